Background: an optimization exercise with open tools, aiming at small area. Do not read the settings as production practice. The RTL was checked by simulation tests, not by an equivalence proof against the original design. Order is by start time. A run may have started before the one above it ended, and the first run may already hold edits. Not every run is shown, and edits may drop behaviour that the tests do not exercise.

`design/flow/design.v`:
```
`timescale 1ns/1ps
   typedef struct packed {
    logic [1:0] rx_trigger;         
    logic [1:0] reserved;           
    logic       dma_mode;           
    logic       tx_rst;             
    logic       rx_rst;             
    logic       ena;                
  } fcr_t; 
   typedef struct packed {
    logic       dlab;               
    logic       set_break;          
    logic       stick_parity;       
    logic       eps;                
    logic       pen;                
    logic       stb;                
    logic [1:0] wls;                
  } lcr_t;   
typedef struct packed {
    logic       rx_fifo_error;      
    logic       temt;               
    logic       thre;               
    logic       bi;                 
    logic       fe;                 
    logic       pe;                 
    logic       oe;                 
    logic       dr;                 
  } lsr_t; 
 typedef struct packed {
 fcr_t       fcr;                   
 lcr_t       lcr;                   
 lsr_t       lsr;                   
 logic [7:0] scr;                   
 } csr_t;
 typedef struct packed {
    logic [7:0] dmsb;                
    logic [7:0] dlsb;                
  } div_t;
module regs_uart(
    input logic clk,
    input logic rst,
    input logic wr_i,
    input logic rd_i,
    input logic rx_fifo_empty_i,
    input logic rx_oe,
    input logic rx_pe,
    input logic rx_fe,
    input logic rx_bi,
    input logic [7:0] rx_fifo_in,
    input logic [2:0] addr_i,
    input logic [7:0] din_i,
    output logic tx_push_o,
    output logic rx_pop_o,
    output logic baud_out,
    output logic tx_rst,
    output logic rx_rst,
    output logic [3:0] rx_fifo_threshold,
    output logic [7:0] dout_o,
    output csr_t csr_o
);
    csr_t csr;
    assign csr_o = csr;
    assign tx_push_o = wr_i & (addr_i == 3'b000) & (~csr.lcr.dlab);
    assign rx_pop_o = rd_i & (addr_i == 3'b000) & (~csr.lcr.dlab);
    logic [7:0] rx_data;
    always_ff @(posedge clk, posedge rst) begin
        if(rst)                 rx_data <= '0;
        else if(rx_pop_o) begin
            rx_data <= rx_fifo_in;
        end
    end
    div_t dl;
    logic wr_dlsb;
    assign wr_dlsb = wr_i & (addr_i == 3'b000) & (csr.lcr.dlab);
    always_ff @(posedge clk, posedge rst) begin
        if(rst)             dl.dlsb <= '0;
        else if(wr_dlsb)    dl.dlsb <= din_i;
    end
    logic wr_dmsb;
    assign wr_dmsb = wr_i & (addr_i == 3'b001) & (csr.lcr.dlab);
    always_ff @(posedge clk, posedge rst) begin
        if(rst)             dl.dmsb <= '0;
        else if(wr_dmsb)    dl.dmsb <= din_i;
    end
    logic dl_updated;
    always_ff @ (posedge clk, posedge rst) begin
        if(rst)     dl_updated <= 1'b0;
        else        dl_updated <= wr_dlsb | wr_dmsb;
    end
    logic [15:0] baud_counter;
    always_ff @(posedge clk, posedge rst) begin
        if(rst)                                     baud_counter <= '0;
        else if(dl_updated | (baud_counter == 0))   baud_counter <= {dl.dmsb, dl.dlsb};
        else                                        baud_counter <= baud_counter - 1;
    end
    always @(posedge clk, posedge rst) begin
        if(rst)     baud_out <= 1'b0;
        else        baud_out <= (| dl) & (baud_counter == 0); 
    end
    logic wr_fcr;
    assign wr_fcr = wr_i & (addr_i == 3'h2);
    always_ff @(posedge clk, posedge rst) begin
        if(rst)             csr.fcr <= '0;
        else if(wr_fcr) begin
            csr.fcr.rx_trigger <= din_i[7:6];
            csr.fcr.dma_mode   <= din_i[3];
            csr.fcr.tx_rst     <= din_i[2];
            csr.fcr.rx_rst     <= din_i[1];
            csr.fcr.ena        <= din_i[0];
        end
        else begin
            csr.fcr.tx_rst     <= 1'b0;
            csr.fcr.rx_rst     <= 1'b0;
        end
    end
    assign tx_rst = csr.fcr.tx_rst;
    assign rx_rst = csr.fcr.rx_rst;
    always_comb begin
        if(csr.fcr.ena == 1'b0) begin
            rx_fifo_threshold = 4'd0;
        end
        else
            case(csr.fcr.rx_trigger)
            2'b00: rx_fifo_threshold = 4'd1;
            2'b01: rx_fifo_threshold = 4'd4;
            2'b10: rx_fifo_threshold = 4'd8;
            2'b11: rx_fifo_threshold = 4'd14;
            endcase
    end
    logic wr_lcr;
    assign wr_lcr = wr_i & (addr_i == 3'h3);
    always_ff @(posedge clk, posedge rst) begin
        if(rst)             csr.lcr <= '0;
        else if (wr_lcr)    csr.lcr <= din_i;
    end
    logic [7:0] lcr_temp;
    logic read_lcr; 
    assign read_lcr = rd_i & (addr_i == 3'h3);
    always_ff @( posedge clk, posedge rst ) begin
        if(rst)             lcr_temp <= '0;
        else if(read_lcr)   lcr_temp <= csr.lcr;
    end
    always@(posedge clk, posedge rst) begin
        if(rst)     csr.lsr <= 8'h60;                            
        else begin
                    csr.lsr.dr <=  ~rx_fifo_empty_i;
                    csr.lsr.oe <=   rx_oe;
                    csr.lsr.pe <=   rx_pe;
                    csr.lsr.fe <=   rx_fe;
                    csr.lsr.bi <=   rx_bi;
        end
    end
    logic [7:0] lsr_temp; 
    logic read_lsr;
    assign read_lsr = rd_i & (addr_i == 3'h5); 
    always@(posedge clk, posedge rst) begin
        if(rst)             lsr_temp <= '0;
        else if(read_lsr)   lsr_temp <= csr.lsr; 
    end
    logic wr_scr;
    assign wr_scr = wr_i & (addr_i == 3'h7);
    always_ff @(posedge clk, posedge rst) begin
        if(rst)             csr.scr <= '0;
        else if (wr_scr)    csr.scr <= din_i;
    end
    logic [7:0] scr_temp; 
    logic read_scr;
    assign read_scr = rd_i & (addr_i == 3'h7); 
    always@(posedge clk, posedge rst) begin
        if(rst)             scr_temp <= '0;
        else if(read_scr)   scr_temp <= csr.scr; 
    end
    always_ff @(posedge clk, posedge rst) begin
        if(rst)             dout_o <= '0;
        else
        case(addr_i)
            0: dout_o <= csr.lcr.dlab ? dl.dlsb : rx_data;       
            1: dout_o <= csr.lcr.dlab ? dl.dmsb : 8'h00;         
            2: dout_o <= 8'h00;                                  
            3: dout_o <= lcr_temp;                               
            4: dout_o <= 8'h00;                                  
            5: dout_o <= lsr_temp;                               
            6: dout_o <= 8'h00;                                  
            7: dout_o <= scr_temp;                               
            default: ;
        endcase
    end
endmodule
`timescale 1ns/1ps
module fifo_top (
    input  logic clk,
    input  logic rst,
    input  logic en,
    input  logic push_in,
    input  logic pop_in,
    input  logic [7:0] din,
    output logic [7:0] dout,
    output logic empty,
    output logic full,
    output logic overrun,
    output logic underrun,
    input  logic [3:0] threshold,
    output logic thre_trigger
);
    logic [7:0] mem [16];
    logic [3:0] waddr;
    logic push, pop;
    logic empty_t;
    always_ff@(posedge clk, posedge rst) begin
        if(rst) empty_t <= 1'b1;
        else begin
            case({push, pop})
                2'b01: empty_t <= ((waddr <= 4'd1) | ~en );  
                2'b10: empty_t <= 1'b0;
                default: empty_t <= empty_t;
            endcase
        end
    end
    logic full_t;
    always_ff@(posedge clk, posedge rst) begin
        if(rst) full_t <= 1'b0;
        else begin
            case({push, pop})
                2'b10: full_t <= ((waddr == 4'he) | ~en );  
                2'b01: full_t <= 1'b0;
                default: full_t <= full_t;
            endcase
        end
    end
    assign push = push_in & ~full_t;
    assign pop = pop_in & ~empty_t;
    assign dout = mem [0];
    always_ff@(posedge clk, posedge rst) begin
        if(rst) waddr <= 4'b0;
        else begin
            case({push, pop})
                2'b10: if(waddr != 4'hf && full_t == 1'b0)  waddr <= waddr + 1;
                       else                                 waddr <= waddr;
                2'b01: if(waddr != 4'h0 && empty_t == 1'b0) waddr <= waddr - 1;
                       else                                 waddr <= waddr;
                       default:                             waddr <= waddr;
            endcase
        end
    end
    always_ff@(posedge clk, posedge rst) begin
        if(rst) begin
            for(int i = 0; i < 16; i++) begin
                mem[i] <= '0;
            end
        end
        else begin
            case({push, pop})
                2'b01: begin
                    for(int i = 0; i < 15; i++) begin
                        mem[i] <= mem[i + 1];
                    end
                    mem[15] <= 8'h00;
                end
                2'b10: mem[waddr] <= din;
                2'b11: begin
                    for(int i = 0; i < 15; i++) begin
                        mem[i] <= mem[i + 1];
                    end
                    mem[15] <= 8'h00;
                    mem[waddr - 1] <= din;
                end
                default: ;
            endcase
        end
    end
    logic underrun_t;
    always_ff@(posedge clk, posedge rst) begin
        if(rst)                     underrun_t <= 1'b0;
        else if(pop_in & empty_t)   underrun_t <= 1'b1;
        else                        underrun_t <= 1'b0;
    end
    logic overrun_t;
    always_ff@(posedge clk, posedge rst) begin
        if(rst)                     overrun_t <= 1'b0;
        else if(push_in & full_t)   overrun_t <= 1'b1;
        else                        overrun_t <= 1'b0;
    end
    logic thre_t;
    always_ff@(posedge clk, posedge rst) begin
        if(rst)             thre_t <= 1'b0;
        else if(push ^ pop) thre_t <= (waddr >= threshold) ? 1'b1 : 1'b0;
    end
    assign empty = empty_t;
    assign full = full_t;
    assign overrun = overrun_t;
    assign underrun = underrun_t;
    assign thre_trigger = thre_t;
endmodule
`timescale 1ns / 1ps
module uart_tx_top (
    input logic clk, 
    input logic rst,
    input logic baud_pulse,
    input logic thre,
    input logic set_break,
    input logic sticky_parity,
    input logic eps,
    input logic pen,
    input logic stb,
    input logic [1:0] wls,
    input logic [7:0] din,
    output logic pop,
    output logic sreg_empty,
    output logic tx 
);
    localparam STATE_IDLE = 2'b00;
    localparam STATE_STRT = 2'b01;
    localparam STATE_TRAN = 2'b10;
    localparam STATE_PARI = 2'b11;
    logic [1:0] state_reg;
    logic [1:0] state_next;
    logic [4:0] count;
    logic [2:0] bit_count;
    logic [7:0] shift_reg;
    logic tx_data;
    logic next_pop;
    logic next_sreg_empty;
    logic d_parity;
    logic parity_out;
    always_ff @( posedge clk ) begin
        if ( rst )
            state_reg <= STATE_IDLE;
        else
            state_reg <= state_next;
    end
    always_comb begin
        state_next = state_reg;
        if(baud_pulse) begin
            case(state_reg)
                STATE_IDLE: if((~thre) && (count == 0))                         state_next = STATE_STRT;
                STATE_STRT: if(count == 0)                                      state_next = STATE_TRAN;
                STATE_TRAN: if((bit_count == 0) && (count == 0) && pen)         state_next = STATE_PARI;
                            else if((bit_count == 0) && (count == 0) && ~pen)   state_next = STATE_IDLE;
                STATE_PARI: if(count == 0)                                      state_next = STATE_IDLE;
                default:                                                        state_next = STATE_IDLE;
            endcase
        end
    end
    always_ff@(posedge clk, posedge rst) begin
        if(rst)     count <= 0;
        else if(baud_pulse) begin
            case(state_reg)
                STATE_IDLE:     if(count != 0)                    count <= count - 1;
                                else                              count <= 5'd15;
                STATE_STRT:     if(count != 0)                    count <= count - 1;
                                else                              count <= 5'd15;
                STATE_TRAN:     if(count != 0)                    count <= count - 1;
                                else if(bit_count != 0)           count <= 5'd15;
                                else if(pen)                      count <= 5'd15;
                                else                              count <= (~stb)? 5'd15 : (wls == 2'b00) ? 5'd23 : 5'd31;
                STATE_PARI:     if(count != 0)                    count <= count - 1;
                                else                              count <= (~stb)? 5'd15 : (wls == 2'b00) ? 5'd23 : 5'd31;
                default:                                          count <= count;
            endcase
        end
    end
    always@(posedge clk, posedge rst) begin
        if(rst) bit_count <= '0;
        else if(baud_pulse) begin
            case(state_reg)
                STATE_IDLE:   if((~thre) && (count == 0))                   bit_count <= {1'b1, wls};
                STATE_TRAN:   if(bit_count != 0 && (count == 0))            bit_count <= bit_count - 1;
            endcase
        end
    end    
    always_ff@(posedge clk, posedge rst) begin
        if(rst) shift_reg <= '0;
        else if(baud_pulse) begin
            case(state_reg)
                STATE_IDLE:   if((~thre) && (count == 0))                   shift_reg <= din;
                STATE_STRT:   if(count == 0)                                shift_reg  <= (shift_reg >> 1);
                STATE_TRAN:   if(bit_count != 0 && (count == 0))            shift_reg  <= (shift_reg >> 1);
            endcase
        end
    end    
    always_ff@(posedge clk, posedge rst) begin
        if(rst) tx <= 1'b1;
        else    tx <= tx_data & ~set_break;
    end    
    always_ff@(posedge clk, posedge rst) begin
        if(rst) pop <= 1'b0;
        else    pop <= next_pop;
    end    
    always_ff@(posedge clk, posedge rst) begin
        if(rst) sreg_empty <= 1'b0;
        else    sreg_empty <= next_sreg_empty;
    end    
    task cs
    (
        input logic           cs_tx_data,
        input logic           cs_pop,
        input logic           cs_sreg_empty
    );
    begin
        tx_data = cs_tx_data;
        next_pop = cs_pop;
        next_sreg_empty = cs_sreg_empty;
    end
    endtask
    always_comb begin
        cs( tx, 1'b0, sreg_empty);
        if(baud_pulse) begin
            case(state_reg)
                STATE_IDLE: if((~thre) && (count == 0))                         cs( 1'b0,               1'b1,               1'b0     );
                STATE_STRT: if(count == 0)                                      cs( shift_reg[0],       1'b0,               1'b0     );
                STATE_TRAN: if((bit_count != 0) && (count == 0))                cs( shift_reg[0],       1'b0,               1'b0     );
                            else if((bit_count == 0) && (count == 0) && pen)    cs( parity_out,         1'b0,               1'b1     );
                            else if((bit_count == 0) && (count == 0) && ~pen)   cs( 1'b1,               1'b0,               1'b1     );
                STATE_PARI: if(count == 0)                                      cs( 1'b1,               1'b0,               1'b1     );
            endcase
        end
    end
    always_ff @(posedge clk, posedge rst) begin
        if(rst)     d_parity <= 0;
        else if(baud_pulse) begin
            case(state_reg)
                STATE_STRT: begin
                    case(wls)
                        2'b00: d_parity <= ^shift_reg[4:0];
                        2'b01: d_parity <= ^shift_reg[5:0];
                        2'b10: d_parity <= ^shift_reg[6:0];
                        2'b11: d_parity <= ^shift_reg[7:0];
                    endcase
                end
            endcase
        end
    end
   always_ff @(posedge clk, posedge rst) begin
        if(rst)    parity_out <= 0;
        else if(baud_pulse) begin
            case(state_reg)
                STATE_TRAN: begin
                    case({sticky_parity, eps})
                        2'b00: parity_out <= ~d_parity;
                        2'b01: parity_out <= d_parity;
                        2'b10: parity_out <= 1'b1;
                        2'b11: parity_out <= 1'b0;
                    endcase
                end
            endcase
        end
   end
endmodule
`timescale 1ns / 1ps
module uart_rx_top (
    input logic clk, 
    input logic rst,
    input logic baud_pulse,
    input logic sticky_parity,
    input logic eps,
    input logic pen,
    input logic [1:0] wls,
    input logic rx,
    output logic push,
    output logic pe,             
    output logic fe,             
    output logic bi,
    output logic [7:0] data_out
);
    logic rx_reg;
    logic fall_edge;
    always_ff @(posedge clk, posedge rst) begin
        if(rst) rx_reg <= 1;
        else    rx_reg <= rx;
    end
    assign fall_edge = ~ rx_reg;
    localparam STATE_IDLE = 3'b000;
    localparam STATE_STRT = 3'b001;
    localparam STATE_TRAN = 3'b010;
    localparam STATE_PARI = 3'b011;
    localparam STATE_STOP = 3'b100;
    logic [2:0] state_reg;
    logic [2:0] state_next;
    logic [4:0] count;
    logic [2:0] bit_count;
    logic pe_reg;                           
    always_ff @( posedge clk ) begin
        if ( rst )
            state_reg <= STATE_IDLE;
        else
            state_reg <= state_next;
    end
    always_comb begin
        state_next = state_reg;
        if(baud_pulse) begin
            case(state_reg)
                STATE_IDLE: if(fall_edge)                                       state_next = STATE_STRT;
                STATE_STRT: if(count == 7 && rx)                                state_next = STATE_IDLE;
                            else if(count == 0)                                 state_next = STATE_TRAN;
                STATE_TRAN: if((bit_count == 0) && (count == 0) && pen)         state_next = STATE_PARI;
                            else if((bit_count == 0) && (count == 0) && ~pen)   state_next = STATE_STOP;
                STATE_PARI: if(count == 0)                                      state_next = STATE_STOP;
                STATE_STOP: if(count == 0)                                      state_next = STATE_IDLE;
                default:                                                        state_next = STATE_IDLE;
            endcase
        end
    end
    always_ff@(posedge clk, posedge rst) begin
        if(rst)     count <= '0;
        else if(baud_pulse) begin
            case(state_reg)
                STATE_IDLE:     if(fall_edge)                     count <= 5'd15;
                STATE_STRT:     begin                             count <= count - 1;
                                if(count == 7 && rx)              count <= 5'd15;
                                else if(count == 0)               count <= 5'd15;
                                end
                STATE_TRAN:     begin                             count <= count - 1;
                                if(count == 0)                    count <= 5'd15;
                                end
                STATE_PARI:     begin                             count <= count - 1;
                                if(count == 0)                    count <= 5'd15;
                                end
                STATE_STOP:     begin                             count <= count - 1;
                                if(count == 0)                    count <= 5'd15;
                                end
                default:                                          count <= count;
            endcase
        end
    end
    always_ff@(posedge clk, posedge rst) begin
        if(rst) bit_count <= '0;
        else if(baud_pulse) begin
            case(state_reg)
                STATE_STRT:   if(count == 0)                                bit_count <= {1'b1, wls};
                STATE_TRAN:   if(bit_count != 0 && (count == 0))            bit_count <= bit_count - 1;
            endcase
        end
    end    
    always_ff@(posedge clk, posedge rst) begin
        if(rst) data_out <= '0;
        else if(baud_pulse) begin
            case(state_reg)
                STATE_TRAN:   begin
                    if(count == 7)  begin 
                        case(wls)
                        2'b00: data_out <= {3'b000, rx, data_out[4:1]}; 
                        2'b01: data_out <= {2'b00 , rx, data_out[5:1]}; 
                        2'b10: data_out <= {1'b0  , rx, data_out[6:1]}; 
                        2'b11: data_out <= {        rx, data_out[7:1]}; 
                        endcase
                    end
                end
            endcase
        end
    end
    always_ff@(posedge clk, posedge rst) begin
        if(rst) pe_reg <= '0;
        else if(baud_pulse) begin
            case(state_reg)
                STATE_TRAN:   begin
                    if(count == 0 && bit_count == 0)  begin 
                        case({sticky_parity, eps})
                            2'b00: pe_reg <= ~^{rx,data_out};        
                            2'b01: pe_reg <= ^{rx,data_out};         
                            2'b10: pe_reg <= ~rx;                    
                            2'b11: pe_reg <= rx;                     
                        endcase
                    end
                end
            endcase
        end
    end
    always_ff@(posedge clk, posedge rst) begin
        if(rst) pe <= '0;
        else if(baud_pulse) begin
            case(state_reg)
                STATE_PARI: if(count == 7)    pe <= pe_reg;
            endcase
        end
    end
    always_ff @(posedge clk, posedge rst) begin
        if(rst) fe <= 0;
        else if(baud_pulse) begin
            case(state_reg)
                STATE_STOP: if(count == 7)    fe <= ~rx;
            endcase
        end
    end
    always_ff @(posedge clk, posedge rst) begin
        if(rst) push <= 0;
        else begin
            push <= 1'b0;
            if(baud_pulse) begin
                case(state_reg)
                    STATE_STOP: if(count == 7)    push <= 1'b1;
                endcase
            end
        end
    end
    assign bi = 0;
endmodule
`timescale 1ns /1ps
module all_mod(
        input logic clk, rst, wr, rd,
        input logic rx,
        input logic [2:0] addr,
        input logic [7:0] din,
        output logic tx,
        output logic [7:0] dout
    );
    csr_t csr;
    logic baud_pulse, pen, thre, stb; 
    logic tx_fifo_pop;
    logic [7:0] tx_fifo_out;
    logic tx_fifo_push; 
    logic r_oe, r_pe, r_fe, r_bi;
    logic rx_fifo_push, rx_fifo_pop;
    logic tx_rst, rx_rst;
    logic [7:0] rx_fifo_out;
    logic [3:0] rx_fifo_threshold;
    logic [7:0] rx_out;
    logic tx_fifo_empty, rx_fifo_empty;
    regs_uart uart_regs_inst (
        .clk (clk),
        .rst (rst),
        .wr_i (wr),
        .rd_i (rd),
        .rx_fifo_empty_i (rx_fifo_empty),
        .rx_oe (r_oe),
        .rx_pe (r_pe),
        .rx_fe (r_fe),
        .rx_bi (r_bi),
        .rx_fifo_in(rx_fifo_out),
        .addr_i (addr),
        .din_i (din),
        .tx_push_o (tx_fifo_push),
        .rx_pop_o (rx_fifo_pop),
        .baud_out (baud_pulse),
        .tx_rst (tx_rst),
        .rx_rst (rx_rst),
        .rx_fifo_threshold (rx_fifo_threshold),
        .dout_o (dout),
        .csr_o (csr)
    );
    uart_tx_top uart_tx_inst (
        .clk (clk),
        .rst (rst),
        .baud_pulse (baud_pulse),
        .pen (csr.lcr.pen),
        .thre (tx_fifo_empty),
        .stb (csr.lcr.stb),
        .sticky_parity (csr.lcr.stick_parity),
        .eps (csr.lcr.eps),
        .set_break (csr.lcr.set_break),
        .din (tx_fifo_out),
        .wls (csr.lcr.wls),
        .pop (tx_fifo_pop),
        .sreg_empty (),                      
        .tx (tx)
    );
    fifo_top tx_fifo_inst (
        .rst (rst),
        .clk (clk),
        .en (csr.fcr.ena),
        .push_in (tx_fifo_push),
        .pop_in (tx_fifo_pop),
        .din (din),
        .dout (tx_fifo_out),
        .empty (tx_fifo_empty),              
        .full (),
        .overrun (),
        .underrun (),
        .threshold (4'h0),
        .thre_trigger ()
    );
    uart_rx_top uart_rx_inst (
        .clk (clk),
        .rst (rst),
        .baud_pulse (baud_pulse),
        .sticky_parity (csr.lcr.stick_parity),
        .eps (csr.lcr.eps),
        .pen (csr.lcr.pen),
        .wls (csr.lcr.wls),
        .rx (rx),
        .push (rx_fifo_push),
        .pe (r_pe),
        .fe (r_fe),
        .bi (r_bi),
        .data_out(rx_out)
    );
    fifo_top rx_fifo_inst (
        .rst (rst),
        .clk (clk),
        .en (csr.fcr.ena),
        .push_in (rx_fifo_push),
        .pop_in (rx_fifo_pop),
        .din (rx_out),
        .dout (rx_fifo_out),
        .empty (rx_fifo_empty),          
        .full (),
        .overrun (r_oe),
        .underrun (),
        .threshold (rx_fifo_threshold),
        .thre_trigger ()
    );
endmodule
```
`design/flow/config.mk`:
```
export PLATFORM = sky130hd
export DESIGN_NAME = all_mod
export DESIGN_NICKNAME = all_mod
export VERILOG_FILES = /design/flow/design.v
export SDC_FILE = /design/flow/constraint.sdc
export NUM_CORES = 4
export LEC_CHECK = 0
export CAP_MARGIN = 20
export CORE_MARGIN = 2
export CORE_UTILIZATION = 40
export SLEW_MARGIN = 20
```
`design/flow/constraint.sdc`:
```
create_clock -name core_clock -period 10.0 [get_ports {clk}]
set_input_delay 2.0000 -clock core_clock [delete_from_list [all_inputs] [get_ports {clk}]]
set_output_delay 2.0000 -clock core_clock [all_outputs]
set_load 0.01 [all_outputs]
```
`design/flow/run.sh`:
```
#!/bin/bash
# synth_recipe.tcl (not shown) runs the flow's synth.tcl, then flattens the netlist and writes it again
# the make line also repeats each setting of config.mk as NAME=value (left out here)
make -C /OpenROAD-flow-scripts/flow DESIGN_CONFIG=/design/flow/config.mk WORK_HOME=/design/flow/orfs CLKGATE_MAP_FILE= SYNTH_SCRIPT=/design/flow/synth_recipe.tcl finish
```
==> run notes, run 1 <==
* Status: finished clean
* Worst-path clk slew at around 0.06 ns
* Reg2reg start: rx_fifo_inst.full_t
* Post-synth ARST share at 0.988
* Overall routing resource usage at 0.226
* Top-count cell post-synth: dfrtp_1
* Hold buffer count at cts at 0
* Worst-Margin Slew at around 1.2 ns
* Count of different cell masters after synthesis at between 80 and 90
* CP Capture Type: flip-flop
* Clock latency at the later pin of the worst-skew pair at ~0.6 ns
* H-tree levels at 2
* DRC at 0
* Post-synthesis instance total at between 2000 and 2500
* Hold Path Stages at 0
* R2r setup slk at 5.13 ns
* Most instantiated cells after synthesis: 398 x dfrtp_1, 319 x nor2_1, 198 x a21oi_1
* Required time of the critical path at around 10 ns
* Worst Hold Path EP: uart_regs_inst.csr[9]
* Core area at ~53000 um2
* FF-to-FF End: rx_fifo_inst.mem[1][4]
* Pin count of the biggest net entering global routing at approximately 170
* CTS tree: yes
* Horiz. Die Dim at ~240 um
* Final period util at 0.597
* Vias/cell at around 6.1
* Share of the synthesized area in the top cell type at 0.464
* Synthesized flop and latch total at slightly above 400
* Number of flops mapped to enable cells by yosys at 0
* Post-CTS sizing at 0
* CP Class: input port to flip-flop
* Rows at between 80 and 90
* CTS sink cnt at around 400
* Ys flop type: dfrtp_1
* Synth area leader: dfrtp_1
* Vias post-DR at between 15000 and 20000
* Antenna Nets Post-Route at 0
* RSZ-0062 raised after global routing: no
* Sequential area share after synthesis at 0.474
* Largest cells by area after synthesis: dfrtp_1 46%, nor2_1 5.6%, a21oi_1 4.6%, a221oi_1 4.4%, o21ai_0 3.6%
* Max Slew Vio Count at 0
* Max Freq at between 0.15 and 0.2 GHz
* Die Y at approximately 240 um
* I/O Pins at 25
* IO Port Bufs at 24
* Clk_skew at about 0.030 ns
* Share of layout cells above drive strength 1 at 0.0938
* Setup crit start kind: input port
* CTS buffer count at 47
* Total grt overflow at 0
* Nets at 2284
* Gpl congestion at approximately 0.85
* MaxCap Viol Count at 0
* Post-CTS Setup Repair Bufs at 0
* ANT cells at 0
* Fin crit period at roughly 6.0 ns
* Crit path DAT at roughly 6.4 ns
* Global-route wire length before repair at around 100000 um
* Final WL at between 60000 and 70000 um
* Final Setup Violations at 0
* Mapped cell area at roughly 21000 um2
* Initial antenna violation count at 0
* Max_slew headroom at 0.196
* 1st-pass router iterations at 7
* Worst-case reg-to-reg path depth at 9
* Critical Path Fanout Max at 23
* Synthesized area per cell at around 9.3 um2
* Synth warn at 5
* Post-Synthesis Net Count at around 2300
* Worst hold start: rx_fifo_inst.overrun_t
* Final Hold Fails at 0
* CTS Buffer Depth at 3
* Root Buffer: clkbuf_16
* Post-route setup TNS at 0 ns
* Die area at between 50000 and 60000 um2
* Layout Area Growth over Synthesis at 10.8%
* Vias in the first global route at between 15000 and 20000
* Min-Delay Path Class: flip-flop to flip-flop
* Initial DRC Count at roughly 1700
* DR WL/cell at approximately 22 um
* # fillers at between 5000 and 6000
* Initial Utilization at 0.407
* Post-DP HPWL at between 40000 and 50000 um
* Top Registers: rx_fifo_inst.mem: 128 flops, tx_fifo_inst.mem: 128 flops, uart_regs_inst.csr: 21 flops
worst max-delay path, stage by stage:
cell and delay, ns:
clkdlybuf4s50_1 0.96, or3_1 0.30, nor2_1 0.11, nand3_1 0.20, inv_1 0.10, ha_1 0.35, inv_1 0.51, nand2_1 0.47
a21oi_1 0.95, buf_4 0.32, a221oi_1 0.10
through the flow:
step           utilization  instances  worst slack [ns]  area (um2)  hold slack [ns]
6_report             0.450       2959              4.03       23800            0.371
5_1_grt              0.450       2959              3.72       23800            0.387
4_1_cts              0.450       2959              4.03       23700            0.372
3_5_place_dp         0.420       2876              3.40       22200            0.348
3_3_place_gp         0.420       2876              3.58       22200            0.339
2_1_floorplan            -       2296              1.52       21500            0.331
placed cells by master, fill, tap and decap left out, types with 13 or more instances in the layout:
| cell type | synthesis | layout |
|---|---|---|
| and2_1 | 28 | 28 |
| buf_4 | 2 | 27 |
| mux2_2 | 66 | 66 |
| nand2b_1 | 13 | 13 |
| o21ai_0 | 153 | 153 |
| inv_1 | 56 | 54 |
| a221oi_1 | 109 | 109 |
| nor3_1 | 13 | 13 |
| a21oi_1 | 198 | 183 |
| clkbuf_16 | 0 | 47 |
| and3_1 | 18 | 18 |
| ha_1 | 31 | 31 |
| nor2b_1 | 70 | 70 |
| a31oi_1 | 50 | 50 |
| nand3_1 | 27 | 27 |
| mux2i_1 | 27 | 27 |
| a22oi_1 | 34 | 34 |
| nor2_1 | 319 | 317 |
| a22o_1 | 28 | 28 |
| nand2_1 | 194 | 194 |
| a221o_1 | 60 | 60 |
| clkbuf_1 | 133 | 13 |
| o21a_1 | 13 | 13 |
| or3_1 | 19 | 19 |
| clkdlybuf4s50_1 | 0 | 24 |
| dfrtp_1 | 398 | 398 |
| xnor2_1 | 27 | 27 |
cells by family (layout without fill, tap and decap cells):
| kind of cell | Yosys count | after routing | share of synthesized area |
|---|---|---|---|
| buffers and inverters | 217 | 192 | 0.0397 |
| muxes | 93 | 93 | 0.0472 |
| DFF | 407 | 407 | 0.474 |
| AOI/OAI and AO/OA | 740 | 740 | 0.237 |
| adders and majority gates | 31 | 31 | 0.0181 |
| and+or+nand+nor | 770 | 770 | 0.169 |
| xor gates and xnor gates | 38 | 38 | 0.0155 |
how the worst max path moves through the flow:
stage | slack [ns] | start | cells after the start | endpoint
3_3_place_gp | 3.58 | addr[0] | 9 | rx_fifo_inst.mem[0][2]
3_5_place_dp | 3.40 | addr[0] | 12 | tx_fifo_inst.mem[11][0]
4_1_cts | 4.03 | addr[0] | 12 | tx_fifo_inst.mem[11][0]
5_1_grt | 3.72 | addr[0] | 9 | rx_fifo_inst.mem[14][2]
2_1_floorplan | 1.52 | rst | 3 | uart_tx_inst.state_reg[1]
6_report | 4.03 | addr[0] | 11 | rx_fifo_inst.mem[1][4]
area by class of cell:
cell class,instances,area (um2),share of cell area
inverter,57,218,0.00916
clock buffer,66,1310,0.0550
clock inverter,17,231,0.00974
tap,688,861,0.0362
timing repair buffer,52,463,0.0195
sequential,407,10200,0.428
multi-input combinational,1672,10500,0.443
routing by layer:
metal	global-route usage	share of wire
met5	0	0
met4	0.0718	0.028
met3	0.0393	0.064
met2	0.358	0.46
met1	0.316	0.45
Power of run 1 is not shown: the default activity estimate is doubtful for this run.
==> run 2: changes to the inputs <==
==> design/flow/design.v (replaced) <==
`timescale 1ns/1ps
module regs_uart (
    input  logic       clk,
    input  logic       rst,
    input  logic       wr_i,
    input  logic       rd_i,
    input  logic       rx_fifo_empty_i,
    input  logic       rx_oe,
    input  logic       rx_pe,
    input  logic       rx_fe,
    input  logic [7:0] rx_fifo_in,
    input  logic [2:0] addr_i,
    input  logic [7:0] din_i,
    output logic       tx_push_o,
    output logic       rx_pop_o,
    output logic       baud_out,
    output logic       fifo_en,
    output logic [7:0] lcr,
    output logic [7:0] dout_o
);
    logic dlab;
    assign dlab = lcr[7];
    logic a0, a1, a2, a3, a5, a7;
    assign a0 = (addr_i == 3'd0);
    assign a1 = (addr_i == 3'd1);
    assign a2 = (addr_i == 3'd2);
    assign a3 = (addr_i == 3'd3);
    assign a5 = (addr_i == 3'd5);
    assign a7 = (addr_i == 3'd7);
    assign tx_push_o = wr_i & a0 & ~dlab;
    assign rx_pop_o  = rd_i & a0 & ~dlab;
    logic [7:0] rx_data;
    always_ff @(posedge clk, posedge rst) begin
        if (rst)           rx_data <= '0;
        else if (rx_pop_o) rx_data <= rx_fifo_in;
    end
    logic [7:0] dlsb, dmsb;
    logic wr_dlsb, wr_dmsb;
    assign wr_dlsb = wr_i & a0 & dlab;
    assign wr_dmsb = wr_i & a1 & dlab;
    always_ff @(posedge clk, posedge rst) begin
        if (rst)          dlsb <= '0;
        else if (wr_dlsb) dlsb <= din_i;
    end
    always_ff @(posedge clk, posedge rst) begin
        if (rst)          dmsb <= '0;
        else if (wr_dmsb) dmsb <= din_i;
    end
    logic dl_updated;
    always_ff @(posedge clk, posedge rst) begin
        if (rst) dl_updated <= 1'b0;
        else     dl_updated <= wr_dlsb | wr_dmsb;
    end
    logic [15:0] baud_counter;
    logic        bc_zero;
    assign bc_zero = (baud_counter == 16'd0);
    always_ff @(posedge clk, posedge rst) begin
        if (rst)                         baud_counter <= '0;
        else if (dl_updated | bc_zero)   baud_counter <= {dmsb, dlsb};
        else                             baud_counter <= baud_counter - 16'd1;
    end
    always_ff @(posedge clk, posedge rst) begin
        if (rst) baud_out <= 1'b0;
        else     baud_out <= (|{dmsb, dlsb}) & bc_zero;
    end
    always_ff @(posedge clk, posedge rst) begin
        if (rst)              fifo_en <= 1'b0;
        else if (wr_i & a2)   fifo_en <= din_i[0];
    end
    always_ff @(posedge clk, posedge rst) begin
        if (rst)             lcr <= '0;
        else if (wr_i & a3)  lcr <= din_i;
    end
    logic [7:0] lcr_temp;
    always_ff @(posedge clk, posedge rst) begin
        if (rst)             lcr_temp <= '0;
        else if (rd_i & a3)  lcr_temp <= lcr;
    end
    logic lsr_dr, lsr_oe, lsr_pe, lsr_fe;
    always_ff @(posedge clk, posedge rst) begin
        if (rst) begin
            lsr_dr <= 1'b0;
            lsr_oe <= 1'b0;
            lsr_pe <= 1'b0;
            lsr_fe <= 1'b0;
        end else begin
            lsr_dr <= ~rx_fifo_empty_i;
            lsr_oe <= rx_oe;
            lsr_pe <= rx_pe;
            lsr_fe <= rx_fe;
        end
    end
    logic [4:0] lsr_temp;    
    always_ff @(posedge clk, posedge rst) begin
        if (rst)             lsr_temp <= '0;
        else if (rd_i & a5)  lsr_temp <= {1'b1, lsr_fe, lsr_pe, lsr_oe, lsr_dr};
    end
    logic [7:0] scr, scr_temp;
    always_ff @(posedge clk, posedge rst) begin
        if (rst)             scr <= '0;
        else if (wr_i & a7)  scr <= din_i;
    end
    always_ff @(posedge clk, posedge rst) begin
        if (rst)             scr_temp <= '0;
        else if (rd_i & a7)  scr_temp <= scr;
    end
    always_ff @(posedge clk, posedge rst) begin
        if (rst) dout_o <= '0;
        else case (addr_i)
            3'd0:    dout_o <= dlab ? dlsb : rx_data;
            3'd1:    dout_o <= dlab ? dmsb : 8'h00;
            3'd3:    dout_o <= lcr_temp;
            3'd5:    dout_o <= {1'b0, lsr_temp[4], lsr_temp[4], 1'b0, lsr_temp[3:0]};
            3'd7:    dout_o <= scr_temp;
            default: dout_o <= 8'h00;
        endcase
    end
endmodule
`timescale 1ns/1ps
module fifo_top #(
    parameter bit ZERO_HEAD = 1'b0    
) (
    input  logic       clk,
    input  logic       rst,
    input  logic       en,
    input  logic       push_in,
    input  logic       pop_in,
    input  logic [7:0] din,
    output logic [7:0] dout,
    output logic       empty,
    output logic       overrun
);
    logic [7:0] s [15];
    logic [3:0] p;
    logic       empty_t, full_t;
    logic push, pop;
    assign push = push_in & ~full_t;
    assign pop  = pop_in & ~empty_t;
    always_ff @(posedge clk) begin
        if (push) begin
            s[0] <= din;
            for (int i = 1; i < 15; i++) s[i] <= s[i-1];
        end
    end
    always_ff @(posedge clk, posedge rst) begin
        if (rst) begin
            p       <= 4'hf;
            empty_t <= 1'b1;
            full_t  <= 1'b0;
        end else begin
            case ({push, pop})
                2'b10: begin
                    p       <= p + 4'd1;
                    empty_t <= 1'b0;
                    full_t  <= (p == 4'd13) | ~en;
                end
                2'b01: begin
                    p       <= p - 4'd1;
                    empty_t <= (p == 4'd0) | ~en;
                    full_t  <= 1'b0;
                end
                default: ;
            endcase
        end
    end
    always_comb begin
        dout = ZERO_HEAD ? 8'h00 : s[14];
        for (int i = 0; i < 15; i++)
            if (p == 4'(i)) dout = s[i];
    end
    always_ff @(posedge clk, posedge rst) begin
        if (rst) overrun <= 1'b0;
        else     overrun <= push_in & full_t;
    end
    assign empty = empty_t;
endmodule
`timescale 1ns / 1ps
module uart_tx_top (
    input  logic       clk,
    input  logic       rst,
    input  logic       baud_pulse,
    input  logic       thre,
    input  logic       set_break,
    input  logic       sticky_parity,
    input  logic       eps,
    input  logic       pen,
    input  logic       stb,
    input  logic [1:0] wls,
    input  logic [7:0] din,
    output logic       pop,
    output logic       tx
);
    localparam STATE_IDLE = 2'b00;
    localparam STATE_STRT = 2'b01;
    localparam STATE_TRAN = 2'b10;
    localparam STATE_PARI = 2'b11;
    logic [1:0] state_reg;
    logic [4:0] count;
    logic [2:0] bit_count;
    logic [7:0] shift_reg;
    logic       d_parity, parity_out;
    logic cz, bz, start;
    assign cz    = (count == 5'd0);
    assign bz    = (bit_count == 3'd0);
    assign start = ~thre & cz;
    logic [4:0] stop_len;
    assign stop_len = ~stb ? 5'd15 : (wls == 2'b00) ? 5'd23 : 5'd31;
    always_ff @(posedge clk) begin
        if (rst) state_reg <= STATE_IDLE;
        else if (baud_pulse) begin
            case (state_reg)
                STATE_IDLE: if (start)       state_reg <= STATE_STRT;
                STATE_STRT: if (cz)          state_reg <= STATE_TRAN;
                STATE_TRAN: if (bz & cz)     state_reg <= pen ? STATE_PARI : STATE_IDLE;
                STATE_PARI: if (cz)          state_reg <= STATE_IDLE;
            endcase
        end
    end
    always_ff @(posedge clk, posedge rst) begin
        if (rst) count <= '0;
        else if (baud_pulse) begin
            if (!cz)                                            count <= count - 5'd1;
            else if (state_reg == STATE_PARI ||
                     (state_reg == STATE_TRAN && bz && !pen))   count <= stop_len;
            else                                                count <= 5'd15;
        end
    end
    always_ff @(posedge clk) begin
        if (baud_pulse) begin
            case (state_reg)
                STATE_IDLE: if (start)     bit_count <= {1'b1, wls};
                STATE_TRAN: if (!bz & cz)  bit_count <= bit_count - 3'd1;
                default: ;
            endcase
        end
    end
    always_ff @(posedge clk) begin
        if (baud_pulse) begin
            case (state_reg)
                STATE_IDLE: if (start)     shift_reg <= din;
                STATE_STRT: if (cz)        shift_reg <= shift_reg >> 1;
                STATE_TRAN: if (!bz & cz)  shift_reg <= shift_reg >> 1;
                default: ;
            endcase
        end
    end
    always_ff @(posedge clk) begin
        if (baud_pulse && state_reg == STATE_STRT)
            case (wls)
                2'b00: d_parity <= ^shift_reg[4:0];
                2'b01: d_parity <= ^shift_reg[5:0];
                2'b10: d_parity <= ^shift_reg[6:0];
                2'b11: d_parity <= ^shift_reg[7:0];
            endcase
    end
    always_ff @(posedge clk) begin
        if (baud_pulse && state_reg == STATE_TRAN)
            parity_out <= sticky_parity ? ~eps : (d_parity ^ ~eps);
    end
    logic tx_data, next_pop;
    always_comb begin
        tx_data  = tx;
        next_pop = 1'b0;
        if (baud_pulse) begin
            case (state_reg)
                STATE_IDLE: if (start) begin tx_data = 1'b0; next_pop = 1'b1; end
                STATE_STRT: if (cz) tx_data = shift_reg[0];
                STATE_TRAN: if (cz) tx_data = !bz ? shift_reg[0] : pen ? parity_out : 1'b1;
                STATE_PARI: if (cz) tx_data = 1'b1;
            endcase
        end
    end
    always_ff @(posedge clk, posedge rst) begin
        if (rst) begin
            tx  <= 1'b1;
            pop <= 1'b0;
        end else begin
            tx  <= tx_data & ~set_break;
            pop <= next_pop;
        end
    end
endmodule
`timescale 1ns / 1ps
module uart_rx_top (
    input  logic       clk,
    input  logic       rst,
    input  logic       baud_pulse,
    input  logic       sticky_parity,
    input  logic       eps,
    input  logic       pen,
    input  logic [1:0] wls,
    input  logic       rx,
    output logic       push,
    output logic       pe,
    output logic       fe,
    output logic [7:0] data_out
);
    logic rx_reg;
    always_ff @(posedge clk, posedge rst) begin
        if (rst) rx_reg <= 1'b1;
        else     rx_reg <= rx;
    end
    localparam STATE_IDLE = 3'b000;
    localparam STATE_STRT = 3'b001;
    localparam STATE_TRAN = 3'b010;
    localparam STATE_PARI = 3'b011;
    localparam STATE_STOP = 3'b100;
    logic [2:0] state_reg;
    logic [3:0] count;
    logic [2:0] bit_count;
    logic       pe_reg;
    logic cz, c7, bz;
    assign cz = (count == 4'd0);
    assign c7 = (count == 4'd7);
    assign bz = (bit_count == 3'd0);
    always_ff @(posedge clk) begin
        if (rst) state_reg <= STATE_IDLE;
        else if (baud_pulse) begin
            case (state_reg)
                STATE_IDLE: if (~rx_reg)       state_reg <= STATE_STRT;
                STATE_STRT: if (c7 & rx)       state_reg <= STATE_IDLE;
                            else if (cz)       state_reg <= STATE_TRAN;
                STATE_TRAN: if (bz & cz)       state_reg <= pen ? STATE_PARI : STATE_STOP;
                STATE_PARI: if (cz)            state_reg <= STATE_STOP;
                STATE_STOP: if (cz)            state_reg <= STATE_IDLE;
                default:                       state_reg <= STATE_IDLE;
            endcase
        end
    end
    always_ff @(posedge clk) begin
        if (baud_pulse) begin
            if (state_reg == STATE_IDLE || cz || (state_reg == STATE_STRT && c7 && rx))
                count <= 4'd15;
            else
                count <= count - 4'd1;
        end
    end
    always_ff @(posedge clk) begin
        if (baud_pulse) begin
            case (state_reg)
                STATE_STRT: if (cz)        bit_count <= {1'b1, wls};
                STATE_TRAN: if (!bz & cz)  bit_count <= bit_count - 3'd1;
                default: ;
            endcase
        end
    end
    always_ff @(posedge clk, posedge rst) begin
        if (rst) data_out <= '0;
        else if (baud_pulse && state_reg == STATE_TRAN && c7) begin
            case (wls)
                2'b00: data_out <= {3'b000, rx, data_out[4:1]};
                2'b01: data_out <= {2'b00,  rx, data_out[5:1]};
                2'b10: data_out <= {1'b0,   rx, data_out[6:1]};
                2'b11: data_out <= {        rx, data_out[7:1]};
            endcase
        end
    end
    always_ff @(posedge clk) begin
        if (baud_pulse && state_reg == STATE_TRAN && cz && bz)
            pe_reg <= sticky_parity ? ~(rx ^ eps) : ~^{rx, data_out, eps};
    end
    always_ff @(posedge clk, posedge rst) begin
        if (rst) begin
            pe   <= 1'b0;
            fe   <= 1'b0;
            push <= 1'b0;
        end else begin
            push <= 1'b0;
            if (baud_pulse && c7) begin
                if (state_reg == STATE_PARI) pe <= pe_reg;
                if (state_reg == STATE_STOP) begin
                    fe   <= ~rx;
                    push <= 1'b1;
                end
            end
        end
    end
endmodule
`timescale 1ns /1ps
module all_mod (
    input  logic       clk, rst, wr, rd,
    input  logic       rx,
    input  logic [2:0] addr,
    input  logic [7:0] din,
    output logic       tx,
    output logic [7:0] dout
);
    logic       baud_pulse, fifo_en;
    logic [7:0] lcr;
    logic       tx_fifo_push, tx_fifo_pop, tx_fifo_empty;
    logic [7:0] tx_fifo_out;
    logic       rx_fifo_push, rx_fifo_pop, rx_fifo_empty, r_oe, r_pe, r_fe;
    logic [7:0] rx_fifo_out, rx_out;
    regs_uart uart_regs_inst (
        .clk (clk),
        .rst (rst),
        .wr_i (wr),
        .rd_i (rd),
        .rx_fifo_empty_i (rx_fifo_empty),
        .rx_oe (r_oe),
        .rx_pe (r_pe),
        .rx_fe (r_fe),
        .rx_fifo_in (rx_fifo_out),
        .addr_i (addr),
        .din_i (din),
        .tx_push_o (tx_fifo_push),
        .rx_pop_o (rx_fifo_pop),
        .baud_out (baud_pulse),
        .fifo_en (fifo_en),
        .lcr (lcr),
        .dout_o (dout)
    );
    uart_tx_top uart_tx_inst (
        .clk (clk),
        .rst (rst),
        .baud_pulse (baud_pulse),
        .thre (tx_fifo_empty),
        .set_break (lcr[6]),
        .sticky_parity (lcr[5]),
        .eps (lcr[4]),
        .pen (lcr[3]),
        .stb (lcr[2]),
        .wls (lcr[1:0]),
        .din (tx_fifo_out),
        .pop (tx_fifo_pop),
        .tx (tx)
    );
    fifo_top #(.ZERO_HEAD(1'b0)) tx_fifo_inst (
        .clk (clk),
        .rst (rst),
        .en (fifo_en),
        .push_in (tx_fifo_push),
        .pop_in (tx_fifo_pop),
        .din (din),
        .dout (tx_fifo_out),
        .empty (tx_fifo_empty),
        .overrun ()
    );
    uart_rx_top uart_rx_inst (
        .clk (clk),
        .rst (rst),
        .baud_pulse (baud_pulse),
        .sticky_parity (lcr[5]),
        .eps (lcr[4]),
        .pen (lcr[3]),
        .wls (lcr[1:0]),
        .rx (rx),
        .push (rx_fifo_push),
        .pe (r_pe),
        .fe (r_fe),
        .data_out (rx_out)
    );
    fifo_top #(.ZERO_HEAD(1'b1)) rx_fifo_inst (
        .clk (clk),
        .rst (rst),
        .en (fifo_en),
        .push_in (rx_fifo_push),
        .pop_in (rx_fifo_pop),
        .din (rx_out),
        .dout (rx_fifo_out),
        .empty (rx_fifo_empty),
        .overrun (r_oe)
    );
endmodule
==> run 2 against run 1 <==
  * Global-route usage shrank 4.0 points
  * Cell count shrank 35%
  * First-iteration DRC count down 42%
  * Maximum frequency grew 32%
  * Register-to-register slack better by 1.7 ns
  * Non-clock buffer count shrank 15
  * Worst setup slack better by 1.5 ns
  * Die area fell by 20%
  * Area after synthesis fell by 20%
  * Critical endpoint is now tx_fifo_inst.s[4][7]
==> run notes, run 2 <==
* Critical Path Fanout Max at 65 (was 23)
* CTS Buffer Depth at 3 (unchanged)
* Ys flop type: edfxtp_1 (was dfrtp_1)
* Final Hold Fails at 0 (unchanged)
* Reg2reg start: rx_fifo_inst.p[0] (was rx_fifo_inst.full_t)
* Total grt overflow at 0 (unchanged)
* CP Class: input port to flip-flop (unchanged)
* 1st-pass router iterations at 5 (was 7)
* Required time of the critical path at 10.19 ns (was 10.43 ns)
* CP max stage cell: buf_4 (was clkdlybuf4s50_1)
* Horiz. Die Dim at 211 um (was 236 um)
* Top-count cell post-synth: edfxtp_1 (was dfrtp_1)
* DRC at 0 (unchanged)
* Largest cells by area after synthesis: edfxtp_1 46%, dfrtp_1 16%, mux2_2 4.4%, a21oi_1 2.2%, o21ai_0 2.2% (was dfrtp_1 46%, nor2_1 5.6%, a21oi_1 4.6%, a221oi_1 4.4%, o21ai_0 3.6%)
* Synth Area in Simple Gates at 0.0957 (was 0.169)
* Final Util at 0.458 (was 0.450)
* Largest family of logic cells by synthesized area: compound AO/OA/AOI/OAI gates (unchanged)
* Crit-path cells: clkdlybuf4s50_1 > nor2_1 > nand2_1 > or4_1 > inv_4 > buf_4 (was clkdlybuf4s50_1 > or3_1 > nor2_1 > nand3_1 > inv_1 > ha_1 > inv_1 > nand2_1 > a21oi_1 > buf_4 > a221oi_1)
* Mapped cell area at 17200 um2 (was 21500 um2)
* Max Freq at 0.222 GHz (was 0.167 GHz)
* Worst Hold Path EP: uart_regs_inst.lsr_oe (was uart_regs_inst.csr[9])
* CP Capture Type: flip-flop (unchanged)
* Max Slew Vio Count at 0 (unchanged)
* Post-synthesis mux area share at 0.0497 (was 0.0472)
* I/O Pins at 25 (unchanged)
* Top Registers: rx_fifo_inst.s: 120 flops, tx_fifo_inst.s: 120 flops, uart_regs_inst.baud_counter: 16 flops (was rx_fifo_inst.mem: 128 flops, tx_fifo_inst.mem: 128 flops, uart_regs_inst.csr: 21 flops)
* Worst-case reg-to-reg path depth at 8 (was 9)
* H-tree levels at 2 (unchanged)
* Post-Synthesis Net Count at 1391 (was 2343)
* Max incr delay on CP at 0.71 ns (was 0.96 ns)
* GRT met2 Usage at 0.291 (was 0.358)
* Overall routing resource usage at 0.186 (was 0.226)
* Gpl congestion at 0.817 (was 0.853)
* Count of different cell masters after synthesis at 80 (was 84)
* Initial Utilization at 0.407 (about the same)
* Vias/cell at 5.80 (was 6.10)
* GR Util met3 at 0.0326 (was 0.0393)
* RSZ-0062 raised after global routing: no (unchanged)
* Final period util at 0.451 (was 0.597)
* R2r setup slk at 6.86 ns (was 5.13 ns)
* Synthesized flop and latch total at 390 (was 407)
* Number of flops mapped to enable cells by yosys at 261 (was 0)
* FF-to-FF End: uart_regs_inst.rx_data[4] (was rx_fifo_inst.mem[1][4])
* Status: finished clean (unchanged)
* MaxCap Viol Count at 0 (unchanged)
* Rows at 75 (was 84)
* Core area at 42200 um2 (was 52800 um2)
* Post-synth ARST share at 0.318 (was 0.988)
* Clock latency at the later pin of the worst-skew pair at 0.58 ns (was 0.60 ns)
* Nets at 1396 (was 2284)
* Met1 Use GR at 0.259 (was 0.316)
* Worst hold start: rx_fifo_inst.overrun (was rx_fifo_inst.overrun_t)
* CTS tree: yes (unchanged)
* Max_slew headroom at 0.253 (was 0.196)
* CP startpoint: addr[2] (was addr[0])
* CTS buffer count at 42 (was 47)
* Gr busiest metal: met2 (unchanged)
* Most frequent cells in the layout: 261 x edfxtp_1, 112 x dfrtp_1, 93 x nand2_1 (was 398 x dfrtp_1, 317 x nor2_1, 194 x nand2_1)
* CTS sink cnt at 390 (was 407)
* Share of layout cells above drive strength 1 at 0.137 (was 0.0938)
* Post-CTS Setup Repair Bufs at 0 (unchanged)
* Crit path DAT at 4.71 ns (was 6.40 ns)
* Hold Path Stages at 0 (unchanged)
* Synth warn at 7 (was 5)
* Post-Synth Adder-Cell Area at 0.0175 (was 0.0181)
* Final WL at 40900 um (was 63800 um)
* Min-Delay Path Class: flip-flop to flip-flop (unchanged)
* Synthesized area per cell at 12.7 um2 (was 9.34 um2)
* DR WL/cell at 21.2 um (was 21.5 um)
* Initial DRC Count at 999 (was 1714)
* Global-route wire length before repair at 64600 um (was 101000 um)
* Most instantiated cells after synthesis: 261 x edfxtp_1, 112 x dfrtp_1, 93 x nand2_1 (was 398 x dfrtp_1, 319 x nor2_1, 198 x a21oi_1)
* Setup crit start kind: input port (unchanged)
* Post-synthesis xor/xnor area fraction at 0.0219 (was 0.0155)
* Post-CTS sizing at 0 (unchanged)
* IO Port Bufs at 24 (unchanged)
* Hold buffer count at cts at 0 (unchanged)
* Synth Area in Compound Gates at 0.142 (was 0.237)
* Post-DP HPWL at 25700 um (was 41100 um)
* Antenna Nets Post-Route at 0 (unchanged)
* Layout Area Growth over Synthesis at 12.4% (was 10.8%)
* Sequential area share after synthesis at 0.643 (was 0.474)
* Post-synthesis instance total at 1351 (was 2296)
* Share of the synthesized area in the top cell type at 0.456 (was 0.464)
* Synth area leader: edfxtp_1 (was dfrtp_1)
* Fin crit period at 4.51 ns (was 5.97 ns)
* Worst-path clk slew at 0.06 ns (about the same)
* Die area at 44700 um2 (was 55500 um2)
* Clk_skew at 0.0204 ns (was 0.0300 ns)
* Die Y at 211 um (was 236 um)
* Commonest non-fill, non-tap cell in the layout: edfxtp_1 (was dfrtp_1)
* Initial antenna violation count at 0 (unchanged)
* Final Setup Violations at 0 (unchanged)
* Worst-Margin Slew at 1.12 ns (was 1.21 ns)
* Vias in the first global route at 11100 (was 17500)
* WP buf/inv at 3 (was 4)
* CP delay by family, top: buffers and inverters (unchanged)
* Pin count of the biggest net entering global routing at 85 (was 171)
* Root Buffer: clkbuf_16 (unchanged)
* Vias post-DR at 11200 (was 18100)
* Post-route setup TNS at 0 ns (unchanged)
[run 2: cell types whose count changed in the layout (fill, tap and decap cells not counted), sizes merged, moves of 35 or more]
cell	change
dfrtp	-286
a221o	-55
o21ai	-84
nand2	-100
nor2	-250
a31oi	-35
edfxtp	+261
nor2b	-51
a21oi	-123
a221oi	-73
[run 2: logic make-up after synthesis]
group / Yosys count
buffers and inverters: 134
multiplexers: 77
XOR/XNOR: 43
flip-flops: 390
AND/OR/NAND/NOR: 327
adder cells (fa/ha/maj): 24
AO/OA/AOI/OAI: 356
[run 2: how the worst max path moves through the flow]
stage | end | slack (ns) | cells after the start
floorplan | tx_fifo_inst.s[0][0] | 4.53 | 3
global placement | tx_fifo_inst.s[8][7] | 4.96 | 6
detailed placement | tx_fifo_inst.s[9][7] | 4.92 | 6
finish | tx_fifo_inst.s[4][7] | 5.49 | 6
CTS | tx_fifo_inst.s[7][5] | 5.53 | 6
global route | tx_fifo_inst.s[5][6] | 5.32 | 6
[run 2: layout make-up]
type,count,area [um2]
Fill cell,3808,22900
Clock buffer,62,1250
Antenna cell,1,2.50
Multi-Input combinational cell,827,5640
Clock inverter,16,150
Timing Repair Buffer,37,338
Sequential cell,390,11100
Inverter,58,225
Tap cell,539,674
[run 2: worst register-to-register path, delay by kind of cell (launching register included)]
kind / cells / cell delay (ns)
buffers and inverters: 2 / 0.42
AO/OA/AOI/OAI: 3 / 0.56
AND/OR/NAND/NOR: 2 / 0.95
flip-flops: 1 / 0.40
adder cells (fa/ha/maj): 1 / 0.71
[run 2: per-layer routing]
metal,vias to the layer above,wire (um)
met5,-,0
li1,5140,-
met1,5611,18500
met4,0,1240
met3,77,2400
met2,358,18700
[run 2: metrics by stage]
step	area, um2	hold WS (ns)	setup slack (ns)	cells
3_5_place_dp	17900	0.342	4.92	1851
6_report	19300	0.356	5.49	1930
5_1_grt	19300	0.370	5.32	1929
4_1_cts	19300	0.357	5.53	1929
2_1_floorplan	17200	0.331	4.53	1351
3_3_place_gp	17900	0.338	4.96	1851
Power of run 2 is not shown: the default activity estimate is doubtful for this run.
==> run 3: changes to the inputs <==
--- a/design/flow/config.mk
+++ b/design/flow/config.mk
@@ -10,2 +10,4 @@
 export CORE_UTILIZATION = 40
+export CTS_BUF_LIST = sky130_fd_sc_hd__clkbuf_4
+export CTS_CLUSTER_SIZE = 30
 export SLEW_MARGIN = 20
==> run 3 against run 2 <==
  * Wire length grew 1.5%
  * First-iteration DRC count grew 0.70%
  * Clock-buffer cell count grew 85
  * Register-to-register slack lost 0.09 ns
  * Critical endpoint is now tx_fifo_inst.s[3][5]
  * Worst setup slack gained 0.22 ns
  * Die area is the same
  * Highest routed layer unchanged
  * Clock skew grew 0.048 ns
  * Global-route usage grew 0.32 points
  * Non-clock buffer count is the same
  * Synthesized cell count is the same
  * Sequential share of layout area grew 0.37 points
  * Still clean on timing, DRC and antenna
  * Core utilization shrank 0.29 points
==> run notes, run 3 <==
* Non-Filler Instances at 2032 (was 1930)
* Horiz. Die Dim at 211 um (unchanged)
* Crit path DAT at 4.70 ns (was 4.71 ns)
* Setup crit start kind: input port (unchanged)
* Most frequent cells in the layout: 261 x edfxtp_1, 147 x clkbuf_4, 112 x dfrtp_1 (was 261 x edfxtp_1, 112 x dfrtp_1, 93 x nand2_1)
* Gpl congestion at 0.817 (unchanged)
* Clk_skew at 0.0686 ns (was 0.0204 ns)
* Clock latency at the later pin of the worst-skew pair at 0.83 ns (was 0.58 ns)
* Required time of the critical path at 10.40 ns (was 10.19 ns)
* CTS Buffer Depth at 3 (unchanged)
* Synthesized flop and latch total at 390 (unchanged)
* Root Buffer: clkbuf_4 (was clkbuf_16)
* MaxCap Viol Count at 0 (unchanged)
* Fin crit period at 4.30 ns (was 4.51 ns)
* Initial antenna violation count at 2 (was 0)
* Post-synth ARST share at 0.318 (unchanged)
* CTS buffer count at 101 (was 42)
* Die Y at 211 um (unchanged)
* CP Class: input port to flip-flop (unchanged)
* M1 WL at 18500 um (about the same)
* Post-CTS Setup Repair Bufs at 0 (unchanged)
* Max_slew headroom at 0.230 (was 0.253)
* Rows at 75 (unchanged)
* H-tree levels at 3 (was 2)
* Count of different cell masters after synthesis at 80 (unchanged)
* Max Slew Vio Count at 0 (unchanged)
* Top sig layer: met4 (unchanged)
* Final WL at 41500 um (was 40900 um)
* Synth area leader: edfxtp_1 (unchanged)
* Most instantiated cells after synthesis: 261 x edfxtp_1, 112 x dfrtp_1, 93 x nand2_1 (unchanged)
* Largest cells by area after synthesis: edfxtp_1 46%, dfrtp_1 16%, mux2_2 4.4%, a21oi_1 2.2%, o21ai_0 2.2% (unchanged)
* Layout Area Growth over Synthesis at 11.7% (was 12.4%)
* DR WL/cell at 20.4 um (was 21.2 um)
* Final Setup Violations at 0 (unchanged)
* Top-count cell post-synth: edfxtp_1 (unchanged)
* Post-route setup TNS at 0 ns (unchanged)
* Post-DP HPWL at 25700 um (unchanged)
* DRC at 0 (unchanged)
* Final Hold Fails at 0 (unchanged)
* Share of layout cells above drive strength 1 at 0.188 (was 0.137)
* Sequential area share after synthesis at 0.643 (unchanged)
* Share of the synthesized area in the top cell type at 0.456 (unchanged)
* Final worst setup slack at 5.70 ns (was 5.49 ns)
* CP Capture Type: flip-flop (unchanged)
* Pre-CTS setup slack at 4.92 ns (unchanged)
* Worst-Margin Slew at 1.15 ns (was 1.12 ns)
* Synth warn at 7 (unchanged)
* Total grt overflow at 0 (unchanged)
* Cells after DPL at 1851 (unchanged)
* # fillers at 3873 (was 3808)
* Initial DRC Count at 1006 (was 999)
* Seq. cell area at 11100 um2 (unchanged)
* Pin count of the biggest net entering global routing at 85 (unchanged)
* RSZ-0062 raised after global routing: no (unchanged)
* CTS tree: yes (unchanged)
* Final period util at 0.430 (was 0.451)
* Antenna Nets Post-Route at 0 (unchanged)
* Initial Utilization at 0.407 (unchanged)
* Status: finished clean (unchanged)
* Area of the multi-input gates at 5640 um2 (unchanged)
* Die area at 44700 um2 (unchanged)
* Commonest non-fill, non-tap cell in the layout: edfxtp_1 (unchanged)
* Vias in the first global route at 11600 (was 11100)
* Ys flop type: edfxtp_1 (unchanged)
* Vias/cell at 5.69 (was 5.80)
* Post-CTS sizing at 0 (unchanged)
* Worst-path clk slew at 0.07 ns (was 0.06 ns)
* Mapped cell area at 17200 um2 (unchanged)
* Hold buffer count at cts at 0 (unchanged)
* IO Port Bufs at 24 (unchanged)
* Post-synthesis instance total at 1351 (unchanged)
* Max Freq at 0.233 GHz (was 0.222 GHz)
* Global-route wire length before repair at 65500 um (was 64600 um)
* Synthesized area per cell at 12.7 um2 (unchanged)
* Number of flops mapped to enable cells by yosys at 261 (unchanged)
* CTS sink cnt at 390 (unchanged)
* Overall routing resource usage at 0.189 (was 0.186)
* Nets at 1455 (was 1396)
* Vias post-DR at 11600 (was 11200)
* Post-Synthesis Net Count at 1391 (unchanged)
* Met2 WL at 18600 um (was 18700 um)
* I/O Pins at 25 (unchanged)
* Routed wl met3 at 2700 um (was 2400 um)
* Critical Path Fanout Max at 65 (unchanged)
* Core area at 42200 um2 (unchanged)
* Top Registers: rx_fifo_inst.s: 120 flops, tx_fifo_inst.s: 120 flops, uart_regs_inst.baud_counter: 16 flops (unchanged)
* 1st-pass router iterations at 5 (unchanged)
* Min-Delay Path Class: flip-flop to flip-flop (unchanged)
run 3: through the flow:
stage | hold slack, ns | utilization | cell area [um2]
after global placement | 0.338 | 0.425 | 17900
after detailed placement | 0.342 | 0.425 | 17900
after global routing | 0.383 | 0.455 | 19200
after CTS | 0.362 | 0.455 | 19200
final | 0.360 | 0.455 | 19200
after floorplan | 0.331 | - | 17200
run 3: final cells by class:
type | instances | area share
inverter | 58 | 0.0117
timing repair buffer | 37 | 0.0176
clock inverter | 33 | 0.00905
antenna | 1 | 0.000130
multi-input combinational | 827 | 0.293
tap | 539 | 0.0351
clock buffer | 147 | 0.0574
sequential | 390 | 0.575
run 3: metal layers:
| metal | GRT usage | up-vias |
|---|---|---|
| li1 | - | 5339 |
| met1 | 0.256 | 5713 |
| met2 | 0.285 | 424 |
| met3 | 0.0441 | 93 |
| met4 | 0.0976 | 0 |
| met5 | 0 | - |
run 3: path summary, 6_finish.rpt:
path	slack (ns)	endpoint	start	cells after the start
worst max-delay path	5.70	tx_fifo_inst.s[3][5]	addr[2]	6
max in group asynchronous	6.74	uart_regs_inst.lcr_temp[4]	rst	3
worst max register to register	6.77	uart_tx_inst.shift_reg[4]	tx_fifo_inst.p[2]	5
min in group asynchronous	1.88	uart_tx_inst.count[0]	rst	2
worst min-delay path	0.36	uart_regs_inst.lsr_oe	rx_fifo_inst.overrun	0
worst min register to register	0.36	uart_regs_inst.lsr_oe	rx_fifo_inst.overrun	0
run 3: kinds of logic (layout without fill, tap and decap cells):
group | Yosys count | count (layout) | share of synthesized area
simple gates | 327 | 327 | 0.0957
other cells | 0 | 1 | 0
compound gates | 356 | 356 | 0.142
fa+ha+maj | 24 | 24 | 0.0175
xor+xnor | 43 | 43 | 0.0219
flops | 390 | 390 | 0.643
buf+inv | 134 | 275 | 0.0302
mux | 77 | 77 | 0.0497
run 3: worst max-delay path: stages:
cell             delay (ns)
clkdlybuf4s50_1        0.51
nor2_1                 0.23
nand2_1                0.06
or4_1                  0.48
inv_4                  0.60
buf_4                  0.70
Power of run 3 is not shown: the default activity estimate is doubtful for this run.
==> run 4: changes to the inputs <==
--- a/design/flow/config.mk
+++ b/design/flow/config.mk
@@ -9,5 +9,4 @@
 export CORE_MARGIN = 2
-export CORE_UTILIZATION = 40
-export CTS_BUF_LIST = sky130_fd_sc_hd__clkbuf_4
-export CTS_CLUSTER_SIZE = 30
+export CORE_UTILIZATION = 60
+export CTS_BUF_LIST = sky130_fd_sc_hd__clkbuf_2 sky130_fd_sc_hd__clkbuf_4 sky130_fd_sc_hd__clkbuf_8
 export SLEW_MARGIN = 20
==> run 4 against run 3 <==
  * Still clean on timing, DRC and antenna
  * Critical path depth is the same
  * Clock-buffer cell count shrank 42
  * First-iteration DRC count grew 41%
  * Sequential cell count is the same
  * Wire length shrank 3.8%
  * Non-clock buffer count grew 1
  * Core utilization grew 23 points
  * Sequential share of layout area grew 0.50 points
  * Register-to-register slack gained 0.13 ns
  * Synthesized cell count is the same
  * Via count shrank 1.2%
  * Global-route usage grew 8.2 points
==> run notes, run 4 <==
* Antenna Nets Post-Route at 0 (unchanged)
* Largest family of logic cells by synthesized area: compound AO/OA/AOI/OAI gates (unchanged)
* Initial Utilization at 0.614 (was 0.407)
* Horiz. Die Dim at 173 um (was 211 um)
* Initial antenna violation count at 0 (was 2)
* Worst hold start: rx_fifo_inst.overrun (unchanged)
* Share of layout cells above drive strength 1 at 0.166 (was 0.188)
* CP startpoint: addr[2] (unchanged)
* Required time of the critical path at 10.19 ns (was 10.40 ns)
* Top Registers: rx_fifo_inst.s: 120 flops, tx_fifo_inst.s: 120 flops, uart_regs_inst.baud_counter: 16 flops (unchanged)
* Die Y at 173 um (was 211 um)
* # fillers at 2098 (was 3873)
* CTS buffer count at 66 (was 101)
* Most frequent cells in the layout: 261 x edfxtp_1, 112 x dfrtp_1, 93 x nand2_1 (was 261 x edfxtp_1, 147 x clkbuf_4, 112 x dfrtp_1)
* Synth warn at 7 (unchanged)
* Clock latency at the later pin of the worst-skew pair at 0.58 ns (was 0.83 ns)
* Post-CTS sizing at 0 (unchanged)
* MaxCap Viol Count at 0 (unchanged)
* I/O Pins at 25 (unchanged)
* Most instantiated cells after synthesis: 261 x edfxtp_1, 112 x dfrtp_1, 93 x nand2_1 (unchanged)
* Post-synthesis mux area share at 0.0497 (unchanged)
* Synth area leader: edfxtp_1 (unchanged)
* CP Class: input port to flip-flop (unchanged)
* Largest cells by area after synthesis: edfxtp_1 46%, dfrtp_1 16%, mux2_2 4.4%, a21oi_1 2.2%, o21ai_0 2.2% (unchanged)
* Worst-Margin Slew at 1.10 ns (was 1.15 ns)
* RSZ-0062 raised after global routing: no (unchanged)
* Share of the synthesized area in the top cell type at 0.456 (unchanged)
* Final Setup Violations at 0 (unchanged)
* Gpl congestion at 0.863 (was 0.817)
* H-tree levels at 3 (unchanged)
* Seq. cell area at 11100 um2 (unchanged)
* Overall routing resource usage at 0.271 (was 0.189)
* Met2 WL at 17500 um (was 18600 um)
* Post-DP HPWL at 25200 um (was 25700 um)
* Routed wl met3 at 3320 um (was 2700 um)
* Critical Path Fanout Max at 65 (unchanged)
* ANT cells at 0 (was 1)
* Min-Delay Path Class: flip-flop to flip-flop (unchanged)
* Max Slew Vio Count at 0 (unchanged)
* CP Capture Type: flip-flop (unchanged)
* Max_slew headroom at 0.266 (was 0.230)
* Die area at 30000 um2 (was 44700 um2)
* Synth Area in Simple Gates at 0.0957 (unchanged)
* Top sig layer: met4 (unchanged)
* Post-CTS Setup Repair Bufs at 0 (unchanged)
* Fin crit period at 4.58 ns (was 4.30 ns)
* Worst-case reg-to-reg path depth at 3 (was 5)
* Post-Synthesis Net Count at 1391 (unchanged)
* Clk_skew at 0.0262 ns (was 0.0686 ns)
* Top-count cell post-synth: edfxtp_1 (unchanged)
* Hold buffer count at cts at 0 (unchanged)
* Post-route setup TNS at 0 ns (unchanged)
* DRC at 0 (unchanged)
* Layout Area Growth over Synthesis at 10.7% (was 11.7%)
* Mapped cell area at 17200 um2 (unchanged)
* Core area at 28000 um2 (was 42200 um2)
* Total grt overflow at 0 (unchanged)
* Reg2reg start: uart_regs_inst.lcr[7] (was tx_fifo_inst.p[2])
* Max Freq at 0.218 GHz (was 0.233 GHz)
* Worst-path clk slew at 0.06 ns (was 0.07 ns)
* Post-synthesis xor/xnor area fraction at 0.0219 (unchanged)
* Count of different cell masters after synthesis at 80 (unchanged)
* Final WL at 39900 um (was 41500 um)
* DR WL/cell at 22.1 um (was 20.4 um)
* Pin count of the biggest net entering global routing at 79 (was 85)
* Vias/cell at 6.32 (was 5.69)
* Root Buffer: clkbuf_8 (was clkbuf_4)
* M1 WL at 18100 um (was 18500 um)
* Post-Synth Adder-Cell Area at 0.0175 (unchanged)
* Final Hold Fails at 0 (unchanged)
* IO Port Bufs at 24 (unchanged)
* Synthesized area per cell at 12.7 um2 (unchanged)
* Crit path DAT at 4.77 ns (was 4.70 ns)
* Setup crit start kind: input port (unchanged)
* Area of the multi-input gates at 5640 um2 (unchanged)
* CTS sink cnt at 390 (unchanged)
* Sequential area share after synthesis at 0.643 (unchanged)
* Global-route wire length before repair at 63900 um (was 65500 um)
* Vias post-DR at 11400 (was 11600)
* Post-synth ARST share at 0.318 (unchanged)
* Hold Path Stages at 0 (unchanged)
* Final period util at 0.458 (was 0.430)
* Rows at 61 (was 75)
* 1st-pass router iterations at 8 (was 5)
* Number of flops mapped to enable cells by yosys at 261 (unchanged)
* Status: finished clean (unchanged)
* CTS Buffer Depth at 3 (unchanged)
* Post-synthesis instance total at 1351 (unchanged)
* Ys flop type: edfxtp_1 (unchanged)
* Commonest non-fill, non-tap cell in the layout: edfxtp_1 (unchanged)
* Synthesized flop and latch total at 390 (unchanged)
* Initial DRC Count at 1420 (was 1006)
* CTS tree: yes (unchanged)
* Vias in the first global route at 11300 (was 11600)
* Synth Area in Compound Gates at 0.142 (unchanged)
* Nets at 1421 (was 1455)
[run 4: cell counts after synthesis]
Identical to the previous run, type by type.
[run 4: final timing paths]
kind	end	slack, ns
worst min-delay path	uart_regs_inst.lsr_oe	0.35
worst min register to register	uart_regs_inst.lsr_oe	0.35
min in group asynchronous	uart_regs_inst.lcr[6]	2.11
max in group asynchronous	tx_fifo_inst.full_t	6.57
worst max-delay path	tx_fifo_inst.s[1][7]	5.42
worst max register to register	tx_fifo_inst.s[1][7]	6.90
[run 4: per-stage QoR]
| step | setup WS (ns) | util | hold slack [ns] | std cells | instance area (um2) |
|---|---|---|---|---|---|
| 6_report | 5.42 | 0.680 | 0.350 | 1809 | 19000 |
| 5_1_grt | 5.25 | 0.680 | 0.353 | 1809 | 19000 |
| 4_1_cts | 5.48 | 0.680 | 0.351 | 1809 | 19000 |
| 3_5_place_dp | 4.87 | 0.633 | 0.347 | 1691 | 17700 |
| 3_3_place_gp | 4.96 | 0.633 | 0.337 | 1691 | 17700 |
| 2_1_floorplan | 4.53 | - | 0.331 | 1351 | 17200 |
[run 4: cell families (layout without fill, tap and decap cells)]
group | count (synthesis) | count (layout)
simple gates | 327 | 327
compound gates | 356 | 356
xor+xnor | 43 | 43
flops | 390 | 390
mux | 77 | 77
fa+ha+maj | 24 | 24
buf+inv | 134 | 214
[run 4: critical path, cell delays in order]
cell and delay (ns):
clkdlybuf4s50_1 0.53, nor2_1 0.23, nand2_1 0.09, or4_1 0.51, inv_4 0.57, buf_4 0.76
[run 4: cell type report]
| class | instances | area share |
|---|---|---|
| flip-flops and latches | 390 | 0.580 |
| multi-input cells | 827 | 0.296 |
| clock buffers | 105 | 0.0647 |
| well taps | 378 | 0.0248 |
| repair buffers | 38 | 0.0181 |
| inverters | 58 | 0.0118 |
| clock inverters | 13 | 0.00407 |
[run 4: layer usage]
metal | up-vias | track usage
met5 | - | 0
met4 | 0 | 0.0960
met3 | 82 | 0.0539
met2 | 503 | 0.395
met1 | 5659 | 0.409
li1 | 5184 | -
Power of run 4 is not shown: the default activity estimate is doubtful for this run.
==> run 5: changes to the inputs <==
--- a/design/flow/config.mk
+++ b/design/flow/config.mk
@@ -9,4 +9,6 @@
 export CORE_MARGIN = 2
-export CORE_UTILIZATION = 60
-export CTS_BUF_LIST = sky130_fd_sc_hd__clkbuf_2 sky130_fd_sc_hd__clkbuf_4 sky130_fd_sc_hd__clkbuf_8
+export CORE_UTILIZATION = 40
+export CTS_BUF_LIST = sky130_fd_sc_hd__clkbuf_8
+export CTS_CLUSTER_DIAMETER = 60
+export CTS_CLUSTER_SIZE = 18
 export SLEW_MARGIN = 20
==> run 5 against run 4 <==
  * Non-clock buffer count fell by 1
  * Via count is 2.1% lower
  * Still clean on timing, DRC and antenna
  * Register-to-register slack lost 0.08 ns
  * First-iteration DRC count down 24%
  * Wire length is 1.9% higher
  * Critical path depth stayed put
  * Maximum frequency increased by 2.1%
==> run notes, run 5 <==
* CTS Buffer Depth at 3 (unchanged)
* Critical Path Fanout Max at 65 (unchanged)
* Horiz. Die Dim at 211 um (was 173 um)
* Hold Path Stages at 0 (unchanged)
* Top-count cell post-synth: edfxtp_1 (unchanged)
* Required time of the critical path at 10.21 ns (was 10.19 ns)
* Worst Hold Path EP: uart_regs_inst.lsr_oe (unchanged)
* Max incr delay on CP at 0.70 ns (was 0.76 ns)
* Count of different cell masters after synthesis at 80 (unchanged)
* CP max stage cell: buf_4 (unchanged)
* I/O Pins at 25 (unchanged)
* Synth area leader: edfxtp_1 (unchanged)
* Share of layout cells above drive strength 1 at 0.132 (was 0.166)
* Status: finished clean (unchanged)
* Vias post-DR at 11200 (was 11400)
* Max Freq at 0.223 GHz (was 0.218 GHz)
* Post-CTS Setup Repair Bufs at 0 (unchanged)
* Pin count of the biggest net entering global routing at 85 (was 79)
* Final WL at 40700 um (was 39900 um)
* Most instantiated cells after synthesis: 261 x edfxtp_1, 112 x dfrtp_1, 93 x nand2_1 (unchanged)
* Post-CTS sizing at 0 (unchanged)
* Overall routing resource usage at 0.185 (was 0.271)
* Top Registers: rx_fifo_inst.s: 120 flops, tx_fifo_inst.s: 120 flops, uart_regs_inst.baud_counter: 16 flops (unchanged)
* RSZ-0062 raised after global routing: no (unchanged)
* Die Y at 211 um (was 173 um)
* Post-synth ARST share at 0.318 (unchanged)
* Most frequent cells in the layout: 261 x edfxtp_1, 112 x dfrtp_1, 93 x nand2_1 (unchanged)
* CTS buffer count at 34 (was 66)
* Synthesized flop and latch total at 390 (unchanged)
* Post-synthesis instance total at 1351 (unchanged)
* Antenna Nets Post-Route at 0 (unchanged)
* Crit-path cells: clkdlybuf4s50_1 > nor2_1 > nand2_1 > or4_1 > inv_4 > buf_4 (unchanged)
* Hold buffer count at cts at 0 (unchanged)
* Routed wl met3 at 2380 um (was 3320 um)
* Vias/cell at 5.85 (was 6.32)
* Layout Area Growth over Synthesis at 9.18% (was 10.7%)
* IO Port Bufs at 24 (unchanged)
* H-tree levels at 2 (was 3)
* # fillers at 3859 (was 2098)
* Sequential area share after synthesis at 0.643 (unchanged)
* Area of the multi-input gates at 5640 um2 (unchanged)
* Max Slew Vio Count at 0 (unchanged)
* DR WL/cell at 21.3 um (was 22.1 um)
* Final period util at 0.449 (was 0.458)
* Max_slew headroom at 0.183 (was 0.266)
* DRC at 0 (unchanged)
* Worst-case reg-to-reg path depth at 8 (was 3)
* Setup crit start kind: input port (unchanged)
* WP buf/inv at 3 (unchanged)
* Final Hold Fails at 0 (unchanged)
* Worst-Margin Slew at 1.22 ns (was 1.10 ns)
* Post-Synthesis Net Count at 1391 (unchanged)
* CP Class: input port to flip-flop (unchanged)
* Crit path depth at 6 (unchanged)
* Crit path DAT at 4.69 ns (was 4.77 ns)
* MaxCap Viol Count at 0 (unchanged)
* Mapped cell area at 17200 um2 (unchanged)
* Final Setup Violations at 0 (unchanged)
* Synthesized area per cell at 12.7 um2 (unchanged)
* FF-to-FF End: uart_regs_inst.rx_data[2] (was tx_fifo_inst.s[1][7])
* CP delay by family, top: buffers and inverters (unchanged)
* Met2 WL at 18400 um (was 17500 um)
* CP Capture Type: flip-flop (unchanged)
* M1 WL at 18400 um (was 18100 um)
* CTS sink cnt at 390 (unchanged)
* 1st-pass router iterations at 5 (was 8)
* Fin crit period at 4.49 ns (was 4.58 ns)
* Nets at 1388 (was 1421)
* Share of the synthesized area in the top cell type at 0.456 (unchanged)
* Root Buffer: clkbuf_8 (unchanged)
* Worst-path clk slew at 0.10 ns (was 0.06 ns)
* ANT cells at 0 (unchanged)
* Number of flops mapped to enable cells by yosys at 261 (unchanged)
* Clock latency at the later pin of the worst-skew pair at 0.62 ns (was 0.58 ns)
* Initial DRC Count at 1078 (was 1420)
* Seq. cell area at 11100 um2 (unchanged)
* Rows at 75 (was 61)
* Synth warn at 7 (unchanged)
* Commonest non-fill, non-tap cell in the layout: edfxtp_1 (unchanged)
* Top sig layer: met4 (unchanged)
* Gpl congestion at 0.817 (was 0.863)
* Largest cells by area after synthesis: edfxtp_1 46%, dfrtp_1 16%, mux2_2 4.4%, a21oi_1 2.2%, o21ai_0 2.2% (unchanged)
* CTS tree: yes (unchanged)
* Total grt overflow at 0 (unchanged)
* Initial antenna violation count at 0 (unchanged)
* Reg2reg start: rx_fifo_inst.p[0] (was uart_regs_inst.lcr[7])
* Post-route setup TNS at 0 ns (unchanged)
* Vias in the first global route at 11000 (was 11300)
* Post-DP HPWL at 25700 um (was 25200 um)
* Min-Delay Path Class: flip-flop to flip-flop (unchanged)
* R2r setup slk at 6.82 ns (was 6.90 ns)
* Core area at 42200 um2 (was 28000 um2)
* Die area at 44700 um2 (was 30000 um2)
* Clk_skew at 0.0390 ns (was 0.0262 ns)
* Global-route wire length before repair at 64100 um (was 63900 um)
* Ys flop type: edfxtp_1 (unchanged)
* Worst hold start: rx_fifo_inst.overrun (unchanged)
* Initial Utilization at 0.407 (was 0.614)
==> run 5: cell counts after synthesis <==
No cell type changed its count.
==> run 5: kinds of logic (layout without fill, tap and decap cells) <==
kind of cell	after synthesis	after routing	share of synthesized area
compound gates	356	356	0.142
flops	390	390	0.643
buf+inv	134	157	0.0302
xor+xnor	43	43	0.0219
fa+ha+maj	24	24	0.0175
simple gates	327	327	0.0957
mux	77	77	0.0497
==> run 5: layout make-up <==
class                   count  share of cell area
clock buffers              35              0.0256
clock inverters            27              0.0196
inverters                  58              0.0120
multi-input cells         827               0.300
flip-flops and latches    390               0.589
well taps                 539              0.0359
repair buffers             37              0.0180
==> run 5: worst max-delay path by stage <==
stage / startpoint / endpoint
floorplan: addr[1] / tx_fifo_inst.s[0][0]
global placement: addr[2] / tx_fifo_inst.s[8][7]
detailed placement: addr[2] / tx_fifo_inst.s[9][7]
CTS: addr[2] / tx_fifo_inst.s[12][5]
global route: addr[2] / tx_fifo_inst.s[12][5]
finish: addr[2] / tx_fifo_inst.s[12][5]
==> run 5: worst reg2reg max path: cells and delay by family, from the launching register on <==
| family | cells | cell delay, ns |
|---|---|---|
| and+or+nand+nor | 2 | 0.94 |
| adders and majority gates | 1 | 0.73 |
| AOI/OAI and AO/OA | 3 | 0.58 |
| DFF | 1 | 0.41 |
| buffers and inverters | 2 | 0.42 |
==> run 5: per-stage QoR <==
stage | cells | util | area [um2] | hold slack [ns] | setup WS [ns]
finish | 1913 | 0.445 | 18800 | 0.362 | 5.51
floorplan | 1351 | - | 17200 | 0.331 | 4.53
global route | 1913 | 0.445 | 18800 | 0.391 | 5.34
global placement | 1851 | 0.425 | 17900 | 0.338 | 4.96
CTS | 1913 | 0.445 | 18800 | 0.369 | 5.57
detailed placement | 1851 | 0.425 | 17900 | 0.342 | 4.92
==> run 5: routing by layer <==
layer  up-vias  global-route usage
met4         0              0.0801
li1       5113                   -
met1      5615               0.260
met5         -                   0
met3        75              0.0266
met2       388               0.286
Power of run 5 is not shown: the default activity estimate is doubtful for this run.
==> run 6: changes to the inputs <==
--- a/design/flow/config.mk
+++ b/design/flow/config.mk
@@ -10,5 +10,5 @@
 export CORE_UTILIZATION = 40
-export CTS_BUF_LIST = sky130_fd_sc_hd__clkbuf_8
-export CTS_CLUSTER_DIAMETER = 60
-export CTS_CLUSTER_SIZE = 18
+export CTS_BUF_LIST = sky130_fd_sc_hd__clkbuf_16
+export CTS_CLUSTER_DIAMETER = 100
+export CTS_CLUSTER_SIZE = 30
 export SLEW_MARGIN = 20
==> run 6 against run 5 <==
  * Worst setup slack lost 0.050 ns
  * Cell count shrank 1.8%
  * Final area shrank 2.1%
  * Maximum frequency shrank 1.1%
  * Sequential share of layout area grew 1.3 points
  * Critical endpoint is now tx_fifo_inst.s[1][4]
  * Highest routed layer is now met5
==> run notes, run 6 <==
* Status: finished clean (unchanged)
* Required time of the critical path at 10.16 ns (was 10.21 ns)
* Final Hold Fails at 0 (unchanged)
* Vias post-DR at 10900 (was 11200)
* DR WL/cell at 21.2 um (was 21.3 um)
* # fillers at 3898 (was 3859)
* Top-count cell post-synth: edfxtp_1 (unchanged)
* Worst-Margin Slew at 1.14 ns (was 1.22 ns)
* CP Class: input port to flip-flop (unchanged)
* Max Freq at 0.220 GHz (was 0.223 GHz)
* Most frequent cells in the layout: 261 x edfxtp_1, 112 x dfrtp_1, 93 x nand2_1 (unchanged)
* Antenna Nets Post-Route at 0 (unchanged)
* Post-CTS sizing at 0 (unchanged)
* Worst-path clk slew at 0.11 ns (was 0.10 ns)
* Area of the multi-input gates at 5640 um2 (unchanged)
* Synth warn at 7 (unchanged)
* CTS Buffer Depth at 3 (unchanged)
* Final Setup Violations at 0 (unchanged)
* Root Buffer: clkbuf_16 (was clkbuf_8)
* Horiz. Die Dim at 211 um (unchanged)
* Synth Area in Simple Gates at 0.0957 (unchanged)
* Min-Delay Path Class: flip-flop to flip-flop (unchanged)
* Layout Area Growth over Synthesis at 6.90% (was 9.18%)
* Total grt overflow at 0 (unchanged)
* Post-route setup TNS at 0 ns (unchanged)
* CP Capture Type: flip-flop (unchanged)
* H-tree levels at 1 (was 2)
* Core area at 42200 um2 (unchanged)
* Crit path DAT at 4.70 ns (was 4.69 ns)
* CTS sink cnt at 390 (unchanged)
* Gpl congestion at 0.817 (unchanged)
* Count of different cell masters after synthesis at 80 (unchanged)
* Post-synthesis instance total at 1351 (unchanged)
* Synth Area in Compound Gates at 0.142 (unchanged)
* Synth area leader: edfxtp_1 (unchanged)
* Initial Utilization at 0.407 (unchanged)
* Die area at 44700 um2 (unchanged)
* Most instantiated cells after synthesis: 261 x edfxtp_1, 112 x dfrtp_1, 93 x nand2_1 (unchanged)
* I/O Pins at 25 (unchanged)
* Vias/cell at 5.80 (was 5.85)
* Global-route wire length before repair at 62800 um (was 64100 um)
* Sequential area share after synthesis at 0.643 (unchanged)
* CP max stage cell: buf_4 (unchanged)
* ANT cells at 0 (unchanged)
* Synthesized flop and latch total at 390 (unchanged)
* 1st-pass router iterations at 5 (unchanged)
* Post-CTS Setup Repair Bufs at 0 (unchanged)
* Fin crit period at 4.54 ns (was 4.49 ns)
* Post-synthesis xor/xnor area fraction at 0.0219 (unchanged)
* Clock latency at the later pin of the worst-skew pair at 0.55 ns (was 0.62 ns)
* Share of the synthesized area in the top cell type at 0.456 (unchanged)
* Largest cells by area after synthesis: edfxtp_1 46%, dfrtp_1 16%, mux2_2 4.4%, a21oi_1 2.2%, o21ai_0 2.2% (unchanged)
* Max_slew headroom at 0.241 (was 0.183)
* Final period util at 0.454 (was 0.449)
* Max Slew Vio Count at 0 (unchanged)
* Ys flop type: edfxtp_1 (unchanged)
* Fin area at 18400 um2 (was 18800 um2)
* Synthesized area per cell at 12.7 um2 (unchanged)
* IO Port Bufs at 24 (unchanged)
* Clk_skew at 0.0317 ns (was 0.0390 ns)
* Share of layout cells above drive strength 1 at 0.104 (was 0.132)
* Critical Path Fanout Max at 65 (unchanged)
* Crit-path cells: clkdlybuf4s50_1 > nor2_1 > nand2_1 > or4_1 > inv_4 > buf_4 (unchanged)
* Post-synth ARST share at 0.318 (unchanged)
* Max incr delay on CP at 0.71 ns (was 0.70 ns)
* Nets at 1370 (was 1388)
* Rows at 75 (unchanged)
* CTS tree: yes (unchanged)
* Initial antenna violation count at 0 (unchanged)
* Post-Synthesis Net Count at 1391 (unchanged)
* Number of flops mapped to enable cells by yosys at 261 (unchanged)
* Post-Synth Adder-Cell Area at 0.0175 (unchanged)
* Pin count of the biggest net entering global routing at 85 (unchanged)
* Vias in the first global route at 10800 (was 11000)
* Post-synthesis mux area share at 0.0497 (unchanged)
* Overall routing resource usage at 0.179 (was 0.185)
* R2r setup slk at 6.87 ns (was 6.82 ns)
* CTS buffer count at 16 (was 34)
* Die Y at 211 um (unchanged)
* Final WL at 39800 um (was 40700 um)
* MaxCap Viol Count at 0 (unchanged)
* Top Registers: rx_fifo_inst.s: 120 flops, tx_fifo_inst.s: 120 flops, uart_regs_inst.baud_counter: 16 flops (unchanged)
* Setup crit start kind: input port (unchanged)
* Post-DP HPWL at 25700 um (unchanged)
* Hold buffer count at cts at 0 (unchanged)
* Area post-placement at 17900 um2 (unchanged)
* Commonest non-fill, non-tap cell in the layout: edfxtp_1 (unchanged)
* Initial DRC Count at 1064 (was 1078)
* RSZ-0062 raised after global routing: no (unchanged)
* DRC at 0 (unchanged)
* Largest family of logic cells by synthesized area: compound AO/OA/AOI/OAI gates (unchanged)
* Seq. cell area at 11100 um2 (unchanged)
* Mapped cell area at 17200 um2 (unchanged)
run 6: metrics by stage:
stage                util  setup WS (ns)  cells  hold WS (ns)
finish              0.435           5.46   1879         0.366
global placement    0.425           4.96   1851         0.338
global route        0.435           5.30   1879         0.383
detailed placement  0.425           4.92   1851         0.342
floorplan               -           4.53   1351         0.331
CTS                 0.435           5.50   1879         0.368
run 6: kinds of logic (layout without fill, tap and decap cells):
| family | after synthesis | in the layout |
|---|---|---|
| and+or+nand+nor | 327 | 327 |
| xor gates and xnor gates | 43 | 43 |
| DFF | 390 | 390 |
| AOI/OAI and AO/OA | 356 | 356 |
| adders and majority gates | 24 | 24 |
| buffers and inverters | 134 | 123 |
| muxes | 77 | 77 |
run 6: worst max-delay path: cells and delay by family:
kind                   cells  cell delay [ns]
buffers and inverters      3             1.83
AND/OR/NAND/NOR            3             0.77
run 6: path summary, 6_finish.rpt:
path | cells past startpoint | to | from
setup / recovery | 6 | tx_fifo_inst.s[1][4] | addr[2]
hold / removal | 0 | uart_regs_inst.lsr_oe | rx_fifo_inst.overrun
setup reg to reg | 8 | uart_regs_inst.rx_data[2] | rx_fifo_inst.p[0]
hold reg to reg | 0 | uart_regs_inst.lsr_oe | rx_fifo_inst.overrun
max in group asynchronous | 3 | uart_regs_inst.scr_temp[2] | rst
min in group asynchronous | 2 | uart_tx_inst.count[0] | rst
run 6: cell type report:
type	instances	area share
clock buffers	16	0.0218
multi-input cells	827	0.307
inverters	58	0.0122
clock inverters	12	0.00313
well taps	539	0.0367
repair buffers	37	0.0184
flip-flops and latches	390	0.601
run 6: metal layers:
metal | wire length [um] | up-vias | part of all wire | GRT usage
met5 | 34 | - | 0.00085 | 0.00556
met1 | 18100 | 5470 | 0.45 | 0.256
met3 | 2110 | 55 | 0.053 | 0.0231
met4 | 1330 | 2 | 0.033 | 0.0639
met2 | 18200 | 318 | 0.46 | 0.279
li1 | - | 5062 | - | -
Power of run 6 is not shown: the default activity estimate is doubtful for this run.
==> run 7: changes to the inputs <==
--- a/design/flow/design.v
+++ b/design/flow/design.v
@@ -16,2 +16,3 @@
     output logic       baud_out,
+    output logic       baud_d,
     output logic       fifo_en,
@@ -66,2 +67,6 @@
     always_ff @(posedge clk, posedge rst) begin
+        if (rst) baud_d <= 1'b0;
+        else     baud_d <= baud_out;
+    end
+    always_ff @(posedge clk, posedge rst) begin
         if (rst)              fifo_en <= 1'b0;
@@ -78,3 +83,3 @@
     end
-    logic lsr_dr, lsr_oe, lsr_pe, lsr_fe;
+    logic lsr_dr, lsr_oe;
     always_ff @(posedge clk, posedge rst) begin
@@ -83,4 +88,2 @@
             lsr_oe <= 1'b0;
-            lsr_pe <= 1'b0;
-            lsr_fe <= 1'b0;
         end else begin
@@ -88,4 +91,2 @@
             lsr_oe <= rx_oe;
-            lsr_pe <= rx_pe;
-            lsr_fe <= rx_fe;
         end
@@ -95,3 +96,3 @@
         if (rst)             lsr_temp <= '0;
-        else if (rd_i & a5)  lsr_temp <= {1'b1, lsr_fe, lsr_pe, lsr_oe, lsr_dr};
+        else if (rd_i & a5)  lsr_temp <= {1'b1, rx_fe, rx_pe, lsr_oe, lsr_dr};
     end
@@ -133,7 +134,7 @@
     logic [7:0] s [15];
-    logic [3:0] p;
-    logic       empty_t, full_t;
+    logic [3:0] n;
+    logic       nonempty, full_t;
     logic push, pop;
     assign push = push_in & ~full_t;
-    assign pop  = pop_in & ~empty_t;
+    assign pop  = pop_in & nonempty;
     always_ff @(posedge clk) begin
@@ -146,5 +147,5 @@
         if (rst) begin
-            p       <= 4'hf;
-            empty_t <= 1'b1;
-            full_t  <= 1'b0;
+            n        <= 4'd0;
+            nonempty <= 1'b0;
+            full_t   <= 1'b0;
         end else begin
@@ -152,10 +153,10 @@
                 2'b10: begin
-                    p       <= p + 4'd1;
-                    empty_t <= 1'b0;
-                    full_t  <= (p == 4'd13) | ~en;
+                    n        <= n + 4'd1;
+                    nonempty <= 1'b1;
+                    full_t   <= (n == 4'd14) | ~en;
                 end
                 2'b01: begin
-                    p       <= p - 4'd1;
-                    empty_t <= (p == 4'd0) | ~en;
-                    full_t  <= 1'b0;
+                    n        <= n - 4'd1;
+                    nonempty <= (n != 4'd1) & en;
+                    full_t   <= 1'b0;
                 end
@@ -166,5 +167,9 @@
     always_comb begin
-        dout = ZERO_HEAD ? 8'h00 : s[14];
-        for (int i = 0; i < 15; i++)
-            if (p == 4'(i)) dout = s[i];
+        case (n)
+            4'd1: dout = s[0];   4'd2: dout = s[1];   4'd3: dout = s[2];   4'd4: dout = s[3];
+            4'd5: dout = s[4];   4'd6: dout = s[5];   4'd7: dout = s[6];   4'd8: dout = s[7];
+            4'd9: dout = s[8];   4'd10: dout = s[9];  4'd11: dout = s[10]; 4'd12: dout = s[11];
+            4'd13: dout = s[12]; 4'd14: dout = s[13]; 4'd15: dout = s[14];
+            default: dout = ZERO_HEAD ? 8'h00 : s[0];
+        endcase
     end
@@ -174,3 +179,3 @@
     end
-    assign empty = empty_t;
+    assign empty = ~nonempty;
 endmodule
@@ -181,2 +186,3 @@
     input  logic       baud_pulse,
+    input  logic       baud_d,        
     input  logic       thre,
@@ -259,9 +265,9 @@
     end
-    logic tx_data, next_pop;
+    assign pop = baud_d & (state_reg == STATE_STRT) & (count == 5'd15);
+    logic tx_data;
     always_comb begin
         tx_data  = tx;
-        next_pop = 1'b0;
         if (baud_pulse) begin
             case (state_reg)
-                STATE_IDLE: if (start) begin tx_data = 1'b0; next_pop = 1'b1; end
+                STATE_IDLE: if (start) tx_data = 1'b0;
                 STATE_STRT: if (cz) tx_data = shift_reg[0];
@@ -273,9 +279,4 @@
     always_ff @(posedge clk, posedge rst) begin
-        if (rst) begin
-            tx  <= 1'b1;
-            pop <= 1'b0;
-        end else begin
-            tx  <= tx_data & ~set_break;
-            pop <= next_pop;
-        end
+        if (rst) tx <= 1'b1;
+        else     tx <= tx_data & ~set_break;
     end
@@ -287,2 +288,3 @@
     input  logic       baud_pulse,
+    input  logic       baud_d,        
     input  logic       sticky_parity,
@@ -293,4 +295,4 @@
     output logic       push,
-    output logic       pe,
-    output logic       fe,
+    output logic       pe,            
+    output logic       fe,            
     output logic [7:0] data_out
@@ -311,5 +313,6 @@
     logic       pe_reg;
-    logic cz, c7, bz;
+    logic cz, c7, c6, bz;
     assign cz = (count == 4'd0);
     assign c7 = (count == 4'd7);
+    assign c6 = (count == 4'd6);
     assign bz = (bit_count == 3'd0);
@@ -361,16 +364,12 @@
     end
+    logic pe_strobe;
+    assign pe_strobe = baud_d & c6 & (state_reg == STATE_PARI);
+    assign push      = baud_d & c6 & (state_reg == STATE_STOP);
     always_ff @(posedge clk, posedge rst) begin
         if (rst) begin
-            pe   <= 1'b0;
-            fe   <= 1'b0;
-            push <= 1'b0;
+            pe <= 1'b0;
+            fe <= 1'b0;
         end else begin
-            push <= 1'b0;
-            if (baud_pulse && c7) begin
-                if (state_reg == STATE_PARI) pe <= pe_reg;
-                if (state_reg == STATE_STOP) begin
-                    fe   <= ~rx;
-                    push <= 1'b1;
-                end
-            end
+            if (pe_strobe) pe <= pe_reg;
+            if (push)      fe <= ~rx_reg;
         end
@@ -387,3 +386,3 @@
 );
-    logic       baud_pulse, fifo_en;
+    logic       baud_pulse, baud_d, fifo_en;
     logic [7:0] lcr;
@@ -408,2 +407,3 @@
         .baud_out (baud_pulse),
+        .baud_d (baud_d),
         .fifo_en (fifo_en),
@@ -416,2 +416,3 @@
         .baud_pulse (baud_pulse),
+        .baud_d (baud_d),
         .thre (tx_fifo_empty),
@@ -442,2 +443,3 @@
         .baud_pulse (baud_pulse),
+        .baud_d (baud_d),
         .sticky_parity (lcr[5]),
--- a/design/flow/config.mk
+++ b/design/flow/config.mk
@@ -11,3 +11,3 @@
 export CTS_BUF_LIST = sky130_fd_sc_hd__clkbuf_16
-export CTS_CLUSTER_DIAMETER = 100
+export CTS_CLUSTER_DIAMETER = 70
 export CTS_CLUSTER_SIZE = 30
==> run 7 against run 6 <==
  * Still clean on timing, DRC and antenna
  * Die area fell by 4.1%
  * Via count down 10%
  * Global-route usage fell by 1.3 points
  * Clock-buffer cell count increased by 15
  * Clock skew fell by 0.011 ns
  * Non-clock buffer count is 5 higher
  * Sequential share of layout area shrank 0.051 points
  * Final area fell by 0.71%
  * Register-to-register slack worse by 0.09 ns
  * Worst setup slack worse by 0.33 ns
  * Sequential cell count fell by 3
  * Critical path depth unchanged
==> run notes, run 7 <==
* Status: finished clean (unchanged)
* Synthesized flop and latch total at 387 (was 390)
* Initial Utilization at 0.405 (was 0.407)
* Max incr delay on CP at 0.89 ns (was 0.71 ns)
* Seq. cell area at 11000 um2 (was 11100 um2)
* Vias post-DR at 9768 (was 10900)
* Share of the synthesized area in the top cell type at 0.476 (was 0.456)
* Horiz. Die Dim at 207 um (was 211 um)
* Total grt overflow at 0 (unchanged)
* Commonest non-fill, non-tap cell in the layout: edfxtp_1 (unchanged)
* DRC at 0 (unchanged)
* Post-CTS Setup Repair Bufs at 0 (unchanged)
* Setup crit start kind: input port (unchanged)
* Die Y at 207 um (was 211 um)
* Gr busiest metal: met2 (unchanged)
* Final period util at 0.487 (was 0.454)
* CP Class: input port to flip-flop (unchanged)
* Layout Area Growth over Synthesis at 10.8% (was 6.90%)
* CTS buffer count at 28 (was 16)
* Final Hold Fails at 0 (unchanged)
* CTS sink cnt at 387 (was 390)
* CP Capture Type: flip-flop (unchanged)
* Core area at 40700 um2 (was 42200 um2)
* Most frequent cells in the layout: 261 x edfxtp_1, 119 x dfrtp_1, 73 x mux2_2 (was 261 x edfxtp_1, 112 x dfrtp_1, 93 x nand2_1)
* Crit-path cells: clkdlybuf4s50_1 > nor3_1 > nand2_1 > or3_1 > inv_4 > buf_4 (was clkdlybuf4s50_1 > nor2_1 > nand2_1 > or4_1 > inv_4 > buf_4)
* Synth area leader: edfxtp_1 (unchanged)
* Pin count of the biggest net entering global routing at 88 (was 85)
* Synth warn at 7 (unchanged)
* Root Buffer: clkbuf_16 (unchanged)
* Most instantiated cells after synthesis: 261 x edfxtp_1, 119 x dfrtp_1, 73 x mux2_2 (was 261 x edfxtp_1, 112 x dfrtp_1, 93 x nand2_1)
* Vias/cell at 5.60 (was 5.80)
* Clk_skew at 0.0211 ns (was 0.0317 ns)
* Gpl congestion at 0.818 (was 0.817)
* Die area at 42800 um2 (was 44700 um2)
* Worst-path clk slew at 0.09 ns (was 0.11 ns)
* Top Registers: rx_fifo_inst.s: 120 flops, tx_fifo_inst.s: 120 flops, uart_regs_inst.baud_counter: 16 flops (unchanged)
* Fin crit period at 4.87 ns (was 4.54 ns)
* I/O Pins at 25 (unchanged)
* Post-Synthesis Net Count at 1227 (was 1391)
* Initial DRC Count at 887 (was 1064)
* Area of the multi-input gates at 5120 um2 (was 5640 um2)
* Post-synth ARST share at 0.313 (was 0.318)
* Number of flops mapped to enable cells by yosys at 261 (unchanged)
* CP max stage cell: buf_4 (unchanged)
* Critical Path Fanout Max at 87 (was 65)
* Top-count cell post-synth: edfxtp_1 (unchanged)
* Mapped cell area at 16500 um2 (was 17200 um2)
* Synthesized area per cell at 13.9 um2 (was 12.7 um2)
* Max Slew Vio Count at 0 (unchanged)
* Required time of the critical path at 10.20 ns (was 10.16 ns)
* H-tree levels at 1 (unchanged)
* Met1 Use GR at 0.246 (was 0.256)
* Count of different cell masters after synthesis at 76 (was 80)
* Share of layout cells above drive strength 1 at 0.134 (was 0.104)
* # fillers at 3714 (was 3898)
* Post-route setup TNS at 0 ns (unchanged)
* Clock latency at the later pin of the worst-skew pair at 0.59 ns (was 0.55 ns)
* Largest cells by area after synthesis: edfxtp_1 48%, dfrtp_1 18%, mux2_2 5.0%, ha_1 2.1%, a21oi_1 1.8% (was edfxtp_1 46%, dfrtp_1 16%, mux2_2 4.4%, a21oi_1 2.2%, o21ai_0 2.2%)
* GRT met2 Usage at 0.258 (was 0.279)
* Antenna Nets Post-Route at 0 (unchanged)
* Post-synthesis instance total at 1183 (was 1351)
* Final Setup Violations at 0 (unchanged)
* Post-CTS sizing at 0 (unchanged)
* MaxCap Viol Count at 0 (unchanged)
* Final WL at 34900 um (was 39800 um)
* Crit path DAT at 5.07 ns (was 4.70 ns)
* Sequential area share after synthesis at 0.665 (was 0.643)
* Rows at 74 (was 75)
* DR WL/cell at 20.0 um (was 21.2 um)
* IO Port Bufs at 24 (unchanged)
* CTS tree: yes (unchanged)
* Overall routing resource usage at 0.165 (was 0.179)
* Vias in the first global route at 9499 (was 10800)
* CTS Buffer Depth at 3 (unchanged)
* Max Freq at 0.205 GHz (was 0.220 GHz)
* Min-Delay Path Class: flip-flop to flip-flop (unchanged)
* Ys flop type: edfxtp_1 (unchanged)
* Initial antenna violation count at 0 (unchanged)
* GR Util met3 at 0.0226 (was 0.0231)
* Global-route wire length before repair at 55400 um (was 62800 um)
* Max_slew headroom at 0.305 (was 0.241)
* Nets at 1234 (was 1370)
* RSZ-0062 raised after global routing: no (unchanged)
* 1st-pass router iterations at 7 (was 5)
* Hold buffer count at cts at 0 (unchanged)
* Worst-Margin Slew at 1.02 ns (was 1.14 ns)
* Post-DP HPWL at 22400 um (was 25700 um)
[run 7: final cells by class]
type,instances,area share
flip-flops and latches,387,0.601
multi-input cells,697,0.280
clock buffers,31,0.0425
well taps,532,0.0365
repair buffers,42,0.0206
clock inverters,21,0.0119
inverters,34,0.00740
diodes,1,0.000137
[run 7: through the flow]
step	area [um2]	setup WS, ns	instances	hold WS, ns	util
final	18300	5.13	1745	0.358	0.448
after global routing	18300	4.85	1744	0.350	0.448
after CTS	18300	5.17	1744	0.346	0.448
after detailed placement	17300	4.52	1692	0.345	0.424
after global placement	17300	4.63	1692	0.343	0.424
after floorplan	16500	4.40	1183	0.331	-
[run 7: cell families (layout without fill, tap and decap cells)]
logic type / after synthesis / in the layout / synth area share
other: 0 / 1 / 0
buffers and inverters: 99 / 128 / 0.0243
adders and majority gates: 28 / 28 / 0.0213
muxes: 107 / 107 / 0.0744
DFF: 387 / 387 / 0.665
AOI/OAI and AO/OA: 250 / 250 / 0.107
xor gates and xnor gates: 43 / 43 / 0.0228
and+or+nand+nor: 269 / 269 / 0.0843
[run 7: critical path: cells and delay by family]
family        cells  cell delay [ns]
simple gates      3             0.94
buf+inv           3             2.07
[run 7: layer usage]
metal,share of wire,vias up
met5,0,-
met4,0.017,0
met3,0.047,39
met2,0.46,224
met1,0.47,4979
li1,-,4526
[run 7: path summary, 6_finish.rpt]
path                                      startpoint                endpoint  slack, ns  cells after the start
min in group asynchronous                        rst   uart_tx_inst.count[4]       2.09                      2
min reg2reg                     rx_fifo_inst.overrun   uart_regs_inst.lsr_oe       0.36                      0
max in group asynchronous                        rst  uart_regs_inst.dmsb[7]       6.52                      3
max reg2reg                uart_rx_inst.state_reg[2]   rx_fifo_inst.s[11][0]       6.78                      4
max                                          addr[0]    tx_fifo_inst.s[9][6]       5.13                      6
min                             rx_fifo_inst.overrun   uart_regs_inst.lsr_oe       0.36                      0
Power of run 7 is not shown: the default activity estimate is doubtful for this run.
==> run 8: changes to the inputs <==
--- a/design/flow/config.mk
+++ b/design/flow/config.mk
@@ -11,4 +11,4 @@
 export CTS_BUF_LIST = sky130_fd_sc_hd__clkbuf_16
-export CTS_CLUSTER_DIAMETER = 70
-export CTS_CLUSTER_SIZE = 30
+export CTS_CLUSTER_DIAMETER = 100
+export CTS_CLUSTER_SIZE = 26
 export SLEW_MARGIN = 20
==> run 8 against run 7 <==
  * Hold slack got worse by 0.00093 ns
  * Maximum frequency fell by 1.7%
  * Global-route usage fell by 0.31 points
  * Final area fell by 2.6%
  * Synthesized cell count did not move
==> run notes, run 8 <==
* Status: finished clean (unchanged)
* IO Port Bufs at 24 (unchanged)
* Min-Delay Path Class: flip-flop to flip-flop (unchanged)
* Initial antenna violation count at 0 (unchanged)
* Post-DP HPWL at 22400 um (unchanged)
* Ys flop type: edfxtp_1 (unchanged)
* Layout Area Growth over Synthesis at 7.93% (was 10.8%)
* Sequential area share after synthesis at 0.665 (unchanged)
* Share of layout cells above drive strength 1 at 0.112 (was 0.134)
* Vias/cell at 5.63 (was 5.60)
* # fillers at 3736 (was 3714)
* CTS tree: yes (unchanged)
* CP Capture Type: flip-flop (unchanged)
* DRC at 0 (unchanged)
* CTS buffer count at 18 (was 28)
* Largest cells by area after synthesis: edfxtp_1 48%, dfrtp_1 18%, mux2_2 5.0%, ha_1 2.1%, a21oi_1 1.8% (unchanged)
* Horiz. Die Dim at 207 um (unchanged)
* Pin count of the biggest net entering global routing at 88 (unchanged)
* CTS sink cnt at 387 (unchanged)
* Clock latency at the later pin of the worst-skew pair at 0.53 ns (was 0.59 ns)
* Hold buffer count at cts at 0 (unchanged)
* Most frequent cells in the layout: 261 x edfxtp_1, 119 x dfrtp_1, 73 x mux2_2 (unchanged)
* Total grt overflow at 0 (unchanged)
* Final WL at 34500 um (was 34900 um)
* RSZ-0062 raised after global routing: no (unchanged)
* Nets at 1224 (was 1234)
* DR WL/cell at 20.0 um (about the same)
* Critical Path Fanout Max at 87 (unchanged)
* Die area at 42800 um2 (unchanged)
* GR Util met3 at 0.0151 (was 0.0226)
* Required time of the critical path at 10.15 ns (was 10.20 ns)
* 1st-pass router iterations at 7 (unchanged)
* Max Slew Vio Count at 0 (unchanged)
* Count of different cell masters after synthesis at 76 (unchanged)
* Worst-path clk slew at 0.10 ns (was 0.09 ns)
* CTS Buffer Depth at 3 (unchanged)
* Max Freq at 0.202 GHz (was 0.205 GHz)
* Post-CTS sizing at 0 (unchanged)
* Die Y at 207 um (unchanged)
* Root Buffer: clkbuf_16 (unchanged)
* Top-count cell post-synth: edfxtp_1 (unchanged)
* Post-synth ARST share at 0.313 (unchanged)
* Overall routing resource usage at 0.162 (was 0.165)
* Clk_skew at 0.0142 ns (was 0.0211 ns)
* Worst-Margin Slew at 1.07 ns (was 1.02 ns)
* GRT met2 Usage at 0.257 (was 0.258)
* Synth area leader: edfxtp_1 (unchanged)
* MaxCap Viol Count at 0 (unchanged)
* Core area at 40700 um2 (unchanged)
* Antenna Nets Post-Route at 0 (unchanged)
* Rows at 74 (unchanged)
* Synthesized area per cell at 13.9 um2 (unchanged)
* ANT cells at 0 (was 1)
* Mapped cell area at 16500 um2 (unchanged)
* Synthesized flop and latch total at 387 (unchanged)
* Final period util at 0.495 (was 0.487)
* Post-CTS Setup Repair Bufs at 0 (unchanged)
* CP Class: input port to flip-flop (unchanged)
* Top Registers: rx_fifo_inst.s: 120 flops, tx_fifo_inst.s: 120 flops, uart_regs_inst.baud_counter: 16 flops (unchanged)
* Share of the synthesized area in the top cell type at 0.476 (unchanged)
* WP buf/inv at 3 (unchanged)
* Fin crit period at 4.95 ns (was 4.87 ns)
* Global-route wire length before repair at 54600 um (was 55400 um)
* Number of flops mapped to enable cells by yosys at 261 (unchanged)
* Post-Synthesis Net Count at 1227 (unchanged)
* Crit path DAT at 5.10 ns (was 5.07 ns)
* CP max stage cell: buf_4 (unchanged)
* Vias in the first global route at 9388 (was 9499)
* Vias post-DR at 9703 (was 9768)
* Setup crit start kind: input port (unchanged)
* Commonest non-fill, non-tap cell in the layout: edfxtp_1 (unchanged)
* R2r setup slk at 6.77 ns (was 6.78 ns)
* Final Setup Violations at 0 (unchanged)
* Post-synthesis instance total at 1183 (unchanged)
* Final Hold Fails at 0 (unchanged)
* Initial DRC Count at 931 (was 887)
* CP delay by family, top: buffers and inverters (unchanged)
* Max_slew headroom at 0.290 (was 0.305)
* Gr busiest metal: met2 (unchanged)
* Initial Utilization at 0.405 (unchanged)
* I/O Pins at 25 (unchanged)
* Most instantiated cells after synthesis: 261 x edfxtp_1, 119 x dfrtp_1, 73 x mux2_2 (unchanged)
* Post-route setup TNS at 0 ns (unchanged)
* H-tree levels at 1 (unchanged)
* Max incr delay on CP at 0.91 ns (was 0.89 ns)
* Gpl congestion at 0.818 (unchanged)
* Synth warn at 7 (unchanged)
* Crit-path cells: clkdlybuf4s50_1 > nor3_1 > nand2_1 > or3_1 > inv_4 > buf_4 (unchanged)
* Met1 Use GR at 0.245 (was 0.246)
-- run 8: final timing paths --
path                                           startpoint                     end  depth (start not counted)
worst max register to register  uart_rx_inst.state_reg[2]    rx_fifo_inst.s[3][2]                          4
max in group asynchronous                             rst  uart_regs_inst.dmsb[5]                          3
worst max-delay path                              addr[0]   tx_fifo_inst.s[14][3]                          6
min in group asynchronous                             rst   uart_tx_inst.count[4]                          2
worst min-delay path                 rx_fifo_inst.overrun   uart_regs_inst.lsr_oe                          0
worst min register to register       rx_fifo_inst.overrun   uart_regs_inst.lsr_oe                          0
-- run 8: cells by family (layout without fill, tap and decap cells) --
group	count (synthesis)	count (layout)	synth area share
flip-flops	387	387	0.665
AND/OR/NAND/NOR	269	269	0.0843
AO/OA/AOI/OAI	250	250	0.107
multiplexers	107	107	0.0744
buffers and inverters	99	108	0.0243
XOR/XNOR	43	43	0.0228
adder cells (fa/ha/maj)	28	28	0.0213
-- run 8: stage by stage --
stage	instance area [um2]	hold WS (ns)	worst slack (ns)	cells	util
after floorplan	16500	0.331	4.40	1183	-
final	17800	0.357	5.05	1724	0.437
after global placement	17300	0.343	4.63	1692	0.424
after CTS	17800	0.360	5.11	1724	0.437
after global routing	17800	0.370	4.79	1724	0.437
after detailed placement	17300	0.345	4.52	1692	0.424
-- run 8: cell type report --
class                   count  area, um2  share of cell area
flip-flops and latches    387      11000               0.617
multi-input cells         697       5120               0.288
clock inverters            13       50.0             0.00281
inverters                  34        135             0.00760
repair buffers             42        375              0.0211
clock buffers              19        475              0.0267
well taps                 532        666              0.0374
-- run 8: worst reg2reg max path, cell delays in order (launching register included) --
cell	delay (ns)
dfxtp_1	0.55
or3b_2	0.51
or3_1	0.45
inv_4	0.43
buf_4	0.84
-- run 8: routing by layer --
metal	vias to the layer above	wire length [um]
met1	4971	16500
li1	4486	-
met5	-	0
met2	211	16100
met3	35	1390
met4	0	493
Power of run 8 is not shown: the default activity estimate is doubtful for this run.
==> run 9: changes to the inputs <==
--- a/design/flow/config.mk
+++ b/design/flow/config.mk
@@ -9,3 +9,3 @@
 export CORE_MARGIN = 2
-export CORE_UTILIZATION = 40
+export CORE_UTILIZATION = 60
 export CTS_BUF_LIST = sky130_fd_sc_hd__clkbuf_16
==> run 9 against run 8 <==
  * Highest routed layer unchanged
  * Clock-buffer cell count fell by 1
  * Non-clock buffer count down 1
  * Cell count decreased by 11%
  * Sequential share of layout area grew 0.90 points
  * Worst setup slack better by 0.0097 ns
  * First-iteration DRC count rose by 20%
  * Maximum frequency is 0.20% higher
  * Via count about the same
  * Critical path depth is the same
  * Hold slack improved by 0.0041 ns
==> run notes, run 9 <==
* Status: finished clean (unchanged)
* Required time of the critical path at 10.15 ns (about the same)
* Antenna Nets Post-Route at 0 (unchanged)
* Largest family of logic cells by synthesized area: compound AO/OA/AOI/OAI gates (unchanged)
* CP Class: input port to flip-flop (unchanged)
* CP Capture Type: flip-flop (unchanged)
* Post-CTS Setup Repair Bufs at 0 (unchanged)
* Initial antenna violation count at 0 (unchanged)
* Min-Delay Path Class: flip-flop to flip-flop (unchanged)
* CP max stage cell: clkdlybuf4s50_1 (was buf_4)
* Synth area leader: edfxtp_1 (unchanged)
* Gpl congestion at 0.813 (was 0.818)
* H-tree levels at 1 (unchanged)
* Final WL at 33600 um (was 34500 um)
* CTS buffer count at 18 (unchanged)
* Pre-CTS setup slack at 4.59 ns (was 4.52 ns)
* Most instantiated cells after synthesis: 261 x edfxtp_1, 119 x dfrtp_1, 73 x mux2_2 (unchanged)
* Synth Area in Simple Gates at 0.0843 (unchanged)
* Vias post-DR at 9706 (was 9703)
* Pin count of the biggest net entering global routing at 87 (was 88)
* CTS Buffer Depth at 3 (unchanged)
* Worst-case reg-to-reg path depth at 4 (unchanged)
* Sequential area share after synthesis at 0.665 (unchanged)
* Die area at 28800 um2 (was 42800 um2)
* Max Freq at 0.202 GHz (about the same)
* Rows at 60 (was 74)
* Top-count cell post-synth: edfxtp_1 (unchanged)
* Post-route setup TNS at 0 ns (unchanged)
* Share of layout cells above drive strength 1 at 0.110 (was 0.112)
* Root Buffer: clkbuf_16 (unchanged)
* Post-synthesis xor/xnor area fraction at 0.0228 (unchanged)
* Most frequent cells in the layout: 261 x edfxtp_1, 119 x dfrtp_1, 73 x mux2_2 (unchanged)
* DRC at 0 (unchanged)
* MaxCap Viol Count at 0 (unchanged)
* Final worst setup slack at 5.06 ns (was 5.05 ns)
* WP buf/inv at 3 (unchanged)
* CTS tree: yes (unchanged)
* Max_slew headroom at 0.263 (was 0.290)
* CP delay by family, top: buffers and inverters (unchanged)
* Post-CTS sizing at 0 (unchanged)
* Worst-Margin Slew at 1.10 ns (was 1.07 ns)
* Final period util at 0.494 (was 0.495)
* Synthesized flop and latch total at 387 (unchanged)
* CTS sink cnt at 387 (unchanged)
* Post-Synthesis Net Count at 1227 (unchanged)
* Max Slew Vio Count at 0 (unchanged)
* Die Y at 170 um (was 207 um)
* Vias/cell at 6.34 (was 5.63)
* Total grt overflow at 0 (unchanged)
* Layout Area Growth over Synthesis at 6.38% (was 7.93%)
* Met1 Use GR at 0.375 (was 0.245)
* Worst-path clk slew at 0.10 ns (about the same)
* Initial Utilization at 0.612 (was 0.405)
* Clock latency at the later pin of the worst-skew pair at 0.53 ns (about the same)
* Gr busiest metal: met1 (was met2)
* RSZ-0062 raised after global routing: no (unchanged)
* Horiz. Die Dim at 170 um (was 207 um)
* Initial DRC Count at 1114 (was 931)
* Final Setup Violations at 0 (unchanged)
* Crit path depth at 6 (unchanged)
* Hold Path Stages at 0 (unchanged)
* Post-Synth Adder-Cell Area at 0.0213 (unchanged)
* Share of the synthesized area in the top cell type at 0.476 (unchanged)
* Setup crit start kind: input port (unchanged)
* Global-route wire length before repair at 53500 um (was 54600 um)
* Crit path DAT at 5.09 ns (was 5.10 ns)
* Synth Area in Compound Gates at 0.107 (unchanged)
* Ys flop type: edfxtp_1 (unchanged)
* Final Hold Fails at 0 (unchanged)
* GR Util met3 at 0.0259 (was 0.0151)
* Synth warn at 7 (unchanged)
* Nets at 1223 (was 1224)
* Overall routing resource usage at 0.238 (was 0.162)
* ANT cells at 0 (unchanged)
* GRT met2 Usage at 0.366 (was 0.257)
* Fin crit period at 4.94 ns (was 4.95 ns)
* Post-synth ARST share at 0.313 (unchanged)
* Critical Path Fanout Max at 81 (was 87)
* Clk_skew at 0.0142 ns (about the same)
* Mapped cell area at 16500 um2 (unchanged)
* Post-synthesis instance total at 1183 (unchanged)
* Hold buffer count at cts at 0 (unchanged)
* DR WL/cell at 21.9 um (was 20.0 um)
* Post-synthesis mux area share at 0.0744 (unchanged)
* Largest cells by area after synthesis: edfxtp_1 48%, dfrtp_1 18%, mux2_2 5.0%, ha_1 2.1%, a21oi_1 1.8% (unchanged)
* Crit-path cells: clkdlybuf4s50_1 > nor3_1 > nand2_1 > or3_1 > inv_4 > buf_4 (unchanged)
* Count of different cell masters after synthesis at 76 (unchanged)
* Max incr delay on CP at 0.83 ns (was 0.91 ns)
* I/O Pins at 25 (unchanged)
* 1st-pass router iterations at 5 (was 7)
* Commonest non-fill, non-tap cell in the layout: edfxtp_1 (unchanged)
* Number of flops mapped to enable cells by yosys at 261 (unchanged)
* Post-DP HPWL at 21500 um (was 22400 um)
* Vias in the first global route at 9431 (was 9388)
* Core area at 27000 um2 (was 40700 um2)
* IO Port Bufs at 24 (unchanged)
* Synthesized area per cell at 13.9 um2 (unchanged)
* Top Registers: rx_fifo_inst.s: 120 flops, tx_fifo_inst.s: 120 flops, uart_regs_inst.baud_counter: 16 flops (unchanged)
==> run 9: cell counts after synthesis <==
No cell type changed its count.
==> run 9: final cells by class <==
type / instances / area [um2]
Sequential cell: 387 / 11000
Fill cell: 2014 / 9420
Multi-Input combinational cell: 697 / 5110
Clock buffer: 18 / 450
Tap cell: 341 / 427
Timing Repair Buffer: 41 / 372
Inverter: 34 / 135
Clock inverter: 14 / 66.3
==> run 9: path summary, 6_finish.rpt <==
kind / startpoint / to / slack [ns]
min in group asynchronous: rst / uart_tx_inst.count[4] / 2.04
max in group asynchronous: rst / uart_regs_inst.dmsb[4] / 6.79
min reg2reg: rx_fifo_inst.overrun / uart_regs_inst.lsr_oe / 0.36
max reg2reg: uart_rx_inst.state_reg[2] / rx_fifo_inst.s[0][3] / 6.75
max: addr[0] / tx_fifo_inst.s[12][1] / 5.06
min: rx_fifo_inst.overrun / uart_regs_inst.lsr_oe / 0.36
==> run 9: logic make-up after synthesis <==
group | after synthesis
AO/OA/AOI/OAI | 250
XOR/XNOR | 43
adder cells (fa/ha/maj) | 28
buffers and inverters | 99
flip-flops | 387
multiplexers | 107
AND/OR/NAND/NOR | 269
==> run 9: routing by layer <==
| metal | up-vias | routed length [um] |
|---|---|---|
| met3 | 36 | 1530 |
| met2 | 270 | 15100 |
| met4 | 0 | 576 |
| met1 | 4901 | 16400 |
| met5 | - | 0 |
| li1 | 4499 | - |
==> run 9: worst reg2reg max path: stages, from the launching register on <==
cell     delay [ns]
dfxtp_1        0.55
or3b_2         0.52
or3_1          0.47
inv_4          0.39
buf_4          0.88
==> run 9: metrics by stage <==
stage | hold WS (ns) | cell area (um2) | util | cells
after CTS | 0.366 | 17500 | 0.650 | 1532
after global placement | 0.334 | 17000 | 0.631 | 1500
after floorplan | 0.331 | 16500 | - | 1183
after detailed placement | 0.342 | 17000 | 0.631 | 1500
after global routing | 0.373 | 17500 | 0.651 | 1532
final | 0.361 | 17500 | 0.651 | 1532
Power of run 9 is not shown: the default activity estimate is doubtful for this run.
==> run 10: changes to the inputs <==
--- a/design/flow/design.v
+++ b/design/flow/design.v
@@ -50,6 +50,3 @@
     logic dl_updated;
-    always_ff @(posedge clk, posedge rst) begin
-        if (rst) dl_updated <= 1'b0;
-        else     dl_updated <= wr_dlsb | wr_dmsb;
-    end
+    always_ff @(posedge clk) dl_updated <= wr_dlsb | wr_dmsb;
     logic [15:0] baud_counter;
@@ -62,10 +59,4 @@
     end
-    always_ff @(posedge clk, posedge rst) begin
-        if (rst) baud_out <= 1'b0;
-        else     baud_out <= (|{dmsb, dlsb}) & bc_zero;
-    end
-    always_ff @(posedge clk, posedge rst) begin
-        if (rst) baud_d <= 1'b0;
-        else     baud_d <= baud_out;
-    end
+    always_ff @(posedge clk) baud_out <= (|{dmsb, dlsb}) & bc_zero;
+    always_ff @(posedge clk) baud_d <= baud_out;
     always_ff @(posedge clk, posedge rst) begin
@@ -84,10 +75,5 @@
     logic lsr_dr, lsr_oe;
-    always_ff @(posedge clk, posedge rst) begin
-        if (rst) begin
-            lsr_dr <= 1'b0;
-            lsr_oe <= 1'b0;
-        end else begin
-            lsr_dr <= ~rx_fifo_empty_i;
-            lsr_oe <= rx_oe;
-        end
+    always_ff @(posedge clk) begin
+        lsr_dr <= ~rx_fifo_empty_i;
+        lsr_oe <= rx_oe;
     end
@@ -300,6 +286,3 @@
     logic rx_reg;
-    always_ff @(posedge clk, posedge rst) begin
-        if (rst) rx_reg <= 1'b1;
-        else     rx_reg <= rx;
-    end
+    always_ff @(posedge clk) rx_reg <= rx;
     localparam STATE_IDLE = 3'b000;
--- a/design/flow/config.mk
+++ b/design/flow/config.mk
@@ -9,3 +9,3 @@
 export CORE_MARGIN = 2
-export CORE_UTILIZATION = 60
+export CORE_UTILIZATION = 40
 export CTS_BUF_LIST = sky130_fd_sc_hd__clkbuf_16
==> run 10 against run 9 <==
  * Non-clock buffer count fell by 2
  * Worst setup slack improved by 0.046 ns
  * Core utilization fell by 21 points
  * Maximum frequency increased by 0.95%
  * Sequential share of layout area decreased by 0.76 points
  * Clock-buffer cell count increased by 1
  * Register-to-register slack improved by 0.32 ns
  * Critical path depth unchanged
  * Wire length increased by 3.4%
  * Sequential cell count unchanged
  * Critical path type unchanged
==> run notes, run 10 <==
* Number of flops mapped to enable cells by yosys at 261 (unchanged)
* Final WL at 34800 um (was 33600 um)
* 1st-pass router iterations at 6 (was 5)
* DR WL/cell at 20.3 um (was 21.9 um)
* Critical Path Fanout Max at 68 (was 81)
* End of the critical path: tx_fifo_inst.s[7][5] (was tx_fifo_inst.s[12][1])
* Required time of the critical path at 10.16 ns (was 10.15 ns)
* Share of layout cells above drive strength 1 at 0.114 (was 0.110)
* CTS tree: yes (unchanged)
* Most frequent cells in the layout: 261 x edfxtp_1, 114 x dfrtp_1, 89 x nand2_1 (was 261 x edfxtp_1, 119 x dfrtp_1, 73 x mux2_2)
* Die Y at 206 um (was 170 um)
* Final Setup Violations at 0 (unchanged)
* Synth area leader: edfxtp_1 (unchanged)
* MaxCap Viol Count at 0 (unchanged)
* Top-count cell post-synth: edfxtp_1 (unchanged)
* Post-Synthesis Net Count at 1217 (was 1227)
* H-tree levels at 1 (unchanged)
* Final Hold Fails at 0 (unchanged)
* Overall routing resource usage at 0.165 (was 0.238)
* Antenna Nets Post-Route at 0 (unchanged)
* CP Class: input port to flip-flop (unchanged)
* RSZ-0062 raised after global routing: no (unchanged)
* Synthesized area per cell at 13.9 um2 (about the same)
* Post-route setup TNS at 0 ns (unchanged)
* Worst-case reg-to-reg path depth at 6 (was 4)
* Rows at 74 (was 60)
* Max_slew headroom at 0.281 (was 0.263)
* CP max stage cell: buf_4 (was clkdlybuf4s50_1)
* Pre-CTS setup slack at 4.54 ns (was 4.59 ns)
* Final worst setup slack at 5.11 ns (was 5.06 ns)
* CTS buffer count at 19 (was 18)
* Layout Area Growth over Synthesis at 8.25% (was 6.38%)
* Horiz. Die Dim at 206 um (was 170 um)
* Largest cells by area after synthesis: edfxtp_1 48%, dfrtp_1 17%, mux2_2 5.4%, ha_1 2.1%, nand2_1 2.0% (was edfxtp_1 48%, dfrtp_1 18%, mux2_2 5.0%, ha_1 2.1%, a21oi_1 1.8%)
* Nets at 1212 (was 1223)
* Crit-path cells: clkdlybuf4s50_1 > nor3_2 > nand2_1 > or3_1 > inv_4 > buf_4 (was clkdlybuf4s50_1 > nor3_1 > nand2_1 > or3_1 > inv_4 > buf_4)
* R2r setup slk at 7.07 ns (was 6.75 ns)
* Post-synthesis instance total at 1173 (was 1183)
* WP buf/inv at 3 (unchanged)
* Sequential area share after synthesis at 0.669 (was 0.665)
* Most instantiated cells after synthesis: 261 x edfxtp_1, 114 x dfrtp_1, 89 x nand2_1 (was 261 x edfxtp_1, 119 x dfrtp_1, 73 x mux2_2)
* DRC at 0 (unchanged)
* Worst hold start: rx_fifo_inst.overrun (unchanged)
* Synth warn at 7 (unchanged)
* Share of the synthesized area in the top cell type at 0.479 (was 0.476)
* Post-DP HPWL at 22300 um (was 21500 um)
* Final period util at 0.489 (was 0.494)
* Ys flop type: edfxtp_1 (unchanged)
* Top Registers: rx_fifo_inst.s: 120 flops, tx_fifo_inst.s: 120 flops, uart_regs_inst.baud_counter: 16 flops (unchanged)
* Reg2reg start: uart_tx_inst.count[0] (was uart_rx_inst.state_reg[2])
* Post-CTS sizing at 0 (unchanged)
* Die area at 42500 um2 (was 28800 um2)
* Worst-path clk slew at 0.11 ns (was 0.10 ns)
* Gpl congestion at 0.790 (was 0.813)
* CP startpoint: addr[2] (was addr[0])
* Total grt overflow at 0 (unchanged)
* Global-route wire length before repair at 55000 um (was 53500 um)
* Core area at 40600 um2 (was 27000 um2)
* Commonest non-fill, non-tap cell in the layout: edfxtp_1 (unchanged)
* Status: finished clean (unchanged)
* Clock latency at the later pin of the worst-skew pair at 0.54 ns (was 0.53 ns)
* Vias in the first global route at 9433 (was 9431)
* Pin count of the biggest net entering global routing at 88 (was 87)
* Setup crit start kind: input port (unchanged)
* Clk_skew at 0.0427 ns (was 0.0142 ns)
* Worst-Margin Slew at 1.08 ns (was 1.10 ns)
* Vias/cell at 5.59 (was 6.34)
* Initial DRC Count at 966 (was 1114)
* Initial antenna violation count at 2 (was 0)
* CP delay by family, top: buffers and inverters (unchanged)
* Fin crit period at 4.89 ns (was 4.94 ns)
* Post-synth ARST share at 0.297 (was 0.313)
* Max incr delay on CP at 0.77 ns (was 0.83 ns)
* Crit path DAT at 5.05 ns (was 5.09 ns)
* CTS Buffer Depth at 3 (unchanged)
* IO Port Bufs at 24 (unchanged)
* FF-to-FF End: uart_tx_inst.shift_reg[0] (was rx_fifo_inst.s[0][3])
* Vias post-DR at 9581 (was 9706)
* Synthesized flop and latch total at 387 (unchanged)
* I/O Pins at 25 (unchanged)
* CTS sink cnt at 387 (unchanged)
* Count of different cell masters after synthesis at 69 (was 76)
* Cells after DPL at 1679 (was 1500)
* Non-Filler Instances at 1714 (was 1532)
* Area post-placement at 17100 um2 (was 17000 um2)
* CP Capture Type: flip-flop (unchanged)
* Hold buffer count at cts at 0 (unchanged)
* Post-CTS Setup Repair Bufs at 0 (unchanged)
* Min-Delay Path Class: flip-flop to flip-flop (unchanged)
* Fin area at 17700 um2 (was 17500 um2)
* Root Buffer: clkbuf_16 (unchanged)
* Crit path depth at 6 (unchanged)
* Max Freq at 0.204 GHz (was 0.202 GHz)
* Initial Utilization at 0.403 (was 0.612)
* Mapped cell area at 16300 um2 (was 16500 um2)
* # fillers at 3706 (was 2014)
* Max Slew Vio Count at 0 (unchanged)
run 10: stage by stage:
stage	hold WS (ns)	utilization
finish	0.370	0.436
global route	0.379	0.436
CTS	0.378	0.436
detailed placement	0.357	0.422
global placement	0.339	0.422
floorplan	0.324	-
run 10: kinds of logic (layout without fill, tap and decap cells):
| kind of cell | after synthesis | count (layout) | synth area share |
|---|---|---|---|
| xor+xnor | 44 | 44 | 0.0236 |
| other cells | 0 | 1 | 0 |
| buf+inv | 96 | 104 | 0.0230 |
| simple gates | 260 | 260 | 0.0800 |
| fa+ha+maj | 28 | 28 | 0.0214 |
| compound gates | 258 | 258 | 0.113 |
| mux | 100 | 100 | 0.0696 |
| flops | 387 | 387 | 0.669 |
run 10: cell type report:
| class | count | area, um2 | area share |
|---|---|---|---|
| repair buffers | 39 | 357 | 0.0201 |
| inverters | 31 | 124 | 0.00700 |
| well taps | 532 | 666 | 0.0376 |
| clock buffers | 19 | 475 | 0.0269 |
| diodes | 1 | 2.50 | 0.000141 |
| flip-flops and latches | 387 | 10900 | 0.618 |
| clock inverters | 15 | 92.6 | 0.00523 |
| multi-input cells | 690 | 5040 | 0.285 |
run 10: layer usage:
layer / track usage / routed length [um] / vias to the layer above
met3: 0.0196 / 1330 / 46
met5: 0 / 12 / -
li1: - / - / 4456
met4: 0.0446 / 852 / 2
met1: 0.247 / 16700 / 4850
met2: 0.254 / 15900 / 227
run 10: how the worst min path moves through the flow:
| stage | depth (start not counted) | slack, ns | to |
|---|---|---|---|
| 3_3_place_gp | 0 | 0.34 | uart_regs_inst.lsr_oe |
| 6_report | 0 | 0.37 | uart_regs_inst.lsr_oe |
| 5_1_grt | 0 | 0.38 | uart_regs_inst.lsr_oe |
| 3_5_place_dp | 0 | 0.36 | uart_regs_inst.lsr_dr |
| 4_1_cts | 0 | 0.38 | uart_regs_inst.lsr_oe |
| 2_1_floorplan | 0 | 0.32 | uart_regs_inst.lsr_oe |
run 10: worst reg2reg max path, stage by stage (launching register included):
cell     delay (ns)
dfrtp_1        0.44
inv_1          0.10
ha_1           0.18
or4b_1         0.62
o21ai_2        0.21
nand2_1        0.18
nor3_2         0.81
Power of run 10 is not shown: the default activity estimate is doubtful for this run.
==> run 11: changes to the inputs <==
==> design/flow/flow/run.sh (new file) <==
#!/bin/bash
# Own layout flow: the standard ORFS flow (standard.sh, unchanged synthesis) with two
# layout choices changed through ORFS's own variables:
#  - port buffers use the smallest buffer cell instead of the resizer's default pick;
#  - the clock tree uses clkbuf_16 leaf buffers on clusters of up to 26 flip-flops and
#    inserts no dummy loads.
set -euo pipefail
export BUFFER_PORTS_ARGS="-buffer_cell sky130_fd_sc_hd__buf_1"
export CTS_ARGS="-sink_clustering_enable -repair_clock_nets -sink_clustering_size 26 -sink_clustering_max_diameter 100 -buf_list sky130_fd_sc_hd__clkbuf_16 -dont_use_dummy_load"
bash standard.sh finish > standard_flow.log 2>&1
==> design/flow/standard.sh (new file) <==
#!/bin/bash
# synth_recipe.tcl (not shown) runs the flow's synth.tcl, then flattens the netlist and writes it again
# the make line also repeats each setting of config.mk as NAME=value (left out here)
make -C /OpenROAD-flow-scripts/flow DESIGN_CONFIG=/design/flow/config.mk WORK_HOME=/design/flow/orfs CLKGATE_MAP_FILE= SYNTH_SCRIPT=/design/flow/synth_recipe.tcl "${@:-finish}"
removed: design/flow/run.sh
==> run 11 against run 10 <==
  * Final area shrank 1.4%
  * Worst setup slack gained 0.41 ns
  * Core utilization decreased by 0.60 points
  * Register-to-register slack worse by 0.23 ns
  * Via count increased by 0.37%
  * Clock-buffer cell count unchanged
  * Non-clock buffer count rose by 1
  * Sequential share of layout area rose by 0.86 points
  * Clock skew grew 0.036 ns
==> run notes, run 11 <==
* Status: finished clean (unchanged)
* Count of different cell masters after synthesis at 69 (unchanged)
* Commonest non-fill, non-tap cell in the layout: edfxtp_1 (unchanged)
* ANT cells at 0 (was 1)
* MaxCap Viol Count at 0 (unchanged)
* Antenna Nets Post-Route at 0 (unchanged)
* Number of flops mapped to enable cells by yosys at 261 (unchanged)
* Initial DRC Count at 991 (was 966)
* Ys flop type: edfxtp_1 (unchanged)
* # fillers at 3700 (was 3706)
* Max incr delay on CP at 0.82 ns (was 0.77 ns)
* Synth area leader: edfxtp_1 (unchanged)
* DRC at 0 (unchanged)
* CP delay by family, top: buffers and inverters (unchanged)
* Seq. cell area at 10900 um2 (unchanged)
* Pin count of the biggest net entering global routing at 85 (was 88)
* CTS buffer count at 19 (unchanged)
* Min-Delay Path Class: flip-flop to flip-flop (unchanged)
* WP buf/inv at 3 (unchanged)
* Post-synth ARST share at 0.297 (unchanged)
* Post-synthesis instance total at 1173 (unchanged)
* CP Capture Type: flip-flop (unchanged)
* Nets at 1213 (was 1212)
* Core area at 40600 um2 (unchanged)
* Overall routing resource usage at 0.165 (about the same)
* RSZ-0062 raised after global routing: no (unchanged)
* 1st-pass router iterations at 8 (was 6)
* Most frequent cells in the layout: 261 x edfxtp_1, 114 x dfrtp_1, 89 x nand2_1 (unchanged)
* Final WL at 35100 um (was 34800 um)
* Vias post-DR at 9616 (was 9581)
* Die Y at 206 um (unchanged)
* H-tree levels at 1 (unchanged)
* Mapped cell area at 16300 um2 (unchanged)
* Top-count cell post-synth: edfxtp_1 (unchanged)
* Synth warn at 7 (unchanged)
* Most instantiated cells after synthesis: 261 x edfxtp_1, 114 x dfrtp_1, 89 x nand2_1 (unchanged)
* Fin crit period at 4.48 ns (was 4.89 ns)
* Worst-path clk slew at 0.10 ns (was 0.11 ns)
* Gpl congestion at 0.787 (was 0.790)
* I/O Pins at 25 (unchanged)
* Sequential area share after synthesis at 0.669 (unchanged)
* CTS Buffer Depth at 3 (unchanged)
* CTS sink cnt at 387 (unchanged)
* Rows at 74 (unchanged)
* Final Setup Violations at 0 (unchanged)
* Largest cells by area after synthesis: edfxtp_1 48%, dfrtp_1 17%, mux2_2 5.4%, ha_1 2.1%, nand2_1 2.0% (unchanged)
* Crit path DAT at 4.57 ns (was 5.05 ns)
* DR WL/cell at 20.7 um (was 20.3 um)
* Synthesized area per cell at 13.9 um2 (unchanged)
* IO Port Bufs at 24 (unchanged)
* Die area at 42500 um2 (unchanged)
* Root Buffer: clkbuf_16 (unchanged)
* Final Hold Fails at 0 (unchanged)
* Setup crit start kind: input port (unchanged)
* Required time of the critical path at 10.09 ns (was 10.16 ns)
* Share of layout cells above drive strength 1 at 0.113 (was 0.114)
* Worst-Margin Slew at 1.04 ns (was 1.08 ns)
* Area of the multi-input gates at 5040 um2 (about the same)
* Vias in the first global route at 9355 (was 9433)
* Post-DP HPWL at 22500 um (was 22300 um)
* Max Slew Vio Count at 0 (unchanged)
* Critical Path Fanout Max at 75 (was 68)
* Vias/cell at 5.66 (was 5.59)
* Max Freq at 0.223 GHz (was 0.204 GHz)
* Post-route setup TNS at 0 ns (unchanged)
* Global-route wire length before repair at 54900 um (was 55000 um)
* CP max stage cell: buf_4 (unchanged)
* Post-CTS Setup Repair Bufs at 0 (unchanged)
* Final period util at 0.448 (was 0.489)
* Max_slew headroom at 0.304 (was 0.281)
* Share of the synthesized area in the top cell type at 0.479 (unchanged)
* Initial antenna violation count at 4 (was 2)
* Post-CTS sizing at 0 (unchanged)
* Horiz. Die Dim at 206 um (unchanged)
* CTS tree: yes (unchanged)
* Top Registers: rx_fifo_inst.s: 120 flops, tx_fifo_inst.s: 120 flops, uart_regs_inst.baud_counter: 16 flops (unchanged)
* Total grt overflow at 0 (unchanged)
* Clk_skew at 0.0786 ns (was 0.0427 ns)
* Synthesized flop and latch total at 387 (unchanged)
* Initial Utilization at 0.403 (unchanged)
* Hold buffer count at cts at 0 (unchanged)
* CP Class: input port to flip-flop (unchanged)
* Crit-path cells: buf_1 > nor3_2 > nand2_1 > or3_1 > inv_4 > buf_4 (was clkdlybuf4s50_1 > nor3_2 > nand2_1 > or3_1 > inv_4 > buf_4)
* Layout Area Growth over Synthesis at 6.77% (was 8.25%)
* Clock latency at the later pin of the worst-skew pair at 0.54 ns (about the same)
* Post-Synthesis Net Count at 1217 (unchanged)
[run 11: worst paths after layout]
kind                                                start                              to  slack (ns)  depth (start not counted)
worst min register to register       rx_fifo_inst.overrun           uart_regs_inst.lsr_oe        0.35                          0
worst max register to register  uart_rx_inst.state_reg[2]           rx_fifo_inst.s[13][3]        6.84                          4
worst min-delay path                 rx_fifo_inst.overrun           uart_regs_inst.lsr_oe        0.35                          0
min in group asynchronous                             rst           uart_tx_inst.count[4]        1.61                          2
max in group asynchronous                             rst  uart_regs_inst.baud_counter[9]        7.28                          3
worst max-delay path                              addr[2]            tx_fifo_inst.s[7][6]        5.52                          6
[run 11: layout make-up]
class                      instances  share of cell area
sequential                       387               0.627
timing repair buffer              40              0.0123
multi-input combinational        690               0.289
clock buffer                      19              0.0272
tap                              532              0.0381
inverter                          31             0.00710
[run 11: through the flow]
stage / util / hold slack (ns) / setup WS (ns) / instances / area [um2]
after CTS: 0.430 / 0.351 / 5.49 / 1699 / 17500
after detailed placement: 0.419 / 0.327 / 5.00 / 1680 / 17000
after global routing: 0.430 / 0.360 / 5.28 / 1699 / 17500
final: 0.430 / 0.349 / 5.52 / 1699 / 17500
after global placement: 0.419 / 0.334 / 5.09 / 1680 / 17000
after floorplan: - / 0.324 / 4.32 / 1173 / 16300
[run 11: routing by layer]
layer,global-route usage,share of wire,vias up
li1,-,-,4443
met1,0.244,0.48,4904
met2,0.256,0.46,219
met3,0.0235,0.040,44
met4,0.0385,0.018,6
met5,0,0.0013,-
[run 11: worst register-to-register path: stages, from the launching register on]
cell and delay, ns:
dfxtp_1 0.53, or3b_2 0.51, or3_1 0.39, inv_4 0.36, buf_4 0.91
[run 11: logic make-up after synthesis]
logic type | after synthesis | share of synthesized area
AO/OA/AOI/OAI | 258 | 0.113
multiplexers | 100 | 0.0696
XOR/XNOR | 44 | 0.0236
AND/OR/NAND/NOR | 260 | 0.0800
adder cells (fa/ha/maj) | 28 | 0.0214
flip-flops | 387 | 0.669
buffers and inverters | 96 | 0.0230
Power of run 11 is not shown: the default activity estimate is doubtful for this run.
==> run 12: changes to the inputs <==
--- a/design/flow/flow/run.sh
+++ b/design/flow/flow/run.sh
@@ -8,3 +8,3 @@
 export BUFFER_PORTS_ARGS="-buffer_cell sky130_fd_sc_hd__buf_1"
-export CTS_ARGS="-sink_clustering_enable -repair_clock_nets -sink_clustering_size 26 -sink_clustering_max_diameter 100 -buf_list sky130_fd_sc_hd__clkbuf_16 -dont_use_dummy_load"
+export CTS_ARGS="-sink_clustering_enable -repair_clock_nets -sink_clustering_size 26 -sink_clustering_max_diameter 100 -buf_list sky130_fd_sc_hd__clkbuf_16 -root_buf sky130_fd_sc_hd__clkbuf_8 -tree_buf sky130_fd_sc_hd__clkbuf_8 -sink_clustering_buffer sky130_fd_sc_hd__clkbuf_16 -dont_use_dummy_load"
 bash standard.sh finish > standard_flow.log 2>&1
--- a/design/flow/config.mk
+++ b/design/flow/config.mk
@@ -7,3 +7,3 @@
 export LEC_CHECK = 0
-export CAP_MARGIN = 20
+export CAP_MARGIN = 10
 export CORE_MARGIN = 2
@@ -13,2 +13,2 @@
 export CTS_CLUSTER_SIZE = 26
-export SLEW_MARGIN = 20
+export SLEW_MARGIN = 10
==> run 12 against run 11 <==
  * Still clean
  * Worst setup slack better by 0.056 ns
  * Area after synthesis unchanged
  * Die area unchanged
  * First-iteration DRC count up 2.7%
  * Wire length about the same
  * Clock skew up 0.031 ns
  * Via count up 0.28%
  * Register-to-register slack better by 0.02 ns
  * Critical endpoint unchanged
==> run notes, run 12 <==
* Share of layout cells above drive strength 1 at 0.113 (unchanged)
* Global-route wire length before repair at 54900 um (about the same)
* IO Port Bufs at 24 (unchanged)
* Final Hold Fails at 0 (unchanged)
* Overall routing resource usage at 0.165 (unchanged)
* Clock latency at the later pin of the worst-skew pair at 0.64 ns (was 0.54 ns)
* Min-Delay Path Class: flip-flop to flip-flop (unchanged)
* Total grt overflow at 0 (unchanged)
* Final period util at 0.443 (was 0.448)
* I/O Pins at 25 (unchanged)
* DR WL/cell at 20.6 um (was 20.7 um)
* Cells after DPL at 1680 (unchanged)
* Share of the synthesized area in the top cell type at 0.479 (unchanged)
* MaxCap Viol Count at 0 (unchanged)
* CTS buffer count at 19 (unchanged)
* Die area at 42500 um2 (unchanged)
* Post-Synthesis Net Count at 1217 (unchanged)
* Crit path DAT at 4.57 ns (about the same)
* Hold buffer count at cts at 0 (unchanged)
* Final Setup Violations at 0 (unchanged)
* H-tree levels at 1 (unchanged)
* Max incr delay on CP at 0.81 ns (was 0.82 ns)
* CP Capture Type: flip-flop (unchanged)
* Pin count of the biggest net entering global routing at 85 (unchanged)
* Synthesized flop and latch total at 387 (unchanged)
* Hold Path Stages at 0 (unchanged)
* Mapped cell area at 16300 um2 (unchanged)
* Top-count cell post-synth: edfxtp_1 (unchanged)
* Post-synthesis xor/xnor area fraction at 0.0236 (unchanged)
* CTS Buffer Depth at 3 (unchanged)
* Rows at 74 (unchanged)
* Post-CTS Setup Repair Bufs at 0 (unchanged)
* Vias post-DR at 9643 (was 9616)
* Vias in the first global route at 9363 (was 9355)
* Ys flop type: edfxtp_1 (unchanged)
* Synth area leader: edfxtp_1 (unchanged)
* WP buf/inv at 3 (unchanged)
* Most frequent cells in the layout: 261 x edfxtp_1, 114 x dfrtp_1, 89 x nand2_1 (unchanged)
* Sequential area share after synthesis at 0.669 (unchanged)
* Critical Path Fanout Max at 75 (unchanged)
* CP Class: input port to flip-flop (unchanged)
* CTS sink cnt at 387 (unchanged)
* Synth Area in Compound Gates at 0.113 (unchanged)
* Area post-placement at 17000 um2 (unchanged)
* Max Freq at 0.226 GHz (was 0.223 GHz)
* Vias/cell at 5.67 (was 5.66)
* Max_slew headroom at 0.310 (was 0.304)
* Initial Utilization at 0.403 (unchanged)
* Die Y at 206 um (unchanged)
* Post-CTS sizing at 0 (unchanged)
* Initial DRC Count at 1018 (was 991)
* Synthesized area per cell at 13.9 um2 (unchanged)
* Required time of the critical path at 10.15 ns (was 10.09 ns)
* Worst hold start: rx_fifo_inst.overrun (unchanged)
* Post-synthesis mux area share at 0.0696 (unchanged)
* Post-synth ARST share at 0.297 (unchanged)
* Non-Filler Instances at 1700 (was 1699)
* Top Registers: rx_fifo_inst.s: 120 flops, tx_fifo_inst.s: 120 flops, uart_regs_inst.baud_counter: 16 flops (unchanged)
* Post-synthesis instance total at 1173 (unchanged)
* Worst-Margin Slew at 1.03 ns (was 1.04 ns)
* Status: finished clean (unchanged)
* Worst Hold Path EP: uart_regs_inst.lsr_oe (unchanged)
* Number of flops mapped to enable cells by yosys at 261 (unchanged)
* Synth warn at 7 (unchanged)
* Most instantiated cells after synthesis: 261 x edfxtp_1, 114 x dfrtp_1, 89 x nand2_1 (unchanged)
* Seq. cell area at 10900 um2 (unchanged)
* Worst-path clk slew at 0.10 ns (about the same)
* Max Slew Vio Count at 0 (unchanged)
* Post-DP HPWL at 22500 um (unchanged)
* Count of different cell masters after synthesis at 69 (unchanged)
* RSZ-0062 raised after global routing: no (unchanged)
* # fillers at 3703 (was 3700)
* Area of the multi-input gates at 5040 um2 (unchanged)
* Fin area at 17400 um2 (was 17500 um2)
* Synth Area in Simple Gates at 0.0800 (unchanged)
* Setup crit start kind: input port (unchanged)
* Antenna Nets Post-Route at 0 (unchanged)
* Nets at 1213 (unchanged)
* Largest family of logic cells by synthesized area: compound AO/OA/AOI/OAI gates (unchanged)
* Clk_skew at 0.110 ns (was 0.0786 ns)
* Horiz. Die Dim at 206 um (unchanged)
* Reg2reg start: uart_rx_inst.state_reg[2] (unchanged)
* FF-to-FF End: rx_fifo_inst.s[13][3] (unchanged)
* Final WL at 35100 um (about the same)
* Post-route setup TNS at 0 ns (unchanged)
* CP max stage cell: buf_4 (unchanged)
* CTS tree: yes (unchanged)
* Final Util at 0.430 (about the same)
* DRC at 0 (unchanged)
* Gpl congestion at 0.787 (unchanged)
* R2r setup slk at 6.86 ns (was 6.84 ns)
* Core area at 40600 um2 (unchanged)
* CP delay by family, top: buffers and inverters (unchanged)
* Root Buffer: clkbuf_8 (was clkbuf_16)
* Commonest non-fill, non-tap cell in the layout: edfxtp_1 (unchanged)
* Fin crit period at 4.43 ns (was 4.48 ns)
* 1st-pass router iterations at 6 (was 8)
* Crit-path cells: buf_1 > nor3_2 > nand2_1 > or3_1 > inv_4 > buf_4 (unchanged)
* Layout Area Growth over Synthesis at 6.56% (was 6.77%)
* Largest cells by area after synthesis: edfxtp_1 48%, dfrtp_1 17%, mux2_2 5.4%, ha_1 2.1%, nand2_1 2.0% (unchanged)
* Post-Synth Adder-Cell Area at 0.0214 (unchanged)
* Initial antenna violation count at 5 (was 4)
* Worst-case reg-to-reg path depth at 4 (unchanged)
-- run 12: cell counts after synthesis --
Identical to the previous run, type by type.
-- run 12: worst reg2reg max path, cell delays in order (launching register included) --
cell and delay [ns]:
dfxtp_1 0.53, or3b_2 0.51, or3_1 0.39, inv_4 0.36
buf_4 0.93
-- run 12: cells by family after synthesis --
family	after synthesis
AO/OA/AOI/OAI	258
XOR/XNOR	44
adder cells (fa/ha/maj)	28
buffers and inverters	96
flip-flops	387
multiplexers	100
AND/OR/NAND/NOR	260
-- run 12: cell type report --
| class | count | area share |
|---|---|---|
| antenna | 1 | 0.000144 |
| clock buffer | 19 | 0.0254 |
| sequential | 387 | 0.628 |
| multi-input combinational | 690 | 0.289 |
| tap | 532 | 0.0382 |
| inverter | 31 | 0.00711 |
| timing repair buffer | 40 | 0.0121 |
-- run 12: how the worst max path moves through the flow --
stage | start | end | slack, ns | depth (start not counted)
floorplan | addr[2] | tx_fifo_inst.s[0][0] | 4.32 | 5
global placement | addr[2] | tx_fifo_inst.s[3][5] | 5.09 | 6
detailed placement | addr[2] | tx_fifo_inst.s[12][4] | 5.00 | 6
CTS | addr[2] | tx_fifo_inst.s[7][6] | 5.57 | 6
global route | addr[2] | tx_fifo_inst.s[13][6] | 5.36 | 6
finish | addr[2] | tx_fifo_inst.s[7][6] | 5.57 | 6
-- run 12: per-stage QoR --
stage	hold WS (ns)	worst slack, ns
6_report	0.350	5.57
5_1_grt	0.360	5.36
4_1_cts	0.351	5.57
3_5_place_dp	0.327	5.00
3_3_place_gp	0.334	5.09
2_1_floorplan	0.324	4.32
-- run 12: per-layer routing --
| layer | share of wire | vias up | wire length, um | global-route usage |
|---|---|---|---|---|
| li1 | - | 4435 | - | - |
| met5 | 0.0012 | - | 42 | 0 |
| met2 | 0.46 | 241 | 16300 | 0.256 |
| met1 | 0.47 | 4918 | 16600 | 0.244 |
| met3 | 0.043 | 43 | 1490 | 0.0232 |
| met4 | 0.019 | 6 | 661 | 0.0393 |
Power of run 12 is not shown: the default activity estimate is doubtful for this run.
==> run 13: changes to the inputs <==
==> design/flow/flow/run.sh (replaced) <==
#!/bin/bash
# Own layout flow: the standard ORFS flow (standard.sh, unchanged synthesis) with two
# layout choices changed through ORFS's own variables:
#  - port buffers use the smallest buffer cell instead of the resizer's default pick;
#  - the clock tree uses clkbuf_16 leaf buffers on clusters of up to 26 flip-flops and
#    inserts no dummy loads.
set -euo pipefail
export BUFFER_PORTS_ARGS="-buffer_cell sky130_fd_sc_hd__buf_1"
export CTS_ARGS="-sink_clustering_enable -repair_clock_nets -sink_clustering_size 30 -sink_clustering_max_diameter 100 -buf_list sky130_fd_sc_hd__clkbuf_16 -root_buf sky130_fd_sc_hd__clkbuf_8 -tree_buf sky130_fd_sc_hd__clkbuf_8 -sink_clustering_buffer sky130_fd_sc_hd__clkbuf_16 -dont_use_dummy_load"
bash standard.sh finish > standard_flow.log 2>&1
==> run 13 against run 12 <==
  * Register-to-register slack about the same
  * Core utilization shrank 0.12 points
  * Worst setup slack got worse by 0.015 ns
  * Global-route usage shrank 0.10 points
  * Sequential share of layout area rose by 0.18 points
  * Highest routed layer unchanged
==> run notes, run 13 <==
* CTS sink cnt at 387 (unchanged)
* MaxCap Viol Count at 0 (unchanged)
* DRC at 0 (unchanged)
* Commonest non-fill, non-tap cell in the layout: edfxtp_1 (unchanged)
* Clock latency at the later pin of the worst-skew pair at 0.62 ns (was 0.64 ns)
* Max Slew Vio Count at 0 (unchanged)
* Vias in the first global route at 9324 (was 9363)
* Initial DRC Count at 873 (was 1018)
* CTS tree: yes (unchanged)
* Pin count of the biggest net entering global routing at 85 (unchanged)
* Setup crit start kind: input port (unchanged)
* Post-synth ARST share at 0.297 (unchanged)
* Initial antenna violation count at 5 (unchanged)
* Number of flops mapped to enable cells by yosys at 261 (unchanged)
* Non-Filler Instances at 1698 (was 1700)
* Cells after DPL at 1680 (unchanged)
* Fin area at 17400 um2 (about the same)
* Nets at 1211 (was 1213)
* Final period util at 0.444 (was 0.443)
* Total grt overflow at 0 (unchanged)
* Min-Delay Path Class: flip-flop to flip-flop (unchanged)
* CP Capture Type: flip-flop (unchanged)
* Overall routing resource usage at 0.164 (was 0.165)
* CTS buffer count at 17 (was 19)
* 1st-pass router iterations at 5 (was 6)
* Post-synthesis instance total at 1173 (unchanged)
* Vias/cell at 5.64 (was 5.67)
* Max incr delay on CP at 0.83 ns (was 0.81 ns)
* Core area at 40600 um2 (unchanged)
* Area post-placement at 17000 um2 (unchanged)
* Post-DP HPWL at 22500 um (unchanged)
* Die Y at 206 um (unchanged)
* Post-Synthesis Net Count at 1217 (unchanged)
* Sequential area share after synthesis at 0.669 (unchanged)
* Root Buffer: clkbuf_8 (unchanged)
* Share of the synthesized area in the top cell type at 0.479 (unchanged)
* Fin crit period at 4.44 ns (was 4.43 ns)
* CP max stage cell: buf_4 (unchanged)
* Synth area leader: edfxtp_1 (unchanged)
* Critical Path Fanout Max at 75 (unchanged)
* Clk_skew at 0.114 ns (was 0.110 ns)
* Die area at 42500 um2 (unchanged)
* Post-CTS Setup Repair Bufs at 0 (unchanged)
* RSZ-0062 raised after global routing: no (unchanged)
* Mapped cell area at 16300 um2 (unchanged)
* IO Port Bufs at 24 (unchanged)
* Largest cells by area after synthesis: edfxtp_1 48%, dfrtp_1 17%, mux2_2 5.4%, ha_1 2.1%, nand2_1 2.0% (unchanged)
* Crit path DAT at 4.57 ns (about the same)
* Max_slew headroom at 0.316 (was 0.310)
* Final WL at 35000 um (was 35100 um)
* Max Freq at 0.225 GHz (was 0.226 GHz)
* Hold buffer count at cts at 0 (unchanged)
* I/O Pins at 25 (unchanged)
* Layout Area Growth over Synthesis at 6.25% (was 6.56%)
* Top-count cell post-synth: edfxtp_1 (unchanged)
* Synth warn at 7 (unchanged)
* Worst-Margin Slew at 1.03 ns (about the same)
* Top Registers: rx_fifo_inst.s: 120 flops, tx_fifo_inst.s: 120 flops, uart_regs_inst.baud_counter: 16 flops (unchanged)
* Share of layout cells above drive strength 1 at 0.112 (was 0.113)
* H-tree levels at 1 (unchanged)
* Synthesized flop and latch total at 387 (unchanged)
* Final Setup Violations at 0 (unchanged)
* CTS Buffer Depth at 3 (unchanged)
* Post-CTS sizing at 0 (unchanged)
* # fillers at 3711 (was 3703)
* CP Class: input port to flip-flop (unchanged)
* R2r setup slk at 6.87 ns (was 6.86 ns)
* Rows at 74 (unchanged)
* Crit-path cells: buf_1 > nor3_2 > nand2_1 > or3_1 > inv_4 > buf_4 (unchanged)
* Global-route wire length before repair at 54600 um (was 54900 um)
* Vias post-DR at 9572 (was 9643)
* DR WL/cell at 20.6 um (about the same)
* Gpl congestion at 0.787 (unchanged)
* Required time of the critical path at 10.13 ns (was 10.15 ns)
* Status: finished clean (unchanged)
* Count of different cell masters after synthesis at 69 (unchanged)
* Final Hold Fails at 0 (unchanged)
* Post-route setup TNS at 0 ns (unchanged)
* Initial Utilization at 0.403 (unchanged)
* Most frequent cells in the layout: 261 x edfxtp_1, 114 x dfrtp_1, 89 x nand2_1 (unchanged)
* Worst-path clk slew at 0.11 ns (was 0.10 ns)
* Horiz. Die Dim at 206 um (unchanged)
* Ys flop type: edfxtp_1 (unchanged)
* Antenna Nets Post-Route at 0 (unchanged)
* Synthesized area per cell at 13.9 um2 (unchanged)
* Most instantiated cells after synthesis: 261 x edfxtp_1, 114 x dfrtp_1, 89 x nand2_1 (unchanged)
[run 13: final timing paths]
| path | cells after the start | to | startpoint |
|---|---|---|---|
| min | 0 | uart_regs_inst.lsr_oe | rx_fifo_inst.overrun |
| max in group asynchronous | 3 | tx_fifo_inst.n[2] | rst |
| max | 6 | tx_fifo_inst.s[7][6] | addr[2] |
| min in group asynchronous | 2 | uart_tx_inst.count[4] | rst |
| max reg2reg | 4 | rx_fifo_inst.s[11][5] | uart_rx_inst.state_reg[2] |
| min reg2reg | 0 | uart_regs_inst.lsr_oe | rx_fifo_inst.overrun |
[run 13: critical path: cells and delay by family]
family	cells	cell delay, ns
buf+inv	3	1.57
simple gates	3	0.93
[run 13: stage by stage]
stage                     hold slack [ns]  utilization  setup WS (ns)
after floorplan                     0.324            -           4.32
after global placement              0.334        0.419           5.09
after detailed placement            0.327        0.419           5.00
after CTS                           0.354        0.428           5.54
after global routing                0.363        0.428           5.33
final                               0.353        0.428           5.56
[run 13: layout make-up]
class	count	area, um2	share of cell area
Inverter	31	124	0.00713
Clock buffer	17	392	0.0225
Tap cell	532	666	0.0383
Timing Repair Buffer	40	210	0.0121
Antenna cell	1	2.50	0.000144
Sequential cell	387	10900	0.630
Multi-Input combinational cell	690	5040	0.290
[run 13: layer usage]
metal | GRT usage | up-vias | part of all wire
met2 | 0.255 | 244 | 0.46
li1 | - | 4437 | -
met3 | 0.0225 | 48 | 0.044
met4 | 0.0388 | 6 | 0.022
met1 | 0.242 | 4837 | 0.47
met5 | 0 | - | 0.0013
[run 13: cells by family after synthesis]
logic type               after synthesis  synth area share
adder cells (fa/ha/maj)               28            0.0214
AO/OA/AOI/OAI                        258             0.113
XOR/XNOR                              44            0.0236
buffers and inverters                 96            0.0230
AND/OR/NAND/NOR                      260            0.0800
multiplexers                         100            0.0696
flip-flops                           387             0.669
Power of run 13 is not shown: the default activity estimate is doubtful for this run.
==> run 14: changes to the inputs <==
--- a/design/flow/design.v
+++ b/design/flow/design.v
@@ -33,7 +33,3 @@
     logic [7:0] rx_data;
-    always_ff @(posedge clk, posedge rst) begin
-        if (rst)           rx_data <= '0;
-        else if (rx_pop_o) rx_data <= rx_fifo_in;
-    end
-    logic [7:0] dlsb, dmsb;
+    always_ff @(posedge clk) if (rx_pop_o | rst) rx_data <= rx_fifo_in;
     logic wr_dlsb, wr_dmsb;
@@ -41,10 +37,7 @@
     assign wr_dmsb = wr_i & a1 & dlab;
-    always_ff @(posedge clk, posedge rst) begin
-        if (rst)          dlsb <= '0;
-        else if (wr_dlsb) dlsb <= din_i;
-    end
-    always_ff @(posedge clk, posedge rst) begin
-        if (rst)          dmsb <= '0;
-        else if (wr_dmsb) dmsb <= din_i;
-    end
+    logic [7:0] din_r;       
+    assign din_r = din_i & {8{~rst}};
+    logic [7:0] dlsb, dmsb;
+    always_ff @(posedge clk) if (wr_dlsb | rst) dlsb <= din_r;
+    always_ff @(posedge clk) if (wr_dmsb | rst) dmsb <= din_r;
     logic dl_updated;
@@ -59,12 +52,9 @@
     end
-    always_ff @(posedge clk) baud_out <= (|{dmsb, dlsb}) & bc_zero;
-    always_ff @(posedge clk) baud_d <= baud_out;
-    always_ff @(posedge clk, posedge rst) begin
-        if (rst)              fifo_en <= 1'b0;
-        else if (wr_i & a2)   fifo_en <= din_i[0];
-    end
     always_ff @(posedge clk, posedge rst) begin
-        if (rst)             lcr <= '0;
-        else if (wr_i & a3)  lcr <= din_i;
+        if (rst) baud_out <= 1'b0;
+        else     baud_out <= (|{dmsb, dlsb}) & bc_zero;
     end
+    always_ff @(posedge clk) baud_d <= baud_out;
+    always_ff @(posedge clk) if (wr_i & a2 | rst) fifo_en <= din_r[0];
+    always_ff @(posedge clk) if (wr_i & a3 | rst) lcr <= din_r;
     logic [7:0] lcr_temp;
@@ -85,6 +75,3 @@
     logic [7:0] scr, scr_temp;
-    always_ff @(posedge clk, posedge rst) begin
-        if (rst)             scr <= '0;
-        else if (wr_i & a7)  scr <= din_i;
-    end
+    always_ff @(posedge clk) if (wr_i & a7 | rst) scr <= din_r;
     always_ff @(posedge clk, posedge rst) begin
==> run 14 against run 13 <==
  * Still clean
  * Non-clock buffer count is 4 higher
  * Die area is 0.99% lower
  * Critical path depth is 1 lower
  * Global-route usage is 0.12 points lower
  * Final area is 0.98% lower
  * Clock skew is 0.075 ns lower
  * Register-to-register slack worse by 0.32 ns
  * Wire length is 3.4% lower
  * Highest routed layer unchanged
==> run notes, run 14 <==
* Status: finished clean (unchanged)
* Mapped cell area at 16200 um2 (was 16300 um2)
* Top-count cell post-synth: edfxtp_1 (unchanged)
* Nets at 1186 (was 1211)
* Die area at 42100 um2 (was 42500 um2)
* Final period util at 0.456 (was 0.444)
* R2r setup slk at 6.55 ns (was 6.87 ns)
* Initial Utilization at 0.406 (was 0.403)
* Final Util at 0.432 (was 0.428)
* Hold buffer count at cts at 0 (unchanged)
* Max Freq at 0.219 GHz (was 0.225 GHz)
* Worst Hold Path EP: uart_regs_inst.lsr_oe (unchanged)
* Crit path DAT at 4.76 ns (was 4.57 ns)
* Post-synthesis instance total at 1146 (was 1173)
* Final WL at 33800 um (was 35000 um)
* Largest cells by area after synthesis: edfxtp_1 56%, dfrtp_1 11%, mux2_2 3.5%, ha_1 2.2%, a21oi_1 1.8% (was edfxtp_1 48%, dfrtp_1 17%, mux2_2 5.4%, ha_1 2.1%, nand2_1 2.0%)
* Fin crit period at 4.56 ns (was 4.44 ns)
* ANT cells at 0 (was 1)
* Initial DRC Count at 828 (was 873)
* Share of the synthesized area in the top cell type at 0.560 (was 0.479)
* DRC at 0 (unchanged)
* Number of flops mapped to enable cells by yosys at 302 (was 261)
* Die Y at 205 um (was 206 um)
* Synthesized area per cell at 14.1 um2 (was 13.9 um2)
* Most frequent cells in the layout: 302 x edfxtp_1, 76 x nand2_1, 74 x dfrtp_1 (was 261 x edfxtp_1, 114 x dfrtp_1, 89 x nand2_1)
* Pre-CTS setup slack at 4.83 ns (was 5.00 ns)
* IO Port Bufs at 24 (unchanged)
* Post-CTS sizing at 0 (unchanged)
* Horiz. Die Dim at 205 um (was 206 um)
* Most instantiated cells after synthesis: 302 x edfxtp_1, 76 x nand2_1, 74 x dfrtp_1 (was 261 x edfxtp_1, 114 x dfrtp_1, 89 x nand2_1)
* Final Setup Violations at 0 (unchanged)
* Reg2reg start: uart_regs_inst.lcr[7] (was uart_rx_inst.state_reg[2])
* Synth area leader: edfxtp_1 (unchanged)
* GR Util met3 at 0.0247 (was 0.0225)
* Final worst setup slack at 5.44 ns (was 5.56 ns)
* Required time of the critical path at 10.20 ns (was 10.13 ns)
* CTS Buffer Depth at 3 (unchanged)
* Commonest non-fill, non-tap cell in the layout: edfxtp_1 (unchanged)
* Gr busiest metal: met1 (was met2)
* Gpl congestion at 0.793 (was 0.787)
* Post-route setup TNS at 0 ns (unchanged)
* Setup crit start kind: input port (unchanged)
* Synthesized flop and latch total at 387 (unchanged)
* Initial antenna violation count at 2 (was 5)
* 1st-pass router iterations at 6 (was 5)
* Max incr delay on CP at 0.83 ns (about the same)
* Root Buffer: clkbuf_8 (unchanged)
* DR WL/cell at 20.3 um (was 20.6 um)
* Hold Path Stages at 0 (unchanged)
* Synth warn at 7 (unchanged)
* FF-to-FF End: tx_fifo_inst.s[10][4] (was rx_fifo_inst.s[11][5])
* CP max stage cell: buf_4 (unchanged)
* Worst hold start: rx_fifo_inst.overrun (unchanged)
* Vias post-DR at 9291 (was 9572)
* Post-synth ARST share at 0.194 (was 0.297)
* Post-CTS Setup Repair Bufs at 0 (unchanged)
* H-tree levels at 1 (unchanged)
* Vias in the first global route at 9076 (was 9324)
* MaxCap Viol Count at 0 (unchanged)
* Critical Path Fanout Max at 74 (was 75)
* Share of layout cells above drive strength 1 at 0.0912 (was 0.112)
* Top Registers: rx_fifo_inst.s: 120 flops, tx_fifo_inst.s: 120 flops, uart_regs_inst.baud_counter: 16 flops (unchanged)
* I/O Pins at 25 (unchanged)
* Final Hold Fails at 0 (unchanged)
* Global-route wire length before repair at 53600 um (was 54600 um)
* Total grt overflow at 0 (unchanged)
* Pin count of the biggest net entering global routing at 94 (was 85)
* CTS tree: yes (unchanged)
* Max_slew headroom at 0.232 (was 0.316)
* Sequential area share after synthesis at 0.689 (was 0.669)
* Met1 Use GR at 0.250 (was 0.242)
* Layout Area Growth over Synthesis at 6.29% (was 6.25%)
* Clock latency at the later pin of the worst-skew pair at 0.60 ns (was 0.62 ns)
* Worst-Margin Slew at 1.15 ns (was 1.03 ns)
* Clk_skew at 0.0383 ns (was 0.114 ns)
* Core area at 39800 um2 (was 40600 um2)
* Hold slack at 0.361 ns (was 0.353 ns)
* Overall routing resource usage at 0.162 (was 0.164)
* CP Capture Type: flip-flop (unchanged)
* Antenna Nets Post-Route at 0 (unchanged)
* Post-DP HPWL at 21400 um (was 22500 um)
* Rows at 73 (was 74)
* GRT met2 Usage at 0.242 (was 0.255)
* Min-Delay Path Class: flip-flop to flip-flop (unchanged)
* Worst-case reg-to-reg path depth at 4 (unchanged)
* # fillers at 3669 (was 3711)
* CP Class: input port to flip-flop (unchanged)
* Crit-path cells: buf_1 > nor4_1 > nand3b_1 > inv_4 > buf_4 (was buf_1 > nor3_2 > nand2_1 > or3_1 > inv_4 > buf_4)
* CTS buffer count at 16 (was 17)
* Vias/cell at 5.58 (was 5.64)
* Post-Synthesis Net Count at 1190 (was 1217)
* Worst-path clk slew at 0.10 ns (was 0.11 ns)
* Max Slew Vio Count at 0 (unchanged)
* Count of different cell masters after synthesis at 62 (was 69)
* RSZ-0062 raised after global routing: no (unchanged)
* CTS sink cnt at 387 (unchanged)
* Ys flop type: edfxtp_1 (unchanged)
## run 14: changes by cell type in the layout (fill, tap and decap cells not counted), sizes merged, moves of 7 or more
cell / before / now
o22ai: 2 / 9
nand2: 89 / 76
dfrtp: 114 / 74
mux2: 79 / 50
nor2: 46 / 64
nand3: 27 / 34
edfxtp: 261 / 302
a22o: 23 / 11
o21ai: 52 / 44
a21oi: 41 / 58
a222oi: 20 / 13
## run 14: cells by family after synthesis
logic type,share of synthesized area
and+or+nand+nor,0.0821
buffers and inverters,0.0250
adders and majority gates,0.0216
AOI/OAI and AO/OA,0.107
muxes,0.0530
xor gates and xnor gates,0.0227
DFF,0.689
## run 14: worst max-delay path, delay by kind of cell
kind                   cells  cell delay (ns)
buffers and inverters      3             1.66
and+or+nand+nor            2             1.06
## run 14: through the flow
step           cells  instance area, um2
6_report        1665               17200
5_1_grt         1665               17200
4_1_cts         1665               17200
3_5_place_dp    1649               16800
3_3_place_gp    1649               16800
2_1_floorplan   1146               16200
## run 14: worst max-delay path by stage
stage | from | to | slack [ns] | depth (start not counted)
after floorplan | addr[0] | tx_fifo_inst.s[0][0] | 4.34 | 5
after global placement | addr[2] | tx_fifo_inst.s[8][6] | 4.95 | 5
after detailed placement | addr[2] | tx_fifo_inst.s[10][6] | 4.83 | 5
after CTS | addr[2] | tx_fifo_inst.s[7][7] | 5.48 | 5
after global routing | addr[2] | tx_fifo_inst.s[10][4] | 5.24 | 5
final | addr[2] | tx_fifo_inst.s[10][4] | 5.44 | 5
## run 14: routing by layer
metal	up-vias	part of all wire	routed length, um
met5	-	0.00062	21
met4	4	0.016	538
met3	36	0.046	1560
met2	189	0.44	15000
met1	4726	0.49	16700
li1	4336	-	-
## run 14: cell type report
cell class / instances / area (um2) / share of cell area
clock buffer: 16 / 367 / 0.0213
inverter: 37 / 145 / 0.00844
tap: 525 / 657 / 0.0382
timing repair buffer: 44 / 240 / 0.0140
sequential: 387 / 11100 / 0.648
multi-input combinational: 656 / 4640 / 0.270
Power of run 14 is not shown: the default activity estimate is doubtful for this run.
==> run 15: changes to the inputs <==
==> design/flow/run.sh (new file) <==
#!/bin/bash
# synth_recipe.tcl (not shown) runs the flow's synth.tcl, then flattens the netlist and writes it again
# the make line also repeats each setting of config.mk as NAME=value (left out here)
make -C /OpenROAD-flow-scripts/flow DESIGN_CONFIG=/design/flow/config.mk WORK_HOME=/design/flow/orfs CLKGATE_MAP_FILE= SYNTH_SCRIPT=/design/flow/synth_recipe.tcl finish
--- a/design/flow/config.mk
+++ b/design/flow/config.mk
@@ -7,3 +7,3 @@
 export LEC_CHECK = 0
-export CAP_MARGIN = 10
+export CAP_MARGIN = 20
 export CORE_MARGIN = 2
@@ -13,2 +13,2 @@
 export CTS_CLUSTER_SIZE = 26
-export SLEW_MARGIN = 10
+export SLEW_MARGIN = 20
removed: design/flow/flow/run.sh
removed: design/flow/standard.sh
==> run 15 against run 14 <==
  * Largest cell class unchanged
  * Synthesized cell count is the same
  * Non-clock buffer count shrank 3
  * Still clean on timing, DRC and antenna
  * Clock skew shrank 0.025 ns
  * Die area is the same
  * Critical path depth is the same
  * Critical endpoint unchanged
==> run notes, run 15 <==
* Status: finished clean (unchanged)
* Max incr delay on CP at 0.85 ns (was 0.83 ns)
* Max_slew headroom at 0.292 (was 0.232)
* Synth warn at 7 (unchanged)
* DR WL/cell at 20.2 um (was 20.3 um)
* I/O Pins at 25 (unchanged)
* ANT cells at 0 (unchanged)
* Vias post-DR at 9407 (was 9291)
* Horiz. Die Dim at 205 um (unchanged)
* Max Slew Vio Count at 0 (unchanged)
* Pin count of the biggest net entering global routing at 98 (was 94)
* Fin area at 17500 um2 (was 17200 um2)
* IO Port Bufs at 24 (unchanged)
* GRT met2 Usage at 0.252 (was 0.242)
* Global-route wire length before repair at 53300 um (was 53600 um)
* MaxCap Viol Count at 0 (unchanged)
* Met1 Use GR at 0.242 (was 0.250)
* Crit-path cells: clkdlybuf4s50_1 > nor4_1 > nand3b_1 > inv_4 > buf_6 (was buf_1 > nor4_1 > nand3b_1 > inv_4 > buf_4)
* Layout Area Growth over Synthesis at 8.13% (was 6.29%)
* Most frequent cells in the layout: 302 x edfxtp_1, 76 x nand2_1, 74 x dfrtp_1 (unchanged)
* Post-synth ARST share at 0.194 (unchanged)
* 1st-pass router iterations at 7 (was 6)
* Sequential area share after synthesis at 0.689 (unchanged)
* Final Setup Violations at 0 (unchanged)
* Gpl congestion at 0.845 (was 0.793)
* Mapped cell area at 16200 um2 (unchanged)
* Final WL at 33800 um (about the same)
* CTS Buffer Depth at 3 (unchanged)
* Synthesized flop and latch total at 387 (unchanged)
* Max Freq at 0.206 GHz (was 0.219 GHz)
* Post-DP HPWL at 21800 um (was 21400 um)
* Hold buffer count at cts at 0 (unchanged)
* CTS tree: yes (unchanged)
* Initial DRC Count at 930 (was 828)
* Post-Synthesis Net Count at 1190 (unchanged)
* Area post-placement at 17000 um2 (was 16800 um2)
* Share of the synthesized area in the top cell type at 0.560 (unchanged)
* DRC at 0 (unchanged)
* Antenna Nets Post-Route at 0 (unchanged)
* Initial Utilization at 0.406 (unchanged)
* Required time of the critical path at 10.16 ns (was 10.20 ns)
* Most instantiated cells after synthesis: 302 x edfxtp_1, 76 x nand2_1, 74 x dfrtp_1 (unchanged)
* Vias in the first global route at 9268 (was 9076)
* Setup crit start kind: input port (unchanged)
* Top-count cell post-synth: edfxtp_1 (unchanged)
* Post-route setup TNS at 0 ns (unchanged)
* Die Y at 205 um (unchanged)
* CTS buffer count at 18 (was 16)
* Total grt overflow at 0 (unchanged)
* Critical Path Fanout Max at 97 (was 74)
* Root Buffer: clkbuf_16 (was clkbuf_8)
* Rows at 73 (unchanged)
* RSZ-0062 raised after global routing: no (unchanged)
* CP max stage cell: clkdlybuf4s50_1 (was buf_4)
* Core area at 39800 um2 (unchanged)
* Largest cells by area after synthesis: edfxtp_1 56%, dfrtp_1 11%, mux2_2 3.5%, ha_1 2.2%, a21oi_1 1.8% (unchanged)
* Clk_skew at 0.0129 ns (was 0.0383 ns)
* CP Class: input port to flip-flop (unchanged)
* Count of different cell masters after synthesis at 62 (unchanged)
* Crit path DAT at 5.00 ns (was 4.76 ns)
* Worst-path clk slew at 0.10 ns (about the same)
* Nets at 1185 (was 1186)
* CP Capture Type: flip-flop (unchanged)
* Post-CTS Setup Repair Bufs at 0 (unchanged)
* Ys flop type: edfxtp_1 (unchanged)
* Final period util at 0.485 (was 0.456)
* Die area at 42100 um2 (unchanged)
* Commonest non-fill, non-tap cell in the layout: edfxtp_1 (unchanged)
* Initial antenna violation count at 2 (unchanged)
* Number of flops mapped to enable cells by yosys at 302 (unchanged)
* Post-CTS sizing at 0 (unchanged)
* Overall routing resource usage at 0.161 (was 0.162)
* H-tree levels at 1 (unchanged)
* Vias/cell at 5.61 (was 5.58)
* Post-synthesis instance total at 1146 (unchanged)
* CTS sink cnt at 387 (unchanged)
* Fin crit period at 4.85 ns (was 4.56 ns)
* Top Registers: rx_fifo_inst.s: 120 flops, tx_fifo_inst.s: 120 flops, uart_regs_inst.baud_counter: 16 flops (unchanged)
* Final Hold Fails at 0 (unchanged)
* Synth area leader: edfxtp_1 (unchanged)
* Share of layout cells above drive strength 1 at 0.0919 (was 0.0912)
* GR Util met3 at 0.0245 (was 0.0247)
* Synthesized area per cell at 14.1 um2 (unchanged)
* Worst-Margin Slew at 1.06 ns (was 1.15 ns)
* Gr busiest metal: met2 (was met1)
* Min-Delay Path Class: flip-flop to flip-flop (unchanged)
* Clock latency at the later pin of the worst-skew pair at 0.52 ns (was 0.60 ns)
[run 15: cell types whose count changed in the layout (fill, tap and decap cells not counted), sizes merged]
cell	previous run	this run
clkdlybuf4s50	0	24
clkinv	2	3
inv	35	47
buf	44	17
clkbuf	16	19
[run 15: layout make-up]
class,instances,area [um2]
fillers,3634,22300
repair buffers,41,373
clock inverters,13,50.0
inverters,37,145
clock buffers,19,475
flip-flops and latches,387,11100
well taps,525,657
multi-input cells,656,4650
[run 15: worst paths after layout]
path	startpoint	end	slack [ns]	depth (start not counted)
setup / recovery	addr[1]	tx_fifo_inst.s[10][4]	5.15	5
hold / removal	rx_fifo_inst.overrun	uart_regs_inst.lsr_oe	0.37	0
setup reg to reg	uart_regs_inst.lcr[7]	tx_fifo_inst.s[10][4]	6.92	4
hold reg to reg	rx_fifo_inst.overrun	uart_regs_inst.lsr_oe	0.37	0
max in group asynchronous	rst	tx_fifo_inst.n[0]	6.59	3
min in group asynchronous	rst	uart_regs_inst.scr_temp[7]	2.21	2
[run 15: cells by family after synthesis]
logic type	Yosys count	share of synthesized area
DFF	387	0.689
adders and majority gates	28	0.0216
AOI/OAI and AO/OA	252	0.107
xor gates and xnor gates	42	0.0227
buffers and inverters	103	0.0250
muxes	72	0.0530
and+or+nand+nor	262	0.0821
[run 15: stage by stage]
step	utilization	std cells	worst slack [ns]	hold WS [ns]
CTS	0.439	1677	4.93	0.369
finish	0.439	1678	5.15	0.366
detailed placement	0.426	1645	4.35	0.340
global route	0.439	1678	5.01	0.389
floorplan	-	1146	4.34	0.324
global placement	0.426	1645	4.59	0.330
[run 15: metal layers]
layer  vias up  wire length (um)
met3        38              1630
met1      4805             16200
met2       213             15500
met5         -                27
met4         4               447
li1       4347                 -
[run 15: critical path: cells and delay by family]
kind                   cells  cell delay, ns
and+or+nand+nor            2            1.04
buffers and inverters      3            1.88
Power of run 15 is not shown: the default activity estimate is doubtful for this run.
==> run 16: changes to the inputs <==
==> design/flow/flow/run.sh (new file) <==
#!/bin/bash
# Own layout flow: the standard ORFS flow (standard.sh, unchanged synthesis) with two
# layout choices changed through ORFS's own variables:
#  - port buffers use the smallest buffer cell instead of the resizer's default pick;
#  - the clock tree uses clkbuf_16 leaf buffers on clusters of up to 26 flip-flops and
#    inserts no dummy loads.
set -euo pipefail
export BUFFER_PORTS_ARGS="-buffer_cell sky130_fd_sc_hd__buf_1"
export CTS_ARGS="-sink_clustering_enable -repair_clock_nets -sink_clustering_size 30 -sink_clustering_max_diameter 100 -buf_list sky130_fd_sc_hd__clkbuf_16 -root_buf sky130_fd_sc_hd__clkbuf_8 -tree_buf sky130_fd_sc_hd__clkbuf_8 -sink_clustering_buffer sky130_fd_sc_hd__clkbuf_16 -dont_use_dummy_load"
bash standard.sh finish > standard_flow.log 2>&1
==> design/flow/standard.sh (new file) <==
#!/bin/bash
# synth_recipe.tcl (not shown) runs the flow's synth.tcl, then flattens the netlist and writes it again
# the make line also repeats each setting of config.mk as NAME=value (left out here)
make -C /OpenROAD-flow-scripts/flow DESIGN_CONFIG=/design/flow/config.mk WORK_HOME=/design/flow/orfs CLKGATE_MAP_FILE= SYNTH_SCRIPT=/design/flow/synth_recipe.tcl "${@:-finish}"
==> design/flow/config.mk (replaced) <==
export PLATFORM = sky130hd
export DESIGN_NAME = all_mod
export DESIGN_NICKNAME = all_mod
export VERILOG_FILES = /design/flow/design.v
export SDC_FILE = /design/flow/constraint.sdc
export NUM_CORES = 4
export LEC_CHECK = 0
export CAP_MARGIN = 0
export CORE_MARGIN = 2
export CORE_UTILIZATION = 40
export SLEW_MARGIN = 0
removed: design/flow/run.sh
==> run 16 against run 15 <==
  * Highest routed layer unchanged
  * Synthesized cell count stayed put
  * Register-to-register slack worse by 0.37 ns
  * Worst setup slack better by 0.29 ns
  * Clock skew is 0.025 ns higher
  * Core utilization is 0.75 points lower
  * Largest cell class unchanged
  * First-iteration DRC count is 11% lower
  * Final area is 1.7% lower
  * Sequential share of layout area is 1.1 points higher
==> run notes, run 16 <==
* Nets at 1186 (was 1185)
* Post-CTS Setup Repair Bufs at 0 (unchanged)
* Top-count cell post-synth: edfxtp_1 (unchanged)
* I/O Pins at 25 (unchanged)
* Total grt overflow at 0 (unchanged)
* Min-Delay Path Class: flip-flop to flip-flop (unchanged)
* Fin crit period at 4.56 ns (was 4.85 ns)
* Vias post-DR at 9291 (was 9407)
* Final period util at 0.456 (was 0.485)
* Synth warn at 7 (unchanged)
* CTS buffer count at 16 (was 18)
* ANT cells at 0 (unchanged)
* CP Class: input port to flip-flop (unchanged)
* Commonest non-fill, non-tap cell in the layout: edfxtp_1 (unchanged)
* CP Capture Type: flip-flop (unchanged)
* Share of the synthesized area in the top cell type at 0.560 (unchanged)
* Required time of the critical path at 10.20 ns (was 10.16 ns)
* Post-synthesis instance total at 1146 (unchanged)
* CTS tree: yes (unchanged)
* Pin count of the biggest net entering global routing at 94 (was 98)
* Initial Utilization at 0.406 (unchanged)
* IO Port Bufs at 24 (unchanged)
* Die Y at 205 um (unchanged)
* Gpl congestion at 0.793 (was 0.845)
* Post-synth ARST share at 0.194 (unchanged)
* Synthesized flop and latch total at 387 (unchanged)
* Number of flops mapped to enable cells by yosys at 302 (unchanged)
* Die area at 42100 um2 (unchanged)
* Max_slew headroom at 0.232 (was 0.292)
* Rows at 73 (unchanged)
* Synthesized area per cell at 14.1 um2 (unchanged)
* Worst Hold Path EP: uart_regs_inst.lsr_oe (unchanged)
* Final Setup Violations at 0 (unchanged)
* Post-CTS sizing at 0 (unchanged)
* Reg2reg start: uart_regs_inst.lcr[7] (unchanged)
* Layout Area Growth over Synthesis at 6.29% (was 8.13%)
* DRC at 0 (unchanged)
* Sequential area share after synthesis at 0.689 (unchanged)
* Vias in the first global route at 9076 (was 9268)
* # fillers at 3669 (was 3634)
* Setup crit start kind: input port (unchanged)
* Post-DP HPWL at 21400 um (was 21800 um)
* Overall routing resource usage at 0.162 (was 0.161)
* CTS sink cnt at 387 (unchanged)
* Crit path DAT at 4.76 ns (was 5.00 ns)
* FF-to-FF End: tx_fifo_inst.s[10][4] (unchanged)
* Non-Filler Instances at 1665 (was 1678)
* Clk_skew at 0.0383 ns (was 0.0129 ns)
* Worst-Margin Slew at 1.15 ns (was 1.06 ns)
* 1st-pass router iterations at 6 (was 7)
* Horiz. Die Dim at 205 um (unchanged)
* Initial DRC Count at 828 (was 930)
* Hold Path Stages at 0 (unchanged)
* Final WL at 33800 um (about the same)
* Most instantiated cells after synthesis: 302 x edfxtp_1, 76 x nand2_1, 74 x dfrtp_1 (unchanged)
* Global-route wire length before repair at 53600 um (was 53300 um)
* RSZ-0062 raised after global routing: no (unchanged)
* R2r setup slk at 6.55 ns (was 6.92 ns)
* Ys flop type: edfxtp_1 (unchanged)
* Worst hold start: rx_fifo_inst.overrun (unchanged)
* Vias/cell at 5.58 (was 5.61)
* Core area at 39800 um2 (unchanged)
* Top Registers: rx_fifo_inst.s: 120 flops, tx_fifo_inst.s: 120 flops, uart_regs_inst.baud_counter: 16 flops (unchanged)
* Most frequent cells in the layout: 302 x edfxtp_1, 76 x nand2_1, 74 x dfrtp_1 (unchanged)
* Critical Path Fanout Max at 74 (was 97)
* Max Slew Vio Count at 0 (unchanged)
* Root Buffer: clkbuf_8 (was clkbuf_16)
* Count of different cell masters after synthesis at 62 (unchanged)
* Mapped cell area at 16200 um2 (unchanged)
* Antenna Nets Post-Route at 0 (unchanged)
* Synth area leader: edfxtp_1 (unchanged)
* Initial antenna violation count at 2 (unchanged)
* Max Freq at 0.219 GHz (was 0.206 GHz)
* Post-Synthesis Net Count at 1190 (unchanged)
* Cells after DPL at 1649 (was 1645)
* Worst-case reg-to-reg path depth at 4 (unchanged)
* Share of layout cells above drive strength 1 at 0.0912 (was 0.0919)
* MaxCap Viol Count at 0 (unchanged)
* Fin area at 17200 um2 (was 17500 um2)
* Largest cells by area after synthesis: edfxtp_1 56%, dfrtp_1 11%, mux2_2 3.5%, ha_1 2.2%, a21oi_1 1.8% (unchanged)
* Status: finished clean (unchanged)
* Area post-placement at 16800 um2 (was 17000 um2)
* Hold buffer count at cts at 0 (unchanged)
* CTS Buffer Depth at 3 (unchanged)
* H-tree levels at 1 (unchanged)
* Worst-path clk slew at 0.10 ns (about the same)
* Final Hold Fails at 0 (unchanged)
* Post-route setup TNS at 0 ns (unchanged)
* DR WL/cell at 20.3 um (was 20.2 um)
* Clock latency at the later pin of the worst-skew pair at 0.60 ns (was 0.52 ns)
-- run 16: cell counts after synthesis --
Identical to the previous run, type by type.
-- run 16: through the flow --
step	hold WS (ns)	worst slack, ns	utilization
global route	0.380	5.24	0.432
global placement	0.342	4.95	0.423
detailed placement	0.331	4.83	0.423
CTS	0.365	5.48	0.432
finish	0.361	5.44	0.432
floorplan	0.324	4.34	-
-- run 16: routing by layer --
layer	vias up	GRT usage	part of all wire	wire length (um)
met2	189	0.242	0.44	15000
met5	-	0	0.00062	21
met3	36	0.0247	0.046	1560
met4	4	0.0347	0.016	538
li1	4336	-	-	-
met1	4726	0.250	0.49	16700
-- run 16: critical path, stage by stage --
cell	delay [ns]
buf_1	0.31
nor4_1	0.74
nand3b_1	0.32
inv_4	0.52
buf_4	0.83
-- run 16: cells by family after synthesis --
group,Yosys count,share of synthesized area
compound gates,252,0.107
xor+xnor,42,0.0227
fa+ha+maj,28,0.0216
buf+inv,103,0.0250
flops,387,0.689
mux,72,0.0530
simple gates,262,0.0821
-- run 16: worst max-delay path by stage --
stage,startpoint,endpoint,slack [ns],cells past startpoint
2_1_floorplan,addr[0],tx_fifo_inst.s[0][0],4.34,5
3_3_place_gp,addr[2],tx_fifo_inst.s[8][6],4.95,5
3_5_place_dp,addr[2],tx_fifo_inst.s[10][6],4.83,5
4_1_cts,addr[2],tx_fifo_inst.s[7][7],5.48,5
5_1_grt,addr[2],tx_fifo_inst.s[10][4],5.24,5
6_report,addr[2],tx_fifo_inst.s[10][4],5.44,5
-- run 16: final cells by class --
| class | instances | area, um2 | share of cell area |
|---|---|---|---|
| clock buffers | 16 | 367 | 0.0213 |
| well taps | 525 | 657 | 0.0382 |
| multi-input cells | 656 | 4640 | 0.270 |
| repair buffers | 44 | 240 | 0.0140 |
| inverters | 37 | 145 | 0.00844 |
| flip-flops and latches | 387 | 11100 | 0.648 |
Power of run 16 is not shown: the default activity estimate is doubtful for this run.
==> run 17: changes to the inputs <==
--- a/design/flow/config.mk
+++ b/design/flow/config.mk
@@ -7,5 +7,6 @@
 export LEC_CHECK = 0
-export CAP_MARGIN = 0
+export CAP_MARGIN = 20
 export CORE_MARGIN = 2
 export CORE_UTILIZATION = 40
-export SLEW_MARGIN = 0
+export GPL_TIMING_DRIVEN = 0
+export SLEW_MARGIN = 20
==> run 17 against run 16 <==
  * Non-clock buffer count increased by 47
  * Hold slack got worse by 0.0069 ns
  * Worst setup slack improved by 0.36 ns
  * Wire length increased by 11%
  * Sequential share of layout area decreased by 0.84 points
  * Global-route usage increased by 1.5 points
  * Area after synthesis unchanged
  * Highest routed layer unchanged
  * Register-to-register slack improved by 0.38 ns
  * Clock skew increased by 0.026 ns
  * Cell count increased by 2.9%
  * Critical endpoint is now tx_fifo_inst.s[6][5]
==> run notes, run 17 <==
* Post-synthesis mux area share at 0.0530 (unchanged)
* Antenna Nets Post-Route at 0 (unchanged)
* Die Y at 205 um (unchanged)
* Vias in the first global route at 9551 (was 9076)
* IO Port Bufs at 21 (was 24)
* DRC at 0 (unchanged)
* Final period util at 0.420 (was 0.456)
* Max Slew Vio Count at 0 (unchanged)
* Post-CTS Setup Repair Bufs at 0 (unchanged)
* Mapped cell area at 16200 um2 (unchanged)
* Clock latency at the later pin of the worst-skew pair at 0.60 ns (about the same)
* Fin crit period at 4.20 ns (was 4.56 ns)
* CTS buffer count at 17 (was 16)
* CP Class: input port to flip-flop (unchanged)
* Layout Area Growth over Synthesis at 7.68% (was 6.29%)
* H-tree levels at 1 (unchanged)
* Post-synthesis xor/xnor area fraction at 0.0227 (unchanged)
* Synthesized area per cell at 14.1 um2 (unchanged)
* Critical Path Fanout Max at 84 (was 74)
* CP Capture Type: flip-flop (unchanged)
* Core area at 39800 um2 (unchanged)
* CP max stage cell: nor4_1 (was buf_4)
* Synth Area in Simple Gates at 0.0821 (unchanged)
* Vias/cell at 5.75 (was 5.58)
* Status: finished clean (unchanged)
* Post-DP HPWL at 25100 um (was 21400 um)
* Largest cells by area after synthesis: edfxtp_1 56%, dfrtp_1 11%, mux2_2 3.5%, ha_1 2.2%, a21oi_1 1.8% (unchanged)
* Final Hold Fails at 0 (unchanged)
* Share of the synthesized area in the top cell type at 0.560 (unchanged)
* Share of layout cells above drive strength 1 at 0.0808 (was 0.0912)
* Synth area leader: edfxtp_1 (unchanged)
* ANT cells at 0 (unchanged)
* Horiz. Die Dim at 205 um (unchanged)
* CTS Buffer Depth at 3 (unchanged)
* Pin count of the biggest net entering global routing at 85 (was 94)
* Post-synthesis instance total at 1146 (unchanged)
* Min-Delay Path Class: flip-flop to flip-flop (unchanged)
* Largest family of logic cells by synthesized area: compound AO/OA/AOI/OAI gates (unchanged)
* Die area at 42100 um2 (unchanged)
* Crit path DAT at 4.39 ns (was 4.76 ns)
* Rows at 73 (unchanged)
* Setup crit start kind: input port (unchanged)
* RSZ-0062 raised after global routing: no (unchanged)
* Clk_skew at 0.0643 ns (was 0.0383 ns)
* Crit-path cells: buf_2 > buf_1 > nor4_1 > nand3b_1 > inv_6 > buf_16 (was buf_1 > nor4_1 > nand3b_1 > inv_4 > buf_4)
* Most instantiated cells after synthesis: 302 x edfxtp_1, 76 x nand2_1, 74 x dfrtp_1 (unchanged)
* Worst-path clk slew at 0.11 ns (was 0.10 ns)
* Max_slew headroom at 0.280 (was 0.232)
* Synth Area in Compound Gates at 0.107 (unchanged)
* Overall routing resource usage at 0.177 (was 0.162)
* Ys flop type: edfxtp_1 (unchanged)
* Root Buffer: clkbuf_8 (unchanged)
* Count of different cell masters after synthesis at 62 (unchanged)
* Final Setup Violations at 0 (unchanged)
* Post-Synth Adder-Cell Area at 0.0216 (unchanged)
* Max Freq at 0.238 GHz (was 0.219 GHz)
* Max incr delay on CP at 0.83 ns (about the same)
* Gpl congestion at 0.843 (was 0.793)
* # fillers at 3672 (was 3669)
* Worst-Margin Slew at 1.07 ns (was 1.15 ns)
* Top-count cell post-synth: edfxtp_1 (unchanged)
* Final WL at 37300 um (was 33800 um)
* Hold Path Stages at 0 (unchanged)
* Most frequent cells in the layout: 302 x edfxtp_1, 76 x nand2_1, 74 x dfrtp_1 (unchanged)
* Top Registers: rx_fifo_inst.s: 120 flops, tx_fifo_inst.s: 120 flops, uart_regs_inst.baud_counter: 16 flops (unchanged)
* Total grt overflow at 0 (unchanged)
* 1st-pass router iterations at 8 (was 6)
* Hold buffer count at cts at 0 (unchanged)
* Sequential area share after synthesis at 0.689 (unchanged)
* Initial Utilization at 0.406 (unchanged)
* Number of flops mapped to enable cells by yosys at 302 (unchanged)
* Synth warn at 7 (unchanged)
* Post-Synthesis Net Count at 1190 (unchanged)
* Initial antenna violation count at 2 (unchanged)
* Post-CTS sizing at 0 (unchanged)
* Global-route wire length before repair at 57100 um (was 53600 um)
* CTS sink cnt at 387 (unchanged)
* DR WL/cell at 21.8 um (was 20.3 um)
* Commonest non-fill, non-tap cell in the layout: edfxtp_1 (unchanged)
* Nets at 1234 (was 1186)
* CTS tree: yes (unchanged)
* Required time of the critical path at 10.19 ns (was 10.20 ns)
* MaxCap Viol Count at 0 (unchanged)
* Post-route setup TNS at 0 ns (unchanged)
* Initial DRC Count at 1080 (was 828)
* Post-synth ARST share at 0.194 (unchanged)
* Worst-case reg-to-reg path depth at 6 (was 4)
* I/O Pins at 25 (unchanged)
* Synthesized flop and latch total at 387 (unchanged)
* Vias post-DR at 9843 (was 9291)
-- run 17: cell types whose count changed in the layout (fill, tap and decap cells not counted), moves of 2 or more --
cell      delta
clkbuf_1    +52
buf_4       -19
buf_2        +6
buf_1        +4
buf_16       +3
inv_4        -2
inv_6        +2
-- run 17: area by class of cell --
cell class	count	area, um2	share of cell area
sequential	387	11100	0.640
multi-input combinational	656	4640	0.267
tap	525	657	0.0377
clock buffer	17	392	0.0225
buffer	66	265	0.0152
timing repair buffer	25	166	0.00955
inverter	37	154	0.00883
-- run 17: cell families (layout without fill, tap and decap cells) --
group	count (synthesis)	count (layout)
AND/OR/NAND/NOR	262	262
AO/OA/AOI/OAI	252	252
XOR/XNOR	42	42
buffers and inverters	103	145
flip-flops	387	387
multiplexers	72	72
adder cells (fa/ha/maj)	28	28
-- run 17: routing by layer --
layer / GRT usage / routed length, um / vias up
li1: - / - / 4439
met1: 0.261 / 17100 / 4985
met2: 0.275 / 17100 / 355
met3: 0.0253 / 2280 / 60
met4: 0.0455 / 805 / 4
met5: 0 / 27 / -
-- run 17: worst paths after layout --
path	endpoint	slack, ns	startpoint
max in group asynchronous	rx_fifo_inst.n[2]	7.95	rst
min reg2reg	uart_regs_inst.lsr_oe	0.35	rx_fifo_inst.overrun
max	tx_fifo_inst.s[6][5]	5.80	addr[0]
min	uart_regs_inst.lsr_oe	0.35	rx_fifo_inst.overrun
min in group asynchronous	uart_regs_inst.baud_out	1.44	rst
max reg2reg	uart_regs_inst.rx_data[3]	6.93	rx_fifo_inst.n[0]
-- run 17: worst max-delay path: cells and delay by family --
kind | cells | cell delay [ns]
buf+inv | 4 | 1.19
simple gates | 2 | 1.16
-- run 17: metrics by stage --
| stage | setup slack (ns) | area [um2] | cells | hold slack [ns] | utilization |
|---|---|---|---|---|---|
| 2_1_floorplan | 4.34 | 16200 | 1146 | 0.324 | - |
| 3_3_place_gp | 2.74 | 16900 | 1692 | 0.328 | 0.425 |
| 3_5_place_dp | 5.18 | 17000 | 1696 | 0.330 | 0.428 |
| 4_1_cts | 5.78 | 17400 | 1713 | 0.357 | 0.438 |
| 5_1_grt | 5.59 | 17400 | 1713 | 0.372 | 0.438 |
| 6_report | 5.80 | 17400 | 1713 | 0.354 | 0.438 |
Power of run 17 is not shown: the default activity estimate is doubtful for this run.
==> run 18: changes to the inputs <==
--- a/design/flow/design.v
+++ b/design/flow/design.v
@@ -154,2 +154,72 @@
 endmodule
+module fifo_tx (
+    input  logic       clk,
+    input  logic       rst,
+    input  logic       en,
+    input  logic       push_in,
+    input  logic       pop_in,
+    input  logic [7:0] din,
+    output logic [7:0] dout,
+    output logic       empty
+);
+    logic [3:0] n;               
+    logic       nonempty, full_t;
+    logic push, pop;
+    assign push = push_in & ~full_t;
+    assign pop  = pop_in & nonempty;
+    always_ff @(posedge clk, posedge rst) begin
+        if (rst) begin
+            n        <= 4'd0;
+            nonempty <= 1'b0;
+            full_t   <= 1'b0;
+        end else begin
+            case ({push, pop})
+                2'b10: begin
+                    n        <= n + 4'd1;
+                    nonempty <= 1'b1;
+                    full_t   <= (n == 4'd14) | ~en;
+                end
+                2'b01: begin
+                    n        <= n - 4'd1;
+                    nonempty <= (n != 4'd1) & en;
+                    full_t   <= 1'b0;
+                end
+                default: ;
+            endcase
+        end
+    end
+    assign empty = ~nonempty;
+    logic [7:0] h;
+    logic       hv;
+    logic [7:0] c [14];
+    logic [13:0] v;
+    logic direct, pc;
+    assign direct = push & ((n == 4'd0) | ((n == 4'd1) & pop));
+    assign pc     = push & ~direct;
+    logic [13:0] m;
+    always_comb begin
+        m[13] = v[13] & (~hv | pop);
+        for (int i = 12; i >= 0; i--)
+            m[i] = v[i] & (~v[i+1] | m[i+1]);
+    end
+    always_ff @(posedge clk, posedge rst) begin
+        if (rst) begin
+            v  <= '0;
+            hv <= 1'b0;
+        end else begin
+            v[0] <= pc | (v[0] & ~m[0]);
+            for (int i = 1; i < 14; i++)
+                v[i] <= m[i-1] | (v[i] & ~m[i]);
+            hv <= direct | m[13] | (hv & ~pop);
+        end
+    end
+    always_ff @(posedge clk) begin
+        if (pc) c[0] <= din;
+        for (int i = 1; i < 14; i++)
+            if (m[i-1]) c[i] <= c[i-1];
+        if (direct)     h <= din;
+        else if (m[13]) h <= c[13];
+    end
+    assign dout = h;
+endmodule
 `timescale 1ns / 1ps
@@ -398,3 +468,3 @@
     );
-    fifo_top #(.ZERO_HEAD(1'b0)) tx_fifo_inst (
+    fifo_tx tx_fifo_inst (
         .clk (clk),
@@ -406,4 +476,3 @@
         .dout (tx_fifo_out),
-        .empty (tx_fifo_empty),
-        .overrun ()
+        .empty (tx_fifo_empty)
     );
--- a/design/flow/config.mk
+++ b/design/flow/config.mk
@@ -7,6 +7,8 @@
 export LEC_CHECK = 0
-export CAP_MARGIN = 20
+export CAP_MARGIN = 10
 export CORE_MARGIN = 2
 export CORE_UTILIZATION = 40
-export GPL_TIMING_DRIVEN = 0
-export SLEW_MARGIN = 20
+export CTS_BUF_LIST = sky130_fd_sc_hd__clkbuf_16
+export CTS_CLUSTER_DIAMETER = 100
+export CTS_CLUSTER_SIZE = 26
+export SLEW_MARGIN = 10
==> run 18 against run 17 <==
  * Still clean
  * Sequential cell count is 15 higher
  * Die area is 1.8% lower
  * Wire length is 20% lower
  * First-iteration DRC count is 28% lower
  * Non-clock buffer count is 56 lower
  * Critical endpoint is now tx_fifo_inst.h[1]
  * Global-route usage is 3.3 points lower
  * Core utilization is 0.70 points lower
  * Worst setup slack better by 0.48 ns
  * Via count is 13% lower
  * Sequential share of layout area is 3.9 points higher
  * Area after synthesis is 1.8% lower
  * Hold slack better by 0.0013 ns
  * Largest cell class unchanged
==> run notes, run 18 <==
* Max Freq at 0.269 GHz (was 0.238 GHz)
* Largest Register: rx_fifo_inst.s
* IO Port Bufs at 24 (was 21)
* Max Slew Vio Count at 0 (unchanged)
* Worst hold start: rx_fifo_inst.overrun (unchanged)
* Clk_skew at 0.121 ns (was 0.0643 ns)
* CTS Buffer Depth at 3 (unchanged)
* Final period util at 0.372 (was 0.420)
* Crit path DAT at 4.04 ns (was 4.39 ns)
* Mapped cell area at 15900 um2 (was 16200 um2)
* MaxCap Viol Count at 0 (unchanged)
* CP Class: input port to flip-flop (unchanged)
* Setup crit start kind: input port (unchanged)
* Critical Path Fanout Max at 16 (was 84)
* Post-CTS Setup Repair Bufs at 0 (unchanged)
* FF-to-FF End: tx_fifo_inst.c[4][1] (was uart_regs_inst.rx_data[3])
* Vias in the first global route at 8224 (was 9551)
* CP Capture Type: flip-flop (unchanged)
* I/O Pins at 25 (unchanged)
* Overall routing resource usage at 0.144 (was 0.177)
* Top Registers: rx_fifo_inst.s: 120 flops, tx_fifo_inst.c: 112 flops, uart_regs_inst.baud_counter: 16 flops (was rx_fifo_inst.s: 120 flops, tx_fifo_inst.s: 120 flops, uart_regs_inst.baud_counter: 16 flops)
* Post-route setup TNS at 0 ns (unchanged)
* Worst-Margin Slew at 1.21 ns (was 1.07 ns)
* Synthesized flop and latch total at 402 (was 387)
* Share of the synthesized area in the top cell type at 0.571 (was 0.560)
* Status: finished clean (unchanged)
* Commonest non-fill, non-tap cell in the layout: edfxtp_1 (unchanged)
* Post-DP HPWL at 20000 um (was 25100 um)
* Root Buffer: clkbuf_8 (unchanged)
* Gpl congestion at 0.816 (was 0.843)
* CTS sink cnt at 402 (was 387)
* Final Hold Fails at 0 (unchanged)
* Ys flop type: edfxtp_1 (unchanged)
* Top-count cell post-synth: edfxtp_1 (unchanged)
* Largest register FFs at between 100 and 150
* Worst-case reg-to-reg path depth at 7 (was 6)
* Rows at 73 (unchanged)
* Horiz. Die Dim at 203 um (was 205 um)
* Post-synthesis instance total at 1063 (was 1146)
* Synth warn at 7 (unchanged)
* Min-Delay Path Class: flip-flop to flip-flop (unchanged)
* Share of layout cells above drive strength 1 at 0.0942 (was 0.0808)
* Layout Area Growth over Synthesis at 6.90% (was 7.68%)
* GR Util met3 at 0.0166 (was 0.0253)
* DR WL/cell at 18.7 um (was 21.8 um)
* Post-synth ARST share at 0.224 (was 0.194)
* H-tree levels at 1 (unchanged)
* Max_slew headroom at 0.194 (was 0.280)
* CTS buffer count at 18 (was 17)
* Most instantiated cells after synthesis: 302 x edfxtp_1, 89 x dfrtp_1, 57 x nor2_1 (was 302 x edfxtp_1, 76 x nand2_1, 74 x dfrtp_1)
* Met1 Use GR at 0.219 (was 0.261)
* Worst-path clk slew at 0.11 ns (about the same)
* Vias post-DR at 8532 (was 9843)
* Initial Utilization at 0.403 (was 0.406)
* 1st-pass router iterations at 5 (was 8)
* Gr busiest metal: met2 (unchanged)
* GRT met2 Usage at 0.219 (was 0.275)
* Synth area leader: edfxtp_1 (unchanged)
* Fin crit period at 3.72 ns (was 4.20 ns)
* Count of different cell masters after synthesis at 69 (was 62)
* Number of flops mapped to enable cells by yosys at 302 (unchanged)
* Antenna Nets Post-Route at 0 (unchanged)
* Hold buffer count at cts at 0 (unchanged)
* Pin count of the biggest net entering global routing at 97 (was 85)
* # fillers at 3597 (was 3672)
* Hold Path Stages at 0 (unchanged)
* Worst Hold Path EP: uart_regs_inst.lsr_oe (unchanged)
* Largest cells by area after synthesis: edfxtp_1 57%, dfrtp_1 14%, mux2_2 3.5%, ha_1 2.0%, xnor2_1 1.7% (was edfxtp_1 56%, dfrtp_1 11%, mux2_2 3.5%, ha_1 2.2%, a21oi_1 1.8%)
* DRC at 0 (unchanged)
* Most frequent cells in the layout: 302 x edfxtp_1, 89 x dfrtp_1, 57 x nor2_1 (was 302 x edfxtp_1, 76 x nand2_1, 74 x dfrtp_1)
* Synthesized area per cell at 15.0 um2 (was 14.1 um2)
* Final Setup Violations at 0 (unchanged)
* Total grt overflow at 0 (unchanged)
* Sequential area share after synthesis at 0.725 (was 0.689)
* RSZ-0062 raised after global routing: no (unchanged)
* Core area at 39500 um2 (was 39800 um2)
* Clock latency at the later pin of the worst-skew pair at 0.60 ns (about the same)
* Initial DRC Count at 780 (was 1080)
* Required time of the critical path at 10.32 ns (was 10.19 ns)
* Global-route wire length before repair at 46900 um (was 57100 um)
* CTS tree: yes (unchanged)
* Initial antenna violation count at 1 (was 2)
* Reg2reg start: uart_tx_inst.state_reg[1] (was rx_fifo_inst.n[0])
* Post-CTS sizing at 0 (unchanged)
* Nets at 1116 (was 1234)
* Post-Synthesis Net Count at 1105 (was 1190)
* R2r setup slk at 6.88 ns (was 6.93 ns)
* Vias/cell at 5.34 (was 5.75)
* Final WL at 29900 um (was 37300 um)
* Die area at 41300 um2 (was 42100 um2)
* Die Y at 203 um (was 205 um)
-- run 18: changes by cell type in the layout (fill, tap and decap cells not counted), sizes merged, moves of 6 or more --
| cell | previous run | this run |
|---|---|---|
| dfrtp | 74 | 89 |
| a22oi | 30 | 15 |
| nor2 | 64 | 58 |
| nand2 | 76 | 56 |
| nand4 | 2 | 9 |
| inv | 35 | 45 |
| a21oi | 58 | 51 |
| o31ai | 9 | 3 |
| nand3 | 34 | 19 |
| clkbuf | 69 | 18 |
| o211ai | 10 | 4 |
-- run 18: through the flow --
stage,utilization,setup slack (ns),instance area [um2],hold slack [ns],instances
6_report,0.431,6.28,17000,0.355,1598
5_1_grt,0.430,6.10,17000,0.364,1597
4_1_cts,0.430,6.34,17000,0.355,1597
3_5_place_dp,0.420,5.68,16600,0.329,1579
3_3_place_gp,0.419,5.77,16600,0.325,1579
2_1_floorplan,-,4.71,15900,0.324,1063
-- run 18: kinds of logic (layout without fill, tap and decap cells) --
logic type / count (synthesis) / in the layout / share of synthesized area
flip-flops: 402 / 402 / 0.725
multiplexers: 63 / 63 / 0.0452
XOR/XNOR: 42 / 42 / 0.0231
adder cells (fa/ha/maj): 26 / 26 / 0.0205
other: 0 / 1 / 0
buffers and inverters: 90 / 99 / 0.0221
AO/OA/AOI/OAI: 203 / 203 / 0.0869
AND/OR/NAND/NOR: 237 / 237 / 0.0772
-- run 18: final cells by class --
type                    instances  area, um2  share of cell area
flip-flops and latches        402      11500               0.678
multi-input cells             571       4040               0.238
well taps                     525        657              0.0387
clock buffers                  18        417              0.0245
inverters                      46        178              0.0105
repair buffers                 35        173              0.0102
diodes                          1       2.50            0.000147
-- run 18: critical path, stage by stage --
cell and delay, ns:
buf_1 0.29, inv_1 0.30, nand2b_1 0.10, or4_1 0.51, nor2_2 0.44, mux2_2 0.39
-- run 18: worst max path at each step --
stage                        from                     to
final                     addr[0]      tx_fifo_inst.h[1]
after global routing      addr[0]      tx_fifo_inst.h[1]
after floorplan               rst  uart_regs_inst.lcr[0]
after detailed placement  addr[0]   tx_fifo_inst.c[0][0]
after global placement    addr[0]   tx_fifo_inst.c[0][0]
after CTS                 addr[0]      tx_fifo_inst.h[1]
-- run 18: per-layer routing --
metal | up-vias | wire, um
li1 | 3997 | -
met5 | - | 0
met4 | 0 | 560
met1 | 4293 | 14200
met2 | 205 | 13600
met3 | 37 | 1500
Power of run 18 is not shown: the default activity estimate is doubtful for this run.
==> run 19: changes to the inputs <==
==> design/flow/config.mk (replaced) <==
export PLATFORM = sky130hd
export DESIGN_NAME = all_mod
export DESIGN_NICKNAME = all_mod
export VERILOG_FILES = /design/flow/design.v
export SDC_FILE = /design/flow/constraint.sdc
export NUM_CORES = 4
export LEC_CHECK = 0
export CAP_MARGIN = 20
export CORE_MARGIN = 2
export CORE_UTILIZATION = 55
export SLEW_MARGIN = 20
==> run 19 against run 18 <==
  * Core utilization up 16 points
  * Global-route usage grew 6.2 points
  * Largest cell class unchanged
  * Still clean on timing, DRC and antenna
  * Synthesized cell count stayed put
==> run notes, run 19 <==
* Status: finished clean (unchanged)
* DR WL/cell at 20.9 um (was 18.7 um)
* Largest cells by area after synthesis: edfxtp_1 57%, dfrtp_1 14%, mux2_2 3.5%, ha_1 2.0%, xnor2_1 1.7% (unchanged)
* Initial Utilization at 0.557 (was 0.403)
* Pin count of the biggest net entering global routing at 80 (was 97)
* CP max stage cell: buf_4 (was or4_1)
* Post-route setup TNS at 0 ns (unchanged)
* Reg2reg start: uart_tx_inst.state_reg[1] (unchanged)
* Sequential area share after synthesis at 0.725 (unchanged)
* Hold Path Stages at 0 (unchanged)
* CP delay by family, top: buffers and inverters (was simple AND/OR/NAND/NOR gates)
* FF-to-FF End: tx_fifo_inst.c[4][6] (was tx_fifo_inst.c[4][1])
* Required time of the critical path at 10.25 ns (was 10.32 ns)
* Max Slew Vio Count at 0 (unchanged)
* Core area at 28500 um2 (was 39500 um2)
* Worst hold start: rx_fifo_inst.overrun (unchanged)
* CTS Buffer Depth at 3 (unchanged)
* Count of different cell masters after synthesis at 69 (unchanged)
* R2r setup slk at 6.78 ns (was 6.88 ns)
* Commonest non-fill, non-tap cell in the layout: edfxtp_1 (unchanged)
* Antenna Nets Post-Route at 0 (unchanged)
* Synth area leader: edfxtp_1 (unchanged)
* CP Capture Type: flip-flop (unchanged)
* Worst-path clk slew at 0.12 ns (was 0.11 ns)
* Final WL at 30500 um (was 29900 um)
* Die area at 30300 um2 (was 41300 um2)
* Vias post-DR at 8496 (was 8532)
* Total grt overflow at 0 (unchanged)
* Clock latency at the later pin of the worst-skew pair at 0.59 ns (was 0.60 ns)
* 1st-pass router iterations at 9 (was 5)
* Vias/cell at 5.83 (was 5.34)
* Post-CTS sizing at 0 (unchanged)
* ANT cells at 0 (was 1)
* H-tree levels at 1 (unchanged)
* Synthesized flop and latch total at 402 (unchanged)
* CP startpoint: rst (was addr[0])
* CTS buffer count at 17 (was 18)
* RSZ-0062 raised after global routing: no (unchanged)
* Rows at 62 (was 73)
* I/O Pins at 25 (unchanged)
* DRC at 0 (unchanged)
* Setup crit start kind: input port (unchanged)
* Post-synthesis instance total at 1063 (unchanged)
* Vias in the first global route at 8215 (was 8224)
* Crit path DAT at 4.06 ns (was 4.04 ns)
* # fillers at 2292 (was 3597)
* Nets at 1117 (was 1116)
* Initial DRC Count at 739 (was 780)
* Worst-case reg-to-reg path depth at 8 (was 7)
* WP buf/inv at 3 (was 2)
* Post-Synthesis Net Count at 1105 (unchanged)
* Worst Hold Path EP: uart_regs_inst.lsr_oe (unchanged)
* Post-CTS Setup Repair Bufs at 0 (unchanged)
* Gpl congestion at 0.796 (was 0.816)
* Crit-path cells: buf_1 > inv_4 > buf_4 > nand2_1 (was buf_1 > inv_1 > nand2b_1 > or4_1 > nor2_2 > mux2_2)
* Final Hold Fails at 0 (unchanged)
* Horiz. Die Dim at 174 um (was 203 um)
* Post-DP HPWL at 20600 um (was 20000 um)
* Share of layout cells above drive strength 1 at 0.0941 (was 0.0942)
* Max_slew headroom at 0.314 (was 0.194)
* Min-Delay Path Class: flip-flop to flip-flop (unchanged)
* Share of the synthesized area in the top cell type at 0.571 (unchanged)
* Die Y at 174 um (was 203 um)
* Mapped cell area at 15900 um2 (unchanged)
* Layout Area Growth over Synthesis at 5.63% (was 6.90%)
* Critical Path Fanout Max at 64 (was 16)
* Synthesized area per cell at 15.0 um2 (unchanged)
* IO Port Bufs at 24 (unchanged)
* Overall routing resource usage at 0.206 (was 0.144)
* CP Class: input port to flip-flop (unchanged)
* Number of flops mapped to enable cells by yosys at 302 (unchanged)
* Largest register FFs at 120 (unchanged)
* Pre-CTS setup slack at 5.40 ns (was 5.68 ns)
* Largest Register: rx_fifo_inst.s (unchanged)
* Clk_skew at 0.0831 ns (was 0.121 ns)
* Ys flop type: edfxtp_1 (unchanged)
* MaxCap Viol Count at 0 (unchanged)
* Max Freq at 0.262 GHz (was 0.269 GHz)
* Initial antenna violation count at 0 (was 1)
* Most instantiated cells after synthesis: 302 x edfxtp_1, 89 x dfrtp_1, 57 x nor2_1 (unchanged)
* Root Buffer: clkbuf_8 (unchanged)
* CTS sink cnt at 402 (unchanged)
* Final Util at 0.588 (was 0.431)
* Max incr delay on CP at 0.73 ns (was 0.51 ns)
* Fin crit period at 3.81 ns (was 3.72 ns)
* CTS tree: yes (unchanged)
* Global-route wire length before repair at 48300 um (was 46900 um)
* Top Registers: rx_fifo_inst.s: 120 flops, tx_fifo_inst.c: 112 flops, uart_regs_inst.baud_counter: 16 flops (unchanged)
* Most frequent cells in the layout: 302 x edfxtp_1, 89 x dfrtp_1, 57 x nor2_1 (unchanged)
* Post-synth ARST share at 0.224 (unchanged)
* Final worst setup slack at 6.19 ns (was 6.28 ns)
* Final period util at 0.381 (was 0.372)
* Hold buffer count at cts at 0 (unchanged)
* Worst-Margin Slew at 1.03 ns (was 1.21 ns)
* Top-count cell post-synth: edfxtp_1 (unchanged)
* Final Setup Violations at 0 (unchanged)
* Synth warn at 7 (unchanged)
[run 19: worst max-delay path by stage]
stage                                   to  slack, ns  cells after the start
detailed placement   uart_regs_inst.lcr[0]       5.40                      4
CTS                  uart_regs_inst.lcr[1]       6.03                      4
global placement     uart_regs_inst.lcr[0]       5.44                      4
finish              uart_regs_inst.dlsb[4]       6.19                      4
global route        uart_regs_inst.dlsb[1]       5.91                      4
floorplan            uart_regs_inst.lcr[0]       4.71                      3
[run 19: cell type report]
cell class,count,area (um2),area share
repair buffers,37,188,0.0112
flip-flops and latches,402,11500,0.686
multi-input cells,571,4030,0.240
inverters,46,178,0.0106
well taps,384,480,0.0286
clock buffers,17,392,0.0233
[run 19: per-stage QoR]
step / hold WS (ns) / cell area [um2] / cells
global placement: 0.329 / 16400 / 1440
detailed placement: 0.334 / 16400 / 1440
finish: 0.359 / 16800 / 1457
global route: 0.364 / 16800 / 1457
floorplan: 0.324 / 15900 / 1063
CTS: 0.363 / 16800 / 1457
[run 19: kinds of logic (layout without fill, tap and decap cells)]
family	Yosys count	after routing	share of synthesized area
adder cells (fa/ha/maj)	26	26	0.0205
multiplexers	63	63	0.0452
AND/OR/NAND/NOR	237	237	0.0772
AO/OA/AOI/OAI	203	203	0.0869
XOR/XNOR	42	42	0.0231
flip-flops	402	402	0.725
buffers and inverters	90	100	0.0221
[run 19: metal layers]
metal	track usage	part of all wire	up-vias
li1	-	-	4006
met5	0	0	-
met3	0.0293	0.049	33
met4	0.0462	0.017	0
met1	0.313	0.47	4270
met2	0.319	0.47	187
Power of run 19 is not shown: the default activity estimate is doubtful for this run.
==> run 20: changes to the inputs <==
--- a/design/flow/config.mk
+++ b/design/flow/config.mk
@@ -9,3 +9,4 @@
 export CORE_MARGIN = 2
-export CORE_UTILIZATION = 55
+export CORE_UTILIZATION = 40
+export PLACE_DENSITY = 0.75
 export SLEW_MARGIN = 20
==> run 20 against run 19 <==
  * Sequential cell count stayed put
  * Via count increased by 2.3%
  * Clock skew is 0.0072 ns higher
  * Non-clock buffer count fell by 4
  * Critical path depth grew 1
  * Highest routed layer unchanged
==> run notes, run 20 <==
* Top-count cell post-synth: edfxtp_1 (unchanged)
* Fin crit period at 3.90 ns (was 3.81 ns)
* Overall routing resource usage at 0.139 (was 0.206)
* Core area at 39500 um2 (was 28500 um2)
* Synth Area in Compound Gates at 0.0869 (unchanged)
* Max incr delay on CP at 0.84 ns (was 0.73 ns)
* Max Slew Vio Count at 0 (unchanged)
* Max_slew headroom at 0.303 (was 0.314)
* CTS sink cnt at 402 (unchanged)
* Die area at 41300 um2 (was 30300 um2)
* Hold buffer count at cts at 0 (unchanged)
* Crit-path cells: buf_1 > inv_1 > nand2b_1 > or4_1 > nor2b_1 (was buf_1 > inv_4 > buf_4 > nand2_1)
* Synthesized area per cell at 15.0 um2 (unchanged)
* DR WL/cell at 18.1 um (was 20.9 um)
* Commonest non-fill, non-tap cell in the layout: edfxtp_1 (unchanged)
* Layout Area Growth over Synthesis at 6.64% (was 5.63%)
* Post-synthesis instance total at 1063 (unchanged)
* Die Y at 203 um (was 174 um)
* CP max stage cell: nor2b_1 (was buf_4)
* Post-CTS Setup Repair Bufs at 0 (unchanged)
* Worst-Margin Slew at 1.04 ns (was 1.03 ns)
* WP buf/inv at 2 (was 3)
* Area of the multi-input gates at 4040 um2 (was 4030 um2)
* Seq. cell area at 11500 um2 (unchanged)
* Most instantiated cells after synthesis: 302 x edfxtp_1, 89 x dfrtp_1, 57 x nor2_1 (unchanged)
* CTS tree: yes (unchanged)
* Post-Synth Adder-Cell Area at 0.0205 (unchanged)
* CTS Buffer Depth at 3 (unchanged)
* Final WL at 28800 um (was 30500 um)
* Antenna Nets Post-Route at 0 (unchanged)
* Mapped cell area at 15900 um2 (unchanged)
* Gpl congestion at 0.864 (was 0.796)
* Synth Area in Simple Gates at 0.0772 (unchanged)
* Required time of the critical path at 10.18 ns (was 10.25 ns)
* Global-route wire length before repair at 45900 um (was 48300 um)
* Max Freq at 0.256 GHz (was 0.262 GHz)
* Count of different cell masters after synthesis at 69 (unchanged)
* CTS buffer count at 17 (unchanged)
* Vias in the first global route at 8379 (was 8215)
* Final period util at 0.390 (was 0.381)
* Share of the synthesized area in the top cell type at 0.571 (unchanged)
* Initial Utilization at 0.403 (was 0.557)
* Largest Register: rx_fifo_inst.s (unchanged)
* CP Capture Type: flip-flop (unchanged)
* Horiz. Die Dim at 203 um (was 174 um)
* Min-Delay Path Class: flip-flop to flip-flop (unchanged)
* Post-Synthesis Net Count at 1105 (unchanged)
* Largest family of logic cells by synthesized area: compound AO/OA/AOI/OAI gates (unchanged)
* Clock latency at the later pin of the worst-skew pair at 0.61 ns (was 0.59 ns)
* Post-synth ARST share at 0.224 (unchanged)
* Vias post-DR at 8691 (was 8496)
* Post-route setup TNS at 0 ns (unchanged)
* Final Hold Fails at 0 (unchanged)
* Synthesized flop and latch total at 402 (unchanged)
* H-tree levels at 1 (unchanged)
* Top Registers: rx_fifo_inst.s: 120 flops, tx_fifo_inst.c: 112 flops, uart_regs_inst.baud_counter: 16 flops (unchanged)
* Critical Path Fanout Max at 16 (was 64)
* Root Buffer: clkbuf_8 (unchanged)
* Nets at 1113 (was 1117)
* Largest register FFs at 120 (unchanged)
* Clk_skew at 0.0904 ns (was 0.0831 ns)
* Share of layout cells above drive strength 1 at 0.0917 (was 0.0941)
* Pin count of the biggest net entering global routing at 86 (was 80)
* IO Port Bufs at 24 (unchanged)
* Rows at 73 (was 62)
* Post-CTS sizing at 0 (unchanged)
* RSZ-0062 raised after global routing: no (unchanged)
* Worst-path clk slew at 0.11 ns (was 0.12 ns)
* Initial antenna violation count at 0 (unchanged)
* Final Setup Violations at 0 (unchanged)
* MaxCap Viol Count at 0 (unchanged)
* Crit path DAT at 4.08 ns (was 4.06 ns)
* # fillers at 3501 (was 2292)
* Vias/cell at 5.45 (was 5.83)
* DRC at 0 (unchanged)
* 1st-pass router iterations at 5 (was 9)
* Setup crit start kind: input port (unchanged)
* Status: finished clean (unchanged)
* Number of flops mapped to enable cells by yosys at 302 (unchanged)
* Post-synthesis xor/xnor area fraction at 0.0231 (unchanged)
* Post-synthesis mux area share at 0.0452 (unchanged)
* Ys flop type: edfxtp_1 (unchanged)
* CP delay by family, top: simple AND/OR/NAND/NOR gates (was buffers and inverters)
* Synth area leader: edfxtp_1 (unchanged)
* Post-DP HPWL at 19400 um (was 20600 um)
* Sequential area share after synthesis at 0.725 (unchanged)
* Synth warn at 7 (unchanged)
* Most frequent cells in the layout: 302 x edfxtp_1, 89 x dfrtp_1, 57 x nor2_1 (unchanged)
* I/O Pins at 25 (unchanged)
* Final Util at 0.430 (was 0.588)
* Largest cells by area after synthesis: edfxtp_1 57%, dfrtp_1 14%, mux2_2 3.5%, ha_1 2.0%, xnor2_1 1.7% (unchanged)
* Initial DRC Count at 875 (was 739)
* Total grt overflow at 0 (unchanged)
* CP Class: input port to flip-flop (unchanged)
## run 20: cell count changes in the layout (fill, tap and decap cells not counted), sizes merged
cell | before | now
buf | 37 | 33
diode | 0 | 1
## run 20: cells by family after synthesis
group	count (synthesis)
mux	63
buf+inv	90
fa+ha+maj	26
compound gates	203
simple gates	237
flops	402
xor+xnor	42
## run 20: worst register-to-register path, delay by kind of cell, from the launching register on
family / cells / cell delay [ns]
buf+inv: 1 / 0.10
simple gates: 3 / 0.74
flops: 1 / 0.36
compound gates: 2 / 1.21
fa+ha+maj: 1 / 0.30
## run 20: final timing paths
kind                       slack (ns)                        to                      start  depth (start not counted)
min                              0.35     uart_regs_inst.lsr_oe       rx_fifo_inst.overrun                          0
max in group asynchronous        7.25  uart_rx_inst.data_out[7]                        rst                          4
max                              6.10      tx_fifo_inst.c[0][1]                    addr[0]                          5
min reg2reg                      0.35     uart_regs_inst.lsr_oe       rx_fifo_inst.overrun                          0
max reg2reg                      6.88      tx_fifo_inst.c[4][0]  uart_tx_inst.state_reg[1]                          7
min in group asynchronous        1.66   uart_regs_inst.baud_out                        rst                          3
## run 20: area by class of cell
class,count,share of cell area
timing repair buffer,33,0.00930
clock buffer,17,0.0231
inverter,46,0.0105
sequential,402,0.680
multi-input combinational,571,0.238
tap,525,0.0388
antenna,1,0.000148
## run 20: through the flow
| stage | area, um2 | worst slack [ns] | cells | hold slack [ns] |
|---|---|---|---|---|
| finish | 16900 | 6.10 | 1595 | 0.350 |
| floorplan | 15900 | 4.71 | 1063 | 0.324 |
| global placement | 16500 | 5.70 | 1577 | 0.324 |
| global route | 16900 | 6.01 | 1594 | 0.387 |
| CTS | 16900 | 6.20 | 1594 | 0.361 |
| detailed placement | 16500 | 5.61 | 1577 | 0.336 |
## run 20: per-layer routing
| metal | global-route usage | up-vias | routed length (um) |
|---|---|---|---|
| met4 | 0.0420 | 0 | 856 |
| met5 | 0 | - | 0 |
| met3 | 0.0187 | 54 | 1490 |
| met2 | 0.218 | 258 | 13400 |
| li1 | - | 3997 | - |
| met1 | 0.202 | 4382 | 13100 |
Power of run 20 is not shown: the default activity estimate is doubtful for this run.
==> run 21: changes to the inputs <==
==> design/flow/run.sh (new file) <==
#!/bin/bash
# synth_recipe.tcl (not shown) runs the flow's synth.tcl, then flattens the netlist and writes it again
# the make line also repeats each setting of config.mk as NAME=value (left out here)
make -C /OpenROAD-flow-scripts/flow DESIGN_CONFIG=/design/flow/config.mk WORK_HOME=/design/flow/orfs CLKGATE_MAP_FILE= SYNTH_SCRIPT=/design/flow/synth_recipe.tcl finish
--- a/design/flow/config.mk
+++ b/design/flow/config.mk
@@ -10,2 +10,5 @@
 export CORE_UTILIZATION = 40
+export CTS_BUF_LIST = sky130_fd_sc_hd__clkbuf_16
+export CTS_CLUSTER_DIAMETER = 100
+export CTS_CLUSTER_SIZE = 26
 export PLACE_DENSITY = 0.75
removed: design/flow/flow/run.sh
removed: design/flow/standard.sh
==> run 21 against run 20 <==
  * Cell count up 1.2%
  * Clock skew down 0.056 ns
  * Non-clock buffer count up 1
  * Critical path depth unchanged
  * Clock-buffer cell count up 3
  * Hold slack worse by 0.00084 ns
  * Register-to-register slack about the same
  * Sequential share of layout area down 1.4 points
  * Area after synthesis unchanged
==> run notes, run 21 <==
* Core area at 39500 um2 (unchanged)
* Worst-Margin Slew at 1.01 ns (was 1.04 ns)
* ANT cells at 0 (was 1)
* CTS buffer count at 20 (was 17)
* DRC at 0 (unchanged)
* Synth Area in Simple Gates at 0.0772 (unchanged)
* CP max stage cell: nor2b_1 (unchanged)
* Total grt overflow at 0 (unchanged)
* IO Port Bufs at 24 (unchanged)
* Critical Path Fanout Max at 16 (unchanged)
* CP delay by family, top: simple AND/OR/NAND/NOR gates (unchanged)
* Largest cells by area after synthesis: edfxtp_1 57%, dfrtp_1 14%, mux2_2 3.5%, ha_1 2.0%, xnor2_1 1.7% (unchanged)
* Vias post-DR at 8717 (was 8691)
* Overall routing resource usage at 0.140 (was 0.139)
* Final Util at 0.439 (was 0.430)
* Seq. cell area at 11500 um2 (unchanged)
* Die Y at 203 um (unchanged)
* Clock latency at the later pin of the worst-skew pair at 0.54 ns (was 0.61 ns)
* Final WL at 28800 um (about the same)
* Most frequent cells in the layout: 302 x edfxtp_1, 89 x dfrtp_1, 57 x nor2_1 (unchanged)
* Mapped cell area at 15900 um2 (unchanged)
* Post-synth ARST share at 0.224 (unchanged)
* Synth area leader: edfxtp_1 (unchanged)
* Synth warn at 7 (unchanged)
* Crit-path cells: clkdlybuf4s50_1 > inv_1 > nand2b_1 > or4_1 > nor2b_1 (was buf_1 > inv_1 > nand2b_1 > or4_1 > nor2b_1)
* H-tree levels at 1 (unchanged)
* CP Class: input port to flip-flop (unchanged)
* Post-synthesis mux area share at 0.0452 (unchanged)
* Sequential area share after synthesis at 0.725 (unchanged)
* Synth Area in Compound Gates at 0.0869 (unchanged)
* R2r setup slk at 6.89 ns (was 6.88 ns)
* Share of the synthesized area in the top cell type at 0.571 (unchanged)
* I/O Pins at 25 (unchanged)
* Synthesized area per cell at 15.0 um2 (unchanged)
* # fillers at 3446 (was 3501)
* Largest register FFs at 120 (unchanged)
* Post-Synth Adder-Cell Area at 0.0205 (unchanged)
* MaxCap Viol Count at 0 (unchanged)
* Root Buffer: clkbuf_16 (was clkbuf_8)
* Hold Path Stages at 0 (unchanged)
* WP buf/inv at 2 (unchanged)
* Initial DRC Count at 899 (was 875)
* Required time of the critical path at 10.17 ns (was 10.18 ns)
* Top Registers: rx_fifo_inst.s: 120 flops, tx_fifo_inst.c: 112 flops, uart_regs_inst.baud_counter: 16 flops (unchanged)
* Global-route wire length before repair at 46300 um (was 45900 um)
* Crit path depth at 5 (unchanged)
* Post-CTS Setup Repair Bufs at 0 (unchanged)
* Post-CTS sizing at 0 (unchanged)
* Max incr delay on CP at 0.82 ns (was 0.84 ns)
* Vias/cell at 5.40 (was 5.45)
* Post-synthesis instance total at 1063 (unchanged)
* Area of the multi-input gates at 4030 um2 (was 4040 um2)
* Worst-path clk slew at 0.09 ns (was 0.11 ns)
* Crit path DAT at 4.50 ns (was 4.08 ns)
* Post-synthesis xor/xnor area fraction at 0.0231 (unchanged)
* Die area at 41300 um2 (unchanged)
* Largest family of logic cells by synthesized area: compound AO/OA/AOI/OAI gates (unchanged)
* Commonest non-fill, non-tap cell in the layout: edfxtp_1 (unchanged)
* Number of flops mapped to enable cells by yosys at 302 (unchanged)
* CTS tree: yes (unchanged)
* Final Setup Violations at 0 (unchanged)
* Ys flop type: edfxtp_1 (unchanged)
* Most instantiated cells after synthesis: 302 x edfxtp_1, 89 x dfrtp_1, 57 x nor2_1 (unchanged)
* Layout Area Growth over Synthesis at 8.90% (was 6.64%)
* Hold buffer count at cts at 0 (unchanged)
* RSZ-0062 raised after global routing: no (unchanged)
* Antenna Nets Post-Route at 0 (unchanged)
* Largest Register: rx_fifo_inst.s (unchanged)
* Max Slew Vio Count at 0 (unchanged)
* Min-Delay Path Class: flip-flop to flip-flop (unchanged)
* Horiz. Die Dim at 203 um (unchanged)
* Final period util at 0.433 (was 0.390)
* DR WL/cell at 17.9 um (was 18.1 um)
* Gpl congestion at 0.902 (was 0.864)
* CP startpoint: addr[0] (unchanged)
* Final Hold Fails at 0 (unchanged)
* CTS sink cnt at 402 (unchanged)
* Initial Utilization at 0.403 (unchanged)
* Count of different cell masters after synthesis at 69 (unchanged)
* 1st-pass router iterations at 6 (was 5)
* Reg2reg start: uart_tx_inst.state_reg[1] (unchanged)
* Initial antenna violation count at 0 (unchanged)
* Rows at 73 (unchanged)
* Top-count cell post-synth: edfxtp_1 (unchanged)
* FF-to-FF End: tx_fifo_inst.c[4][5] (was tx_fifo_inst.c[4][0])
* Worst Hold Path EP: uart_regs_inst.lsr_oe (unchanged)
* Max_slew headroom at 0.326 (was 0.303)
* Post-Synthesis Net Count at 1105 (unchanged)
* Post-DP HPWL at 19200 um (was 19400 um)
* Pin count of the biggest net entering global routing at 64 (was 86)
* Nets at 1117 (was 1113)
* Synthesized flop and latch total at 402 (unchanged)
* Setup crit start kind: input port (unchanged)
* Post-route setup TNS at 0 ns (unchanged)
* Worst-case reg-to-reg path depth at 7 (unchanged)
* CP Capture Type: flip-flop (unchanged)
* CTS Buffer Depth at 3 (unchanged)
* Status: finished clean (unchanged)
* Max Freq at 0.231 GHz (was 0.256 GHz)
* Worst hold start: rx_fifo_inst.overrun (unchanged)
* Vias in the first global route at 8592 (was 8379)
* Share of layout cells above drive strength 1 at 0.0964 (was 0.0917)
* Clk_skew at 0.0342 ns (was 0.0904 ns)
* Fin crit period at 4.33 ns (was 3.90 ns)
## run 21: layer usage
metal	vias to the layer above	GRT usage	routed length, um
met3	51	0.0193	1500
met1	4394	0.205	13100
met4	0	0.0438	817
met2	238	0.219	13400
met5	-	0	0
li1	4034	-	-
## run 21: worst max path at each step
stage                       endpoint  slack [ns]
6_report        tx_fifo_inst.c[0][1]        5.67
4_1_cts         tx_fifo_inst.c[0][7]        5.75
2_1_floorplan  uart_regs_inst.lcr[0]        4.71
3_3_place_gp    tx_fifo_inst.c[0][1]        5.27
3_5_place_dp    tx_fifo_inst.c[0][1]        5.19
5_1_grt         tx_fifo_inst.c[0][3]        5.58
## run 21: layout make-up
class / count / share of cell area
Multi-Input combinational cell: 571 / 0.233
Inverter: 46 / 0.0103
Timing Repair Buffer: 34 / 0.0184
Tap cell: 525 / 0.0380
Clock buffer: 20 / 0.0289
Clock inverter: 16 / 0.00600
Sequential cell: 402 / 0.666
## run 21: cell families (layout without fill, tap and decap cells)
family / after synthesis / in the layout
AOI/OAI and AO/OA: 203 / 203
DFF: 402 / 402
buffers and inverters: 90 / 116
xor gates and xnor gates: 42 / 42
and+or+nand+nor: 237 / 237
muxes: 63 / 63
adders and majority gates: 26 / 26
## run 21: metrics by stage
stage	cell area (um2)	hold WS [ns]	std cells	setup slack, ns
floorplan	15900	0.324	1063	4.71
global placement	16700	0.330	1577	5.27
detailed placement	16700	0.327	1578	5.19
CTS	17300	0.349	1614	5.75
global route	17300	0.372	1614	5.58
finish	17300	0.349	1614	5.67
Power of run 21 is not shown: the default activity estimate is doubtful for this run.
==> run 22: changes to the inputs <==
==> design/flow/flow/run.sh (new file) <==
#!/bin/bash
# Own layout flow: the standard ORFS flow (standard.sh, with its synthesis unchanged) with
# two layout choices changed through ORFS's own variables:
#  - port buffers use the smallest buffer cell (buf_1) instead of the resizer's default pick;
#  - the clock tree uses clkbuf_16 leaf buffers on clusters of up to 30 flip-flops (clkbuf_8
#    above them) and inserts no dummy loads.
# make's full output goes to standard_flow.log here; each ORFS step also logs under orfs/logs.
set -euo pipefail
export BUFFER_PORTS_ARGS="-buffer_cell sky130_fd_sc_hd__buf_1"
export CTS_ARGS="-sink_clustering_enable -repair_clock_nets -sink_clustering_size 30 -sink_clustering_max_diameter 100 -buf_list sky130_fd_sc_hd__clkbuf_16 -root_buf sky130_fd_sc_hd__clkbuf_8 -tree_buf sky130_fd_sc_hd__clkbuf_8 -sink_clustering_buffer sky130_fd_sc_hd__clkbuf_16 -dont_use_dummy_load"
bash standard.sh finish > standard_flow.log 2>&1
==> design/flow/standard.sh (new file) <==
#!/bin/bash
# synth_recipe.tcl (not shown) runs the flow's synth.tcl, then flattens the netlist and writes it again
# the make line also repeats each setting of config.mk as NAME=value (left out here)
make -C /OpenROAD-flow-scripts/flow DESIGN_CONFIG=/design/flow/config.mk WORK_HOME=/design/flow/orfs CLKGATE_MAP_FILE= SYNTH_SCRIPT=/design/flow/synth_recipe.tcl "${@:-finish}"
--- a/design/flow/config.mk
+++ b/design/flow/config.mk
@@ -10,5 +10,2 @@
 export CORE_UTILIZATION = 40
-export CTS_BUF_LIST = sky130_fd_sc_hd__clkbuf_16
-export CTS_CLUSTER_DIAMETER = 100
-export CTS_CLUSTER_SIZE = 26
 export PLACE_DENSITY = 0.75
removed: design/flow/run.sh
==> run 22 against run 21 <==
  * Non-clock buffer count shrank 1
  * Final area fell by 2.1%
  * Register-to-register slack about the same
  * Maximum frequency increased by 11%
  * Critical path type unchanged
  * Largest cell class unchanged
  * Highest routed layer unchanged
==> run notes, run 22 <==
* Status: finished clean (unchanged)
* Vias/cell at 5.45 (was 5.40)
* Max_slew headroom at 0.303 (was 0.326)
* Number of flops mapped to enable cells by yosys at 302 (unchanged)
* Horiz. Die Dim at 203 um (unchanged)
* Sequential area share after synthesis at 0.725 (unchanged)
* Hold buffer count at cts at 0 (unchanged)
* Initial Utilization at 0.403 (unchanged)
* Vias in the first global route at 8379 (was 8592)
* RSZ-0062 raised after global routing: no (unchanged)
* CTS tree: yes (unchanged)
* CTS Buffer Depth at 3 (unchanged)
* IO Port Bufs at 24 (unchanged)
* Most instantiated cells after synthesis: 302 x edfxtp_1, 89 x dfrtp_1, 57 x nor2_1 (unchanged)
* Post-CTS Setup Repair Bufs at 0 (unchanged)
* Post-CTS sizing at 0 (unchanged)
* Max Freq at 0.256 GHz (was 0.231 GHz)
* Initial DRC Count at 875 (was 899)
* Top Registers: rx_fifo_inst.s: 120 flops, tx_fifo_inst.c: 112 flops, uart_regs_inst.baud_counter: 16 flops (unchanged)
* Final WL at 28800 um (about the same)
* Post-synth ARST share at 0.224 (unchanged)
* Post-route setup TNS at 0 ns (unchanged)
* Gpl congestion at 0.864 (was 0.902)
* Core area at 39500 um2 (unchanged)
* Top-count cell post-synth: edfxtp_1 (unchanged)
* Fin crit period at 3.90 ns (was 4.33 ns)
* DR WL/cell at 18.1 um (was 17.9 um)
* CTS buffer count at 17 (was 20)
* Required time of the critical path at 10.18 ns (was 10.17 ns)
* Final period util at 0.390 (was 0.433)
* Synth area leader: edfxtp_1 (unchanged)
* Global-route wire length before repair at 45900 um (was 46300 um)
* Total grt overflow at 0 (unchanged)
* Largest register FFs at 120 (unchanged)
* Clk_skew at 0.0904 ns (was 0.0342 ns)
* R2r setup slk at 6.88 ns (was 6.89 ns)
* Largest cells by area after synthesis: edfxtp_1 57%, dfrtp_1 14%, mux2_2 3.5%, ha_1 2.0%, xnor2_1 1.7% (unchanged)
* Synthesized area per cell at 15.0 um2 (unchanged)
* Die area at 41300 um2 (unchanged)
* Overall routing resource usage at 0.139 (was 0.140)
* Final Hold Fails at 0 (unchanged)
* Share of the synthesized area in the top cell type at 0.571 (unchanged)
* Final Setup Violations at 0 (unchanged)
* Post-Synthesis Net Count at 1105 (unchanged)
* Rows at 73 (unchanged)
* Pin count of the biggest net entering global routing at 86 (was 64)
* # fillers at 3501 (was 3446)
* Worst-Margin Slew at 1.04 ns (was 1.01 ns)
* Post-DP HPWL at 19400 um (was 19200 um)
* Ys flop type: edfxtp_1 (unchanged)
* Worst-path clk slew at 0.11 ns (was 0.09 ns)
* MaxCap Viol Count at 0 (unchanged)
* Post-synthesis instance total at 1063 (unchanged)
* 1st-pass router iterations at 5 (was 6)
* CTS sink cnt at 402 (unchanged)
* Die Y at 203 um (unchanged)
* Count of different cell masters after synthesis at 69 (unchanged)
* Critical Path Fanout Max at 16 (unchanged)
* Min-Delay Path Class: flip-flop to flip-flop (unchanged)
* Nets at 1113 (was 1117)
* Most frequent cells in the layout: 302 x edfxtp_1, 89 x dfrtp_1, 57 x nor2_1 (unchanged)
* CP Capture Type: flip-flop (unchanged)
* Setup crit start kind: input port (unchanged)
* Max Slew Vio Count at 0 (unchanged)
* Root Buffer: clkbuf_8 (was clkbuf_16)
* Initial antenna violation count at 0 (unchanged)
* DRC at 0 (unchanged)
* I/O Pins at 25 (unchanged)
* Vias post-DR at 8691 (was 8717)
* Largest Register: rx_fifo_inst.s (unchanged)
* Synthesized flop and latch total at 402 (unchanged)
* Synth warn at 7 (unchanged)
* Commonest non-fill, non-tap cell in the layout: edfxtp_1 (unchanged)
* CP Class: input port to flip-flop (unchanged)
* H-tree levels at 1 (unchanged)
* Crit path DAT at 4.08 ns (was 4.50 ns)
* Antenna Nets Post-Route at 0 (unchanged)
* Layout Area Growth over Synthesis at 6.64% (was 8.90%)
* Clock latency at the later pin of the worst-skew pair at 0.61 ns (was 0.54 ns)
* Mapped cell area at 15900 um2 (unchanged)
* Share of layout cells above drive strength 1 at 0.0917 (was 0.0964)
run 22: cell counts after synthesis:
No cell type changed its count.
run 22: routing by layer:
layer | share of wire | global-route usage | vias up
met1 | 0.45 | 0.202 | 4382
met4 | 0.030 | 0.0420 | 0
met5 | 0 | 0 | -
met3 | 0.052 | 0.0187 | 54
li1 | - | - | 3997
met2 | 0.46 | 0.218 | 258
run 22: cell families (layout without fill, tap and decap cells):
family	count (synthesis)	after routing	synth area share
compound gates	203	203	0.0869
fa+ha+maj	26	26	0.0205
xor+xnor	42	42	0.0231
mux	63	63	0.0452
simple gates	237	237	0.0772
flops	402	402	0.725
other cells	0	1	0
buf+inv	90	96	0.0221
run 22: critical path, stage by stage:
cell	delay [ns]
buf_1	0.30
inv_1	0.29
nand2b_1	0.10
or4_1	0.54
nor2b_1	0.84
run 22: worst paths after layout:
path,startpoint,endpoint,cells past startpoint
max,addr[0],tx_fifo_inst.c[0][1],5
min,rx_fifo_inst.overrun,uart_regs_inst.lsr_oe,0
max reg2reg,uart_tx_inst.state_reg[1],tx_fifo_inst.c[4][0],7
min reg2reg,rx_fifo_inst.overrun,uart_regs_inst.lsr_oe,0
max in group asynchronous,rst,uart_rx_inst.data_out[7],4
min in group asynchronous,rst,uart_regs_inst.baud_out,3
run 22: through the flow:
step / setup slack, ns / std cells / hold WS, ns / cell area, um2 / util
5_1_grt: 6.01 / 1594 / 0.387 / 16900 / 0.429
3_5_place_dp: 5.61 / 1577 / 0.336 / 16500 / 0.419
4_1_cts: 6.20 / 1594 / 0.361 / 16900 / 0.429
2_1_floorplan: 4.71 / 1063 / 0.324 / 15900 / -
3_3_place_gp: 5.70 / 1577 / 0.324 / 16500 / 0.419
6_report: 6.10 / 1595 / 0.350 / 16900 / 0.430
run 22: final cells by class:
cell class / count / area, um2 / area share
clock buffer: 17 / 392 / 0.0231
sequential: 402 / 11500 / 0.680
inverter: 46 / 178 / 0.0105
tap: 525 / 657 / 0.0388
multi-input combinational: 571 / 4040 / 0.238
antenna: 1 / 2.50 / 0.000148
timing repair buffer: 33 / 158 / 0.00930
Power of run 22 is not shown: the default activity estimate is doubtful for this run.

[what the ideal ports hide]
How much do the figures lean on ideal ports? The routed layouts below were timed once more, with nothing changed but the port constraints. Step 1 assumes that a clkbuf_16 drives the clock port and a buf_2 every other input. Step 2 moves the port delays by t, midway between the first and last clock arrival at a register: inputs arrive t later, outputs are due t later. That takes back most of the time a late clock gives input paths. a / b / c = no drivers / after step 1 / after step 2; a / b = the first two.
| run | shift t [ns] | slack for setup (ns) | worst setup path at the end | slew at the worst register clock pin (ns) |
|---|---|---|---|---|
| run 1 | 0.647 | 4.026 / 4.062 / 3.414 | input to register | 0.07 / 0.07 |
| run 2 | 0.627 | 5.488 / 5.516 / 4.889 | input to register | 0.06 / 0.06 |
| run 3 | 0.855 | 5.704 / 5.722 / 4.867 | input to register | 0.07 / 0.07 |
| run 4 | 0.618 | 5.419 / 5.440 / 4.822 | input to register | 0.06 / 0.06 |
| run 5 | 0.647 | 5.515 / 5.537 / 4.889 | input to register | 0.12 / 0.12 |
| run 6 | 0.587 | 5.465 / 5.492 / 4.905 | input to register | 0.12 / 0.12 |
| run 7 | 0.625 | 5.132 / 5.147 / 4.522 | input to register | 0.09 / 0.09 |
| run 8 | 0.571 | 5.050 / 5.065 / 4.494 | input to register | 0.11 / 0.11 |
| run 9 | 0.571 | 5.060 / 5.087 / 4.516 | input to register | 0.11 / 0.11 |
| run 10 | 0.574 | 5.106 / 5.125 / 4.552 | input to register | 0.11 / 0.11 |
| run 11 | 0.558 | 5.519 / 5.540 / 4.981 | input to register | 0.10 / 0.10 |
| run 12 | 0.629 | 5.575 / 5.592 / 4.963 | input to register | 0.11 / 0.11 |
| run 13 | 0.610 | 5.559 / 5.574 / 4.965 | input to register | 0.12 / 0.12 |
| run 14 | 0.631 | 5.440 / 5.466 / 4.834 | input to register | 0.12 / 0.12 |
| run 15 | 0.567 | 5.155 / 5.184 / 4.617 | input to register | 0.11 / 0.11 |
| run 16 | 0.631 | 5.440 / 5.466 / 4.834 | input to register | 0.12 / 0.12 |
| run 17 | 0.621 | 5.798 / 5.830 / 5.209 | input to register | 0.12 / 0.12 |
| run 18 | 0.598 | 6.279 / 6.293 / 5.696 | input to register | 0.12 / 0.12 |
| run 19 | 0.603 | 6.187 / 6.212 / 5.610 | input to register | 0.12 / 0.12 |
| run 20 | 0.615 | 6.098 / 6.110 / 5.495 | input to register | 0.11 / 0.11 |
| run 21 | 0.577 | 5.672 / 5.694 / 5.118 | input to register | 0.10 / 0.10 |
| run 22 | 0.615 | 6.098 / 6.110 / 5.495 | input to register | 0.11 / 0.11 |
After both steps every run listed still meets setup and hold. The setup slack of run 3, which loses most, moves by +0.018 ns with the drivers and by -0.837 ns with both steps.
